This design comes from an exercise in tuning for small area and a short achievable clock period on the open sky130 flow, not from production work. Only simulation tests tie the RTL to the original design; equivalence was not proved. Order is by start time. A run may have started before the one above it ended, and the first run may already hold edits. Not every run is shown, and edits may drop behaviour that the tests do not exercise. Power is estimated from default activity; no workload was simulated.

[flow/config.mk]
export PLATFORM = sky130hd
export DESIGN_NAME = microprocessor
export DESIGN_NICKNAME = microprocessor
export VERILOG_FILES = /design/flow/design.v
export SDC_FILE = /design/flow/constraint.sdc
export NUM_CORES = 4
export LEC_CHECK = 0
export CAP_MARGIN = 20
export CORE_MARGIN = 2
export CORE_UTILIZATION = 40
export SLEW_MARGIN = 20
[flow/constraint.sdc]
create_clock -name core_clock -period 6.0 [get_ports {clk}]
set_input_delay 1.2000 -clock core_clock [delete_from_list [all_inputs] [get_ports {clk}]]
set_output_delay 1.2000 -clock core_clock [all_outputs]
set_load 0.01 [all_outputs]
[flow/design.v]
module alu(A, B, selector, R, flagZ, flagN, flagC);
    parameter BUS_SIZE = 32;
    input[BUS_SIZE - 1: 0] A;
    input[BUS_SIZE - 1: 0] B;
    input[2: 0] selector;
    output flagZ;
    output flagN;
    output reg flagC;
    output reg [BUS_SIZE - 1 : 0] R;
	always @(A, B, selector)
	begin
		flagC = 1'b0;
		if (selector == 3'b000)	
			{flagC, R} = A + B;
		else if (selector == 3'b001)
			R = A - B;
		else if (selector == 3'b010)
			R = A & B;
		else if (selector == 3'b011)
			R = A | B;
		else if (selector == 3'b100)
			R = A ^ B;
		else 
			R = {BUS_SIZE{1'b0}};
	end 
	assign flagZ = ~(|R);
	assign flagN = R[BUS_SIZE - 1];
endmodule
module extend_sign(dataIn, dataOut);
	parameter BUS_IN = 16;
	parameter BUS_SIZE = 32;
	input [BUS_IN - 1 : 0] dataIn;
	output [BUS_SIZE - 1 : 0] dataOut;
	assign dataOut = {{(BUS_SIZE - BUS_IN){dataIn[BUS_IN - 1]}}, dataIn};
endmodule 
module register(D, Q, enable, clk, rst);
	parameter BUS_SIZE = 32;
	input [BUS_SIZE - 1 : 0] D;
	input enable;
	input clk;
	input rst;
	output reg [BUS_SIZE - 1 : 0] Q;
	always @(posedge clk)
	begin
		if (rst)
			Q <= {BUS_SIZE{1'b0}};
		else if(enable)
			Q <= D;
	end
endmodule
module ports(
    input [2:0] portWrite,
    input valueWrite,
    input enWrite,
    output [7:0] valuePort,
    input clk,
    input rst
    );
	reg [7:0] enable;
	always @(portWrite, valueWrite)
	begin
		case(portWrite)
			3'd0:	enable = {{7{1'b0}}, 1'b1};
			3'd1:	enable = {{6{1'b0}}, 1'b1, {1{1'b0}}};
			3'd2:	enable = {{5{1'b0}}, 1'b1, {2{1'b0}}};
			3'd3:	enable = {{4{1'b0}}, 1'b1, {3{1'b0}}};
			3'd4:	enable = {{3{1'b0}}, 1'b1, {4{1'b0}}};
			3'd5:	enable = {{2{1'b0}}, 1'b1, {5{1'b0}}};
			3'd6:	enable = {{1{1'b0}}, 1'b1, {6{1'b0}}};
			3'd7:	enable = {1'b1, {7{1'b0}}};
		endcase 	
	end
	genvar i;
	generate
		for (i = 0; i < 8; i = i + 1)
		begin: GENERATE_REGISTERS_BLOCK
			register #(.BUS_SIZE(1)) regi (
				.D(valueWrite),
				.Q(valuePort[i]),
				.enable(enable[i] & enWrite),
				.clk(clk),
				.rst(rst)
			);
		end
	endgenerate
endmodule
module port_memory(dirSelect, enWrMemory, enWrPort, selectRead, inputPorts, valueWriteMem);
    input [7:0] dirSelect;
    output reg enWrMemory;
    output reg enWrPort;
    output reg selectRead;
    input [1:0] inputPorts;
    output reg [31:0] valueWriteMem;
    always @(*) begin
        selectRead = 1'b0;
        valueWriteMem = 32'b0;
        enWrMemory = 1'b0;
        enWrPort = 1'b0;
        if (dirSelect < 7'd8)
        begin
            enWrMemory = 1'b0;
            enWrPort = 1'b1;
        end else if (dirSelect == 7'd8 || dirSelect == 7'd9) begin
            selectRead = 1'b1;
            if (dirSelect == 7'd8) begin
                valueWriteMem = {{31'b0}, inputPorts[0]};              
            end else begin
                valueWriteMem = {{31'b0}, inputPorts[1]};
            end
        end else begin
            enWrMemory = 1'b1;
            enWrPort = 1'b0;
        end
    end
endmodule
module sram(outA, outB, clk, enWrite, writeData, dirWrite, dirA, dirB);
	parameter BUS_SIZE = 32;
	parameter DIR_SIZE_INTERNAL = 5;
	parameter MEM_SIZE = 32;
	input clk;
	input enWrite;
	input [BUS_SIZE - 1 : 0] writeData;
	input [DIR_SIZE_INTERNAL - 1 : 0] dirWrite;
	input [DIR_SIZE_INTERNAL - 1 : 0] dirA;
	input [DIR_SIZE_INTERNAL - 1 : 0] dirB;
	output [BUS_SIZE - 1 : 0] outA;
	output [BUS_SIZE - 1 : 0] outB;
	reg [BUS_SIZE - 1 : 0] MEM [0 : MEM_SIZE - 1];
	assign outA = (dirA == {DIR_SIZE_INTERNAL{1'b0}}) ? {BUS_SIZE{1'b0}} : MEM[dirA];
	assign outB = (dirB == {DIR_SIZE_INTERNAL{1'b0}}) ? {BUS_SIZE{1'b0}} : MEM[dirB];
	always @(posedge clk)
	begin
		if (enWrite)
			MEM[dirWrite] <= writeData;
	end	
endmodule 
module program_counter(clk, rst, enable, dirInBranch, dirInJump, dirSel, dirOut);
	parameter DIR_SIZE = 32;
	input clk;
	input rst;
	input enable;
	input [1 : 0] dirSel;
	input [DIR_SIZE - 1 : 0] dirInBranch;
	input [DIR_SIZE - 1 : 0] dirInJump;
	output reg [DIR_SIZE - 1 : 0] dirOut;
	wire [DIR_SIZE - 1 : 0] dirBranch_src, dirJump_src, dirNormal, dirOut_src;	
	reg [DIR_SIZE - 1 : 0] dirOut_A, dirOut_B, dirBranch, dirJump;
	assign dirOut_src = dirSel[0] == 1'b1 ? dirBranch : (dirSel[1] == 1'b1 ? dirJump_src : dirNormal);
	assign dirBranch_src = dirOut_B + dirInBranch;	
	assign dirJump_src = dirOut_B + dirInJump;
	assign dirNormal = dirOut + {{(DIR_SIZE - 1){1'b0}}, 1'b1};
	always @(posedge clk) begin
	   if (rst)
	       dirOut <= {DIR_SIZE{1'b0}};
	   else
	       dirOut <= dirOut_src;
	end	
	always @(posedge clk) begin
	   if (rst) begin
	       dirOut_A <= {DIR_SIZE{1'b0}};
	       dirOut_B <= {DIR_SIZE{1'b0}};
	       dirJump <= {DIR_SIZE{1'b0}};
	       dirBranch <= {DIR_SIZE{1'b0}};
	   end else begin
	       dirOut_A <= dirOut;
	       dirOut_B <= dirOut_A;
	       dirJump <= dirJump_src;
	       dirBranch <= dirBranch_src;
	   end
	end
endmodule 
module control_path(opCode, functionCode, MemaReg, enWrSram, ALUSelector, enWriteMemory, enablePC, fteALU, clk, rst, regDst, flagZ, dirSelPC);
	parameter BUS_SIZE = 32;
	parameter DIR_SIZE = 32;
	parameter OPC_SIZE = BUS_SIZE;
	input [6 - 1 : 0] opCode;
	input [6 - 1 : 0] functionCode;
	input clk;
	input rst;
	input flagZ;
	output reg MemaReg;
	output reg enWrSram;
	output reg [2 : 0] ALUSelector;
	output reg fteALU;
	output reg enWriteMemory;
	output reg enablePC;
	output reg regDst;
	output [1:0] dirSelPC;	
	reg branch_src;
	reg branch_A;
	reg branch_B;
	reg jump;
	reg regDst_src;
	reg [2 : 0] ALUSelector_src;
	reg fteALU_src;
	reg enWriteMemory_src; 
	reg enWriteMemory_A;
	reg MemaReg_src;
	reg MemaReg_A;
	reg MemaReg_B;
	reg enWrSram_src;
	reg enWrSram_A;
	reg enWrSram_B;
	always @(posedge clk) begin
	   if (rst) begin
	       regDst <= 1'b0;
	       ALUSelector <= 3'b000;
	       fteALU <= 1'b0;
	       branch_A <= 1'b0;
	       branch_B <= 1'b0;
	       enWriteMemory_A <= 1'b0;
	       enWriteMemory <= 1'b0;
	       MemaReg_A <= 1'b0;
	       MemaReg_B <= 1'b0;
	       MemaReg <= 1'b0;
	       enWrSram <= 1'b0;
	       enWrSram_A <= 1'b0;
	       enWrSram_B <= 1'b0;
	   end else begin
	       regDst <= regDst_src;
	       fteALU <= fteALU_src;
	       ALUSelector <= ALUSelector_src;
	       branch_A <= branch_src;
	       branch_B <= branch_A;
	       enWriteMemory_A <= enWriteMemory_src;
	       enWriteMemory <= enWriteMemory_A;
	       MemaReg_A <= MemaReg_src;
	       MemaReg_B <= MemaReg_A;
	       MemaReg <= MemaReg_B;
	       enWrSram_A <= enWrSram_src;
	       enWrSram_B <= enWrSram_A;
	       enWrSram <= enWrSram_B;
	   end
	end
	assign dirSelPC = {jump, branch_B & flagZ};
	always @(opCode, functionCode)
	begin
		MemaReg_src = 1'b0;
		enWrSram_src = 1'b0;
		ALUSelector_src = 3'b000;
		enWriteMemory_src = 1'b0;
		branch_src = 1'b0;
		jump = 1'b0;
		enablePC = 1'b1;
		fteALU_src = 1'b0;
		regDst_src = 1'b0;		
		if (opCode == 6'b0) begin
			regDst_src = 1'b1;
			case (functionCode)
				6'b100000: begin  
					ALUSelector_src = 3'b000;
                    enWrSram_src = 1'b1;
                end
				6'b100010: begin  
					ALUSelector_src = 3'b001;
                    enWrSram_src = 1'b1;
                end
				6'b100100: begin 
					ALUSelector_src = 3'b010;
                    enWrSram_src = 1'b1;
                end
				6'b100101: begin 
					ALUSelector_src = 3'b011;
                    enWrSram_src = 1'b1;
                end
				6'b100110: begin 
					ALUSelector_src = 3'b100;
                    enWrSram_src = 1'b1;
                end
				6'b000000: begin 
					ALUSelector_src = 3'b000;
			     end
				default: begin
					ALUSelector_src = 3'b000;
					enWrSram_src = 1'b0;
                end
			endcase
		end
		else begin
			case(opCode)
				6'b100011: begin  
					enWrSram_src = 1'b1;	
					fteALU_src = 1'b1;
					MemaReg_src = 1'b1;
				end
				6'b101011: begin  
					fteALU_src = 1'b1;
					enWriteMemory_src = 1'b1;
					regDst_src = 1'b0;
					MemaReg_src = 1'b0;
				end
				6'b000100: begin  
					branch_src = 1'b1;
					ALUSelector_src = 3'b001;
					regDst_src = 1'b0;	
					MemaReg_src = 1'b0;
				end
				6'b000010: begin  
					jump = 1'b1;
					regDst_src = 1'b0;
					fteALU_src = 1'b0;
					branch_src = 1'b0;	
					MemaReg_src = 1'b0;
					ALUSelector_src = 3'b000;
				end
				6'b001111: begin  
					regDst_src = 1'b0;
					fteALU_src = 1'b1;
					enWrSram_src = 1'b1;
				end
				6'b001000: begin  
				    fteALU_src = 1'b1;
					ALUSelector_src = 3'b000;
					enWrSram_src = 1'b1;
					regDst_src = 1'b0;
				end
				6'b001100: begin  
				    fteALU_src = 1'b1;
					ALUSelector_src = 3'b010;	
					enWrSram_src = 1'b1;
					regDst_src = 1'b0;
				end
				6'b001101: begin  
				    fteALU_src = 1'b1;
					ALUSelector_src = 3'b011;
					enWrSram_src = 1'b1;
					regDst_src = 1'b0; 
				end
				6'b001110: begin  
				    fteALU_src = 1'b1;
					ALUSelector_src = 3'b100;	
					enWrSram_src = 1'b1;
					regDst_src = 1'b0;
				end
				default: begin
					enWrSram_src = 1'b0;
					regDst_src = 1'b0;
					fteALU_src = 1'b0;
				end
			endcase
		end
	end
endmodule 
module data_path(opCode, MemaReg, enWrSram, ALUSelector, enablePC, fteALU, clk, rst, regDst, flagZ, dirSelPC, ALU_res_memory, outMemory_memory, DRB_reg_file_memory, imem_addr, imem_data);
	parameter BUS_SIZE = 32;
	parameter DIR_SIZE = BUS_SIZE;
	parameter OPC_SIZE = BUS_SIZE; 
	parameter DIR_SIZE_INTERNAL = 5;  
	input clk;
	input rst;
	input MemaReg;
	input enWrSram;
	input [2 : 0] ALUSelector;
	input enablePC;
	input fteALU;
	input regDst;
	output reg flagZ;
	input [1:0] dirSelPC;
	output [BUS_SIZE - 1 : 0] ALU_res_memory;
	input [BUS_SIZE - 1 : 0] outMemory_memory;
	output [BUS_SIZE - 1 : 0] DRB_reg_file_memory;	
	output [7 : 0] imem_addr;
	input [OPC_SIZE - 1 : 0] imem_data;
	output [OPC_SIZE - 1 : 0] opCode;
	wire [BUS_SIZE - 1 : 0] ALU_res;
	wire [BUS_SIZE - 1 : 0] DW_reg_file;	
	wire [BUS_SIZE - 1 : 0] ALU_inB;
	wire [BUS_SIZE - 1 : 0] extendedData6;
	wire [DIR_SIZE - 1 : 0] dirPC;
	wire [DIR_SIZE_INTERNAL - 1 : 0] dirWriteRF;
	wire flagN, flagC;
	reg [OPC_SIZE - 1 : 0] opCode_reg;
	wire [OPC_SIZE - 1 : 0] opCode_src;
	reg [BUS_SIZE - 1 : 0] DRA_reg_file_reg;
    reg [BUS_SIZE - 1 : 0] DRB_reg_file_reg;
    reg [BUS_SIZE - 1 : 0] DRB_B_reg_file_reg;
	wire [BUS_SIZE - 1 : 0] DRA_reg_file_src;
	wire [BUS_SIZE - 1 : 0] DRB_reg_file_src;
	wire [BUS_SIZE - 1 : 0] ALU_res_src;
	reg [BUS_SIZE - 1 : 0] ALU_res_reg;
	reg [BUS_SIZE - 1 : 0] ALU_B_res_reg;
	wire flagZ_src;
	wire [DIR_SIZE_INTERNAL - 1 : 0] RtE_src;
	reg [DIR_SIZE_INTERNAL - 1 : 0] RtE_reg;
	wire [DIR_SIZE_INTERNAL - 1 : 0] RdE_src;
	reg [DIR_SIZE_INTERNAL - 1 : 0] RdE_reg;
	wire [DIR_SIZE_INTERNAL - 1 : 0] dirWriteRF_src;
	reg [DIR_SIZE_INTERNAL - 1 : 0] dirWriteRFA_reg;
	reg [DIR_SIZE_INTERNAL - 1 : 0] dirWriteRFB_reg;
	reg [BUS_SIZE - 1 : 0] outMemory_reg;
	wire [BUS_SIZE - 1 : 0] extendedData16_src;
	reg [BUS_SIZE - 1 : 0] extendedData16_reg;
	assign RtE_src = opCode_reg[15 : 11];
	assign RdE_src = opCode_reg[20 : 16];
	assign opCode = opCode_reg;
	assign ALU_res_memory = ALU_res_reg;
	always @(posedge clk) begin
	   if (rst) begin
	       opCode_reg <= {OPC_SIZE{1'b0}};
	       DRA_reg_file_reg <= {BUS_SIZE{1'b0}};
	       DRB_reg_file_reg <= {BUS_SIZE{1'b0}};
	       DRB_B_reg_file_reg <= {BUS_SIZE{1'b0}};
	       ALU_res_reg <= {BUS_SIZE{1'b0}};
	       ALU_B_res_reg <= {BUS_SIZE{1'b0}};
	       RtE_reg <= {DIR_SIZE_INTERNAL{1'b0}};
	       RdE_reg <= {DIR_SIZE_INTERNAL{1'b0}};
	       dirWriteRFA_reg <= {DIR_SIZE_INTERNAL{1'b0}};
	       dirWriteRFB_reg <= {DIR_SIZE_INTERNAL{1'b0}};
	       outMemory_reg <= {BUS_SIZE{1'b0}};
	       extendedData16_reg <= {BUS_SIZE{1'b0}};
	       flagZ <= 1'b0;
	   end else begin
	       opCode_reg <= opCode_src;
	       DRA_reg_file_reg <= DRA_reg_file_src;
	       DRB_reg_file_reg <= DRB_reg_file_src;
	       DRB_B_reg_file_reg <= DRB_reg_file_reg; 
	       ALU_res_reg <= ALU_res_src;
	       ALU_B_res_reg <= ALU_res_reg;
	       RdE_reg <= RdE_src;
	       RtE_reg <= RtE_src;
	       dirWriteRFA_reg <= dirWriteRF_src;
	       dirWriteRFB_reg <= dirWriteRFA_reg;
	       outMemory_reg <= outMemory_memory;
	       flagZ <= flagZ_src;
	       extendedData16_reg <= extendedData16_src;
	   end	   
	end
	assign DW_reg_file = MemaReg ? outMemory_reg : ALU_B_res_reg;
	assign ALU_inB = fteALU ? extendedData16_reg : DRB_reg_file_reg;
	assign dirWriteRF_src = regDst ? RtE_reg : RdE_reg;
	assign DRB_reg_file_memory = DRB_B_reg_file_reg; 
	sram #(.BUS_SIZE(BUS_SIZE), .DIR_SIZE_INTERNAL(DIR_SIZE_INTERNAL)) RegFile (
		.outA(DRA_reg_file_src),
		.outB(DRB_reg_file_src),
		.clk(clk),
		.enWrite(enWrSram),
		.writeData(DW_reg_file),
		.dirWrite(dirWriteRFB_reg),  
		.dirA(opCode_reg[25 : 21]),  
		.dirB(opCode_reg[20 : 16])  
	);
	assign imem_addr = dirPC[7 : 0];
	assign opCode_src = imem_data;
	alu #(.BUS_SIZE(BUS_SIZE)) MyALU (
		.A(DRA_reg_file_reg),
		.B(ALU_inB),
		.selector(ALUSelector),
		.R(ALU_res_src),
		.flagZ(flagZ_src),
		.flagN(flagN),
		.flagC(flagC)
	);
	extend_sign #(.BUS_IN(16), .BUS_SIZE(BUS_SIZE)) ex_signal16(
		.dataIn(opCode_reg[15 : 0]),
		.dataOut(extendedData16_src)
	);
	extend_sign #(.BUS_IN(26), .BUS_SIZE(BUS_SIZE)) ex_signal6(
		.dataIn(opCode_reg[25 : 0]),
		.dataOut(extendedData6)
	);
	program_counter #(.DIR_SIZE(DIR_SIZE)) MyPC(
		.clk(clk),
		.rst(rst),
		.enable(enablePC),
		.dirInBranch(extendedData16_reg),
		.dirInJump(extendedData6),
		.dirSel(dirSelPC),
		.dirOut(dirPC)
	);
endmodule 
module microprocessor(clk, rst, outputPorts, inputPorts, imem_addr, imem_data, dmem_addr, dmem_we, dmem_wdata, dmem_rdata);
	parameter BUS_SIZE = 32;
	parameter DIR_SIZE = BUS_SIZE;
	parameter OPC_SIZE = BUS_SIZE; 
	parameter DIR_SIZE_INTERNAL = 5;  
	input clk;
	input rst;
	input [1:0] inputPorts;
	output [7:0] outputPorts;
	output [7:0] imem_addr;
	input [31:0] imem_data;
	output [7:0] dmem_addr;
	output dmem_we;
	output [31:0] dmem_wdata;
	input [31:0] dmem_rdata;
	wire MemaReg;
	wire rst_n;
	wire enWrSram;
	wire [2 : 0] ALUSelector;
	wire enWriteMemory;
	wire branch;
	wire jump;
	wire enablePC;
	wire fteALU;
	wire regDst;
	wire [OPC_SIZE - 1 : 0] opCode;
	wire flagZ;
	wire [1:0] dirSelPC;
	wire [BUS_SIZE - 1 : 0] outMemory;
	wire [BUS_SIZE - 1 : 0] DRB_reg_file;
	wire [BUS_SIZE - 1 : 0] ALU_res;	
	assign rst_n = rst;
	data_path #(.BUS_SIZE(BUS_SIZE), .DIR_SIZE(DIR_SIZE)) myData(
		.opCode(opCode),
		.MemaReg(MemaReg),
		.enWrSram(enWrSram),
		.ALUSelector(ALUSelector),
		.enablePC(enablePC),
		.fteALU(fteALU),
		.clk(clk),
		.rst(rst_n),
		.regDst(regDst),
		.dirSelPC(dirSelPC),
		.flagZ(flagZ),
		.ALU_res_memory(ALU_res),
		.outMemory_memory(outMemory),
		.DRB_reg_file_memory(DRB_reg_file),
		.imem_addr(imem_addr),
		.imem_data(imem_data)
	);
	control_path #(.BUS_SIZE(BUS_SIZE), .DIR_SIZE(DIR_SIZE)) myControl(
		.opCode(opCode[31:26]),
		.functionCode(opCode[5:0]),
		.MemaReg(MemaReg),
		.enWrSram(enWrSram),
		.ALUSelector(ALUSelector),
		.enWriteMemory(enWriteMemory),
		.fteALU(fteALU),
		.enablePC(enablePC),
		.clk(clk),
		.rst(rst_n),
		.regDst(regDst),
		.dirSelPC(dirSelPC),
		.flagZ(flagZ)	
	);
	wire [7:0] dirmemory;
	wire enablePortsController;
	wire enableMemoryController;
	wire selectReadMemory;
	wire [31:0] valueWriteMemAlt, memoryOut;
	assign dirmemory = ALU_res[7:0];
	assign dmem_addr = dirmemory;
	assign dmem_we = enWriteMemory & enableMemoryController;
	assign dmem_wdata = DRB_reg_file;
	assign memoryOut = dmem_rdata;
	assign outMemory = !selectReadMemory ? memoryOut : valueWriteMemAlt;
	port_memory cont_mem(
	   .dirSelect(dirmemory),
	   .enWrMemory(enableMemoryController),
	   .enWrPort(enablePortsController),
	   .selectRead(selectReadMemory),
	   .inputPorts(inputPorts),
	   .valueWriteMem(valueWriteMemAlt)
	);
	ports pt(
        .portWrite(dirmemory[2:0]),
        .valueWrite(DRB_reg_file[0]),
        .enWrite(enablePortsController & enWriteMemory),
        .valuePort(outputPorts),
        .clk(clk),
        .rst(rst_n)
	);
endmodule 
[flow/run.sh]
#!/bin/bash
# synth_recipe.tcl (not shown) runs the flow's synth.tcl, then flattens the netlist and writes it again
# the make line also repeats each setting of config.mk as NAME=value (left out here)
make -C /OpenROAD-flow-scripts/flow DESIGN_CONFIG=/design/flow/config.mk WORK_HOME=/design/flow/orfs CLKGATE_MAP_FILE= SYNTH_SCRIPT=/design/flow/synth_recipe.tcl finish
==> results of run 1 <==
-- power groups by stage --
stage	combinational, uW	clock (uW)	sequential [uW]
6_report	2450	8930	10300
5_1_grt	2630	9430	10300
4_1_cts	2420	9070	10300
3_5_place_dp	2410	0	10500
3_3_place_gp	2400	0	10500
2_1_floorplan	1630	0	10400
-- layout make-up --
class                           instances  share of cell area [%]
Timing Repair Buffer                  229                    3.23
Sequential cell                      1343                    51.7
Antenna cell                            4                  0.0139
Clock buffer                          186                    5.58
Multi-Input combinational cell       2897                    34.2
Inverter                              125                   0.653
Tap cell                             2058                    3.58
Clock inverter                         76                    1.02
-- placed cells by master, fill, tap and decap left out, drive strengths merged, types with 10 or more instances in the layout --
cell           Yosys  final
nand2b            18     18
o211ai            25     25
clkbuf           244    187
nor3              87     87
a21oi            437    437
a211oi            23     23
mux4             256    256
a31oi             14     14
and2              16     16
o21bai            17     17
buf              101    105
xnor2             33     33
edfxtp          1024   1024
ha               111    111
o31ai             15     15
dfxtp            319    319
and3              38     38
a21o              19     19
o221ai           131    131
mux2             163    163
inv              124    134
o21ai            191    191
bufinv             0     10
nand2             94     94
nand3             36     36
xor2              11     11
nor2             321    321
nand4             12     12
clkinv             1     54
a21boi            10     10
mux2i            414    414
nor2b            154    154
o22ai            142    142
clkdlybuf4s50      0    123
-- worst max path at each step --
stage / slack, ns / startpoint / end / cells past startpoint
global route: 0.54 / myControl.fteALU / myData.flagZ / 14
detailed placement: 0.81 / myControl.fteALU / myData.flagZ / 14
global placement: 0.88 / myControl.fteALU / myData.flagZ / 14
finish: 0.74 / myControl.fteALU / myData.flagZ / 14
CTS: 0.79 / myControl.fteALU / myData.flagZ / 14
floorplan: 1.42 / myControl.fteALU / myData.flagZ / 17
-- layer usage --
| metal | vias up | GRT usage (%) | share of wire [%] |
|---|---|---|---|
| met3 | 431 | 4.78 | 8.4 |
| met4 | 0 | 9.63 | 3.9 |
| li1 | 18355 | - | - |
| met5 | - | 0 | 0 |
| met2 | 2056 | 40.7 | 47 |
| met1 | 21928 | 33.9 | 41 |
-- logic make-up after synthesis --
logic type      Yosys count  synth area share [%]
xor+xnor                 44                 0.609
simple gates            823                  6.38
flops                  1343                  58.7
mux                     833                  18.6
compound gates         1082                  10.5
buf+inv                 470                  2.92
fa+ha+maj               115                  2.32
-- per-stage QoR --
stage / util [%] / total power (uW) / cell area [sq um]
finish: 45.9 / 21700 / 71900
global route: 45.9 / 22400 / 71900
CTS: 45.9 / 21800 / 71900
detailed placement: 42.9 / 12900 / 67100
global placement: 42.8 / 12900 / 67000
floorplan: - / 12100 / 63300
-- worst register-to-register path, stage by stage, from the launching register on --
cell       delay (ns)
dfxtp_1          0.77
clkinv_1         0.54
a21oi_1          0.37
ha_1             0.47
nor2b_1          0.33
a211oi_1         0.13
o21bai_2         0.20
o21ai_1          0.09
a2111o_1         0.45
o31ai_1          0.28
xnor2_1          0.14
a2111oi_0        0.46
nand4_1          0.17
or4_1            0.52
nor4_2           0.25
==> run summary, run 1 <==
Run status
The flow ran to the end and the layout has no timing, DRC or antenna violations.

Finish
At the end of the flow, the number of nets in the layout was 4,922. The sequential cell area in the final layout is 37,200 sq um. The layout filler cell count is 13,757. The synthesis-to-finish area growth is 13.6%. The flip-flop count of the largest register, all copies and words added is 1,024. The post-route non-filler standard cell count is 6,918. Summing all multi-input logic gate instances after layout gives 24,600 sq um. The register with the highest flop count is myData.RegFile.MEM. The ratio of cells with drive above 1 in the final layout is 17.0%.

Min path
The hold-critical path endpoint is myData.ALU_B_res_reg[24]. The tightest min-delay check is of the register to register type. The worst hold path startpoint is myData.ALU_res_reg[24]. The number of stages on the worst hold path is 1.

Yosys
The netlist uses 84 different library cells. The area fraction of the dominant cell type after synthesis is 48.6%. In the post-synthesis netlist, the biggest area contributors are edfxtp_1, dfxtp_1, mux4_2.

By count the netlist is led by edfxtp_1, a21oi_1, mux2i_1. The number of storage elements in the synthesis netlist is 1,343. The sequential-to-total area share from yosys stat is 58.7%.

The most frequently used flop master after synthesis is edfxtp_1. The most numerous cell in the Yosys netlist is edfxtp_1. Synthesis handed over a netlist of 4,710 instances.

Summing every instance area after synthesis gives 63,300 sq um. The count of flip-flops with a built-in enable after synthesis is 1,024. The Yosys warning count is 8. The fraction of registers with async set/reset is 0%.

The average footprint of a synthesized cell is 13.4 sq um. The synthesized design spends more area on one cell type than any other, namely edfxtp_1.

Timing
The number of max-slew violations in the final report came to 0. Setup violations remaining at the end of the flow were counted as 0. Across all setup checks in the final design, the least slack found is 0.740 ns.

The maximum frequency from static timing analysis is 190 MHz. At the pin with the least slew margin, the transition time is 1.16 ns. The final critical path takes up 87.7% of the cycle. The final hold violation count is 0. The clock skew after layout is 0.0377 ns. The remaining max-slew budget at the tightest pin is 22.8%. For the finished layout, the period the worst path requires is 5.26 ns. The total negative slack for setup checks is 0 ns.

Setup repair after global routing left no endpoint under its margin. The minimum hold slack is 0.418 ns.

Worst setup path
STA classifies the critical path endpoint as a register. The launch instance of the worst register-to-register path is myControl.fteALU. The depth of the most critical reg-to-reg path is 14. The terminus of the critical flop-to-flop path is myData.flagZ. Along the worst path, the maximum fanout reaches 16.

The required time at the endpoint of the critical path is 6.71 ns. The register-to-register setup slack is 0.74 ns. STA classifies the critical path startpoint as a register. The critical path start-end classification is register to register.

The library cell contributing the largest single delay on the critical path is dfxtp_1. The arrival time at the worst endpoint is 5.97 ns. Together, buffers and inverters on the worst path number 1. On the worst path, the slowest cell contributes a delay of 0.77 ns.

The signal on the critical path passes through clkinv_1, a21oi_1, ha_1, nor2b_1, a211oi_1, o21bai_2, o21ai_1, a2111o_1, o31ai_1, xnor2_1, a2111oi_0, nand4_1, or4_1, nor4_2. Grouping stages by cell kind, the critical path spends the most delay in compound AO/OA/AOI/OAI gates.

CTS
The H-tree was split into 4 levels. The CTS tree is built. The number of resized instances in the post-cts repair step is 0. Counting along the longest clock path gives a buffer depth of 3. For this design, the sink count on the clock tree is 1,343. The number of buffers inserted to repair setup after CTS is 0. The buffer type at the clock tree root is clkbuf_16.

The number of hold buffers added after CTS was 0. Buffers inserted during clock tree synthesis total 143. After clock tree synthesis, the clock-pin slew on the worst setup and hold paths is 0.07 ns.

At the later pin of the worst-skew pair, clock insertion delay measures 0.81 ns.

Place
The congestion estimate from routability-driven global placement came to 0.880. Prior to clock tree synthesis, the placed netlist has a worst setup slack of 0.807 ns. The HPWL reported at the end of detailed placement is 126,000 microns. In this run the tool buffered the top-level ports with 124 buffer cells. The cell total after placement is 6,652.

Route
For this run, the detailed router's first-pass iteration total came to 6. The total via count in the routed design is 42,770. The number of vias per cell is 6.18. The detail route stage leaves a number of antenna-violating nets equal to 0. The violation count after the first detailed-routing iteration is 5,040. The detailed-route wire length is 208,000 microns. In the final routed layout, each cell accounts on average for 30.1 microns. The detailed-route DRC error count is 0.

Floorplanning
The initial utilization of the core area, before any placement, comes to 40.4%. The die area is 161,000 sq um. The y dimension of the die is 402 microns.

After floorplanning, the core was sized to cover 157,000 sq um. 125 I/O pins were placed. The die span in x is 402 microns. In this run the core area contains 145 standard-cell rows.

Power
For this design the static power due to leakage is 0.0239 uW. The share of total power dissipated in sequential elements is 47.6%. Per report_power, the combinational group accounts for 11.3% of the total. Power spread over the standard cell area amounts to 302 nW/um^2. VDD sags by at most 0.296 mV.

The internal power of the cells totals 16,200 uW. For this design the total switching power over the nets is 5480 uW. The switching portion of total power is 25.2%. The clock network fraction of total power is 41.1%.

Global route
The maximum number of pins on one net before global-route repair is 98. The first global-routing pass estimated 295,000 microns of wire. The total congestion overflow is 0.

The via count of the first global-routing pass came to 42,005. The initial antenna violation count is 5. Global routing consumed, over all layers together, 25.3% of the routing resources.

Flow run
The max-capacitance violation count is 0.
==> inputs of run 2 (changes only) <==
==> flow/design.v (replaced) <==
module g_inv(input a, output y); assign y = ~a; endmodule
module g_nand2(input a, b, output y); assign y = ~(a & b); endmodule
module g_nor2(input a, b, output y); assign y = ~(a | b); endmodule
module g_aoi21(input a1, a2, b1, output y); assign y = ~((a1 & a2) | b1); endmodule
module g_oai21(input a1, a2, b1, output y); assign y = ~((a1 | a2) & b1); endmodule
module g_mux2(input a0, a1, s, output y); assign y = s ? a1 : a0; endmodule
module g_majn(input a, b, c, output y); assign y = ~((a & b) | (a & c) | (b & c)); endmodule
module alu_bit(input a, b, q, input [4:0] sel, output gn, tn, x0, x1);
	wire p = a ^ b;
	wire l = (sel[1] & a & b) | (sel[2] & (a | b)) | (sel[3] & p) | (sel[4] & q);
	assign gn = ~(a & b);
	assign tn = ~(a | b);
	assign x0 = (sel[0] & p) | l;
	assign x1 = (sel[0] & ~p) | l;
endmodule
module alu(a, b, q, ci, sel_lo, sel_hi, out, co);
	input [15:0] a, b, q;
	input ci;
	input [4:0] sel_lo, sel_hi;
	output [15:0] out;
	output co;
	wire [15:0] gn, tn, x0, x1;
	wire g0n;
	wire g_1, g_2, t_3, g_4, t_5, g_6, t_7, g_8, t_9, g_10, t_11, g_12, t_13, g_14, t_15, n_16, g_17, g_18, n_19, g_20, n_21, t_22, g_23, t_24, n_25, g_26, n_27, t_28, g_29, t_30, n_31, g_32, n_33, t_34, g_35, t_36, g_37, n_38, g_39, g_40, g_41, g_42, t_43, n_44, g_45, n_46, t_47, g_48, t_49, g_50, t_51, n_52, g_53, g_54, g_55, g_56, g_57, g_58, g_59, g_60;
	genvar i;
	generate
		for (i = 0; i < 16; i = i + 1) begin : BIT
			alu_bit u_bit(.a(a[i]), .b(b[i]), .q(q[i]), .sel(i < 8 ? sel_lo : sel_hi),
				.gn(gn[i]), .tn(tn[i]), .x0(x0[i]), .x1(x1[i]));
		end
	endgenerate
	g_majn u_c0(.a(a[0]), .b(b[0]), .c(ci), .y(g0n));
	g_oai21 u_g_1(.a1(tn[1]), .a2(g0n), .b1(gn[1]), .y(g_1));
	g_oai21 u_g_2(.a1(tn[3]), .a2(gn[2]), .b1(gn[3]), .y(g_2));
	g_nor2 u_t_3(.a(tn[3]), .b(tn[2]), .y(t_3));
	g_oai21 u_g_4(.a1(tn[5]), .a2(gn[4]), .b1(gn[5]), .y(g_4));
	g_nor2 u_t_5(.a(tn[5]), .b(tn[4]), .y(t_5));
	g_oai21 u_g_6(.a1(tn[7]), .a2(gn[6]), .b1(gn[7]), .y(g_6));
	g_nor2 u_t_7(.a(tn[7]), .b(tn[6]), .y(t_7));
	g_oai21 u_g_8(.a1(tn[9]), .a2(gn[8]), .b1(gn[9]), .y(g_8));
	g_nor2 u_t_9(.a(tn[9]), .b(tn[8]), .y(t_9));
	g_oai21 u_g_10(.a1(tn[11]), .a2(gn[10]), .b1(gn[11]), .y(g_10));
	g_nor2 u_t_11(.a(tn[11]), .b(tn[10]), .y(t_11));
	g_oai21 u_g_12(.a1(tn[13]), .a2(gn[12]), .b1(gn[13]), .y(g_12));
	g_nor2 u_t_13(.a(tn[13]), .b(tn[12]), .y(t_13));
	g_oai21 u_g_14(.a1(tn[15]), .a2(gn[14]), .b1(gn[15]), .y(g_14));
	g_nor2 u_t_15(.a(tn[15]), .b(tn[14]), .y(t_15));
	g_inv u_n_16(.a(g_1), .y(n_16));
	g_oai21 u_g_17(.a1(tn[2]), .a2(n_16), .b1(gn[2]), .y(g_17));
	g_aoi21 u_g_18(.a1(t_3), .a2(g_1), .b1(g_2), .y(g_18));
	g_inv u_n_19(.a(g_4), .y(n_19));
	g_oai21 u_g_20(.a1(tn[6]), .a2(n_19), .b1(gn[6]), .y(g_20));
	g_inv u_n_21(.a(t_5), .y(n_21));
	g_nor2 u_t_22(.a(tn[6]), .b(n_21), .y(t_22));
	g_aoi21 u_g_23(.a1(t_7), .a2(g_4), .b1(g_6), .y(g_23));
	g_nand2 u_t_24(.a(t_7), .b(t_5), .y(t_24));
	g_inv u_n_25(.a(g_8), .y(n_25));
	g_oai21 u_g_26(.a1(tn[10]), .a2(n_25), .b1(gn[10]), .y(g_26));
	g_inv u_n_27(.a(t_9), .y(n_27));
	g_nor2 u_t_28(.a(tn[10]), .b(n_27), .y(t_28));
	g_aoi21 u_g_29(.a1(t_11), .a2(g_8), .b1(g_10), .y(g_29));
	g_nand2 u_t_30(.a(t_11), .b(t_9), .y(t_30));
	g_inv u_n_31(.a(g_12), .y(n_31));
	g_oai21 u_g_32(.a1(tn[14]), .a2(n_31), .b1(gn[14]), .y(g_32));
	g_inv u_n_33(.a(t_13), .y(n_33));
	g_nor2 u_t_34(.a(tn[14]), .b(n_33), .y(t_34));
	g_aoi21 u_g_35(.a1(t_15), .a2(g_12), .b1(g_14), .y(g_35));
	g_nand2 u_t_36(.a(t_15), .b(t_13), .y(t_36));
	g_oai21 u_g_37(.a1(tn[4]), .a2(g_18), .b1(gn[4]), .y(g_37));
	g_inv u_n_38(.a(g_18), .y(n_38));
	g_aoi21 u_g_39(.a1(t_5), .a2(n_38), .b1(g_4), .y(g_39));
	g_aoi21 u_g_40(.a1(t_22), .a2(n_38), .b1(g_20), .y(g_40));
	g_oai21 u_g_41(.a1(t_24), .a2(g_18), .b1(g_23), .y(g_41));
	g_oai21 u_g_42(.a1(tn[12]), .a2(g_29), .b1(gn[12]), .y(g_42));
	g_nor2 u_t_43(.a(tn[12]), .b(t_30), .y(t_43));
	g_inv u_n_44(.a(g_29), .y(n_44));
	g_aoi21 u_g_45(.a1(t_13), .a2(n_44), .b1(g_12), .y(g_45));
	g_inv u_n_46(.a(t_30), .y(n_46));
	g_nand2 u_t_47(.a(t_13), .b(n_46), .y(t_47));
	g_aoi21 u_g_48(.a1(t_34), .a2(n_44), .b1(g_32), .y(g_48));
	g_nand2 u_t_49(.a(t_34), .b(n_46), .y(t_49));
	g_oai21 u_g_50(.a1(t_36), .a2(g_29), .b1(g_35), .y(g_50));
	g_nor2 u_t_51(.a(t_36), .b(t_30), .y(t_51));
	g_inv u_n_52(.a(g_41), .y(n_52));
	g_oai21 u_g_53(.a1(tn[8]), .a2(n_52), .b1(gn[8]), .y(g_53));
	g_aoi21 u_g_54(.a1(t_9), .a2(g_41), .b1(g_8), .y(g_54));
	g_aoi21 u_g_55(.a1(t_28), .a2(g_41), .b1(g_26), .y(g_55));
	g_oai21 u_g_56(.a1(t_30), .a2(n_52), .b1(g_29), .y(g_56));
	g_aoi21 u_g_57(.a1(t_43), .a2(g_41), .b1(g_42), .y(g_57));
	g_oai21 u_g_58(.a1(t_47), .a2(n_52), .b1(g_45), .y(g_58));
	g_oai21 u_g_59(.a1(t_49), .a2(n_52), .b1(g_48), .y(g_59));
	g_aoi21 u_g_60(.a1(t_51), .a2(g_41), .b1(g_50), .y(g_60));
	g_mux2 u_o0(.a0(x0[0]), .a1(x1[0]), .s(ci), .y(out[0]));
	g_mux2 u_o1(.a0(x1[1]), .a1(x0[1]), .s(g0n), .y(out[1]));
	g_mux2 u_o2(.a0(x0[2]), .a1(x1[2]), .s(g_1), .y(out[2]));
	g_mux2 u_o3(.a0(x0[3]), .a1(x1[3]), .s(g_17), .y(out[3]));
	g_mux2 u_o4(.a0(x1[4]), .a1(x0[4]), .s(g_18), .y(out[4]));
	g_mux2 u_o5(.a0(x0[5]), .a1(x1[5]), .s(g_37), .y(out[5]));
	g_mux2 u_o6(.a0(x1[6]), .a1(x0[6]), .s(g_39), .y(out[6]));
	g_mux2 u_o7(.a0(x1[7]), .a1(x0[7]), .s(g_40), .y(out[7]));
	g_mux2 u_o8(.a0(x0[8]), .a1(x1[8]), .s(g_41), .y(out[8]));
	g_mux2 u_o9(.a0(x0[9]), .a1(x1[9]), .s(g_53), .y(out[9]));
	g_mux2 u_o10(.a0(x1[10]), .a1(x0[10]), .s(g_54), .y(out[10]));
	g_mux2 u_o11(.a0(x1[11]), .a1(x0[11]), .s(g_55), .y(out[11]));
	g_mux2 u_o12(.a0(x0[12]), .a1(x1[12]), .s(g_56), .y(out[12]));
	g_mux2 u_o13(.a0(x1[13]), .a1(x0[13]), .s(g_57), .y(out[13]));
	g_mux2 u_o14(.a0(x0[14]), .a1(x1[14]), .s(g_58), .y(out[14]));
	g_mux2 u_o15(.a0(x0[15]), .a1(x1[15]), .s(g_59), .y(out[15]));
	assign co = ~g_60;
endmodule
module microprocessor(clk, rst, outputPorts, inputPorts, imem_addr, imem_data, dmem_addr, dmem_we, dmem_wdata, dmem_rdata);
	input clk;
	input rst;
	input [1:0] inputPorts;
	output reg [7:0] outputPorts;
	output [7:0] imem_addr;
	input [31:0] imem_data;
	output [7:0] dmem_addr;
	output dmem_we;
	output [31:0] dmem_wdata;
	input [31:0] dmem_rdata;
	reg [7:0] pc, pc_a;
	assign imem_addr = pc;
	wire [4:0] f_rs = imem_data[25:21];
	wire [4:0] f_rt = imem_data[20:16];
	wire [11:0] f_rs_dec = {4'b0001 << f_rs[4:3], 8'b00000001 << f_rs[2:0]};
	wire [11:0] f_rt_dec = {4'b0001 << f_rt[4:3], 8'b00000001 << f_rt[2:0]};
	reg [5:0] d_op;             
	reg [15:0] d_ir;            
	reg [4:0] d_rt;
	reg [11:0] d_rs_dec, d_rt_dec;
	reg d_jump;                 
	reg [7:0] d_jt;             
	wire [5:0] d_fn = d_ir[5:0];
	wire [4:0] d_rd = d_ir[15:11];
	reg d_wr, d_load, d_store, d_branch, d_imm, d_sub;
	reg [3:0] d_res;            
	always @(*) begin
		d_wr = 1'b0; d_load = 1'b0; d_store = 1'b0; d_branch = 1'b0;
		d_imm = 1'b0; d_sub = 1'b0; d_res = 4'b0001;
		case (d_op)
			6'b000000: case (d_fn)
				6'b100000: d_wr = 1'b1;
				6'b100010: begin d_wr = 1'b1; d_sub = 1'b1; end
				6'b100100: begin d_wr = 1'b1; d_res = 4'b0010; end
				6'b100101: begin d_wr = 1'b1; d_res = 4'b0100; end
				6'b100110: begin d_wr = 1'b1; d_res = 4'b1000; end
				default: ;
			endcase
			6'b100011: begin d_wr = 1'b1; d_imm = 1'b1; d_load = 1'b1; end
			6'b101011: begin d_imm = 1'b1; d_store = 1'b1; end
			6'b000100: d_branch = 1'b1;
			6'b001111, 6'b001000: begin d_wr = 1'b1; d_imm = 1'b1; end
			6'b001100: begin d_wr = 1'b1; d_imm = 1'b1; d_res = 4'b0010; end
			6'b001101: begin d_wr = 1'b1; d_imm = 1'b1; d_res = 4'b0100; end
			6'b001110: begin d_wr = 1'b1; d_imm = 1'b1; d_res = 4'b1000; end
			default: ;
		endcase
	end
	wire [4:0] d_dest = (d_op == 6'b000000) ? d_rd : d_rt;
	wire [31:0] rf [1:31];
	reg [31:0] d_a, d_b;
	integer k;
	always @(*) begin
		d_a = 32'd0;
		d_b = 32'd0;
		for (k = 1; k < 32; k = k + 1) begin
			d_a = d_a | ({32{d_rs_dec[8 + k / 8] & d_rs_dec[k % 8]}} & rf[k]);
			d_b = d_b | ({32{d_rt_dec[8 + k / 8] & d_rt_dec[k % 8]}} & rf[k]);
		end
	end
	reg [31:0] e_a, e_b;
	reg [15:0] e_i;
	reg [7:0] e_tgt;
	reg [4:0] e_dest;
	reg [3:0] e_res;
	reg e_wr, e_load, e_store, e_branch, e_imm, e_sub;
	wire [31:0] e_bop = (e_imm ? {{16{e_i[15]}}, e_i} : e_b) ^ {32{e_sub}};
	wire [4:0] e_sel_mid = e_store ? 5'b10000 : {1'b0, e_res};
	wire [15:0] e_lo;
	wire e_c16;
	alu e_alu(.a(e_a[15:0]), .b(e_bop[15:0]), .q(e_b[15:0]), .ci(e_sub),
		.sel_lo({1'b0, e_res}), .sel_hi(e_sel_mid), .out(e_lo), .co(e_c16));
	wire e_eq = (e_a == e_b);
	wire e_io = (e_lo[7:3] == 5'd0) | (e_lo[7:1] == 7'b0000100);
	reg [15:0] m_lo;            
	reg [15:0] m_a, m_b;        
	reg m_c16;
	reg [4:0] m_sel;
	reg [7:0] m_sd;             
	reg [4:0] m_dest;
	reg [7:0] m_tgt;
	reg m_wr, m_load, m_store, m_we, m_taken;
	wire [7:0] m_addr = m_lo[7:0];
	assign dmem_addr = m_addr;
	assign dmem_we = m_we;
	assign dmem_wdata = {m_b, m_lo[15:8], m_sd};
	wire [15:0] m_hi;
	alu m_alu(.a(m_a), .b(m_b), .q(m_b), .ci(m_c16), .sel_lo(m_sel), .sel_hi(m_sel), .out(m_hi), .co());
	wire m_in = (m_addr[7:1] == 7'b0000100);
	wire [31:0] m_ld = m_in ? {31'd0, inputPorts[m_addr[0]]} : dmem_rdata;
	wire [11:0] m_dest_dec = {(4'b0001 << m_dest[4:3]) & {4{m_wr}}, 8'b00000001 << m_dest[2:0]};
	reg [31:0] w_data;
	reg [3:0] w_hi;             
	reg [7:0] w_lo;
	always @(posedge clk) begin
		if (rst) begin
			pc <= 8'd0; pc_a <= 8'd0;
			d_op <= 6'h3f;     
			d_jump <= 1'b0;
			e_wr <= 1'b0; e_store <= 1'b0; e_branch <= 1'b0;
			m_wr <= 1'b0; m_we <= 1'b0; m_store <= 1'b0; m_taken <= 1'b0;
			w_hi <= 4'd0;
			outputPorts <= 8'd0;
		end else begin
			pc <= m_taken ? m_tgt : (d_jump ? d_jt : pc + 8'd1);
			pc_a <= pc;
			d_op <= imem_data[31:26];
			d_jump <= (imem_data[31:26] == 6'b000010);
			e_wr <= d_wr; e_store <= d_store; e_branch <= d_branch;
			m_wr <= e_wr; m_store <= e_store; m_taken <= e_branch & e_eq;
			m_we <= e_store & ~e_io;
			w_hi <= m_dest_dec[11:8];
			if (m_store && m_addr[7:3] == 5'd0) outputPorts[m_addr[2:0]] <= m_sd[0];
		end
	end
	always @(posedge clk) begin
		d_ir <= imem_data[15:0];
		d_jt <= pc_a + imem_data[7:0];
		d_rt <= f_rt;
		d_rs_dec <= f_rs_dec;
		d_rt_dec <= f_rt_dec;
		e_a <= d_a; e_b <= d_b; e_i <= d_ir; e_dest <= d_dest;
		e_tgt <= pc_a + d_ir[7:0];
		e_load <= d_load; e_imm <= d_imm; e_sub <= d_sub; e_res <= d_res;
		m_lo <= e_lo; m_c16 <= e_c16; m_a <= e_a[31:16];
		m_b <= e_store ? e_b[31:16] : e_bop[31:16];
		m_sel <= e_sel_mid;
		m_sd <= e_b[7:0]; m_dest <= e_dest; m_load <= e_load;
		m_tgt <= e_tgt;
		w_data <= m_load ? m_ld : {m_hi, m_lo};
		w_lo <= m_dest_dec[7:0];
	end
	genvar g;
	generate
		for (g = 1; g < 32; g = g + 1) begin : RF_WRITE
			reg [31:0] r;
			always @(posedge clk)
				if (w_hi[g / 8] & w_lo[g % 8]) r <= w_data;
			assign rf[g] = r;
		end
	endgenerate
endmodule
--- a/flow/config.mk
+++ b/flow/config.mk
@@ -7,5 +7,9 @@
 export LEC_CHECK = 0
 export CAP_MARGIN = 20
 export CORE_MARGIN = 2
-export CORE_UTILIZATION = 40
+export CORE_UTILIZATION = 45
+export CTS_CLUSTER_DIAMETER = 60
+export CTS_CLUSTER_SIZE = 30
+export SETUP_SLACK_MARGIN = 3.5
 export SLEW_MARGIN = 20
+export SYNTH_HIERARCHICAL = 1
==> run 2 against run 1 <==
Worst setup slack better by 2.7 ns; via count rose by 0.78%; power up 0.84%; still clean; maximum frequency up 100%; sequential cell count decreased by 40; utilization rose by 5.5 points; critical endpoint is now e_a[5]; sequential share of layout area increased by 6.2 points; cell count shrank 12%; highest routed layer is now met5; routed wire length grew 7.6%; largest power group unchanged; final area down 13%; sequential power is 18% higher.
==> run summary, run 2 <==
Timing
The clock skew after layout is 0.0471 ns (+0.00931 ns). The final hold violation count is 0 (unchanged). The worst-margin pin slew came to 1.14 ns (-0.0199 ns). The final worst-path cycle share is 43.0% (-45 points).

The total negative slack for setup checks is 0 ns (unchanged). The maximum frequency from static timing analysis was 387 MHz (+100%). The remaining max-slew budget at the tightest pin is 24.3% (+1.5 points). The post-layout minimum cycle time is 2.58 ns (-2.68 ns). The number of max-slew violations in the final report is 0 (unchanged). The count of endpoints failing setup in the final report is 0 (unchanged).

Setup repair after global routing could not meet its margin everywhere.

Yosys
The average footprint of a synthesized cell is 12.9 sq um (-4.3%). The Yosys warning count is 7 (-1). The gate count of the mapped netlist is 4,293 (-8.9%). The mapped cell area is 55,200 sq um (-13%).

Worst setup path
The critical path start-end classification is register to register. The depth of the most critical reg-to-reg path is 5 (-9). STA classifies the critical path endpoint as a register. The nature of the critical path startpoint is a register.

The terminus of the critical flop-to-flop path is e_a[5]. The combined buffer and inverter count along the critical path is 1 (unchanged). The register-to-register setup slack is 3.42 ns (+2.68 ns). On the critical path the largest part of the delay comes from flip-flops.

The arrival time at the worst endpoint came to 3.18 ns (-2.79 ns). The required time at the endpoint of the critical path is 6.60 ns (-0.11 ns). The delay contributed by the slowest stage of the critical path was 0.85 ns (+0.08 ns). The biggest fanout along the worst timing path is 37 (+21). Walking the worst path, the cells encountered are buf_4, a22oi_1, a31oi_1, nor3_1, nand2_1. The slowest stage of the critical path belongs to the cell dfxtp_4. The launch instance of the worst register-to-register path is d_rs_dec[6].

Power
The overall power consumption was 21,900 uW (+0.84%). The peak supply drop is 0.383 mV (+29%). The cell area power density is 350 nW/um^2 (+16%). The leakage power came to 0.0207 uW (-13%).

Global route
The maximum number of pins on one net before global-route repair is 78 (-20%). The total global-route track usage is 34.2% (+8.9 points). The via count of the first global-routing pass is 40,911 (-2.6%). The first-pass GRT wire length is 307,000 microns (+3.9%). The initial antenna violation count was 3 (-2). The total congestion overflow is 0 (unchanged).

CTS
The number of clock sinks was 1,303 (-3.0%). The maximum number of buffers from clock root to sink came to 3 (unchanged). The CTS tree is built. The number of clock buffers inserted by TritonCTS is 99 (-31%).

The clock-pin slew on the worst setup and hold paths is 0.09 ns (+0.02 ns). The clock insertion delay at the later pin of the skew report was 0.75 ns (-0.06 ns). The number of H-tree levels was 3 (-1). The buffer type at the clock tree root is clkbuf_16.

Finish
The area growth from synthesis to layout is 13.4%. In the layout the commonest cells are edfxtp_1, a22oi_1, nand3_1, dfxtp_1, inv_1. The final standard cell utilization of the core is 51.4% (+5.5 points).

The ratio of cells with drive above 1 in the final layout is 14.1% (-2.9 points). The layout filler cell count is 10,395 (-24%). The final-stage net count was 4,521 (-8.1%). The register with the highest flop count is RF_WRITE.r. The library cell used most frequently in the layout, excluding fill and tap cells, is edfxtp_1. The flip-flop count of the largest register, all copies and words added came to 992 (-3.1%).

Floorplanning
The y dimension of the die is 354 microns (-12%). The number of placed I/O pins is 125 (unchanged). The effective utilization at floorplan is 45.3% (+4.9 points). The row count was 128 (-12%). The area of the placeable core is 122,000 sq um (-22%).

The die span in x came to 354 microns (-12%). The die area came to 125,000 sq um (-22%).

Route
The detailed-route DRC error count was 0 (unchanged). The detailed-route wire length is 224,000 microns (+7.6%). The per-cell routed wire length is 36.8 microns (+22%). The routed length on met1 is 78,000 microns (-7.9%). The amount of wire on met3 after detailed routing is 35,400 microns (+100%).

The number of optimization iterations in the first detailed-route pass was 10 (+4). The number of vias per cell is 7.08 (+15%). The highest metal layer carrying signal wires in the routed design is met5. The total via count in the routed design is 43,102 (+0.78%).

The routed wire length on met2 is 96,500 microns (-1.4%). The count of antenna-violating nets left after detailed routing is 0 (unchanged). The violation count after the first detailed-routing iteration is 8,608 (+71%).

Place
The HPWL reported at the end of detailed placement was 121,000 microns (-4.3%). The number of input and output port buffers inserted is 124 (unchanged). The weighted congestion reported at the end of routability-driven placement was 0.884 (+0.48%).

Run status
The run finished with no timing, DRC or antenna violations.

Min path
The class of the worst hold path is register to register. The worst hold path terminates at e_i[8]. The worst hold path begins at d_ir[8]. The number of stages on the worst hold path is 0 (-1).

Flow run
The max-capacitance violation count came to 0 (unchanged).
-- run 2: cell type report --
cell class	instances	area [sq um]	share of cell area (%)
Antenna cell	3	7.51	0.0120
Clock buffer	111	2620	4.19
Clock inverter	77	1050	1.67
Inverter	226	873	1.40
Multi-Input combinational cell	2472	17400	27.8
Sequential cell	1303	36200	57.9
Tap cell	1625	2030	3.25
Timing Repair Buffer	270	2350	3.75
-- run 2: routing by layer --
layer  vias up  track usage [%]
met5         -            0.981
met4         4             17.7
met2      3947             51.4
li1      17316                -
met1     21061             44.4
met3       774             10.8
-- run 2: report_power, final --
group	total [uW]	internal [uW]	switching (uW)
Clock	7410	3590	3820
Combinational	2260	926	1330
Sequential	12200	10900	1340
Total	21900	15400	6490
-- run 2: worst max-delay path by stage --
stage	start	endpoint	slack (ns)	cells after the start
6_report	d_rs_dec[6]	e_a[5]	3.42	5
2_1_floorplan	e_imm	m_we	3.51	12
3_3_place_gp	imem_data[0]	d_jt[6]	2.82	8
5_1_grt	e_imm	m_we	3.26	10
3_5_place_dp	imem_data[0]	d_jt[6]	2.86	8
4_1_cts	m_lo[0]	dmem_addr[0]	3.35	1
-- run 2: timing repair --
item	CTS	global route
endpoints found under the setup margin	108	43
hold buffers	0	0
buffers inserted	31	9
pin swaps	16	11
gates cloned	1	2
resized for setup	316	45
-- run 2: per-stage QoR --
| step | hold WS, ns | setup WS (ns) | cell area [sq um] | instances |
|---|---|---|---|---|
| 3_5_place_dp | 0.313 | 2.86 | 58300 | 5853 |
| 3_3_place_gp | 0.310 | 2.82 | 58300 | 5853 |
| 2_1_floorplan | 0.310 | 3.51 | 55200 | 4300 |
| 5_1_grt | 0.330 | 3.26 | 62600 | 6084 |
| 4_1_cts | 0.326 | 3.35 | 62300 | 6073 |
| 6_report | 0.326 | 3.42 | 62600 | 6087 |
==> inputs of run 3 (changes only) <==
==> flow/design.v (replaced) <==
module g_inv(input a, output y); assign y = ~a; endmodule
module g_nand2(input a, b, output y); assign y = ~(a & b); endmodule
module g_nor2(input a, b, output y); assign y = ~(a | b); endmodule
module g_aoi21(input a1, a2, b1, output y); assign y = ~((a1 & a2) | b1); endmodule
module g_oai21(input a1, a2, b1, output y); assign y = ~((a1 | a2) & b1); endmodule
module g_and2(input a, b, output y); assign y = a & b; endmodule
module g_or2(input a, b, output y); assign y = a | b; endmodule
module g_xor2(input a, b, output y); assign y = a ^ b; endmodule
module g_xnor2(input a, b, output y); assign y = ~(a ^ b); endmodule
module g_maj(input a, b, c, output y); assign y = (a & b) | (a & c) | (b & c); endmodule
module g_a222oi(input a1, a2, b1, b2, c1, c2, output y);
	assign y = ~((a1 & a2) | (b1 & b2) | (c1 & c2));
endmodule
module alu_bit(input a, b, q, spx, s1, s2, s4, output g, t, x0);
	wire p, y3, yq;
	g_and2 u_g(.a(a), .b(b), .y(g));
	g_or2 u_t(.a(a), .b(b), .y(t));
	g_xor2 u_p(.a(a), .b(b), .y(p));
	g_a222oi u_l(.a1(spx), .a2(p), .b1(s1), .b2(g), .c1(s2), .c2(t), .y(y3));
	g_nand2 u_q(.a(s4), .b(q), .y(yq));
	g_nand2 u_x(.a(y3), .b(yq), .y(x0));
endmodule
module alu(a, b, q, ci, sel_lo, sel_hi, out, co);
	input [15:0] a, b, q;
	input ci;
	input [4:0] sel_lo, sel_hi;
	output [15:0] out;
	output co;
	wire [15:0] g, t, x0;
	wire g0;
	wire s0n_lo = ~sel_lo[0], s0n_hi = ~sel_hi[0];
	wire spx_lo = sel_lo[0] | sel_lo[3], spx_hi = sel_hi[0] | sel_hi[3];
	wire g_1, g_2, t_3, g_4, t_5, g_6, t_7, g_8, t_9, g_10, t_11, g_12, t_13, g_14, t_15, n_16, g_17, g_18, n_19, g_20, n_21, t_22, g_23, t_24, n_25, g_26, n_27, t_28, g_29, t_30, n_31, g_32, n_33, t_34, g_35, t_36, g_37, n_38, g_39, g_40, g_41, g_42, t_43, n_44, g_45, n_46, t_47, g_48, t_49, g_50, t_51, n_52, g_53, g_54, g_55, g_56, g_57, g_58, g_59, g_60, k_61, k_62, k_63, k_64, k_65, k_66, k_67, k_68, k_69, k_70, k_71, k_72, k_73, k_74, k_75, k_76;
	genvar i;
	generate
		for (i = 0; i < 16; i = i + 1) begin : BIT
			alu_bit u_bit(.a(a[i]), .b(b[i]), .q(q[i]),
				.spx(i < 8 ? spx_lo : spx_hi), .s1(i < 8 ? sel_lo[1] : sel_hi[1]),
				.s2(i < 8 ? sel_lo[2] : sel_hi[2]), .s4(i < 8 ? sel_lo[4] : sel_hi[4]),
				.g(g[i]), .t(t[i]), .x0(x0[i]));
		end
	endgenerate
	g_maj u_c0(.a(a[0]), .b(b[0]), .c(ci), .y(g0));
	g_aoi21 u_g_1(.a1(t[1]), .a2(g0), .b1(g[1]), .y(g_1));
	g_aoi21 u_g_2(.a1(t[3]), .a2(g[2]), .b1(g[3]), .y(g_2));
	g_nand2 u_t_3(.a(t[3]), .b(t[2]), .y(t_3));
	g_aoi21 u_g_4(.a1(t[5]), .a2(g[4]), .b1(g[5]), .y(g_4));
	g_nand2 u_t_5(.a(t[5]), .b(t[4]), .y(t_5));
	g_aoi21 u_g_6(.a1(t[7]), .a2(g[6]), .b1(g[7]), .y(g_6));
	g_nand2 u_t_7(.a(t[7]), .b(t[6]), .y(t_7));
	g_aoi21 u_g_8(.a1(t[9]), .a2(g[8]), .b1(g[9]), .y(g_8));
	g_nand2 u_t_9(.a(t[9]), .b(t[8]), .y(t_9));
	g_aoi21 u_g_10(.a1(t[11]), .a2(g[10]), .b1(g[11]), .y(g_10));
	g_nand2 u_t_11(.a(t[11]), .b(t[10]), .y(t_11));
	g_aoi21 u_g_12(.a1(t[13]), .a2(g[12]), .b1(g[13]), .y(g_12));
	g_nand2 u_t_13(.a(t[13]), .b(t[12]), .y(t_13));
	g_aoi21 u_g_14(.a1(t[15]), .a2(g[14]), .b1(g[15]), .y(g_14));
	g_nand2 u_t_15(.a(t[15]), .b(t[14]), .y(t_15));
	g_inv u_n_16(.a(g_1), .y(n_16));
	g_aoi21 u_g_17(.a1(t[2]), .a2(n_16), .b1(g[2]), .y(g_17));
	g_oai21 u_g_18(.a1(t_3), .a2(g_1), .b1(g_2), .y(g_18));
	g_inv u_n_19(.a(g_4), .y(n_19));
	g_aoi21 u_g_20(.a1(t[6]), .a2(n_19), .b1(g[6]), .y(g_20));
	g_inv u_n_21(.a(t_5), .y(n_21));
	g_nand2 u_t_22(.a(t[6]), .b(n_21), .y(t_22));
	g_oai21 u_g_23(.a1(t_7), .a2(g_4), .b1(g_6), .y(g_23));
	g_nor2 u_t_24(.a(t_7), .b(t_5), .y(t_24));
	g_inv u_n_25(.a(g_8), .y(n_25));
	g_aoi21 u_g_26(.a1(t[10]), .a2(n_25), .b1(g[10]), .y(g_26));
	g_inv u_n_27(.a(t_9), .y(n_27));
	g_nand2 u_t_28(.a(t[10]), .b(n_27), .y(t_28));
	g_oai21 u_g_29(.a1(t_11), .a2(g_8), .b1(g_10), .y(g_29));
	g_nor2 u_t_30(.a(t_11), .b(t_9), .y(t_30));
	g_inv u_n_31(.a(g_12), .y(n_31));
	g_aoi21 u_g_32(.a1(t[14]), .a2(n_31), .b1(g[14]), .y(g_32));
	g_inv u_n_33(.a(t_13), .y(n_33));
	g_nand2 u_t_34(.a(t[14]), .b(n_33), .y(t_34));
	g_oai21 u_g_35(.a1(t_15), .a2(g_12), .b1(g_14), .y(g_35));
	g_nor2 u_t_36(.a(t_15), .b(t_13), .y(t_36));
	g_aoi21 u_g_37(.a1(t[4]), .a2(g_18), .b1(g[4]), .y(g_37));
	g_inv u_n_38(.a(g_18), .y(n_38));
	g_oai21 u_g_39(.a1(t_5), .a2(n_38), .b1(g_4), .y(g_39));
	g_oai21 u_g_40(.a1(t_22), .a2(n_38), .b1(g_20), .y(g_40));
	g_aoi21 u_g_41(.a1(t_24), .a2(g_18), .b1(g_23), .y(g_41));
	g_aoi21 u_g_42(.a1(t[12]), .a2(g_29), .b1(g[12]), .y(g_42));
	g_nand2 u_t_43(.a(t[12]), .b(t_30), .y(t_43));
	g_inv u_n_44(.a(g_29), .y(n_44));
	g_oai21 u_g_45(.a1(t_13), .a2(n_44), .b1(g_12), .y(g_45));
	g_inv u_n_46(.a(t_30), .y(n_46));
	g_nor2 u_t_47(.a(t_13), .b(n_46), .y(t_47));
	g_oai21 u_g_48(.a1(t_34), .a2(n_44), .b1(g_32), .y(g_48));
	g_nor2 u_t_49(.a(t_34), .b(n_46), .y(t_49));
	g_aoi21 u_g_50(.a1(t_36), .a2(g_29), .b1(g_35), .y(g_50));
	g_nand2 u_t_51(.a(t_36), .b(t_30), .y(t_51));
	g_inv u_n_52(.a(g_41), .y(n_52));
	g_aoi21 u_g_53(.a1(t[8]), .a2(n_52), .b1(g[8]), .y(g_53));
	g_oai21 u_g_54(.a1(t_9), .a2(g_41), .b1(g_8), .y(g_54));
	g_oai21 u_g_55(.a1(t_28), .a2(g_41), .b1(g_26), .y(g_55));
	g_aoi21 u_g_56(.a1(t_30), .a2(n_52), .b1(g_29), .y(g_56));
	g_oai21 u_g_57(.a1(t_43), .a2(g_41), .b1(g_42), .y(g_57));
	g_aoi21 u_g_58(.a1(t_47), .a2(n_52), .b1(g_45), .y(g_58));
	g_aoi21 u_g_59(.a1(t_49), .a2(n_52), .b1(g_48), .y(g_59));
	g_oai21 u_g_60(.a1(t_51), .a2(g_41), .b1(g_50), .y(g_60));
	g_nand2 u_k_61(.a(ci), .b(sel_lo[0]), .y(k_61));
	g_xnor2 u_o0(.a(x0[0]), .b(k_61), .y(out[0]));
	g_nand2 u_k_62(.a(g0), .b(sel_lo[0]), .y(k_62));
	g_xnor2 u_o1(.a(x0[1]), .b(k_62), .y(out[1]));
	g_nor2 u_k_63(.a(g_1), .b(s0n_lo), .y(k_63));
	g_xor2 u_o2(.a(x0[2]), .b(k_63), .y(out[2]));
	g_nor2 u_k_64(.a(g_17), .b(s0n_lo), .y(k_64));
	g_xor2 u_o3(.a(x0[3]), .b(k_64), .y(out[3]));
	g_nand2 u_k_65(.a(g_18), .b(sel_lo[0]), .y(k_65));
	g_xnor2 u_o4(.a(x0[4]), .b(k_65), .y(out[4]));
	g_nor2 u_k_66(.a(g_37), .b(s0n_lo), .y(k_66));
	g_xor2 u_o5(.a(x0[5]), .b(k_66), .y(out[5]));
	g_nand2 u_k_67(.a(g_39), .b(sel_lo[0]), .y(k_67));
	g_xnor2 u_o6(.a(x0[6]), .b(k_67), .y(out[6]));
	g_nand2 u_k_68(.a(g_40), .b(sel_lo[0]), .y(k_68));
	g_xnor2 u_o7(.a(x0[7]), .b(k_68), .y(out[7]));
	g_nor2 u_k_69(.a(g_41), .b(s0n_hi), .y(k_69));
	g_xor2 u_o8(.a(x0[8]), .b(k_69), .y(out[8]));
	g_nor2 u_k_70(.a(g_53), .b(s0n_hi), .y(k_70));
	g_xor2 u_o9(.a(x0[9]), .b(k_70), .y(out[9]));
	g_nand2 u_k_71(.a(g_54), .b(sel_hi[0]), .y(k_71));
	g_xnor2 u_o10(.a(x0[10]), .b(k_71), .y(out[10]));
	g_nand2 u_k_72(.a(g_55), .b(sel_hi[0]), .y(k_72));
	g_xnor2 u_o11(.a(x0[11]), .b(k_72), .y(out[11]));
	g_nor2 u_k_73(.a(g_56), .b(s0n_hi), .y(k_73));
	g_xor2 u_o12(.a(x0[12]), .b(k_73), .y(out[12]));
	g_nand2 u_k_74(.a(g_57), .b(sel_hi[0]), .y(k_74));
	g_xnor2 u_o13(.a(x0[13]), .b(k_74), .y(out[13]));
	g_nor2 u_k_75(.a(g_58), .b(s0n_hi), .y(k_75));
	g_xor2 u_o14(.a(x0[14]), .b(k_75), .y(out[14]));
	g_nor2 u_k_76(.a(g_59), .b(s0n_hi), .y(k_76));
	g_xor2 u_o15(.a(x0[15]), .b(k_76), .y(out[15]));
	assign co = g_60;
endmodule
module g_nand3(input a, b, c, output y); assign y = ~(a & b & c); endmodule
module g_nand4(input a, b, c, d, output y); assign y = ~(a & b & c & d); endmodule
module g_or3(input a, b, c, output y); assign y = a | b | c; endmodule
module rdport_bit(input [31:1] sel, input [31:1] d, output q);
	wire [10:0] t;
	genvar j;
	generate
		for (j = 0; j < 10; j = j + 1) begin : T
			g_a222oi u(.a1(sel[3*j+1]), .a2(d[3*j+1]), .b1(sel[3*j+2]), .b2(d[3*j+2]),
				.c1(sel[3*j+3]), .c2(d[3*j+3]), .y(t[j]));
		end
	endgenerate
	g_nand2 u_t10(.a(sel[31]), .b(d[31]), .y(t[10]));
	wire u0, u1, u2;
	g_nand4 u_u0(.a(t[0]), .b(t[1]), .c(t[2]), .d(t[3]), .y(u0));
	g_nand4 u_u1(.a(t[4]), .b(t[5]), .c(t[6]), .d(t[7]), .y(u1));
	g_nand3 u_u2(.a(t[8]), .b(t[9]), .c(t[10]), .y(u2));
	g_or3 u_q(.a(u0), .b(u1), .c(u2), .y(q));
endmodule
module rdport(dec, rf, q);
	input [11:0] dec;
	input [32*31-1:0] rf;
	output [31:0] q;
	wire [31:1] sel;
	genvar k, b;
	generate
		for (k = 1; k < 32; k = k + 1) begin : SEL
			assign sel[k] = dec[8 + k / 8] & dec[k % 8];
		end
		for (b = 0; b < 32; b = b + 1) begin : BIT
			wire [31:1] d;
			for (k = 1; k < 32; k = k + 1) begin : D
				assign d[k] = rf[32*(k-1) + b];
			end
			rdport_bit u(.sel(sel), .d(d), .q(q[b]));
		end
	endgenerate
endmodule
module microprocessor(clk, rst, outputPorts, inputPorts, imem_addr, imem_data, dmem_addr, dmem_we, dmem_wdata, dmem_rdata);
	input clk;
	input rst;
	input [1:0] inputPorts;
	output reg [7:0] outputPorts;
	output [7:0] imem_addr;
	input [31:0] imem_data;
	output [7:0] dmem_addr;
	output dmem_we;
	output [31:0] dmem_wdata;
	input [31:0] dmem_rdata;
	reg [7:0] pc, pc_a;
	assign imem_addr = pc;
	wire [4:0] f_rs = imem_data[25:21];
	wire [4:0] f_rt = imem_data[20:16];
	wire [11:0] f_rs_dec = {4'b0001 << f_rs[4:3], 8'b00000001 << f_rs[2:0]};
	wire [11:0] f_rt_dec = {4'b0001 << f_rt[4:3], 8'b00000001 << f_rt[2:0]};
	reg [5:0] d_op;             
	reg [15:0] d_ir;            
	reg [4:0] d_rt;
	reg [11:0] d_rs_dec, d_rt_dec;
	reg d_jump;                 
	reg [7:0] d_jt;             
	wire [5:0] d_fn = d_ir[5:0];
	wire [4:0] d_rd = d_ir[15:11];
	reg d_wr, d_load, d_store, d_branch, d_imm, d_sub;
	reg [4:0] d_res;            
	always @(*) begin
		d_wr = 1'b0; d_load = 1'b0; d_store = 1'b0; d_branch = 1'b0;
		d_imm = 1'b0; d_sub = 1'b0; d_res = 5'b00001;
		case (d_op)
			6'b000000: case (d_fn)
				6'b100000: d_wr = 1'b1;
				6'b100010: begin d_wr = 1'b1; d_sub = 1'b1; end
				6'b100100: begin d_wr = 1'b1; d_res = 5'b00010; end
				6'b100101: begin d_wr = 1'b1; d_res = 5'b00100; end
				6'b100110: begin d_wr = 1'b1; d_res = 5'b01000; end
				default: ;
			endcase
			6'b100011: begin d_wr = 1'b1; d_imm = 1'b1; d_load = 1'b1; end
			6'b101011: begin d_imm = 1'b1; d_store = 1'b1; end
			6'b000100: begin d_branch = 1'b1; d_res = 5'b10000; end   
			6'b001111, 6'b001000: begin d_wr = 1'b1; d_imm = 1'b1; end
			6'b001100: begin d_wr = 1'b1; d_imm = 1'b1; d_res = 5'b00010; end
			6'b001101: begin d_wr = 1'b1; d_imm = 1'b1; d_res = 5'b00100; end
			6'b001110: begin d_wr = 1'b1; d_imm = 1'b1; d_res = 5'b01000; end
			default: ;
		endcase
	end
	wire [4:0] d_dest = (d_op == 6'b000000) ? d_rd : d_rt;
	wire [32*31-1:0] rf;        
	wire [31:0] d_a, d_b;
	rdport rd_a(.dec(d_rs_dec), .rf(rf), .q(d_a));
	rdport rd_b(.dec(d_rt_dec), .rf(rf), .q(d_b));
	reg [31:0] e_a, e_b;
	reg [15:0] e_i;
	reg [7:0] e_tgt;
	reg [4:0] e_dest;
	reg [4:0] e_res;
	reg e_wr, e_load, e_store, e_branch, e_imm, e_sub;
	wire [31:0] e_bop = (e_imm ? {{16{e_i[15]}}, e_i} : e_b) ^ {32{e_sub}};
	wire [4:0] e_sel_mid = e_store ? 5'b10000 : e_res;
	wire [15:0] e_lo;
	wire e_c16;
	alu e_alu(.a(e_a[15:0]), .b(e_bop[15:0]), .q({e_b[15:8], e_tgt}), .ci(e_sub),
		.sel_lo(e_res), .sel_hi(e_sel_mid), .out(e_lo), .co(e_c16));
	wire e_eq = (e_a == e_b);
	wire e_io = (e_lo[7:3] == 5'd0) | (e_lo[7:1] == 7'b0000100);
	reg [15:0] m_lo;            
	reg [15:0] m_a, m_b;        
	reg m_c16;
	reg [4:0] m_sel;
	reg [7:0] m_sd;             
	reg [4:0] m_dest;
	reg m_wr, m_load, m_store, m_we, m_taken;
	wire [7:0] m_addr = m_lo[7:0];
	assign dmem_addr = m_addr;
	assign dmem_we = m_we;
	assign dmem_wdata = {m_b, m_lo[15:8], m_sd};
	wire [15:0] m_hi;
	alu m_alu(.a(m_a), .b(m_b), .q(m_b), .ci(m_c16), .sel_lo(m_sel), .sel_hi(m_sel), .out(m_hi), .co());
	wire m_in = (m_addr[7:1] == 7'b0000100);
	wire [31:0] m_ld = m_in ? {31'd0, inputPorts[m_addr[0]]} : dmem_rdata;
	wire [11:0] m_dest_dec = {(4'b0001 << m_dest[4:3]) & {4{m_wr}}, 8'b00000001 << m_dest[2:0]};
	reg [31:0] w_data;
	reg [3:0] w_hi;             
	reg [7:0] w_lo;
	always @(posedge clk) begin
		if (rst) begin
			pc <= 8'd0; pc_a <= 8'd0;
			d_op <= 6'h3f;     
			d_jump <= 1'b0;
			e_wr <= 1'b0; e_store <= 1'b0; e_branch <= 1'b0;
			m_wr <= 1'b0; m_we <= 1'b0; m_store <= 1'b0; m_taken <= 1'b0;
			w_hi <= 4'd0;
			outputPorts <= 8'd0;
		end else begin
			pc <= m_taken ? m_lo[7:0] : (d_jump ? d_jt : pc + 8'd1);
			pc_a <= pc;
			d_op <= imem_data[31:26];
			d_jump <= (imem_data[31:26] == 6'b000010);
			e_wr <= d_wr; e_store <= d_store; e_branch <= d_branch;
			m_wr <= e_wr; m_store <= e_store; m_taken <= e_branch & e_eq;
			m_we <= e_store & ~e_io;
			w_hi <= m_dest_dec[11:8];
			if (m_store && m_addr[7:3] == 5'd0) outputPorts[m_addr[2:0]] <= m_sd[0];
		end
	end
	always @(posedge clk) begin
		d_ir <= imem_data[15:0];
		d_jt <= pc_a + imem_data[7:0];
		d_rt <= f_rt;
		d_rs_dec <= f_rs_dec;
		d_rt_dec <= f_rt_dec;
		e_a <= d_a; e_b <= d_b; e_i <= d_ir; e_dest <= d_dest;
		e_tgt <= pc_a + d_ir[7:0];
		e_load <= d_load; e_imm <= d_imm; e_sub <= d_sub; e_res <= d_res;
		m_lo <= e_lo; m_c16 <= e_c16; m_a <= e_a[31:16];
		m_b <= e_store ? e_b[31:16] : e_bop[31:16];
		m_sel <= e_sel_mid;
		m_sd <= e_b[7:0]; m_dest <= e_dest; m_load <= e_load;
		w_data <= m_load ? m_ld : {m_hi, m_lo};
		w_lo <= m_dest_dec[7:0];
	end
	genvar g;
	generate
		for (g = 1; g < 32; g = g + 1) begin : RF_WRITE
			reg [31:0] r;
			always @(posedge clk)
				if (w_hi[g / 8] & w_lo[g % 8]) r <= w_data;
			assign rf[32*(g-1) +: 32] = r;
		end
	endgenerate
endmodule
--- a/flow/config.mk
+++ b/flow/config.mk
@@ -7,9 +7,10 @@
 export LEC_CHECK = 0
 export CAP_MARGIN = 20
 export CORE_MARGIN = 2
-export CORE_UTILIZATION = 45
+export CORE_UTILIZATION = 40
 export CTS_CLUSTER_DIAMETER = 60
 export CTS_CLUSTER_SIZE = 30
+export PLACE_DENSITY = 0.55
 export SETUP_SLACK_MARGIN = 3.5
 export SLEW_MARGIN = 20
 export SYNTH_HIERARCHICAL = 1
==> run 3 against run 2 <==
Synthesized area shrank 8.6%; routed wire length shrank 14%; critical path depth is the same; clock-buffer cell count grew 17; synthesized cell count shrank 24%; critical path type unchanged; cell count shrank 11%.
==> run summary, run 3 <==
Run status
The run finished with no timing, DRC or antenna violations.

Min path
The worst hold path begins at e_dest[1]. The hold-critical path endpoint is m_dest[1]. The number of stages on the worst hold path is 0 (unchanged).

The class of the worst hold path is register to register.

CTS
The number of clock sinks was 1,296 (-0.54%). The buffer type at the clock tree root is clkbuf_16. The clock-pin slew on the worst setup and hold paths is 0.08 ns (about the same). The maximum number of buffers from clock root to sink was 3 (unchanged). The count of hold buffers inserted by post-cts repair was 0 (unchanged). The number of H-tree levels came to 3 (unchanged). TritonCTS built the clock tree. The clock insertion delay at the later pin of the skew report was 0.74 ns (about the same). The number of clock buffers inserted by TritonCTS came to 112 (+13%).

Finish
The final-stage net count is 3,721 (-18%). The final standard cell utilization of the core came to 47.0% (-4.4 points). The most frequent standard cell in the layout excluding fill and tap cells is edfxtp_1. Leaving out fill and tap cells, the most frequent cells in the layout are edfxtp_1, a222oi_1, dfxtp_1, nand2_1, buf_4. The ratio of cells with drive above 1 in the final layout came to 15.5% (+1.4 points). The layout filler cell count is 10,915 (+5.0%). From synthesis to final layout, the design area changed by 16.9%.

The flip-flop count of the largest register, all copies and words added was 992 (unchanged). Counting flops per register, the top entry is RF_WRITE.r.

Floorplanning
The die area is 129,000 sq um (+2.7%). The number of placed I/O pins was 125 (unchanged). The row count is 130 (+1.6%). The effective utilization at floorplan came to 40.2% (-5.1 points). The die span in x is 359 microns (+1.4%). The y dimension of the die came to 359 microns (+1.4%).

The area of the placeable core was 125,000 sq um (+3.0%).

Timing
The worst-margin pin slew is 1.06 ns (-0.0721 ns). Setup repair after global routing could not meet its margin everywhere. The final worst-path cycle share is 43.3% (+0.26 points).

The final hold violation count is 0 (unchanged). The total negative slack for setup checks is 0 ns (unchanged). The number of max-slew violations in the final report was 0 (unchanged).

The minimum hold slack came to 0.328 ns (+0.00182 ns). The count of endpoints failing setup in the final report was 0 (unchanged). The remaining max-slew budget at the tightest pin is 29.0% (+4.7 points). The clock skew after layout is 0.0475 ns (+0.000471 ns). The final worst-path setup slack is 3.40 ns (-0.0154 ns). The post-layout minimum cycle time was 2.60 ns (+0.0154 ns). The maximum frequency from static timing analysis was 385 MHz (-0.59%).

Route
The per-cell routed wire length is 35.8 microns (-2.7%). The number of vias per cell came to 6.89 (-2.8%). The number of optimization iterations in the first detailed-route pass is 14 (+4). The detailed-route DRC error count is 0 (unchanged). The count of antenna-violating nets left after detailed routing was 0 (unchanged). The violation count after the first detailed-routing iteration was 8,602 (-0.070%).

The detailed-route wire length came to 193,000 microns (-14%). The total via count in the routed design was 37,101 (-14%).

Worst setup path
The arrival time at the worst endpoint is 3.13 ns (-0.05 ns). The launch instance of the worst register-to-register path is d_rt_dec[9]. The type of destination of the critical path is a register. The worst setup path is launched from a register.

The register-to-register setup slack is 3.40 ns (-0.02 ns). The critical path start-end classification is register to register. The terminus of the critical flop-to-flop path is e_b[24]. The library cell contributing the largest single delay on the critical path is or3_1.

The biggest fanout along the worst timing path is 32 (-14%). The required time at the endpoint of the critical path was 6.54 ns (-0.06 ns). The depth of the most critical reg-to-reg path is 5 (unchanged). Traced cell by cell, the critical path runs through and2_1, buf_4, a222oi_1, nand4_1, or3_1.

The delay contributed by the slowest stage of the critical path was 0.61 ns (-0.24 ns).

Power
The peak supply drop is 0.226 mV (-41%). The leakage power is 0.0196 uW (-5.2%). The cell area power density is 382 nW/um^2 (+9.2%). The overall power consumption is 22,500 uW (+2.9%).

Global route
The maximum number of pins on one net before global-route repair is 41 (-47%). The via count of the first global-routing pass is 35,053 (-14%). The initial antenna violation count was 11 (+8). The first-pass GRT wire length is 265,000 microns (-14%). The total global-route track usage is 28.7% (-5.5 points). The total congestion overflow is 0 (unchanged).

Flow run
The max-capacitance violation count was 0 (unchanged).

Yosys
The Yosys warning count is 7 (unchanged). The average footprint of a synthesized cell is 15.4 sq um (+20%). The mapped cell area was 50,400 sq um (-8.6%). The gate count of the mapped netlist came to 3,269 (-24%).

Place
The weighted congestion reported at the end of routability-driven placement is 0.862 (-2.5%). The HPWL reported at the end of detailed placement is 110,000 microns (-9.4%). The minimum setup slack after placement is 3.00 ns (+0.137 ns). The number of input and output port buffers inserted is 124 (unchanged).
==> run 3: cell count changes in the layout (fill, tap and decap cells not counted), moves of 52 or more <==
cell and change:
a21oi_1 -143, a222oi_1 +530, a22o_1 -71, a22oi_1 -732, a31oi_1 -53, and2_1 +90, ha_1 -57, inv_1 -131
nand2_1 +57, nand3_1 -152, nand4_1 +102, o22ai_1 -67, or3_1 +52
==> run 3: timing repair <==
| item | CTS | global route |
|---|---|---|
| gates resized for setup | 299 | 36 |
| hold endpoints to repair | 0 | 0 |
| endpoints found under the setup margin | 70 | 36 |
| setup buffers | 29 | 3 |
| pin swaps | 10 | 21 |
==> run 3: how the worst max path moves through the flow <==
stage | startpoint | to | slack, ns | cells after the start
floorplan | e_imm | m_lo[12] | 3.59 | 12
global placement | imem_data[0] | d_jt[6] | 2.96 | 8
detailed placement | imem_data[0] | d_jt[6] | 3.00 | 8
CTS | m_lo[2] | dmem_addr[2] | 3.42 | 1
global route | e_imm | m_we | 3.45 | 13
finish | d_rt_dec[9] | e_b[24] | 3.40 | 5
==> run 3: power breakdown <==
part / switching [uW] / total (uW) / internal (uW)
clock: 3760 / 7850 / 4090
combinational: 2200 / 3080 / 882
sequential: 560 / 11600 / 11000
==> run 3: metrics by stage <==
stage	std cells	cell area, sq um
after detailed placement	5137	54600
after CTS	5380	58800
final	5388	58900
after global placement	5137	54600
after global routing	5383	58900
after floorplan	3269	50400
==> run 3: routing by layer <==
metal / global-route usage [%] / part of all wire [%] / up-vias
li1: - / - / 15133
met1: 38.3 / 37 / 18584
met2: 43.8 / 44 / 2965
met3: 7.85 / 14 / 417
met4: 13.0 / 4.9 / 2
met5: 0 / 0.0067 / -
==> run 3: worst max-delay path: cells and delay by family, from the launching register on <==
| kind | cells | cell delay [ns] |
|---|---|---|
| AND/OR/NAND/NOR | 3 | 1.20 |
| AO/OA/AOI/OAI | 1 | 0.46 |
| flip-flops | 1 | 0.40 |
| buffers and inverters | 1 | 0.34 |
==> run 3: layout make-up <==
class                      instances  area, sq um  share of cell area, %
multi-input combinational       1868        14300                   24.3
sequential                      1296        36000                   61.1
antenna                            5         12.5                 0.0212
tap                             1650         2060                   3.50
inverter                          77          289                  0.490
timing repair buffer             278         2220                   3.77
clock buffer                     128         2990                   5.08
clock inverter                    86         1030                   1.74
==> inputs of run 4 (changes only) <==
==> flow/flow/run.sh (new file) <==
#!/bin/bash
# The standard layout, with plain buffers (buf_4) on the ports in place of
# the delay cells buffer_ports picks by itself.
set -euo pipefail
export BUFFER_PORTS_ARGS="-buffer_cell sky130_fd_sc_hd__buf_4"
bash standard.sh > standard.log 2>&1
==> flow/standard.sh (new file) <==
#!/bin/bash
# synth_recipe.tcl (not shown) runs the flow's synth.tcl, then flattens the netlist and writes it again
# the make line also repeats each setting of config.mk as NAME=value (left out here)
make -C /OpenROAD-flow-scripts/flow DESIGN_CONFIG=/design/flow/config.mk WORK_HOME=/design/flow/orfs CLKGATE_MAP_FILE= SYNTH_SCRIPT=/design/flow/synth_recipe.tcl "${@:-finish}"
removed: flow/run.sh
==> run 4 against run 3 <==
Still clean; global-route usage is 0.53 points lower; sequential power hardly changed; final area is 0.84% lower; register-to-register slack hardly changed.
==> run summary, run 4 <==
Timing
The total negative slack for setup checks came to 0 ns (unchanged). The number of max-slew violations in the final report is 0 (unchanged). The count of endpoints failing setup in the final report is 0 (unchanged). The final hold violation count was 0 (unchanged). The maximum frequency from static timing analysis is 386 MHz (+0.37%). The post-layout minimum cycle time is 2.59 ns (-0.00962 ns). Setup repair after global routing could not meet its margin everywhere. The final worst-path cycle share is 43.1% (-0.16 points). The clock skew after layout came to 0.0341 ns (-0.0134 ns). The remaining max-slew budget at the tightest pin is 20.5% (-8.5 points). The worst-margin pin slew is 1.19 ns (+0.130 ns).

Worst setup path
The biggest fanout along the worst timing path is 32 (unchanged). The arrival time at the worst endpoint is 3.17 ns (+0.04 ns). The critical path is of the register to register type. The worst register-to-register path begins at d_rt_dec[10]. The worst setup path is captured at a register. Walking the worst path, the cells encountered are and2_1, buf_4, a222oi_1, nand4_1, or3_4. The delay contributed by the slowest stage of the critical path is 0.57 ns (-0.04 ns). The terminus of the critical flop-to-flop path is e_b[11]. The required time at the endpoint of the critical path is 6.58 ns (+0.04 ns). The nature of the critical path startpoint is a register. The register-to-register setup slack is 3.41 ns (about the same).

The depth of the most critical reg-to-reg path is 5 (unchanged). The slowest stage of the critical path is the or3_4 cell. Among cell families on the critical path, the largest total delay comes from simple AND/OR/NAND/NOR gates.

The combined buffer and inverter count along the critical path is 1 (unchanged).

Route
The violation count after the first detailed-routing iteration is 8,007 (-6.9%). The per-cell routed wire length is 35.4 microns (-0.97%). The number of optimization iterations in the first detailed-route pass is 14 (unchanged). The detailed-route DRC error count is 0 (unchanged). The number of vias per cell is 6.82 (-0.90%). The detailed-route wire length was 189,000 microns (-1.7%).

The count of antenna-violating nets left after detailed routing is 0 (unchanged). The total via count in the routed design is 36,481 (-1.7%).

Finish
The final-stage net count is 3,687 (-0.91%). The area of the multi-input gates is 14,300 sq um (about the same). More flip-flops sit in one register than any other, and that register is RF_WRITE.r.

The sequential cell area in the final layout is 36,000 sq um (-0.16%). Leaving out fill and tap cells, the most frequent cells in the layout are edfxtp_1, a222oi_1, dfxtp_1, buf_4, nand2_1. The layout filler cell count came to 10,939 (+0.22%). The library cell used most frequently in the layout, excluding fill and tap cells, is edfxtp_1.

The final standard cell utilization of the core was 46.6% (-0.40 points). Relative to the synthesized area, the layout overhead comes to 15.9%. The ratio of cells with drive above 1 in the final layout is 16.4% (+0.87 points). The flip-flop count of the largest register, all copies and words added is 992 (unchanged). The post-route cell area came to 58,400 sq um (-0.84%).

Global route
The total global-route track usage is 28.2% (-0.53 points). The total congestion overflow is 0 (unchanged). The via count of the first global-routing pass is 34,732 (-0.92%). The maximum number of pins on one net before global-route repair is 38 (-7.3%). The initial antenna violation count came to 7 (-4). The first-pass GRT wire length is 260,000 microns (-1.9%).

Min path
The class of the worst hold path is register to register. The hold-critical path endpoint is m_dest[3]. The worst hold path startpoint is e_dest[3]. The number of stages on the worst hold path was 0 (unchanged).

Yosys
The gate count of the mapped netlist came to 3,269 (unchanged). The mapped cell area is 50,400 sq um (unchanged). The average footprint of a synthesized cell came to 15.4 sq um (unchanged). The Yosys warning count is 7 (unchanged).

CTS
In this run the clock root is driven by a clkbuf_16. The CTS tree is built. The clock insertion delay at the later pin of the skew report was 0.73 ns (about the same).

The number of clock sinks is 1,296 (unchanged). The maximum number of buffers from clock root to sink is 3 (unchanged). The number of H-tree levels came to 3 (unchanged). The count of hold buffers inserted by post-cts repair is 0 (unchanged). The clock-pin slew on the worst setup and hold paths is 0.08 ns (about the same).

The number of clock buffers inserted by TritonCTS is 106 (-5.4%).

Run status
The flow ran to the end and the layout has no timing, DRC or antenna violations.

Place
The HPWL reported at the end of detailed placement is 108,000 microns (-1.3%). The weighted congestion reported at the end of routability-driven placement is 0.873 (+1.2%). The placed instance area came to 54,200 sq um (-0.59%). The number of input and output port buffers inserted is 124 (unchanged).

Floorplanning
The effective utilization at floorplan is 40.2% (unchanged). The number of placed I/O pins is 125 (unchanged). The die span in x is 359 microns (unchanged).

The area of the placeable core is 125,000 sq um (unchanged). The row count came to 130 (unchanged). The die area was 129,000 sq um (unchanged). The y dimension of the die is 359 microns (unchanged).

Power
The cell area power density is 380 nW/um^2 (-0.71%). The overall power consumption came to 22,200 uW (-1.5%). The peak supply drop is 0.225 mV (-0.79%). The leakage power is 0.0195 uW (-0.48%).

Flow run
The max-capacitance violation count is 0 (unchanged).
[run 4: cell count changes in the layout (fill, tap and decap cells not counted), sizes merged]
cell	delta
clkdlybuf4s50	-66
buf	+50
clkdlybuf4s15	-9
bufinv	-6
clkinvlp	-5
clkbuf	-4
clkinv	-4
inv	+4
diode	-2
[run 4: power by group]
group	leakage (uW)	total [uW]	switching, uW	internal (uW)
Sequential	0.0115	11600	571	11000
Clock	0.00191	7590	3680	3910
Combinational	0.00616	3000	2130	867
Total	0.0195	22200	6380	15800
[run 4: layout make-up]
type                    count  share of cell area, %
diodes                      3                 0.0128
clock buffers             127                   5.25
clock inverters            75                   1.41
inverters                  77                  0.495
multi-input cells        1868                   24.5
flip-flops and latches   1296                   61.5
well taps                1650                   3.53
repair buffers            250                   3.28
[run 4: worst max-delay path by stage]
stage | startpoint | to | slack [ns] | cells after the start
finish | d_rt_dec[10] | e_b[11] | 3.41 | 5
global route | e_imm | m_we | 3.39 | 11
CTS | e_imm | m_we | 3.42 | 11
detailed placement | e_imm | m_we | 2.57 | 11
global placement | e_imm | m_we | 2.61 | 11
floorplan | e_imm | m_lo[12] | 3.59 | 12
[run 4: per-stage QoR]
step	hold slack, ns	cells	worst slack, ns
floorplan	0.310	3269	3.59
global placement	0.311	5135	2.61
detailed placement	0.312	5135	2.57
CTS	0.328	5341	3.42
global route	0.338	5343	3.39
finish	0.328	5346	3.41
[run 4: routing by layer]
| layer | up-vias | GRT usage (%) | wire, microns |
|---|---|---|---|
| met3 | 427 | 9.39 | 26900 |
| met4 | 2 | 13.8 | 10000 |
| met5 | - | 0 | 13 |
| li1 | 15055 | - | - |
| met1 | 18145 | 36.8 | 70500 |
| met2 | 2852 | 42.2 | 82000 |
[run 4: repair_timing]
action,CTS,global route
endpoints found under the hold margin,0,0
endpoints found under the setup margin,78,28
pin swaps,1,18
gates resized for setup,62,32
setup buffers,4,2
==> inputs of run 5 (changes only) <==
--- a/flow/design.v
+++ b/flow/design.v
@@ -154,16 +154,12 @@
 	g_nand3 u_u2(.a(t[8]), .b(t[9]), .c(t[10]), .y(u2));
 	g_or3 u_q(.a(u0), .b(u1), .c(u2), .y(q));
 endmodule
-module rdport(dec, rf, q);
-	input [11:0] dec;
+module rdport(sel, rf, q);
+	input [31:1] sel;
 	input [32*31-1:0] rf;
 	output [31:0] q;
-	wire [31:1] sel;
 	genvar k, b;
 	generate
-		for (k = 1; k < 32; k = k + 1) begin : SEL
-			assign sel[k] = dec[8 + k / 8] & dec[k % 8];
-		end
 		for (b = 0; b < 32; b = b + 1) begin : BIT
 			wire [31:1] d;
 			for (k = 1; k < 32; k = k + 1) begin : D
@@ -188,12 +184,12 @@
 	assign imem_addr = pc;
 	wire [4:0] f_rs = imem_data[25:21];
 	wire [4:0] f_rt = imem_data[20:16];
-	wire [11:0] f_rs_dec = {4'b0001 << f_rs[4:3], 8'b00000001 << f_rs[2:0]};
-	wire [11:0] f_rt_dec = {4'b0001 << f_rt[4:3], 8'b00000001 << f_rt[2:0]};
+	wire [31:0] f_rs_sel = 32'd1 << f_rs;
+	wire [31:0] f_rt_sel = 32'd1 << f_rt;
 	reg [5:0] d_op;             
 	reg [15:0] d_ir;            
 	reg [4:0] d_rt;
-	reg [11:0] d_rs_dec, d_rt_dec;
+	reg [31:1] d_rs_sel, d_rt_sel;
 	reg d_jump;                 
 	reg [7:0] d_jt;             
 	wire [5:0] d_fn = d_ir[5:0];
@@ -225,8 +221,8 @@
 	wire [4:0] d_dest = (d_op == 6'b000000) ? d_rd : d_rt;
 	wire [32*31-1:0] rf;        
 	wire [31:0] d_a, d_b;
-	rdport rd_a(.dec(d_rs_dec), .rf(rf), .q(d_a));
-	rdport rd_b(.dec(d_rt_dec), .rf(rf), .q(d_b));
+	rdport rd_a(.sel(d_rs_sel), .rf(rf), .q(d_a));
+	rdport rd_b(.sel(d_rt_sel), .rf(rf), .q(d_b));
 	reg [31:0] e_a, e_b;
 	reg [15:0] e_i;
 	reg [7:0] e_tgt;
@@ -285,8 +281,8 @@
 		d_ir <= imem_data[15:0];
 		d_jt <= pc_a + imem_data[7:0];
 		d_rt <= f_rt;
-		d_rs_dec <= f_rs_dec;
-		d_rt_dec <= f_rt_dec;
+		d_rs_sel <= f_rs_sel[31:1];
+		d_rt_sel <= f_rt_sel[31:1];
 		e_a <= d_a; e_b <= d_b; e_i <= d_ir; e_dest <= d_dest;
 		e_tgt <= pc_a + d_ir[7:0];
 		e_load <= d_load; e_imm <= d_imm; e_sub <= d_sub; e_res <= d_res;
==> flow/run.sh (new file) <==
#!/bin/bash
# synth_recipe.tcl (not shown) runs the flow's synth.tcl, then flattens the netlist and writes it again
# the make line also repeats each setting of config.mk as NAME=value (left out here)
make -C /OpenROAD-flow-scripts/flow DESIGN_CONFIG=/design/flow/config.mk WORK_HOME=/design/flow/orfs CLKGATE_MAP_FILE= SYNTH_SCRIPT=/design/flow/synth_recipe.tcl finish
removed: flow/flow/run.sh
removed: flow/standard.sh
==> run 5 against run 4 <==
First-iteration DRC count decreased by 5.3%; register-to-register slack improved by 0.05 ns; global-route usage decreased by 0.17 points; largest cell class unchanged; via count increased by 0.37%; critical endpoint is now e_b[4]; worst hold slack got worse by 0.0077 ns; non-clock buffer count increased by 22; clock-buffer cell count decreased by 8; combinational power decreased by 3%; sequential power about the same; sequential cell count increased by 38.
==> run summary, run 5 <==
Timing
The clock skew after layout came to 0.0625 ns (+0.0284 ns). Setup repair after global routing could not meet its margin everywhere. The worst-margin pin slew was 1.24 ns (+0.0511 ns).

The final hold violation count came to 0 (unchanged). The remaining max-slew budget at the tightest pin was 17.1% (-3.4 points). The maximum frequency from static timing analysis is 393 MHz (+1.8%). The total negative slack for setup checks is 0 ns (unchanged). The final worst-path cycle share is 42.4% (-0.76 points). The number of max-slew violations in the final report came to 0 (unchanged). The count of endpoints failing setup in the final report is 0 (unchanged). The final worst-path setup slack came to 3.46 ns (+0.0455 ns).

The post-layout minimum cycle time is 2.54 ns (-0.0455 ns).

Power
The peak supply drop came to 0.240 mV (+6.7%). The overall power consumption came to 22,400 uW (+0.98%). The part of the total power dissipated in sequential elements is 53.3% (+1.0 points).

The switching power summed over all nets was 6410 uW (+0.40%). The leakage power is 0.0197 uW (+0.86%). The internal power is 16,000 uW (+1.2%). The cell area power density is 378 nW/um^2 (-0.34%). The clock network fraction of total power is 33.7% (-0.5 points). The switching portion of total power is 28.6% (-0.16 points). The relative contribution of combinational cells to total power was 13.0% (-0.5 points).

Route
The total via count in the routed design is 36,616 (+0.37%). The number of optimization iterations in the first detailed-route pass is 11 (-3). The detailed-route DRC error count is 0 (unchanged). The detailed-route wire length is 189,000 microns (about the same). The per-cell routed wire length came to 34.9 microns (-1.6%). The violation count after the first detailed-routing iteration is 7,583 (-5.3%). The number of vias per cell is 6.74 (-1.3%). The count of antenna-violating nets left after detailed routing is 0 (unchanged).

CTS
The clock-pin slew on the worst setup and hold paths is 0.08 ns (about the same). The number of clock buffers inserted by TritonCTS is 107 (+0.94%). In this run the clock root is driven by a clkbuf_16. The CTS tree is built. The number of clock sinks is 1,334 (+2.9%).

The clock insertion delay at the later pin of the skew report came to 0.76 ns (+0.03 ns). The count of hold buffers inserted by post-cts repair is 0 (unchanged). The maximum number of buffers from clock root to sink is 3 (unchanged). The number of H-tree levels came to 3 (unchanged).

Worst setup path
STA classifies the critical path startpoint as a register. The required time at the endpoint of the critical path is 6.61 ns (+0.03 ns). The depth of the most critical reg-to-reg path is 4 (-1).

The worst setup path is captured at a register. Following the worst setup path forward leads to its endpoint at e_b[4]. The timing startpoint of the critical path is d_rt_sel[18]. The register-to-register setup slack was 3.46 ns (+0.05 ns). The biggest fanout along the worst timing path is 26 (-19%). The worst setup path is of the register to register kind. In this run the critical register-to-register path is launched from d_rt_sel[18]. In this run the critical register-to-register path is captured at e_b[4]. The arrival time at the worst endpoint came to 3.15 ns (-0.02 ns).

Place
The minimum setup slack after placement is 2.95 ns (+0.379 ns). The number of input and output port buffers inserted is 124 (unchanged). The cell total after placement is 5,183 (+0.93%).

The weighted congestion reported at the end of routability-driven placement is 0.853 (-2.2%). The placed instance area came to 55,100 sq um (+1.6%). The HPWL reported at the end of detailed placement was 109,000 microns (+0.98%).

Run status
The run finished with no timing, DRC or antenna violations.

Finish
The layout filler cell count is 11,121 (+1.7%). In the layout the commonest cells are edfxtp_1, a222oi_1, dfxtp_1, nand2_1, buf_4. The final-stage net count is 3,757 (+1.9%).

The flip-flop count of the largest register, all copies and words added is 992 (unchanged). The synthesis-to-finish area growth is 16.0% (about the same). The ratio of cells with drive above 1 in the final layout is 15.5% (-0.83 points). The register with the highest flop count is RF_WRITE.r. Leaving out fill and tap cells, the most frequent cell in the layout is edfxtp_1. The post-route non-filler standard cell count is 5,434 (+1.6%). The post-route cell area is 59,200 sq um (+1.3%).

Global route
The maximum number of pins on one net before global-route repair was 41 (+7.9%). The total global-route track usage is 28.0% (-0.17 points). The via count of the first global-routing pass is 35,035 (+0.87%). The initial antenna violation count is 9 (+2). The total congestion overflow came to 0 (unchanged). The first-pass GRT wire length is 260,000 microns (+0.27%).

Floorplanning
The number of placed I/O pins came to 125 (unchanged). The die area is 131,000 sq um (+1.3%). The die span in x is 361 microns (+0.63%). The effective utilization at floorplan is 40.1% (-0.054 points). The row count is 131 (+0.77%). The y dimension of the die is 361 microns (+0.63%). The area of the placeable core is 127,000 sq um (+1.4%).

Flow run
The max-capacitance violation count came to 0 (unchanged).

Min path
The class of the worst hold path is register to register.

Yosys
The average footprint of a synthesized cell is 15.3 sq um (-0.48%). The gate count of the mapped netlist is 3,327 (+1.8%). The mapped cell area came to 51,100 sq um (+1.3%). The Yosys warning count is 7 (unchanged).
[run 5: worst max-delay path: stages (launching register included)]
cell	delay (ns)
dfxtp_1	0.43
buf_4	0.33
a222oi_1	0.65
nand4_1	0.45
or3_1	0.49
[run 5: area by class of cell]
type	instances	area [sq um]	share of cell area, %
Antenna cell	10	25.0	0.0423
Clock buffer	119	2850	4.81
Clock inverter	83	928	1.57
Inverter	77	289	0.488
Multi-Input combinational cell	1877	14100	23.8
Sequential cell	1334	36800	62.2
Tap cell	1662	2080	3.51
Timing Repair Buffer	272	2130	3.60
[run 5: routing by layer]
metal	global-route usage (%)	wire [microns]	vias to the layer above	part of all wire (%)
met5	0	13	-	0.0069
met2	43.9	84700	2558	45
li1	-	-	15244	-
met1	36.1	70300	18369	37
met4	15.8	11900	2	6.3
met3	6.25	22600	443	12
[run 5: per-stage QoR]
stage               hold slack, ns  utilization, %
global placement             0.311            43.3
detailed placement           0.317            43.3
finish                       0.320            46.6
CTS                          0.321            46.4
global route                 0.330            46.5
floorplan                    0.310               -
[run 5: worst min path at each step]
stage	from	end	slack, ns	depth (start not counted)
after floorplan	d_ir[10]	e_i[10]	0.31	0
after global placement	e_dest[2]	m_dest[2]	0.31	0
after detailed placement	e_load	m_load	0.32	0
after CTS	e_dest[3]	m_dest[3]	0.32	0
after global routing	e_dest[3]	m_dest[3]	0.33	0
final	e_dest[3]	m_dest[3]	0.32	0
[run 5: power by group through the flow]
stage	Combinational [uW]	Sequential, uW	Clock (uW)
6_report	2910	11900	7560
5_1_grt	3080	12000	8000
4_1_cts	2820	11900	7630
3_5_place_dp	2800	12100	0
3_3_place_gp	2770	12100	0
2_1_floorplan	1010	12200	0
[run 5: what timing repair did]
item                       CTS  global route
hold endpoints to repair     0             0
pin swaps                    3            16
setup endpoints to repair   69            28
gates cloned                 0             2
setup buffers               26            11
resized for setup          310            24
==> inputs of run 6 (changes only) <==
==> flow/flow/run.sh (new file) <==
#!/bin/bash
# The standard layout, with plain buffers (buf_4) on the ports in place of
# the delay cells buffer_ports picks by itself.
set -euo pipefail
export BUFFER_PORTS_ARGS="-buffer_cell sky130_fd_sc_hd__buf_4"
bash standard.sh > standard.log 2>&1
==> flow/standard.sh (new file) <==
#!/bin/bash
# synth_recipe.tcl (not shown) runs the flow's synth.tcl, then flattens the netlist and writes it again
# the make line also repeats each setting of config.mk as NAME=value (left out here)
make -C /OpenROAD-flow-scripts/flow DESIGN_CONFIG=/design/flow/config.mk WORK_HOME=/design/flow/orfs CLKGATE_MAP_FILE= SYNTH_SCRIPT=/design/flow/synth_recipe.tcl "${@:-finish}"
removed: flow/run.sh
==> run 6 against run 5 <==
Global-route usage grew 0.33 points; utilization grew 0.22 points; routed wire length grew 1.2%; register-to-register slack gained 0.06 ns; sequential power is essentially flat; clock skew shrank 0.027 ns; first-iteration DRC count grew 0.71%; synthesized area is the same; critical path depth is the same; sequential cell count is the same; final area grew 0.48%; highest routed layer unchanged.
==> run summary, run 6 <==
Timing
Setup repair after global routing could not meet its margin everywhere. The maximum frequency from static timing analysis came to 402 MHz (+2.3%). The post-layout minimum cycle time is 2.49 ns (-0.0568 ns). The final worst-path cycle share is 41.4% (-0.95 points). The final hold violation count is 0 (unchanged). The clock skew after layout is 0.0357 ns (-0.0268 ns). The total negative slack for setup checks is 0 ns (unchanged). The number of max-slew violations in the final report came to 0 (unchanged). The count of endpoints failing setup in the final report was 0 (unchanged). The worst-margin pin slew was 1.31 ns (+0.0636 ns).

The remaining max-slew budget at the tightest pin is 12.8% (-4.2 points).

Worst setup path
The depth of the most critical reg-to-reg path came to 4 (unchanged). The timing startpoint of the critical path is d_rt_sel[21]. The critical path is of the register to register type. The worst setup path is launched from a register. The required time at the endpoint of the critical path is 6.57 ns (-0.04 ns). The arrival time at the worst endpoint is 3.05 ns (-0.10 ns). The launch instance of the worst register-to-register path is d_rt_sel[21]. The biggest fanout along the worst timing path is 22 (-15%).

The type of destination of the critical path is a register.

Finish
The synthesis-to-finish area growth is 16.5%. The post-route cell area was 59,500 sq um (+0.48%). The flip-flop count of the largest register, all copies and words added is 992 (unchanged).

The layout filler cell count came to 11,050 (-0.64%). The library cells used most frequently in the layout, excluding fill and tap cells, are edfxtp_1, a222oi_1, dfxtp_1, buf_4, nand2_1. The final-stage net count is 3,751 (-0.16%).

The ratio of cells with drive above 1 in the final layout came to 16.8% (+1.3 points). The most frequent standard cell in the layout excluding fill and tap cells is edfxtp_1. The post-route non-filler standard cell count is 5,437 (+0.055%). The register with the highest flop count is RF_WRITE.r.

Power
The overall power consumption is 23,100 uW (+3.2%). The clock network fraction of total power was 35.5% (+1.8 points). The relative contribution of combinational cells to total power is 13.7% (+0.7 points). The peak supply drop is 0.234 mV (-2.3%). The switching portion of total power was 29.6% (+0.96 points). The cell area power density is 389 nW/um^2 (+2.7%). The leakage power is 0.0199 uW (+1.2%). The internal power is 16,300 uW (+1.9%). The switching power summed over all nets is 6830 uW (+6.7%). The part of the total power dissipated in sequential elements is 50.8% (-2.5 points).

Global route
The initial antenna violation count came to 16 (+7). The total global-route track usage is 28.4% (+0.33 points). The maximum number of pins on one net before global-route repair is 53 (+29%).

The via count of the first global-routing pass is 35,016 (-0.054%). The first-pass GRT wire length is 262,000 microns (+0.79%). The total congestion overflow is 0 (unchanged).

Floorplanning
The area of the placeable core came to 127,000 sq um (unchanged). The die span in x is 361 microns (unchanged). The row count is 131 (unchanged). The y dimension of the die came to 361 microns (unchanged).

The die area is 131,000 sq um (unchanged). The effective utilization at floorplan is 40.1% (unchanged). The number of placed I/O pins is 125 (unchanged).

Flow run
The max-capacitance violation count came to 0 (unchanged).

Route
The number of optimization iterations in the first detailed-route pass is 11 (unchanged). The number of vias per cell was 6.78 (+0.66%). The violation count after the first detailed-routing iteration was 7,637 (+0.71%).

The detailed-route DRC error count is 0 (unchanged). The detailed-route wire length is 192,000 microns (+1.2%). The total via count in the routed design is 36,878 (+0.72%). The count of antenna-violating nets left after detailed routing is 0 (unchanged). The per-cell routed wire length is 35.3 microns (+1.1%).

CTS
The clock insertion delay at the later pin of the skew report is 0.74 ns (-0.02 ns). The number of clock sinks is 1,334 (unchanged). The maximum number of buffers from clock root to sink is 3 (unchanged). The tree is rooted in a clkbuf_16. The CTS tree is built. The number of H-tree levels is 3 (unchanged).

The clock-pin slew on the worst setup and hold paths is 0.08 ns (about the same). The number of clock buffers inserted by TritonCTS is 113 (+5.6%).

Place
The HPWL reported at the end of detailed placement is 110,000 microns (+0.64%). The weighted congestion reported at the end of routability-driven placement came to 0.891 (+4.4%). The number of input and output port buffers inserted is 124 (unchanged).

The cell total after placement came to 5,188 (+0.096%). The placed instance area is 54,900 sq um (-0.43%).

Min path
In this run the most critical hold path is launched from e_dest[3]. The number of stages on the worst hold path was 0 (unchanged). The class of the worst hold path is register to register.

Yosys
The gate count of the mapped netlist is 3,327 (unchanged). The mapped cell area is 51,100 sq um (unchanged). The Yosys warning count is 7 (unchanged). The average footprint of a synthesized cell is 15.3 sq um (unchanged).

Run status
The flow ran to the end and the layout has no timing, DRC or antenna violations.
run 6: worst paths after layout:
check / end / slack, ns
worst max-delay path: e_b[16] / 3.51
worst min-delay path: m_dest[3] / 0.33
worst max register to register: e_b[16] / 3.51
worst min register to register: m_dest[3] / 0.33
run 6: final cells by class:
| class | instances | area (sq um) | share of cell area (%) |
|---|---|---|---|
| sequential | 1334 | 36800 | 61.8 |
| tap | 1662 | 2080 | 3.49 |
| multi-input combinational | 1877 | 14100 | 23.6 |
| clock buffer | 118 | 2930 | 4.93 |
| inverter | 77 | 289 | 0.486 |
| antenna | 11 | 27.5 | 0.0463 |
| timing repair buffer | 260 | 2040 | 3.43 |
| clock inverter | 98 | 1280 | 2.15 |
run 6: metrics by stage:
stage	hold WS [ns]	utilization (%)	worst slack [ns]
after floorplan	0.310	-	3.59
after global placement	0.311	43.1	2.69
after detailed placement	0.312	43.1	2.66
after CTS	0.332	46.6	3.50
after global routing	0.338	46.8	3.48
final	0.332	46.8	3.51
run 6: critical path, cell delays in order, from the launching register on:
cell and delay [ns]:
dfxtp_1 0.52, buf_6 0.32, a222oi_1 0.46, nand4_1 0.40
or3_1 0.61
run 6: routing by layer:
| metal | vias to the layer above | routed length (microns) | part of all wire [%] | track usage [%] |
|---|---|---|---|---|
| li1 | 15257 | - | - | - |
| met1 | 18418 | 70700 | 37 | 36.9 |
| met2 | 2700 | 84800 | 44 | 43.3 |
| met3 | 491 | 24400 | 13 | 6.72 |
| met4 | 12 | 11700 | 6.1 | 16.8 |
| met5 | - | 87 | 0.045 | 0 |
run 6: power by group through the flow:
stage          combinational [uW]  clock [uW]  sequential [uW]
4_1_cts                      3070        8320            11700
3_5_place_dp                 2970           0            12000
5_1_grt                      3340        8670            11800
6_report                     3160        8220            11700
3_3_place_gp                 2940           0            12000
2_1_floorplan                1010           0            12200
run 6: repair_timing:
| action | CTS | global route |
|---|---|---|
| setup buffers | 15 | 5 |
| hold buffers | 0 | 0 |
| endpoints found under the setup margin | 50 | 22 |
| cloned | 0 | 0 |
| gates resized for setup | 65 | 18 |
| pin swaps | 0 | 5 |
==> inputs of run 7 (changes only) <==
--- a/flow/design.v
+++ b/flow/design.v
@@ -252,10 +252,9 @@
 	alu m_alu(.a(m_a), .b(m_b), .q(m_b), .ci(m_c16), .sel_lo(m_sel), .sel_hi(m_sel), .out(m_hi), .co());
 	wire m_in = (m_addr[7:1] == 7'b0000100);
 	wire [31:0] m_ld = m_in ? {31'd0, inputPorts[m_addr[0]]} : dmem_rdata;
-	wire [11:0] m_dest_dec = {(4'b0001 << m_dest[4:3]) & {4{m_wr}}, 8'b00000001 << m_dest[2:0]};
 	reg [31:0] w_data;
-	reg [3:0] w_hi;             
-	reg [7:0] w_lo;
+	reg [4:0] w_dest;
+	reg w_wr;
 	always @(posedge clk) begin
 		if (rst) begin
 			pc <= 8'd0; pc_a <= 8'd0;
@@ -263,7 +262,7 @@
 			d_jump <= 1'b0;
 			e_wr <= 1'b0; e_store <= 1'b0; e_branch <= 1'b0;
 			m_wr <= 1'b0; m_we <= 1'b0; m_store <= 1'b0; m_taken <= 1'b0;
-			w_hi <= 4'd0;
+			w_wr <= 1'b0;
 			outputPorts <= 8'd0;
 		end else begin
 			pc <= m_taken ? m_lo[7:0] : (d_jump ? d_jt : pc + 8'd1);
@@ -273,7 +272,7 @@
 			e_wr <= d_wr; e_store <= d_store; e_branch <= d_branch;
 			m_wr <= e_wr; m_store <= e_store; m_taken <= e_branch & e_eq;
 			m_we <= e_store & ~e_io;
-			w_hi <= m_dest_dec[11:8];
+			w_wr <= m_wr;
 			if (m_store && m_addr[7:3] == 5'd0) outputPorts[m_addr[2:0]] <= m_sd[0];
 		end
 	end
@@ -291,14 +290,14 @@
 		m_sel <= e_sel_mid;
 		m_sd <= e_b[7:0]; m_dest <= e_dest; m_load <= e_load;
 		w_data <= m_load ? m_ld : {m_hi, m_lo};
-		w_lo <= m_dest_dec[7:0];
+		w_dest <= m_dest;
 	end
 	genvar g;
 	generate
 		for (g = 1; g < 32; g = g + 1) begin : RF_WRITE
 			reg [31:0] r;
 			always @(posedge clk)
-				if (w_hi[g / 8] & w_lo[g % 8]) r <= w_data;
+				if (w_wr && w_dest == g) r <= w_data;
 			assign rf[32*(g-1) +: 32] = r;
 		end
 	endgenerate
==> flow/flow/run.sh (replaced) <==
#!/bin/bash
# The standard layout, with the port buffers chosen in flow/ports.tcl (run
# just before global placement) in place of the delay cells that
# buffer_ports picks by itself.
set -euo pipefail
export DONT_BUFFER_PORTS=1
export PRE_GLOBAL_PLACE_TCL="$PWD/flow/ports.tcl"
bash standard.sh > standard.log 2>&1
==> flow/flow/ports.tcl (new file) <==
# Port buffers, placed before global placement in place of the standard
# flow's buffer_ports call: small buffers on the inputs, which have slack,
# and plain buf_4 buffers on the outputs.
buffer_ports -inputs -buffer_cell sky130_fd_sc_hd__buf_1
buffer_ports -outputs -buffer_cell sky130_fd_sc_hd__buf_4
==> run 7 against run 6 <==
Non-clock buffer count down 147; worst setup slack gained 0.033 ns; maximum frequency is 1.4% higher; routed wire length fell by 7.8%; largest cell class unchanged.
==> run summary, run 7 <==
Run status
The run finished with no timing, DRC or antenna violations.

Floorplanning
The y dimension of the die is 360 microns (-0.23%). The area of the placeable core was 126,000 sq um (-1.0%). The effective utilization at floorplan is 40.4% (+0.23 points). The number of placed I/O pins is 125 (unchanged). The row count is 130 (-0.76%).

The die area was 130,000 sq um (-0.46%). The die span in x is 360 microns (-0.23%).

Place
The number of input and output port buffers inserted is 123 (-0.81%). The placed instance area came to 53,800 sq um (-2.0%). The weighted congestion reported at the end of routability-driven placement was 0.902 (+1.3%). The minimum setup slack after placement is 2.70 ns (+0.0366 ns).

The HPWL reported at the end of detailed placement is 105,000 microns (-4.1%).

Worst setup path
The type of destination of the critical path is a register. The delay contributed by the slowest stage of the critical path is 0.55 ns (-0.06 ns). The biggest fanout along the worst timing path was 19 (-14%). The endpoint identified for the worst register-to-register timing path is e_a[25]. The launch instance of the worst register-to-register path is d_rs_sel[12].

The worst setup path is launched from a register. The family of cells with the greatest summed delay on the critical path is simple AND/OR/NAND/NOR gates. The timing startpoint of the critical path is d_rs_sel[12].

The depth of the most critical reg-to-reg path came to 4 (unchanged). The library cell contributing the largest single delay on the critical path is or3_1. The register-to-register setup slack is 3.55 ns (+0.03 ns). The required time at the endpoint of the critical path is 6.56 ns (about the same).

Traced cell by cell, the critical path runs through buf_4, a222oi_1, nand4_1, or3_1. The total stage count of the critical path is 4 (unchanged). The combined buffer and inverter count along the critical path is 1 (unchanged). The critical path in this run is classified as register to register. The last element of the critical path is e_a[25]. The arrival time at the worst endpoint is 3.01 ns (-0.04 ns).

Finish
The area growth from synthesis to layout is 13.6%. The flip-flop count of the largest register, all copies and words added is 992 (unchanged). The final standard cell utilization of the core is 45.9% (-0.90 points).

The ratio of cells with drive above 1 in the final layout is 12.4% (-4.4 points). The most frequent standard cell in the layout excluding fill and tap cells is edfxtp_1. In the layout the commonest cells are edfxtp_1, a222oi_1, dfxtp_1, nand2_1, nand4_1.

The final-stage net count is 3,582 (-4.5%). The post-route cell area is 57,800 sq um (-2.9%). The layout filler cell count came to 11,003 (-0.43%). The register with the highest flop count is RF_WRITE.r.

Min path
The number of stages on the worst hold path came to 0 (unchanged). The class of the worst hold path is register to register.

Route
The per-cell routed wire length was 33.7 microns (-4.4%). The count of antenna-violating nets left after detailed routing is 0 (unchanged). The detailed-route wire length is 177,000 microns (-7.8%). The amount of wire on met3 after detailed routing is 24,800 microns (+1.6%).

The routed wire length on met2 was 80,000 microns (-5.6%). The total via count in the routed design is 35,458 (-3.9%). The routed length on met1 is 66,200 microns (-6.4%). The number of optimization iterations in the first detailed-route pass was 15 (+4).

The violation count after the first detailed-routing iteration is 6,763 (-11%). The number of vias per cell is 6.77 (-0.25%). The detailed-route DRC error count is 0 (unchanged). The top routing layer in use is met4.

Timing
Setup repair after global routing could not meet its margin everywhere. The number of max-slew violations in the final report is 0 (unchanged). The worst-margin pin slew is 1.07 ns (-0.240 ns). The final hold violation count is 0 (unchanged). The total negative slack for setup checks is 0 ns (unchanged).

The final worst-path cycle share is 40.9% (-0.55 points). The minimum hold slack came to 0.329 ns (-0.00302 ns). The remaining max-slew budget at the tightest pin was 28.8% (+16 points). The post-layout minimum cycle time is 2.45 ns (-0.0333 ns). The final worst-path setup slack is 3.55 ns (+0.0333 ns). The count of endpoints failing setup in the final report is 0 (unchanged). The maximum frequency from static timing analysis is 408 MHz (+1.4%). The clock skew after layout is 0.0474 ns (+0.0116 ns).

Power
The cell area power density came to 381 nW/um^2 (-2.0%). The peak supply drop is 0.226 mV (-3.5%). The leakage power was 0.0189 uW (-5.5%).

Global route
The via count of the first global-routing pass is 33,774 (-3.5%). The total global-route track usage is 26.1% (-2.3 points). The first-pass GRT wire length is 246,000 microns (-6.3%).

The maximum number of pins on one net before global-route repair came to 65 (+23%). The total congestion overflow is 0 (unchanged). The initial antenna violation count is 14 (-2).

CTS
The number of H-tree levels was 3 (unchanged). The clock insertion delay at the later pin of the skew report is 0.72 ns (-0.02 ns). The maximum number of buffers from clock root to sink is 3 (unchanged). The number of clock buffers inserted by TritonCTS is 105 (-7.1%). The buffer type at the clock tree root is clkbuf_16.

The count of hold buffers inserted by post-cts repair came to 0 (unchanged). The number of clock sinks was 1,328 (-0.45%). The clock-pin slew on the worst setup and hold paths is 0.08 ns (about the same).

TritonCTS built the clock tree.

Yosys
The average footprint of a synthesized cell is 15.3 sq um (about the same). The gate count of the mapped netlist came to 3,314 (-0.39%). The mapped cell area is 50,800 sq um (-0.46%). The Yosys warning count is 7 (unchanged).

Flow run
The max-capacitance violation count came to 0 (unchanged).
[run 7: cell types whose count changed in the layout (fill, tap and decap cells not counted), moves of 6 or more]
cell and delta:
buf_4 -142, nor2_4 +31, and2_2 -30, dfxtp_4 -28, dfxtp_1 +16, clkinv_8 +10, clkbuf_16 -9, dfxtp_2 +6
inv_12 -6, inv_16 -6, nor3_1 -6
[run 7: final cells by class]
type                    count  area, sq um  share of cell area (%)
diodes                      6         15.0                  0.0260
clock buffers             113         2720                    4.71
clock inverters            85         1090                    1.88
inverters                  75          282                   0.487
multi-input cells        1871        14100                    24.5
flip-flops and latches   1328        36600                    63.3
well taps                1650         2060                    3.57
repair buffers            113          877                    1.52
[run 7: worst min path at each step]
stage | from | endpoint | slack (ns)
floorplan | d_ir[10] | e_i[10] | 0.31
global placement | e_dest[4] | m_dest[4] | 0.31
detailed placement | e_dest[0] | m_dest[0] | 0.32
CTS | d_ir[8] | e_i[8] | 0.33
global route | e_load | m_load | 0.34
finish | d_ir[8] | e_i[8] | 0.33
[run 7: routing by layer]
layer | vias up | global-route usage, %
met4 | 0 | 8.80
met5 | - | 0
met1 | 17757 | 33.8
met2 | 2462 | 40.9
met3 | 356 | 9.03
li1 | 14883 | -
[run 7: repair_timing]
item                                   in CTS  in global routing
endpoints found under the hold margin       0                  0
resized for setup                          13                 12
setup endpoints to repair                  23                 43
buffers inserted                            3                  5
pin swaps                                   0                 11
[run 7: per-stage QoR]
step / std cells / power, uW
5_1_grt: 5235 / 22600
4_1_cts: 5230 / 22000
3_5_place_dp: 5029 / 14500
3_3_place_gp: 5029 / 14500
6_report: 5241 / 22000
2_1_floorplan: 3314 / 13200
[run 7: power by group]
| group | internal, uW | total, uW | switching, uW |
|---|---|---|---|
| logic | 643 | 1990 | 1340 |
| registers | 11200 | 12400 | 1190 |
| clock network | 3690 | 7570 | 3880 |
==> inputs of run 8 (changes only) <==
--- a/flow/config.mk
+++ b/flow/config.mk
@@ -8,8 +8,8 @@
 export CAP_MARGIN = 20
 export CORE_MARGIN = 2
 export CORE_UTILIZATION = 40
-export CTS_CLUSTER_DIAMETER = 60
-export CTS_CLUSTER_SIZE = 30
+export CTS_CLUSTER_DIAMETER = 70
+export CTS_CLUSTER_SIZE = 36
 export PLACE_DENSITY = 0.55
 export SETUP_SLACK_MARGIN = 3.5
 export SLEW_MARGIN = 20
==> run 8 against run 7 <==
Still clean on timing, DRC and antenna; clock skew fell by 0.013 ns; sequential power about the same; synthesized cell count did not move; critical path depth fell by 4; cell count fell by 0.95%; combinational power hardly changed; first-iteration DRC count rose by 3.8%; final area fell by 1.4%; non-clock buffer count unchanged; worst setup slack worse by 0.011 ns; clock-buffer cell count decreased by 29; register-to-register slack is essentially flat; critical endpoint is now dmem_addr[4]; largest power group unchanged; highest routed layer is now met5.
==> run summary, run 8 <==
Timing
The final worst-path setup slack came to 3.54 ns (-0.0109 ns). The final hold violation count is 0 (unchanged). The minimum hold slack came to 0.337 ns (+0.00765 ns).

The worst-margin pin slew is 1.08 ns (+0.00996 ns). The remaining max-slew budget at the tightest pin was 28.1% (-0.66 points). The maximum frequency from static timing analysis was 406 MHz (-0.44%). The final worst-path cycle share is 41.0% (+0.18 points).

The number of max-slew violations in the final report is 0 (unchanged). The total negative slack for setup checks was 0 ns (unchanged). Setup repair after global routing could not meet its margin everywhere. The post-layout minimum cycle time is 2.46 ns (+0.0109 ns).

The count of endpoints failing setup in the final report is 0 (unchanged). The clock skew after layout is 0.0340 ns (-0.0134 ns).

Place
The number of input and output port buffers inserted is 123 (unchanged). The weighted congestion reported at the end of routability-driven placement is 0.902 (unchanged). The minimum setup slack after placement came to 2.70 ns (unchanged). The HPWL reported at the end of detailed placement is 105,000 microns (unchanged). The placed instance area was 53,800 sq um (unchanged).

Route
The number of optimization iterations in the first detailed-route pass is 12 (-3). The number of vias per cell is 6.83 (+1.0%). The total via count in the routed design is 35,470 (+0.034%). The per-cell routed wire length is 33.9 microns (+0.64%). The detailed-route DRC error count is 0 (unchanged). The violation count after the first detailed-routing iteration is 7,020 (+3.8%).

The count of antenna-violating nets left after detailed routing was 0 (unchanged). The detailed-route wire length is 176,000 microns (-0.32%).

Finish
The ratio of cells with drive above 1 in the final layout was 11.3% (-1.2 points). The top cell types in the final layout, fill and taps aside, are edfxtp_1, a222oi_1, dfxtp_1, nand2_1, nand4_1. The area of the multi-input gates was 14,100 sq um (about the same). The library cell used most frequently in the layout, excluding fill and tap cells, is edfxtp_1. The post-route cell area is 57,000 sq um (-1.4%).

The final-stage net count is 3,557 (-0.70%). The layout filler cell count was 11,075 (+0.65%). Relative to the synthesized area, the layout overhead comes to 12.1%. The register with the highest flop count is RF_WRITE.r. The sequential cell area in the final layout is 36,600 sq um (about the same). The flip-flop count of the largest register, all copies and words added is 992 (unchanged).

Run status
The run finished with no timing, DRC or antenna violations.

Global route
The via count of the first global-routing pass is 33,595 (-0.53%). The total global-route track usage is 26.0% (-0.082 points). The total congestion overflow is 0 (unchanged). The maximum number of pins on one net before global-route repair was 65 (unchanged). The initial antenna violation count is 15 (+1).

The first-pass GRT wire length came to 245,000 microns (-0.41%).

Floorplanning
The die span in x was 360 microns (unchanged). The y dimension of the die came to 360 microns (unchanged). The row count was 130 (unchanged).

The number of placed I/O pins was 125 (unchanged). The effective utilization at floorplan came to 40.4% (unchanged). The die area is 130,000 sq um (unchanged). The area of the placeable core is 126,000 sq um (unchanged).

Min path
The class of the worst hold path is register to register.

Yosys
The gate count of the mapped netlist was 3,314 (unchanged). The mapped cell area was 50,800 sq um (unchanged). The average footprint of a synthesized cell was 15.3 sq um (unchanged). The Yosys warning count is 7 (unchanged).

CTS
The number of clock buffers inserted by TritonCTS came to 80 (-24%). The maximum number of buffers from clock root to sink came to 3 (unchanged). The buffer type at the clock tree root is clkbuf_16. The CTS tree is built. The clock-pin slew on the worst setup and hold paths was 0.09 ns (about the same). The count of hold buffers inserted by post-cts repair was 0 (unchanged).

The number of clock sinks came to 1,328 (unchanged). The clock insertion delay at the later pin of the skew report is 0.72 ns (about the same). The number of H-tree levels is 3 (unchanged).

Worst setup path
The worst setup path is of the register to output port kind. The arrival time at the worst endpoint is 1.26 ns (-1.75 ns). The required time at the endpoint of the critical path is 4.80 ns (-1.76 ns). The type of destination of the critical path is an output port. The biggest fanout along the worst timing path is 4 (-15). The nature of the critical path startpoint is a register.

Power
The leakage power came to 0.0185 uW (-2.1%). The cell area power density is 368 nW/um^2 (-3.3%). The peak supply drop came to 0.211 mV (-6.6%).

Flow run
The max-capacitance violation count is 0 (unchanged).
[run 8: report_power, final]
part | leakage [uW] | internal (uW) | switching [uW] | total, uW
combinational | 0.00528 | 642 | 1350 | 1990
clock | 0.00146 | 2920 | 3620 | 6540
sequential | 0.0117 | 11200 | 1190 | 12400
[run 8: stage by stage]
stage,util (%),power (uW),std cells
2_1_floorplan,-,13200,3314
3_3_place_gp,42.7,14500,5029
3_5_place_dp,42.7,14500,5029
4_1_cts,45.2,21000,5182
5_1_grt,45.2,21600,5187
6_report,45.3,21000,5191
[run 8: what timing repair did]
item | CTS | global route
resized for setup | 11 | 13
hold endpoints to repair | 0 | 0
buffers inserted | 3 | 5
pin swaps | 0 | 4
endpoints found under the setup margin | 22 | 32
[run 8: path summary, 6_finish.rpt]
| kind | slack [ns] | start | cells past startpoint | end |
|---|---|---|---|---|
| max reg2reg | 3.55 | d_rs_sel[19] | 4 | e_a[24] |
| max | 3.54 | m_lo[4] | 0 | dmem_addr[4] |
| min | 0.34 | d_ir[10] | 0 | e_i[10] |
| min reg2reg | 0.34 | d_ir[10] | 0 | e_i[10] |
[run 8: final cells by class]
cell class,instances,area share (%)
Timing Repair Buffer,113,1.53
Antenna cell,4,0.0176
Tap cell,1650,3.62
Clock buffer,84,3.60
Sequential cell,1328,64.2
Inverter,75,0.494
Clock inverter,66,1.73
Multi-Input combinational cell,1871,24.8
[run 8: per-layer routing]
| metal | part of all wire, % | track usage, % | vias up |
|---|---|---|---|
| met4 | 3.4 | 9.54 | 4 |
| met3 | 14 | 8.45 | 374 |
| met1 | 37 | 34.2 | 17785 |
| li1 | - | - | 14796 |
| met2 | 45 | 40.2 | 2511 |
| met5 | 0.014 | 0 | - |
==> inputs of run 9 (changes only) <==
==> flow/flow/run.sh (replaced) <==
#!/bin/bash
# The standard layout, with two changes:
# - the port buffers are chosen in flow/ports.tcl (run just before global
#   placement) in place of the delay cells that buffer_ports picks by itself;
# - clock tree synthesis clusters up to 36 flip-flops within 70 um per leaf
#   buffer and inserts no dummy loads.
set -euo pipefail
export DONT_BUFFER_PORTS=1
export PRE_GLOBAL_PLACE_TCL="$PWD/flow/ports.tcl"
export CTS_ARGS="-sink_clustering_enable -repair_clock_nets -sink_clustering_size 36 -sink_clustering_max_diameter 70 -dont_use_dummy_load"
bash standard.sh > standard.log 2>&1
--- a/flow/config.mk
+++ b/flow/config.mk
@@ -8,8 +8,6 @@
 export CAP_MARGIN = 20
 export CORE_MARGIN = 2
 export CORE_UTILIZATION = 40
-export CTS_CLUSTER_DIAMETER = 70
-export CTS_CLUSTER_SIZE = 36
 export PLACE_DENSITY = 0.55
 export SETUP_SLACK_MARGIN = 3.5
 export SLEW_MARGIN = 20
==> run 9 against run 8 <==
Routed wire length down 0.39%; largest cell class unchanged; clock-buffer cell count down 4; still clean on timing, DRC and antenna; non-clock buffer count unchanged.
==> run summary, run 9 <==
Run status
The run finished with no timing, DRC or antenna violations.

Min path
The number of stages on the worst hold path came to 0 (unchanged). The class of the worst hold path is register to register.

Floorplanning
The row count is 130 (unchanged). The die span in x is 360 microns (unchanged). The area of the placeable core is 126,000 sq um (unchanged).

The effective utilization at floorplan is 40.4% (unchanged). The y dimension of the die is 360 microns (unchanged). The die area is 130,000 sq um (unchanged). The number of placed I/O pins is 125 (unchanged).

Yosys
The average footprint of a synthesized cell came to 15.3 sq um (unchanged). The Yosys warning count was 7 (unchanged). The gate count of the mapped netlist is 3,314 (unchanged).

The mapped cell area is 50,800 sq um (unchanged).

Route
The amount of wire on met3 after detailed routing is 24,700 microns (-0.66%). The total via count in the routed design is 35,218 (-0.71%). The routed length on met1 is 66,100 microns (+0.16%).

The count of antenna-violating nets left after detailed routing is 0 (unchanged). The routed wire length on met2 is 78,400 microns (-1.2%). The violation count after the first detailed-routing iteration is 6,816 (-2.9%).

The per-cell routed wire length is 34.3 microns (+1.0%). The detailed-route DRC error count is 0 (unchanged). The number of optimization iterations in the first detailed-route pass is 14 (+2). The detailed router used layers up to and including met5. The detailed-route wire length was 175,000 microns (-0.39%). The number of vias per cell is 6.88 (+0.69%).

Power
The internal power is 14,200 uW (-3.7%). The switching power summed over all nets is 5400 uW (-12%). The part of the total power dissipated in sequential elements is 63.2% (+3.9 points).

The peak supply drop came to 0.208 mV (-1.4%). The leakage power is 0.0180 uW (-2.5%). The cell area power density was 351 nW/um^2 (-4.5%). The clock network fraction of total power is 26.6% (-4.6 points). The switching portion of total power came to 27.5% (-1.9 points). The relative contribution of combinational cells to total power is 10.1% (+0.6 points).

Worst setup path
The startpoint identified for the worst register-to-register timing path is d_rs_sel[12]. The register-to-register setup slack is 3.56 ns (about the same). The last element of the critical path is dmem_addr[1]. The type of destination of the critical path is an output port.

The depth of the most critical reg-to-reg path came to 4 (unchanged). The terminus of the critical flop-to-flop path is e_a[25]. The required time at the endpoint of the critical path is 4.80 ns (about the same). The timing startpoint of the critical path is m_lo[1]. By startpoint and endpoint, the worst setup path is classified as register to output port. STA classifies the critical path startpoint as a register.

The arrival time at the worst endpoint was 1.26 ns (about the same). The total stage count of the critical path is 0 (unchanged). The biggest fanout along the worst timing path was 5 (+1).

Timing
The worst-margin pin slew is 1.09 ns (+0.00846 ns). The count of endpoints failing setup in the final report is 0 (unchanged). The maximum frequency from static timing analysis is 406 MHz (+0.11%). The clock skew after layout is 0.0682 ns (+0.0341 ns). The number of max-slew violations in the final report is 0 (unchanged). The post-layout minimum cycle time was 2.46 ns (-0.00264 ns).

Setup repair after global routing could not meet its margin everywhere. The final worst-path cycle share is 41.0% (-0.044 points). The total negative slack for setup checks is 0 ns (unchanged). The final hold violation count is 0 (unchanged). The remaining max-slew budget at the tightest pin is 27.6% (-0.56 points).

Global route
The total congestion overflow is 0 (unchanged). The total global-route track usage came to 26.0% (-0.065 points). The via count of the first global-routing pass is 33,451 (-0.43%). The initial antenna violation count is 17 (+2). The first-pass GRT wire length is 244,000 microns (-0.33%). The maximum number of pins on one net before global-route repair was 65 (unchanged).

CTS
The buffer type at the clock tree root is clkbuf_16. The number of H-tree levels was 3 (unchanged). TritonCTS built the clock tree.

The clock-pin slew on the worst setup and hold paths is 0.09 ns (about the same). The number of clock sinks came to 1,328 (unchanged). The maximum number of buffers from clock root to sink is 3 (unchanged). The clock insertion delay at the later pin of the skew report is 0.72 ns (about the same). The number of clock buffers inserted by TritonCTS is 80 (unchanged). The count of hold buffers inserted by post-cts repair came to 0 (unchanged).

Finish
The final-stage net count is 3,557 (unchanged). The most frequent standard cell in the layout excluding fill and tap cells is edfxtp_1. The final standard cell utilization of the core is 44.4% (-0.82 points). The synthesis-to-finish area growth is 10.1%. More flip-flops sit in one register than any other, and that register is RF_WRITE.r. The flip-flop count of the largest register, all copies and words added came to 992 (unchanged). Leaving out fill and tap cells, the most frequent cells in the layout are edfxtp_1, a222oi_1, dfxtp_1, nand2_1, nand4_1.

The ratio of cells with drive above 1 in the final layout came to 9.49% (-1.8 points).

Flow run
The max-capacitance violation count came to 0 (unchanged).

Place
The weighted congestion reported at the end of routability-driven placement is 0.902 (unchanged). The HPWL reported at the end of detailed placement came to 105,000 microns (unchanged). The number of input and output port buffers inserted was 123 (unchanged).
-- run 9: cell count changes in the layout (fill, tap and decap cells not counted), sizes merged --
| cell | change |
|---|---|
| diode | -2 |
| inv | -35 |
| clkinv | -26 |
| bufinv | -3 |
| clkbuf | -4 |
| clkinvlp | -2 |
-- run 9: per-stage QoR --
step           setup slack, ns  hold WS (ns)  instance area, sq um  total power [uW]  cells
5_1_grt                   3.49         0.341                 55900             20300   5117
2_1_floorplan             3.45         0.310                 50800             13200   3314
4_1_cts                   3.50         0.332                 55800             19600   5112
3_3_place_gp              2.75         0.310                 53700             14500   5029
6_report                  3.54         0.327                 55900             19700   5119
3_5_place_dp              2.70         0.315                 53800             14500   5029
-- run 9: metal layers --
layer / vias up / GRT usage (%)
met5: - / 0
met4: 2 / 9.63
met3: 379 / 8.37
met2: 2509 / 40.2
met1: 17648 / 34.1
li1: 14680 / -
-- run 9: area by class of cell --
class	instances	area [sq um]
Antenna cell	2	5.00
Timing Repair Buffer	113	877
Inverter	75	282
Tap cell	1650	2060
Sequential cell	1328	36600
Fill cell	11153	70000
Clock buffer	80	2000
Multi-Input combinational cell	1871	14100
-- run 9: worst min path at each step --
stage                   start        end  slack (ns)
floorplan            d_ir[10]    e_i[10]        0.31
global placement    e_dest[4]  m_dest[4]        0.31
detailed placement  e_dest[0]  m_dest[0]        0.32
CTS                  d_ir[10]    e_i[10]        0.33
global route           e_load     m_load        0.34
finish               d_ir[10]    e_i[10]        0.33
-- run 9: timing repair --
action,4_1_cts,5_1_grt
setup endpoints to repair,19,30
pin swaps,0,11
resized for setup,9,13
cloned,0,0
setup buffers,3,5
-- run 9: power groups by stage --
stage / clock network, uW / logic [uW] / registers (uW)
5_1_grt: 5620 / 2130 / 12500
6_report: 5230 / 1990 / 12400
4_1_cts: 5310 / 1930 / 12400
2_1_floorplan: 0 / 1020 / 12100
3_3_place_gp: 0 / 1900 / 12600
3_5_place_dp: 0 / 1910 / 12600
==> inputs of run 10 (changes only) <==
--- a/flow/design.v
+++ b/flow/design.v
@@ -11,8 +11,8 @@
 module g_a222oi(input a1, a2, b1, b2, c1, c2, output y);
 	assign y = ~((a1 & a2) | (b1 & b2) | (c1 & c2));
 endmodule
-module alu_bit(input a, b, q, spx, s1, s2, s4, output g, t, x0);
-	wire p, y3, yq;
+module alu_bit(input a, b, q, spx, s1, s2, s4, output g, t, p, x0);
+	wire y3, yq;
 	g_and2 u_g(.a(a), .b(b), .y(g));
 	g_or2 u_t(.a(a), .b(b), .y(t));
 	g_xor2 u_p(.a(a), .b(b), .y(p));
@@ -20,11 +20,11 @@
 	g_nand2 u_q(.a(s4), .b(q), .y(yq));
 	g_nand2 u_x(.a(y3), .b(yq), .y(x0));
 endmodule
-module alu(a, b, q, ci, sel_lo, sel_hi, out, co);
+module alu(a, b, q, ci, sel_lo, sel_hi, out, co, p);
 	input [15:0] a, b, q;
 	input ci;
 	input [4:0] sel_lo, sel_hi;
-	output [15:0] out;
+	output [15:0] out, p;
 	output co;
 	wire [15:0] g, t, x0;
 	wire g0;
@@ -37,7 +37,7 @@
 			alu_bit u_bit(.a(a[i]), .b(b[i]), .q(q[i]),
 				.spx(i < 8 ? spx_lo : spx_hi), .s1(i < 8 ? sel_lo[1] : sel_hi[1]),
 				.s2(i < 8 ? sel_lo[2] : sel_hi[2]), .s4(i < 8 ? sel_lo[4] : sel_hi[4]),
-				.g(g[i]), .t(t[i]), .x0(x0[i]));
+				.g(g[i]), .t(t[i]), .p(p[i]), .x0(x0[i]));
 		end
 	endgenerate
 	g_maj u_c0(.a(a[0]), .b(b[0]), .c(ci), .y(g0));
@@ -230,12 +230,13 @@
 	reg [4:0] e_res;
 	reg e_wr, e_load, e_store, e_branch, e_imm, e_sub;
 	wire [31:0] e_bop = (e_imm ? {{16{e_i[15]}}, e_i} : e_b) ^ {32{e_sub}};
-	wire [4:0] e_sel_mid = e_store ? 5'b10000 : e_res;
+	wire [4:0] e_sel_mid = (e_store | e_load) ? 5'b10000 : e_res;
 	wire [15:0] e_lo;
 	wire e_c16;
+	wire [15:0] e_p;
 	alu e_alu(.a(e_a[15:0]), .b(e_bop[15:0]), .q({e_b[15:8], e_tgt}), .ci(e_sub),
-		.sel_lo(e_res), .sel_hi(e_sel_mid), .out(e_lo), .co(e_c16));
-	wire e_eq = (e_a == e_b);
+		.sel_lo(e_res), .sel_hi(e_sel_mid), .out(e_lo), .co(e_c16), .p(e_p));
+	wire e_eq = (e_p == 16'd0) & (e_a[31:16] == e_b[31:16]);
 	wire e_io = (e_lo[7:3] == 5'd0) | (e_lo[7:1] == 7'b0000100);
 	reg [15:0] m_lo;            
 	reg [15:0] m_a, m_b;        
@@ -249,8 +250,9 @@
 	assign dmem_we = m_we;
 	assign dmem_wdata = {m_b, m_lo[15:8], m_sd};
 	wire [15:0] m_hi;
-	alu m_alu(.a(m_a), .b(m_b), .q(m_b), .ci(m_c16), .sel_lo(m_sel), .sel_hi(m_sel), .out(m_hi), .co());
 	wire m_in = (m_addr[7:1] == 7'b0000100);
+	wire [4:0] m_sel_ld = {m_sel[4] & ~m_in, m_sel[3:0]};   
+	alu m_alu(.a(m_a), .b(m_b), .q(dmem_rdata[31:16]), .ci(m_c16), .sel_lo(m_sel_ld), .sel_hi(m_sel_ld), .out(m_hi), .co(), .p());
 	wire [31:0] m_ld = m_in ? {31'd0, inputPorts[m_addr[0]]} : dmem_rdata;
 	reg [31:0] w_data;
 	reg [4:0] w_dest;
@@ -289,7 +291,7 @@
 		m_b <= e_store ? e_b[31:16] : e_bop[31:16];
 		m_sel <= e_sel_mid;
 		m_sd <= e_b[7:0]; m_dest <= e_dest; m_load <= e_load;
-		w_data <= m_load ? m_ld : {m_hi, m_lo};
+		w_data <= {m_hi, m_load ? m_ld[15:0] : m_lo};
 		w_dest <= m_dest;
 	end
 	genvar g;
==> flow/flow/run.sh (replaced) <==
#!/bin/bash
# The standard layout, with two changes:
# - buffer_ports puts plain buf_4 buffers on the ports, in place of the delay
#   cells it picks by itself;
# - clock tree synthesis clusters up to 36 flip-flops within 70 um per leaf
#   buffer and inserts no dummy loads.
set -euo pipefail
export BUFFER_PORTS_ARGS="-buffer_cell sky130_fd_sc_hd__buf_4"
export CTS_ARGS="-sink_clustering_enable -repair_clock_nets -sink_clustering_size 36 -sink_clustering_max_diameter 70 -dont_use_dummy_load"
bash standard.sh > standard.log 2>&1
removed: flow/flow/ports.tcl
==> run 10 against run 9 <==
Global-route usage rose by 0.93 points; first-iteration DRC count rose by 9.3%; clock power fell by 1%; final area rose by 1.2%; critical path type unchanged; power fell by 0.10%; clock skew rose by 0.022 ns.
==> run summary, run 10 <==
Run status
The run finished with no timing, DRC or antenna violations.

Worst setup path
The delay contributed by the slowest stage of the critical path is 0.42 ns. Traced cell by cell, the critical path runs through buf_4. The arrival time at the worst endpoint is 1.27 ns (about the same).

The combined buffer and inverter count along the critical path is 1. On the critical path, the stage with the largest delay is an instance of dfxtp_4. The terminus of the critical flop-to-flop path is m_lo[12]. The depth of the most critical reg-to-reg path came to 12 (+8).

Grouping stages by cell kind, the critical path spends the most delay in flip-flops. The biggest fanout along the worst timing path is 5 (unchanged). The total stage count of the critical path is 1 (+1).

The startpoint identified for the worst register-to-register timing path is e_imm. The required time at the endpoint of the critical path was 4.80 ns (about the same). The critical path start-end classification is register to output port.

The worst setup path is captured at an output port. The nature of the critical path startpoint is a register. The register-to-register setup slack is 3.57 ns (about the same). The timing startpoint of the critical path is m_b[0].

Global route
The first-pass GRT wire length is 249,000 microns (+2.2%). met2 is the most crowded layer. The initial antenna violation count was 27 (+10). The met3 track demand over resource is 6.58% (-1.8 points). The met2 track demand over resource is 40.6% (+0.43 points). The total global-route track usage is 26.9% (+0.93 points). The total congestion overflow came to 0 (unchanged). The global routing usage on met1 is 37.1% (+3.0 points). The via count of the first global-routing pass is 33,954 (+1.5%). The maximum number of pins on one net before global-route repair is 38 (-42%).

CTS
The clock-pin slew on the worst setup and hold paths is 0.12 ns (+0.03 ns). The maximum number of buffers from clock root to sink is 3 (unchanged). The buffer type at the clock tree root is clkbuf_16. The number of clock buffers inserted by TritonCTS came to 78 (-2.5%). The CTS tree is built.

The clock insertion delay at the later pin of the skew report came to 0.72 ns (about the same). The number of H-tree levels came to 3 (unchanged). The number of clock sinks is 1,328 (unchanged). The count of hold buffers inserted by post-cts repair is 0 (unchanged).

Finish
The most frequent standard cell in the layout excluding fill and tap cells is edfxtp_1. The final-stage net count is 3,622 (+1.8%). Relative to the synthesized area, the layout overhead comes to 12.1%.

The register with the highest flop count is RF_WRITE.r. The flip-flop count of the largest register, all copies and words added is 992 (unchanged). In the layout the commonest cells are edfxtp_1, a222oi_1, dfxtp_1, buf_4, nand2_1. The final standard cell utilization of the core was 45.2% (+0.73 points).

The ratio of cells with drive above 1 in the final layout is 13.9% (+4.4 points).

Flow run
The max-capacitance violation count is 0 (unchanged).

Floorplanning
The row count is 130 (unchanged). The die span in x is 359 microns (-0.30%). The effective utilization at floorplan is 40.3% (-0.090 points). The die area is 129,000 sq um (-0.60%).

The y dimension of the die is 359 microns (-0.30%). The area of the placeable core came to 125,000 sq um (-0.39%). The number of placed I/O pins is 125 (unchanged).

Min path
The class of the worst hold path is register to register. The worst hold path startpoint is e_dest[2]. The number of stages on the worst hold path is 0 (unchanged). The hold-critical path endpoint is m_dest[2].

Timing
The worst-margin pin slew was 1.20 ns (+0.109 ns). The final worst-path setup slack was 3.53 ns (-0.0110 ns). The clock skew after layout is 0.0905 ns (+0.0223 ns). The total negative slack for setup checks is 0 ns (unchanged). Setup repair after global routing could not meet its margin everywhere. The remaining max-slew budget at the tightest pin is 20.3% (-7.2 points).

The final hold violation count is 0 (unchanged). The final worst-path cycle share came to 41.2% (+0.18 points). The maximum frequency from static timing analysis came to 405 MHz (-0.45%). The number of max-slew violations in the final report was 0 (unchanged).

The count of endpoints failing setup in the final report is 0 (unchanged). The post-layout minimum cycle time is 2.47 ns (+0.0110 ns).

Power
The overall power consumption was 19,600 uW (-0.10%). The cell area power density is 347 nW/um^2 (-1.3%). The leakage power is 0.0184 uW (+2.4%). The peak supply drop is 0.183 mV (-12%).

Place
The number of input and output port buffers inserted came to 124 (+0.81%). The minimum setup slack after placement is 3.18 ns (+0.481 ns). The HPWL reported at the end of detailed placement came to 105,000 microns (-0.67%). The weighted congestion reported at the end of routability-driven placement was 0.872 (-3.3%).

Route
The number of vias per cell is 6.89 (+0.16%). The count of antenna-violating nets left after detailed routing is 0 (unchanged). The detailed-route wire length was 181,000 microns (+3.0%).

The total via count in the routed design is 35,744 (+1.5%). The violation count after the first detailed-routing iteration is 7,453 (+9.3%). The detailed-route DRC error count is 0 (unchanged).

The per-cell routed wire length came to 34.8 microns (+1.6%). The number of optimization iterations in the first detailed-route pass is 13 (-1).

Yosys
The mapped cell area was 50,500 sq um (-0.61%). The gate count of the mapped netlist is 3,251 (-1.9%). The Yosys warning count is 7 (unchanged). The average footprint of a synthesized cell is 15.5 sq um (+1.3%).
==> run 10: cell type report <==
class                   instances  area (sq um)
inverters                      56           210
diodes                          5          12.5
repair buffers                239          1850
fillers                     10916         68800
multi-input cells            1831         13900
flip-flops and latches       1328         36600
clock buffers                  78          1950
well taps                    1650          2060
==> run 10: worst max path at each step <==
stage | end | slack, ns
detailed placement | m_lo[12] | 3.18
floorplan | RF_WRITE[28].r[0] | 3.45
CTS | m_we | 3.43
global placement | m_lo[12] | 3.22
global route | m_we | 3.45
finish | dmem_wdata[16] | 3.53
==> run 10: power breakdown <==
| part | total (uW) | switching (uW) | internal (uW) |
|---|---|---|---|
| Clock | 5170 | 2860 | 2310 |
| Sequential | 12200 | 959 | 11200 |
| Combinational | 2260 | 1510 | 753 |
| Total | 19600 | 5330 | 14300 |
==> run 10: metal layers <==
metal,vias up,wire length (microns)
met1,17927,69000
met2,2662,79400
li1,14763,-
met3,380,25000
met4,12,7140
met5,-,80
==> run 10: what timing repair did <==
action / CTS / global route
gates cloned: 0 / 1
pin swaps: 0 / 7
endpoints found under the setup margin: 41 / 8
resized for setup: 32 / 21
setup buffers: 0 / 7
==> run 10: stage by stage <==
step	std cells	hold WS, ns	instance area [sq um]
detailed placement	5096	0.313	54400
floorplan	3251	0.310	50500
global route	5183	0.334	56600
global placement	5095	0.313	54400
CTS	5174	0.330	56400
finish	5187	0.330	56600
==> inputs of run 11 (changes only) <==
==> flow/flow/run.sh (replaced) <==
#!/bin/bash
# The standard layout, with two changes:
# - buffer_ports puts plain buf_4 buffers on the ports, in place of the delay
#   cells it picks by itself;
# - clock tree synthesis clusters up to 32 flip-flops within 64 um per leaf
#   buffer and inserts no dummy loads.
set -euo pipefail
export BUFFER_PORTS_ARGS="-buffer_cell sky130_fd_sc_hd__buf_4"
export CTS_ARGS="-sink_clustering_enable -repair_clock_nets -sink_clustering_size 32 -sink_clustering_max_diameter 64 -dont_use_dummy_load"
bash standard.sh > standard.log 2>&1
==> run 11 against run 10 <==
Combinational power barely moved; largest power group unchanged; critical path type unchanged; synthesized cell count unchanged; clock skew decreased by 0.012 ns.
==> run summary, run 11 <==
Timing
The final worst-path cycle share was 41.3% (+0.12 points). The total negative slack for setup checks is 0 ns (unchanged). The number of max-slew violations in the final report is 0 (unchanged). The worst-margin pin slew was 1.24 ns (+0.0461 ns).

The clock skew after layout is 0.0782 ns (-0.0123 ns). The final hold violation count is 0 (unchanged). Setup repair after global routing could not meet its margin everywhere. The post-layout minimum cycle time is 2.48 ns (+0.00722 ns). The final worst-path setup slack came to 3.52 ns (-0.00722 ns). The remaining max-slew budget at the tightest pin came to 17.2% (-3.1 points). The maximum frequency from static timing analysis is 403 MHz (-0.29%). The count of endpoints failing setup in the final report is 0 (unchanged).

Floorplanning
The area of the placeable core is 125,000 sq um (unchanged). The row count is 130 (unchanged). The die span in x is 359 microns (unchanged). The y dimension of the die is 359 microns (unchanged).

The number of placed I/O pins is 125 (unchanged). The die area is 129,000 sq um (unchanged). The effective utilization at floorplan is 40.3% (unchanged).

Worst setup path
The delay contributed by the slowest stage of the critical path is 0.44 ns (+0.02 ns). The biggest fanout along the worst timing path is 8 (+3). The register-to-register setup slack is 3.57 ns (about the same).

The signal on the critical path passes through buf_4. The type of destination of the critical path is an output port. The nature of the critical path startpoint is a register. The library cell contributing the largest single delay on the critical path is dfxtp_2. The required time at the endpoint of the critical path is 4.80 ns (about the same). The terminus of the critical flop-to-flop path is m_we. In this run the critical register-to-register path is launched from e_imm. The combined buffer and inverter count along the critical path was 1 (unchanged). The arrival time at the worst endpoint is 1.28 ns (about the same). The depth of the most critical reg-to-reg path was 12 (unchanged). The family of cells with the greatest summed delay on the critical path is flip-flops. The total stage count of the critical path is 1 (unchanged).

The critical path is of the register to output port type.

CTS
The number of clock buffers inserted by TritonCTS is 97 (+24%). The clock insertion delay at the later pin of the skew report is 0.71 ns (about the same). The maximum number of buffers from clock root to sink came to 3 (unchanged). The number of H-tree levels is 3 (unchanged).

Clock tree synthesis selected as its root buffer the cell clkbuf_16. The clock-pin slew on the worst setup and hold paths is 0.06 ns (-0.06 ns). The number of clock sinks was 1,328 (unchanged).

TritonCTS built the clock tree.

Global route
The total global-route track usage is 26.9% (+0.054 points). The via count of the first global-routing pass is 34,329 (+1.1%). The maximum number of pins on one net before global-route repair came to 38 (unchanged). The total congestion overflow is 0 (unchanged). The initial antenna violation count is 27 (unchanged). The first-pass GRT wire length was 250,000 microns (+0.38%).

Min path
The number of stages on the worst hold path is 0 (unchanged). The hold-critical path endpoint is m_dest[2]. The class of the worst hold path is register to register. The worst hold path startpoint is e_dest[2].

Place
The placed instance area was 54,400 sq um (unchanged). The HPWL reported at the end of detailed placement is 105,000 microns (unchanged). The minimum setup slack after placement is 3.18 ns (unchanged). The number of input and output port buffers inserted was 124 (unchanged). The weighted congestion reported at the end of routability-driven placement is 0.872 (unchanged).

Yosys
The mapped cell area is 50,500 sq um (unchanged). The Yosys warning count is 7 (unchanged). The average footprint of a synthesized cell is 15.5 sq um (unchanged). The gate count of the mapped netlist is 3,251 (unchanged).

Route
The number of vias per cell was 6.85 (-0.54%). The detailed-route wire length came to 181,000 microns (about the same). The violation count after the first detailed-routing iteration is 7,409 (-0.59%).

The total via count in the routed design is 35,700 (-0.12%). The per-cell routed wire length came to 34.7 microns (-0.38%). The number of optimization iterations in the first detailed-route pass is 10 (-3). The count of antenna-violating nets left after detailed routing is 0 (unchanged). The detailed-route DRC error count is 0 (unchanged).

Power
The clock network fraction of total power is 28.5% (+2.1 points). The peak supply drop is 0.188 mV (+2.8%). The internal power is 14,800 uW (+3.8%). The switching power summed over all nets was 5410 uW (+1.7%). The relative contribution of combinational cells to total power is 11.2% (-0.3 points). The leakage power is 0.0187 uW (+1.3%).

The switching portion of total power came to 26.7% (-0.41 points). The overall power consumption is 20,300 uW (+3.2%). The cell area power density is 355 nW/um^2 (+2.3%). The part of the total power dissipated in sequential elements was 60.2% (-1.9 points).

Finish
RF_WRITE.r holds more flip-flops than any other register. The layout filler cell count came to 10,896 (-0.18%). The flip-flop count of the largest register, all copies and words added is 992 (unchanged). The final-stage net count is 3,643 (+0.58%). The synthesis-to-finish area growth is 13.1%. The ratio of cells with drive above 1 in the final layout is 14.4% (+0.57 points).

The final standard cell utilization of the core is 45.6% (+0.41 points). In the layout the commonest cells are edfxtp_1, a222oi_1, dfxtp_1, buf_4, nand2_1. The library cell used most frequently in the layout, excluding fill and tap cells, is edfxtp_1. The post-route cell area was 57,100 sq um (+0.90%).

Flow run
The max-capacitance violation count is 0 (unchanged).

Run status
The flow ran to the end and the layout has no timing, DRC or antenna violations.
[run 11: cell count changes in the layout (fill, tap and decap cells not counted), sizes merged]
cell	previous run	this run
buf	238	241
clkbuf	79	97
diode	5	6
[run 11: layout make-up]
class	instances	area, sq um	share of cell area, %
well taps	1650	2060	3.61
diodes	6	15.0	0.0263
multi-input cells	1831	14000	24.5
clock buffers	97	2430	4.25
repair buffers	241	1850	3.23
flip-flops and latches	1328	36600	64.0
inverters	56	210	0.368
[run 11: repair_timing]
action	in CTS	in global routing
hold buffers	0	0
setup endpoints to repair	43	10
pin swaps	4	12
resized for setup	30	26
setup buffers	5	5
[run 11: worst max path at each step]
stage | to | start | slack (ns)
detailed placement | m_lo[12] | e_imm | 3.18
global route | m_we | e_sub | 3.47
global placement | m_lo[12] | e_imm | 3.22
CTS | dmem_addr[3] | m_lo[3] | 3.50
floorplan | RF_WRITE[28].r[0] | w_dest[1] | 3.45
finish | dmem_wdata[0] | m_sd[0] | 3.52
[run 11: power groups by stage]
| stage | registers, uW | clock network [uW] | logic [uW] |
|---|---|---|---|
| floorplan | 12100 | 0 | 936 |
| global placement | 12400 | 0 | 2130 |
| detailed placement | 12400 | 0 | 2170 |
| CTS | 12200 | 5870 | 2200 |
| global route | 12300 | 6200 | 2420 |
| finish | 12200 | 5780 | 2280 |
[run 11: stage by stage]
stage / instances / hold slack (ns)
5_1_grt: 5204 / 0.335
4_1_cts: 5198 / 0.329
3_5_place_dp: 5096 / 0.313
3_3_place_gp: 5095 / 0.313
6_report: 5209 / 0.330
2_1_floorplan: 3251 / 0.310
[run 11: routing by layer]
layer | up-vias | GRT usage [%] | wire [microns]
met1 | 17859 | 37.0 | 69800
met4 | 12 | 11.6 | 7920
li1 | 14819 | - | -
met2 | 2597 | 40.7 | 78700
met5 | - | 0 | 75
met3 | 413 | 6.61 | 24200
==> inputs of run 12 (changes only) <==
--- a/flow/config.mk
+++ b/flow/config.mk
@@ -7,8 +7,8 @@
 export LEC_CHECK = 0
 export CAP_MARGIN = 20
 export CORE_MARGIN = 2
-export CORE_UTILIZATION = 40
-export PLACE_DENSITY = 0.55
+export CORE_UTILIZATION = 50
+export PLACE_DENSITY = 0.6
 export SETUP_SLACK_MARGIN = 3.5
 export SLEW_MARGIN = 20
 export SYNTH_HIERARCHICAL = 1
==> run 12 against run 11 <==
Still clean; combinational power down 11%; register-to-register slack about the same; non-clock buffer count down 2; maximum frequency down 1.3%; synthesized area unchanged; critical endpoint is now dmem_wdata[17]; sequential share of layout area up 0.85 points.
==> run summary, run 12 <==
Timing
The minimum hold slack is 0.327 ns (-0.00291 ns). The post-layout minimum cycle time is 2.51 ns (+0.0328 ns). The final hold violation count is 0 (unchanged).

The maximum frequency from static timing analysis is 398 MHz (-1.3%). The remaining max-slew budget at the tightest pin came to 22.0% (+4.8 points). The number of max-slew violations in the final report is 0 (unchanged).

The count of endpoints failing setup in the final report is 0 (unchanged). Setup repair after global routing could not meet its margin everywhere. The final worst-path cycle share is 41.9% (+0.55 points). The total negative slack for setup checks is 0 ns (unchanged). The clock skew after layout came to 0.0752 ns (-0.00300 ns).

The worst-margin pin slew is 1.17 ns (-0.0738 ns).

Floorplanning
The effective utilization at floorplan is 50.4% (+10 points). The y dimension of the die was 322 microns (-10%). The number of placed I/O pins was 125 (unchanged). The die area is 104,000 sq um (-20%). The die span in x was 322 microns (-10%).

The area of the placeable core came to 100,000 sq um (-20%). The row count is 116 (-11%).

Route
The detailed-route wire length came to 177,000 microns (-1.9%). The number of vias per cell is 7.46 (+8.8%). The count of antenna-violating nets left after detailed routing is 0 (unchanged).

The total via count in the routed design is 36,137 (+1.2%). The violation count after the first detailed-routing iteration came to 8,498 (+15%). The number of optimization iterations in the first detailed-route pass was 13 (+3). The detailed-route DRC error count is 0 (unchanged). The per-cell routed wire length was 36.6 microns (+5.4%).

Power
The internal power is 14,600 uW (-1.9%). The clock network fraction of total power came to 27.6% (-0.9 points). The switching power summed over all nets is 5290 uW (-2.2%). The peak supply drop was 0.240 mV (+28%). The cell area power density is 352 nW/um^2 (-0.64%). The leakage power is 0.0185 uW (-0.82%). The part of the total power dissipated in sequential elements is 62.3% (+2.1 points). The relative contribution of combinational cells to total power is 10.2% (-1.0 points).

The switching portion of total power is 26.7% (-0.059 points).

Global route
The initial antenna violation count is 3 (-89%). The maximum number of pins on one net before global-route repair is 38 (unchanged). The total global-route track usage is 33.2% (+6.2 points). The first-pass GRT wire length was 244,000 microns (-2.4%). The via count of the first global-routing pass is 34,675 (+1.0%). The total congestion overflow is 0 (unchanged).

Place
The number of input and output port buffers inserted is 124 (unchanged). The HPWL reported at the end of detailed placement is 104,000 microns (-1.1%). The weighted congestion reported at the end of routability-driven placement came to 0.944 (+8.2%).

CTS
The count of hold buffers inserted by post-cts repair was 0 (unchanged). The clock insertion delay at the later pin of the skew report was 0.71 ns (about the same). The number of clock buffers inserted by TritonCTS came to 88 (-9.3%). The buffer type at the clock tree root is clkbuf_16.

The clock-pin slew on the worst setup and hold paths came to 0.09 ns (+0.03 ns). The number of H-tree levels is 3 (unchanged). The maximum number of buffers from clock root to sink was 3 (unchanged).

The CTS tree is built. The number of clock sinks is 1,328 (unchanged).

Flow run
The max-capacitance violation count is 0 (unchanged).

Finish
The flip-flop count of the largest register, all copies and words added came to 992 (unchanged). The most frequent standard cell in the layout excluding fill and tap cells is edfxtp_1. The ratio of cells with drive above 1 in the final layout is 13.4% (-1.1 points). The synthesis-to-finish area growth is 11.6%. The final-stage net count is 3,632 (-0.30%). The register with the highest flop count is RF_WRITE.r. The layout filler cell count is 7,852 (-28%). In the layout the commonest cells are edfxtp_1, a222oi_1, dfxtp_1, buf_4, nand2_1.

Worst setup path
Grouping stages by cell kind, the critical path spends the most delay in flip-flops. The critical path start-end classification is register to output port. STA classifies the critical path startpoint as a register. The library cell contributing the largest single delay on the critical path is dfxtp_2. The critical path goes through buf_4.

The combined buffer and inverter count along the critical path is 1 (unchanged). The biggest fanout along the worst timing path came to 4 (-4). The type of destination of the critical path is an output port.

The delay contributed by the slowest stage of the critical path is 0.46 ns (+0.02 ns). The arrival time at the worst endpoint is 1.31 ns (+0.03 ns). The required time at the endpoint of the critical path was 4.80 ns (about the same).

Min path
The class of the worst hold path is register to register.

Run status
The flow ran to the end and the layout has no timing, DRC or antenna violations.

Yosys
The gate count of the mapped netlist is 3,251 (unchanged). The average footprint of a synthesized cell was 15.5 sq um (unchanged). The mapped cell area came to 50,500 sq um (unchanged). The Yosys warning count came to 7 (unchanged).
==> run 12: power by group through the flow <==
stage	sequential (uW)	combinational (uW)	clock, uW
final	12400	2020	5470
after global routing	12400	2120	5840
after CTS	12300	1950	5520
after detailed placement	12500	1930	0
after global placement	12500	1890	0
after floorplan	12100	936	0
==> run 12: per-layer routing <==
layer	routed length, microns	share of wire [%]	GRT usage [%]
met4	10800	6.1	17.6
met5	0	0	0
met1	61200	35	42.8
met3	24000	14	7.58
met2	81200	46	52.5
==> run 12: final timing paths <==
kind                     to  cells past startpoint  slack (ns)       from
max reg2reg        m_lo[14]                     11        3.58      e_imm
max          dmem_wdata[17]                      1        3.49     m_b[1]
min reg2reg       w_dest[3]                      0        0.33  m_dest[3]
min               w_dest[3]                      0        0.33  m_dest[3]
==> run 12: cell type report <==
type,count,area (sq um),share of cell area [%]
Tap cell,1298,1620,2.88
Sequential cell,1328,36600,64.9
Multi-Input combinational cell,1831,13900,24.7
Antenna cell,7,17.5,0.0311
Inverter,56,210,0.373
Clock buffer,88,2200,3.91
Timing Repair Buffer,239,1800,3.19
==> run 12: through the flow <==
stage	setup slack [ns]	utilization, %	cells	total power (uW)	cell area, sq um
after floorplan	3.45	-	3251	13100	50500
after global placement	3.09	53.8	4743	14300	53900
after detailed placement	3.03	53.8	4743	14500	53900
after global routing	3.47	56.3	4840	20400	56300
final	3.49	56.3	4847	19900	56400
after CTS	3.49	56.1	4832	19800	56200
==> run 12: what timing repair did <==
action,CTS,global route
setup endpoints to repair,34,15
gates cloned,0,0
pin swaps,2,11
buffers inserted,1,8
resized for setup,30,17
==> inputs of run 13 (changes only) <==
--- a/flow/config.mk
+++ b/flow/config.mk
@@ -7,8 +7,8 @@
 export LEC_CHECK = 0
 export CAP_MARGIN = 20
 export CORE_MARGIN = 2
-export CORE_UTILIZATION = 50
-export PLACE_DENSITY = 0.6
-export SETUP_SLACK_MARGIN = 3.5
+export CORE_UTILIZATION = 40
+export PLACE_DENSITY = 0.55
+export SETUP_SLACK_MARGIN = 3.65
 export SLEW_MARGIN = 20
 export SYNTH_HIERARCHICAL = 1
==> run 13 against run 12 <==
Critical endpoint is now dmem_wdata[30]; clock-buffer cell count rose by 12; non-clock buffer count rose by 57; clock skew fell by 0.0014 ns; final area rose by 3.0%; critical path type unchanged; routed wire length rose by 3.7%; sequential power fell by 4%; cell count rose by 8.6%.
==> run summary, run 13 <==
Timing
The post-layout minimum cycle time was 2.45 ns (-0.0584 ns). The final hold violation count is 0 (unchanged). The clock skew after layout is 0.0738 ns (-0.00137 ns). Setup repair after global routing could not meet its margin everywhere. The maximum frequency from static timing analysis is 408 MHz (+2.4%). The worst-margin pin slew is 0.902 ns (-0.266 ns). The remaining max-slew budget at the tightest pin is 39.9% (+18 points).

The final worst-path cycle share is 40.9% (-0.97 points). The number of max-slew violations in the final report came to 0 (unchanged). The count of endpoints failing setup in the final report is 0 (unchanged). The total negative slack for setup checks came to 0 ns (unchanged).

Worst setup path
Traced cell by cell, the critical path runs through buf_6. By startpoint and endpoint, the worst setup path is classified as register to output port. The slowest stage of the critical path is the dfxtp_4 cell. The worst setup path is launched from a register. The arrival time at the worst endpoint is 1.25 ns (-0.06 ns). The family of cells with the greatest summed delay on the critical path is flip-flops.

The worst setup path is captured at an output port. The required time at the endpoint of the critical path is 4.80 ns (about the same). The total stage count of the critical path is 1 (unchanged). The biggest fanout along the worst timing path is 2 (-2). The combined buffer and inverter count along the critical path is 1 (unchanged). The delay contributed by the slowest stage of the critical path was 0.40 ns (-0.06 ns). The depth of the most critical reg-to-reg path is 12 (+1).

Yosys
The Yosys warning count came to 7 (unchanged). The average footprint of a synthesized cell is 15.5 sq um (unchanged). The mapped cell area is 50,500 sq um (unchanged). The gate count of the mapped netlist came to 3,251 (unchanged).

CTS
The number of clock buffers inserted by TritonCTS is 100 (+14%). The clock insertion delay at the later pin of the skew report is 0.74 ns (+0.03 ns). The buffer type at the clock tree root is clkbuf_16. The count of hold buffers inserted by post-cts repair was 0 (unchanged). The number of clock sinks came to 1,328 (unchanged). The CTS tree is built. The maximum number of buffers from clock root to sink is 3 (unchanged). The clock-pin slew on the worst setup and hold paths came to 0.10 ns (about the same). The number of H-tree levels was 3 (unchanged).

Route
The per-cell routed wire length was 34.9 microns (-4.5%). The number of optimization iterations in the first detailed-route pass came to 11 (-2). The total via count in the routed design was 36,374 (+0.66%).

The number of vias per cell came to 6.91 (-7.3%). The violation count after the first detailed-routing iteration came to 7,716 (-9.2%). The detailed-route wire length was 184,000 microns (+3.7%).

The count of antenna-violating nets left after detailed routing is 0 (unchanged). The detailed-route DRC error count is 0 (unchanged).

Floorplanning
The effective utilization at floorplan was 40.3% (-10 points). The die area is 129,000 sq um (+25%). The number of placed I/O pins was 125 (unchanged). The row count is 130 (+12%). The y dimension of the die is 359 microns (+12%). The area of the placeable core came to 125,000 sq um (+25%). The die span in x is 359 microns (+12%).

Power
The leakage power is 0.0191 uW (+3.1%). The cell area power density was 356 nW/um^2 (+1.0%). The peak supply drop is 0.224 mV (-6.6%).

Place
The HPWL reported at the end of detailed placement is 103,000 microns (-0.59%). The weighted congestion reported at the end of routability-driven placement was 0.888 (-5.9%). The placed instance area is 54,500 sq um (+1.1%). The number of input and output port buffers inserted is 124 (unchanged). The cell total after placement is 5,107 (+7.7%).

Global route
The maximum number of pins on one net before global-route repair is 38 (unchanged). The via count of the first global-routing pass came to 34,089 (-1.7%). The first-pass GRT wire length is 252,000 microns (+3.4%). The total global-route track usage was 27.3% (-5.9 points).

The initial antenna violation count is 10 (+7). The total congestion overflow is 0 (unchanged).

Finish
The post-route non-filler standard cell count is 5,263 (+8.6%). The synthesis-to-finish area growth is 14.9%. The layout filler cell count was 10,926 (+39%). The area of the multi-input gates is 14,000 sq um (+0.75%). The sequential cell area in the final layout is 36,700 sq um (+0.37%).

Ranked by flip-flop count, first place goes to RF_WRITE.r. The library cell used most frequently in the layout, excluding fill and tap cells, is edfxtp_1. The post-route cell area is 58,000 sq um (+3.0%). The final-stage net count is 3,701 (+1.9%). The flip-flop count of the largest register, all copies and words added is 992 (unchanged). The library cells used most frequently in the layout, excluding fill and tap cells, are edfxtp_1, a222oi_1, dfxtp_1, buf_4, nand2_1. The ratio of cells with drive above 1 in the final layout came to 16.9% (+3.6 points).

Min path
The class of the worst hold path is register to register. The number of stages on the worst hold path is 0 (unchanged).

Run status
The run finished with no timing, DRC or antenna violations.

Flow run
The max-capacitance violation count is 0 (unchanged).
run 13: path summary, 6_finish.rpt:
| path | to | slack [ns] | start |
|---|---|---|---|
| hold / removal | e_i[9] | 0.28 | d_ir[9] |
| setup / recovery | dmem_wdata[30] | 3.55 | m_b[14] |
| setup reg to reg | m_lo[12] | 3.65 | e_imm |
| hold reg to reg | e_i[9] | 0.28 | d_ir[9] |
run 13: timing repair:
item | CTS | global route
pin swaps | 14 | 17
gates cloned | 0 | 0
resized for setup | 163 | 28
setup endpoints to repair | 115 | 140
setup buffers | 34 | 20
run 13: layout make-up:
class / instances / area share, %
inverters: 56 / 0.362
multi-input cells: 1831 / 24.2
flip-flops and latches: 1328 / 63.3
repair buffers: 296 / 4.30
clock buffers: 100 / 4.31
well taps: 1650 / 3.56
diodes: 2 / 0.00862
run 13: through the flow:
stage / hold slack, ns / util, % / setup slack [ns] / power [uW]
2_1_floorplan: 0.310 / - / 3.45 / 13100
3_3_place_gp: 0.313 / 43.5 / 3.22 / 14500
3_5_place_dp: 0.312 / 43.5 / 3.19 / 14500
4_1_cts: 0.292 / 46.0 / 3.51 / 20600
5_1_grt: 0.275 / 46.3 / 3.49 / 21200
6_report: 0.280 / 46.3 / 3.55 / 20600
run 13: per-layer routing:
metal / vias up / wire length [microns] / track usage (%)
li1: 14922 / - / -
met2: 2649 / 82400 / 42.2
met3: 403 / 24200 / 6.34
met5: - / 22 / 0
met4: 4 / 6620 / 10.7
met1: 18396 / 70500 / 37.3
run 13: power by group:
group	total [uW]	switching [uW]	internal, uW
Clock	5940	3020	2920
Sequential	11900	686	11300
Combinational	2760	1840	916

[re-timing with driven ports]
In the flow no input, the clock included, has a driving cell. The finished layouts below were timed again as built, in two steps.
Step 1 sets driving cells, clkbuf_16 on the clock port and buf_2 on the other inputs (assumed; they add their load-dependent delay and slew).
Step 2 also shifts input and output timing later by t, the mid clock arrival at the registers, as if the neighbouring blocks saw the same clock.
Three values: ideal ports, drivers, drivers and shift; two values: the first two.
run | t (ns) | setup slack, ns | worst setup path after step 2 | worst register clock-pin slew, ns | cell pins on the clock port's net
run 1 | 0.871 | 0.740 / 0.740 / 0.740 | register to register | 0.07 / 0.07 | 1
run 2 | 0.797 | 3.418 / 3.418 / 2.910 | input to register | 0.11 / 0.11 | 1
run 3 | 0.786 | 3.403 / 3.403 / 2.956 | input to register | 0.10 / 0.10 | 1
run 4 | 0.789 | 3.412 / 3.412 / 3.279 | input to register | 0.09 / 0.09 | 1
run 5 | 0.797 | 3.458 / 3.458 / 2.940 | input to register | 0.10 / 0.10 | 1
run 6 | 0.790 | 3.515 / 3.478 / 3.337 | input to register | 0.09 / 0.09 | 1
run 7 | 0.769 | 3.548 / 3.486 / 3.423 | input to register | 0.10 / 0.10 | 1
run 8 | 0.764 | 3.537 / 3.466 / 3.420 | input to register | 0.12 / 0.12 | 1
run 9 | 0.737 | 3.540 / 3.469 / 3.410 | input to register | 0.12 / 0.12 | 1
run 10 | 0.750 | 3.529 / 3.452 / 3.274 | input to register | 0.12 / 0.12 | 1
run 11 | 0.737 | 3.521 / 3.445 / 3.280 | input to register | 0.10 / 0.10 | 1
run 12 | 0.736 | 3.489 / 3.416 / 3.272 | input to register | 0.11 / 0.11 | 1
run 13 | 0.775 | 3.547 / 3.474 / 3.416 | input to register | 0.10 / 0.10 | 1
After both steps every run listed still meets setup and hold. The setup slack of run 5, which loses most, moves by 0.000 ns with the drivers and by -0.518 ns with both steps.
